Background: an optimization exercise with open tools, aiming at small area, a short achievable clock period and few clock cycles. Do not read the settings as production practice.
At most, simulation tests tie the RTL to the original design; equivalence was not proved.
Runs are listed by start time; runs that overlapped did not see each other's results, and the first one shown may already differ from the original design.
The series may have gaps, and a smaller design here may also do less where the tests do not look.
No functional check of the RTL was part of runs 14 to 18, 20, 27 and 28.
The clock port is modelled as an ideal driver, which makes a skipped or thinned clock tree look cheaper than it is; a real chip needs a root buffer or a tree.

--- flow/run.sh ---
#!/bin/bash
# synth_recipe.tcl (not shown) runs the flow's synth.tcl, then flattens the netlist and writes it again
# the make line also repeats each setting of config.mk as NAME=value (left out here)
make -C /OpenROAD-flow-scripts/flow DESIGN_CONFIG=/design/flow/config.mk WORK_HOME=/design/flow/orfs CLKGATE_MAP_FILE= SYNTH_SCRIPT=/design/flow/synth_recipe.tcl finish
--- flow/config.mk ---
export PLATFORM = sky130hd
export DESIGN_NAME = axi_data_width_converter_top
export DESIGN_NICKNAME = axi_data_width_converter_top
export VERILOG_FILES = /design/flow/design.v
export SDC_FILE = /design/flow/constraint.sdc
export NUM_CORES = 4
export LEC_CHECK = 0
export CAP_MARGIN = 20
export CORE_MARGIN = 2
export CORE_UTILIZATION = 40
export SLEW_MARGIN = 20
--- flow/constraint.sdc ---
create_clock -name core_clock -period 4.0 [get_ports {aclk}]
set_input_delay 0.8000 -clock core_clock [delete_from_list [all_inputs] [get_ports {aclk}]]
set_output_delay 0.8000 -clock core_clock [all_outputs]
set_load 0.01 [all_outputs]
--- flow/design.v ---
module axi_data_width_downsizer #(
	parameter			DATA_WIDTH_FROM	= 64,
	parameter			DATA_WIDTH_TO	= 8,
	parameter	byte	TID_WIDTH		= 1,
	parameter	byte	TDEST_WIDTH		= 1,
	parameter	byte	TUSER_WIDTH		= 1,
	parameter	bit		TID_EN			= 0,
	parameter	bit		TDEST_EN		= 0,
	parameter	bit		TUSER_EN		= 0
)(
	input logic aclk,
	input logic areset_n,
	output	logic								s_axis_tready,
	input	logic								s_axis_tvalid,
	input	logic [DATA_WIDTH_FROM - 1:0]		s_axis_tdata,
	input	logic [DATA_WIDTH_FROM / 8 - 1:0]	s_axis_tkeep,
	input	logic								s_axis_tlast,
	input	logic [TID_WIDTH - 1:0]				s_axis_tid,
	input	logic [TDEST_WIDTH - 1:0]			s_axis_tdest,
	input	logic [TUSER_WIDTH - 1:0]			s_axis_tuser,
	input	logic								m_axis_tready,
	output	logic								m_axis_tvalid,
	output	logic [DATA_WIDTH_TO - 1:0]			m_axis_tdata,
	output	logic [DATA_WIDTH_TO / 8 - 1:0]		m_axis_tkeep,
	output	logic								m_axis_tlast,
	output	logic [TID_WIDTH - 1:0]				m_axis_tid,
	output	logic [TDEST_WIDTH - 1:0]			m_axis_tdest,
	output	logic [TUSER_WIDTH - 1:0]			m_axis_tuser
);
localparam	COUNT = DATA_WIDTH_FROM / DATA_WIDTH_TO;
logic [DATA_WIDTH_FROM - 1:0]		data_in;
logic [DATA_WIDTH_FROM / 8 - 1:0]	data_in_keep;
logic								data_in_last;
logic [$clog2(COUNT):0]				counter;
assign s_axis_tready = counter == 0;
assign m_axis_tvalid = counter != 0;
logic [$clog2(COUNT):0]				chunk;
logic								end_of_beat;
assign chunk = COUNT - counter;
assign end_of_beat = (counter == 1) ||
	((counter > 1) && ('0 == data_in_keep[(chunk + 1) * (DATA_WIDTH_TO / 8) +: (DATA_WIDTH_TO / 8)]));
always_comb begin
	m_axis_tdata = '0;
	if (counter != 0)
		m_axis_tdata = data_in[chunk * DATA_WIDTH_TO +: DATA_WIDTH_TO];
end
always_comb begin
	m_axis_tkeep = '0;
	if (counter != 0)
		m_axis_tkeep = data_in_keep[chunk * (DATA_WIDTH_TO / 8) +: (DATA_WIDTH_TO / 8)];
end
always_comb begin
	m_axis_tlast = '0;
	if (counter != 0) begin
		if (counter == 1)
			m_axis_tlast = data_in_last;
		else if (end_of_beat)
			m_axis_tlast = 1'b1;
	end
end
always_ff @(posedge aclk) begin
	if (!areset_n)
		counter <= 0;
	else begin
		if (s_axis_tready && s_axis_tvalid)
			counter <= COUNT;
		else if (m_axis_tready && m_axis_tvalid) begin
			if (end_of_beat)
				counter <= '0;
			else
				counter <= counter - 1;
		end
	end
end
always_ff @(posedge aclk) begin
	if (!areset_n)
		data_in_last <= '0;
	else if (s_axis_tready && s_axis_tvalid)
		data_in_last <= s_axis_tlast;
end
always_ff @(posedge aclk) begin
	if (!areset_n)
		data_in_keep <= '0;
	else if (s_axis_tready && s_axis_tvalid)
		data_in_keep <= s_axis_tkeep;
end
always_ff @(posedge aclk) begin
	if (!areset_n)
		data_in <= '0;
	else if (s_axis_tready && s_axis_tvalid)
		data_in <= s_axis_tdata;
end
always_ff @(posedge aclk) begin
	if (!areset_n)
		m_axis_tuser <= 'b0;
	else if (TUSER_EN)
		m_axis_tuser <= s_axis_tuser;
end
always_ff @(posedge aclk) begin
	if (!areset_n)
		m_axis_tid <= 'b0;
	else if (TID_EN)
		m_axis_tid <= s_axis_tid;
end
always_ff @(posedge aclk) begin
	if (!areset_n) 
		m_axis_tdest <= 'b0;
	else if (TDEST_EN)
		m_axis_tdest <= s_axis_tdest;
end
endmodule
module axi_data_width_converter_top #(
	parameter		SLAVE_DATA_WIDTH	= 256,
	parameter		MASTER_DATA_WIDTH	= 32,
	parameter byte	TID_WIDTH			= 1, 
	parameter byte	TDEST_WIDTH			= 1,
	parameter byte	TUSER_WIDTH			= 1,
	parameter bit	TID_EN				= 0,
	parameter bit	TDEST_EN			= 0,
	parameter bit	TUSER_EN			= 0
)(
	input logic aclk,
	input logic areset_n,
	output	logic								s_axis_tready,
	input	logic								s_axis_tvalid,
	input	logic [SLAVE_DATA_WIDTH - 1:0]		s_axis_tdata,
	input	logic [SLAVE_DATA_WIDTH / 8 - 1:0]	s_axis_tkeep,
	input	logic								s_axis_tlast,
	input	logic [TID_WIDTH - 1:0]				s_axis_tid,
	input	logic [TDEST_WIDTH - 1:0]			s_axis_tdest,
	input	logic [TUSER_WIDTH - 1:0]			s_axis_tuser,
	input	logic								m_axis_tready,
	output	logic								m_axis_tvalid,
	output	logic [MASTER_DATA_WIDTH - 1:0]		m_axis_tdata,
	output	logic [MASTER_DATA_WIDTH / 8 - 1:0]	m_axis_tkeep,
	output	logic								m_axis_tlast,
	output	logic [TID_WIDTH - 1:0]				m_axis_tid,
	output	logic [TDEST_WIDTH - 1:0]			m_axis_tdest,
	output	logic [TUSER_WIDTH - 1:0]			m_axis_tuser
);
logic [SLAVE_DATA_WIDTH - 1:0]		reg_s_axis_tdata;
logic [SLAVE_DATA_WIDTH / 8 - 1:0]	reg_s_axis_tkeep;
logic [MASTER_DATA_WIDTH - 1:0]		reg_m_axis_tdata;
logic [MASTER_DATA_WIDTH / 8 - 1:0] reg_m_axis_tkeep;
logic reg_m_axis_tvalid;
logic reg_m_axis_tready;
logic reg_m_axis_tlast;
logic reg_s_axis_tready;
logic reg_s_axis_tvalid;
logic reg_s_axis_tlast;
assign s_axis_tready = reg_s_axis_tready || !reg_s_axis_tvalid;
assign reg_m_axis_tready = m_axis_tready || !m_axis_tvalid;
always_ff @(posedge aclk) begin
	if (!areset_n) begin 
		reg_s_axis_tvalid <= 'b0;
		reg_s_axis_tdata <= 'b0;
		reg_s_axis_tkeep <= 'b0;
		reg_s_axis_tlast <= 'b0;
	end
	else if (s_axis_tready) begin 
		reg_s_axis_tvalid <= s_axis_tvalid;
		reg_s_axis_tdata <= s_axis_tdata;
		reg_s_axis_tkeep <= s_axis_tkeep;
		reg_s_axis_tlast <= s_axis_tlast;
	end
end
always_ff @(posedge aclk) begin
	if (!areset_n) begin
		m_axis_tvalid <= 'b0;
		m_axis_tdata <= 'b0;
		m_axis_tkeep <= 'b0;
		m_axis_tlast <= 'b0;
	end
	else if (m_axis_tready || !m_axis_tvalid) begin 
		m_axis_tvalid <= reg_m_axis_tvalid;
		m_axis_tdata <= reg_m_axis_tdata;
		m_axis_tkeep <= reg_m_axis_tkeep;
		m_axis_tlast <= reg_m_axis_tlast;
	end
end
axi_data_width_downsizer #(
		.DATA_WIDTH_FROM(SLAVE_DATA_WIDTH),
		.DATA_WIDTH_TO(MASTER_DATA_WIDTH),
		.TID_WIDTH(TID_WIDTH),
		.TDEST_WIDTH(TDEST_WIDTH),
		.TUSER_WIDTH(TUSER_WIDTH),
		.TID_EN(TID_EN),
		.TDEST_EN(TDEST_EN),
		.TUSER_EN(TUSER_EN)
	) downsizer(
		.aclk(aclk),
		.areset_n(areset_n),
		.s_axis_tid(s_axis_tid),
		.s_axis_tdest(s_axis_tdest),
		.s_axis_tuser(s_axis_tuser),
		.m_axis_tid(m_axis_tid),
		.m_axis_tdest(m_axis_tdest),
		.m_axis_tuser(m_axis_tuser),
		.s_axis_tready(reg_s_axis_tready),
		.s_axis_tvalid(reg_s_axis_tvalid),
		.s_axis_tkeep(reg_s_axis_tkeep),
		.s_axis_tdata(reg_s_axis_tdata),
		.s_axis_tlast(reg_s_axis_tlast),
		.m_axis_tready(reg_m_axis_tready),
		.m_axis_tvalid(reg_m_axis_tvalid),
		.m_axis_tdata(reg_m_axis_tdata),
		.m_axis_tkeep(reg_m_axis_tkeep),
		.m_axis_tlast(reg_m_axis_tlast)
	);
endmodule
==> out/summary.md, run 1 <==
* **# clock sinks** 621
* **width of the die** 254.3 um
* **initial antenna violation count** 10
* **number of cells in the finished layout apart from fillers** 3942
* **clock latency at the later pin of the worst-skew pair** 600 ps
* **setup repair after global routing missed its margin** no
* **weighted congestion reported at the end of routability-driven placement** 0.8793
* **wire length per cell** 18.25 um
* **gr usage total** 22.10%
* **max-cap viol count** 0
* **net total in the final layout** 3356
* **minimum period implied by the final worst setup slack** 3485 ps
* **floorplan die area** 0.06468 mm2
* **required time of the critical path** 3200 ps
* **post-synth top area cell** sky130_fd_sc_hd__dfxtp_1
* **fillers** 5729
* **register-to-register setup slack** 960 ps
* **start-to-end type of the worst setup path** reg2out
* **number of instances in the synthesized netlist** 2856
* **hold bufs inserted after CTS** 0
* **cell type of the slowest stage on the worst timing path** sky130_fd_sc_hd__clkdlybuf4s50_1
* **global route overflow** 0
* **hold slack final** 447.3 ps
* **first-pass iteration count of the detailed router** 8
* **Synth top area share** 49.60%
* **synthesized area divided by synthesized cell count** 8.775 um2
* **cells along the critical path** inv_1, ha_4, or3b_1, and2_4, inv_8, clkdlybuf4s50_1
* **post-synthesis instance area** 0.02506 mm2
* **outcome** finished clean
* **half-perimeter wire length of the detailed placement result** 48960 um
* **Max Buffers Root-to-Sink** 3
* **final cycle utilization of the critical path** 87.13%
* **detailed router's first-iteration violation count** 1230
* **H-tree levels** 3
* **final routed wirelength across all metal layers** 71930 um
* **Worst Max-Slew Pin Slew** 1004 ps
* **via count of the first global-routing pass** 19430
* **worst hold path type** reg2reg
* **DP Cell Count** 3825
* **number of slew-limit violations in the final report** 0
* **top fanout value on the critical path** 20
* **total clock buffers created by CTS** 68
* **Root Buffer** sky130_fd_sc_hd__clkbuf_16
* **largest net degree at the start of global routing** 161
* **DRC viols** 0
* **input/output buffers** 331
* **dominant cell by count in the synthesized netlist** sky130_fd_sc_hd__nand2_1
* **CORE AREA** 0.06183 mm2
* **crit path buf inv count** 3
* **final antenna-violating net count** 0
* **vertical die dimension** 254.3 um
* **count of synthesis-stage warnings from yosys** 2
* **number of distinct library cells after synthesis** 39
* **via total after detailed routing** 19760
* **TritonCTS clock tree** done
* **layout-stage area growth over the synthesis result** 23.52%
* **Finished Core Util** 50.07%
* **arrival time of data at the critical path endpoint** 2690 ps
* **endpoint type of the worst setup path** output pin
* **fmax** 286.9 MHz
* **share of cells above drive strength 1** 6.765%
* **Final Hold Violating Endpoints** 0
* **Setup Viol. Count Final** 0
* **Area contributors post-synth** sky130_fd_sc_hd__dfxtp_1, sky130_fd_sc_hd__nand2_1, sky130_fd_sc_hd__a21boi_0
* **most used flip-flop cell after synthesis** sky130_fd_sc_hd__dfxtp_1
* **number of register bits inferred by synthesis** 621
* **io pins** 338
* **cell family with most CP delay** buffers and inverters
* **most common library cells after synthesis** sky130_fd_sc_hd__nand2_1, sky130_fd_sc_hd__dfxtp_1, sky130_fd_sc_hd__a21boi_0
* **number of synthesized flops with an enable pin** 0
* **placement row count** 91
* **setup_tns** 0 ps
* **Via density** 5.012
* **slowest cell delay on critical path** 550 ps
* **Max-slew headroom** 33.05%
* **sequential element share of the synthesized area** 49.60%
* **Critical Path Start Type** register
* **setup skew after layout** 21.69 ps
* **first-pass GRT wire length** 111200 um
* **starting density of the core** 40.54%
* **post-CTS resize count** 0
* **async set-reset flop share out of synthesis** 0%
* **clock-pin transition on the worst setup and hold timing paths** 60 ps
* **number of buffers added for setup after CTS** 0
through the flow:
stage | setup slack, ps | instance area, um2
5_1_grt | 409.7 | 30960
2_1_floorplan | 1313 | 25070
3_3_place_gp | 1070 | 28770
3_5_place_dp | 952.6 | 28770
6_report | 514.9 | 30960
4_1_cts | 460.6 | 30960
per-layer routing:
| layer | vias to the layer above | routed length [um] | GRT usage, % |
|---|---|---|---|
| met2 | 402 | 33070 | 35.58 |
| li1 | 9784 | - | - |
| met5 | - | 115 | 0 |
| met4 | 18 | 1435 | 5.445 |
| met3 | 107 | 3972 | 4.848 |
| met1 | 9446 | 33350 | 30.16 |
worst reg2reg max path, delay by kind of cell (launching register included):
| kind | cells | cell delay, ps |
|---|---|---|
| buffers and inverters | 3 | 1440 |
| and+or+nand+nor | 3 | 770 |
| DFF | 1 | 340 |
| adders and majority gates | 1 | 210 |
| AOI/OAI and AO/OA | 1 | 190 |
flip-flops by register name (all words and copies together) (netlist names):
name                    cells
reg_s_axis_tvalid           1
downsizer.data_in         256
downsizer.data_in_last      1
m_axis_tdata               32
m_axis_tkeep                4
reg_s_axis_tlast            1
downsizer.counter           4
downsizer.data_in_keep     32
m_axis_tlast                1
reg_s_axis_tdata          256
reg_s_axis_tkeep           32
m_axis_tvalid               1
final cells by class:
class,count,area [um2],share of cell area (%)
Antenna cell,1,2.502,0.008083
Clock buffer,100,2016,6.511
Clock inverter,16,167.7,0.5416
Inverter,5,26.28,0.08487
Multi-Input combinational cell,2002,11590,37.44
Sequential cell,621,12440,40.17
Tap cell,837,1047,3.383
Timing Repair Buffer,360,3674,11.87
cells in the final DEF (no fill, tap or decap), types with 2 or more instances in the layout:
cell                              synthesis  final
sky130_fd_sc_hd__nand2_1               1199   1199
sky130_fd_sc_hd__dfxtp_1                621    620
sky130_fd_sc_hd__a21boi_0               479    479
sky130_fd_sc_hd__clkdlybuf4s50_1          0    330
sky130_fd_sc_hd__a21boi_1               100    100
sky130_fd_sc_hd__mux4_2                  72     72
sky130_fd_sc_hd__clkbuf_16                0     71
sky130_fd_sc_hd__o21ai_0                 40     40
sky130_fd_sc_hd__mux2i_1                 37     37
sky130_fd_sc_hd__and2_1                  38     37
sky130_fd_sc_hd__buf_4                   14     18
sky130_fd_sc_hd__clkbuf_1               137     16
sky130_fd_sc_hd__clkbuf_8                 0     13
sky130_fd_sc_hd__buf_12                   0     11
sky130_fd_sc_hd__clkinv_2                 0      7
sky130_fd_sc_hd__nor4_1                   5      5
sky130_fd_sc_hd__inv_1                    4      4
sky130_fd_sc_hd__conb_1                   1      3
sky130_fd_sc_hd__clkinvlp_4               0      3
sky130_fd_sc_hd__nor3_1                   2      2
sky130_fd_sc_hd__nor2_1                   2      2
sky130_fd_sc_hd__nand3_1                  3      2
sky130_fd_sc_hd__o31ai_1                  2      2
sky130_fd_sc_hd__o21a_1                   2      2
sky130_fd_sc_hd__clkinv_8                 0      2
sky130_fd_sc_hd__bufinv_16                0      2
sky130_fd_sc_hd__inv_6                    0      2
final timing paths:
kind / from / endpoint / depth (start not counted)
setup / recovery: downsizer.counter[0] / s_axis_tready / 6
hold / removal: reg_s_axis_tdata[170] / reg_s_axis_tdata[170] / 2
setup reg to reg: downsizer.counter[0] / reg_s_axis_tdata[50] / 8
hold reg to reg: reg_s_axis_tdata[170] / reg_s_axis_tdata[170] / 2
logic make-up (layout without fill, tap and decap cells):
| family | count (synthesis) | after routing | share of synthesized area (%) |
|---|---|---|---|
| simple gates | 1258 | 1258 | 19.43 |
| compound gates | 628 | 628 | 18.42 |
| flops | 621 | 621 | 49.60 |
| buf+inv | 235 | 481 | 4.418 |
| mux | 109 | 109 | 7.948 |
| fa+ha+maj | 2 | 2 | 0.09983 |
| xor+xnor | 2 | 2 | 0.06990 |
| other cells | 1 | 4 | 0.01496 |
Testbench counts, summed over its fixed seeds: cycles 21,026.
Power of run 1 is not shown: the default activity estimate is doubtful for this run.
==> run 2, diff against run 1 <==
==> flow/design.v (replaced) <==
module axi_data_width_downsizer #(
	parameter			DATA_WIDTH_FROM	= 64,
	parameter			DATA_WIDTH_TO	= 8,
	parameter	byte	TID_WIDTH		= 1,
	parameter	byte	TDEST_WIDTH		= 1,
	parameter	byte	TUSER_WIDTH		= 1,
	parameter	bit		TID_EN			= 0,
	parameter	bit		TDEST_EN		= 0,
	parameter	bit		TUSER_EN		= 0
)(
	input logic aclk,
	input logic areset_n,
	output	logic								s_axis_tready,
	input	logic								s_axis_tvalid,
	input	logic [DATA_WIDTH_FROM - 1:0]		s_axis_tdata,
	input	logic [DATA_WIDTH_FROM / 8 - 1:0]	s_axis_tkeep,
	input	logic								s_axis_tlast,
	input	logic [TID_WIDTH - 1:0]				s_axis_tid,
	input	logic [TDEST_WIDTH - 1:0]			s_axis_tdest,
	input	logic [TUSER_WIDTH - 1:0]			s_axis_tuser,
	input	logic								m_axis_tready,
	output	logic								m_axis_tvalid,
	output	logic [DATA_WIDTH_TO - 1:0]			m_axis_tdata,
	output	logic [DATA_WIDTH_TO / 8 - 1:0]		m_axis_tkeep,
	output	logic								m_axis_tlast,
	output	logic [TID_WIDTH - 1:0]				m_axis_tid,
	output	logic [TDEST_WIDTH - 1:0]			m_axis_tdest,
	output	logic [TUSER_WIDTH - 1:0]			m_axis_tuser
);
localparam	COUNT	= DATA_WIDTH_FROM / DATA_WIDTH_TO;
localparam	KW		= DATA_WIDTH_TO / 8;
localparam	IW		= (COUNT > 1) ? $clog2(COUNT) : 1;
logic								b_valid;
logic [IW - 1:0]					b_idx;		 
logic [DATA_WIDTH_FROM - 1:0]		b_data;
logic [DATA_WIDTH_FROM / 8 - 1:0]	b_keep;
logic								b_last;
logic								o_valid;
logic [DATA_WIDTH_TO - 1:0]			o_data;
logic [KW - 1:0]					o_keep;
logic								o_last;
logic								o_load;
logic [DATA_WIDTH_TO - 1:0]			b_chunk_data;
logic [KW - 1:0]					b_chunk_keep;
logic								b_end;
logic								b_chunk_last;
logic								s_end;
assign s_axis_tready = !b_valid;
assign m_axis_tvalid = o_valid;
assign m_axis_tdata  = o_data;
assign m_axis_tkeep  = o_keep;
assign m_axis_tlast  = o_last;
assign m_axis_tid    = '0;
assign m_axis_tdest  = '0;
assign m_axis_tuser  = '0;
assign o_load = !o_valid || m_axis_tready;
assign b_chunk_data = b_data[b_idx * DATA_WIDTH_TO +: DATA_WIDTH_TO];
assign b_chunk_keep = b_keep[b_idx * KW +: KW];
always_comb begin
	b_end = 1'b1;
	b_chunk_last = b_last;
	for (int j = 0; j < COUNT - 1; j++)
		if (b_idx == j) begin
			b_end = (b_keep[(j + 1) * KW +: KW] == '0);
			b_chunk_last = b_end;
		end
end
assign s_end = (COUNT == 1) || (s_axis_tkeep[KW +: KW] == '0);
always_ff @(posedge aclk) begin
	if (!areset_n) begin
		b_valid <= 1'b0;
		o_valid <= 1'b0;
	end else begin
		if (o_load) begin
			if (b_valid) begin
				o_valid <= 1'b1;
				if (b_end)
					b_valid <= 1'b0;
			end else begin
				o_valid <= s_axis_tvalid;
				b_valid <= s_axis_tvalid && !s_end;
			end
		end else if (!b_valid)
			b_valid <= s_axis_tvalid;
	end
end
always_ff @(posedge aclk) begin
	if (b_valid) begin
		if (o_load)
			b_idx <= b_idx + 1'b1;
	end else
		b_idx <= o_load ? IW'(1) : IW'(0);
end
always_ff @(posedge aclk) begin
	if (!b_valid) begin
		b_data <= s_axis_tdata;
		b_keep <= s_axis_tkeep;
		b_last <= s_axis_tlast;
	end
end
always_ff @(posedge aclk) begin
	if (o_load) begin
		if (b_valid) begin
			o_data <= b_chunk_data;
			o_keep <= b_chunk_keep;
			o_last <= b_chunk_last;
		end else begin
			o_data <= s_axis_tdata[DATA_WIDTH_TO - 1:0];
			o_keep <= s_axis_tkeep[KW - 1:0];
			o_last <= s_end ? (COUNT == 1 ? s_axis_tlast : 1'b1) : 1'b0;
		end
	end
end
endmodule
module axi_data_width_converter_top #(
	parameter		SLAVE_DATA_WIDTH	= 256,
	parameter		MASTER_DATA_WIDTH	= 32,
	parameter byte	TID_WIDTH			= 1, 
	parameter byte	TDEST_WIDTH			= 1,
	parameter byte	TUSER_WIDTH			= 1,
	parameter bit	TID_EN				= 0,
	parameter bit	TDEST_EN			= 0,
	parameter bit	TUSER_EN			= 0
)(
	input logic aclk,
	input logic areset_n,
	output	logic								s_axis_tready,
	input	logic								s_axis_tvalid,
	input	logic [SLAVE_DATA_WIDTH - 1:0]		s_axis_tdata,
	input	logic [SLAVE_DATA_WIDTH / 8 - 1:0]	s_axis_tkeep,
	input	logic								s_axis_tlast,
	input	logic [TID_WIDTH - 1:0]				s_axis_tid,
	input	logic [TDEST_WIDTH - 1:0]			s_axis_tdest,
	input	logic [TUSER_WIDTH - 1:0]			s_axis_tuser,
	input	logic								m_axis_tready,
	output	logic								m_axis_tvalid,
	output	logic [MASTER_DATA_WIDTH - 1:0]		m_axis_tdata,
	output	logic [MASTER_DATA_WIDTH / 8 - 1:0]	m_axis_tkeep,
	output	logic								m_axis_tlast,
	output	logic [TID_WIDTH - 1:0]				m_axis_tid,
	output	logic [TDEST_WIDTH - 1:0]			m_axis_tdest,
	output	logic [TUSER_WIDTH - 1:0]			m_axis_tuser
);
axi_data_width_downsizer #(
		.DATA_WIDTH_FROM(SLAVE_DATA_WIDTH),
		.DATA_WIDTH_TO(MASTER_DATA_WIDTH),
		.TID_WIDTH(TID_WIDTH),
		.TDEST_WIDTH(TDEST_WIDTH),
		.TUSER_WIDTH(TUSER_WIDTH),
		.TID_EN(TID_EN),
		.TDEST_EN(TDEST_EN),
		.TUSER_EN(TUSER_EN)
	) downsizer(
		.aclk(aclk),
		.areset_n(areset_n),
		.s_axis_tid(s_axis_tid),
		.s_axis_tdest(s_axis_tdest),
		.s_axis_tuser(s_axis_tuser),
		.m_axis_tid(m_axis_tid),
		.m_axis_tdest(m_axis_tdest),
		.m_axis_tuser(m_axis_tuser),
		.s_axis_tready(s_axis_tready),
		.s_axis_tvalid(s_axis_tvalid),
		.s_axis_tkeep(s_axis_tkeep),
		.s_axis_tdata(s_axis_tdata),
		.s_axis_tlast(s_axis_tlast),
		.m_axis_tready(m_axis_tready),
		.m_axis_tvalid(m_axis_tvalid),
		.m_axis_tdata(m_axis_tdata),
		.m_axis_tkeep(m_axis_tkeep),
		.m_axis_tlast(m_axis_tlast)
	);
endmodule
==> run 2 against run 1 <==
  * Worst hold slack better by 330 ps
  * Non-clock buffer count shrank 17
  * Routed wire length down 59%
  * Sequential share of layout area up 16 points
  * Sequential cell count is 290 lower
  * Clock skew shrank 6.1 ps
  * Synthesized area shrank 49%
  * Cell area decreased by 43%
  * Maximum frequency increased by 26%
  * Utilization grew 5.9 points
  * Global-route usage is 4.4 points lower
==> out/summary.md, run 2 <==
* **outcome** finished clean
* **synthesized area divided by synthesized cell count** 20.14 um2, +130%
* **setup repair after global routing missed its margin** no
* **Root Buffer** sky130_fd_sc_hd__clkbuf_16
* **worst hold path type** reg2reg
* **via total after detailed routing** 7123, -64%
* **io pins** 338, unchanged
* **placement row count** 65, -29%
* **first-pass iteration count of the detailed router** 5, -3
* **input/output buffers** 331, unchanged
* **final antenna-violating net count** 0, unchanged
* **worst path setup slack after routing** 1245 ps, +730.1 ps
* **setup skew after layout** 15.62 ps, -6.071 ps
* **starting density of the core** 40.45%, -0.089 points
* **CORE AREA** 0.03147 mm2, -49%
* **H-tree levels** 2, -1
* **final routed wirelength across all metal layers** 29670 um, -59%
* **top fanout value on the critical path** 19, -5.0%
* **setup slack after placement** 1351 ps, +398.6 ps
* **Area contributors post-synth** sky130_fd_sc_hd__edfxtp_1, sky130_fd_sc_hd__mux4_2, sky130_fd_sc_hd__nand2_1
* **async set-reset flop share out of synthesis** 0%, unchanged
* **max-cap viol count** 0, unchanged
* **wire length per cell** 21.06 um, +15%
* **Largest regs** downsizer.b_data x256, downsizer.b_keep x32, downsizer.o_data x32
* **minimum period implied by the final worst setup slack** 2755 ps, -730.1 ps
* **vertical die dimension** 182.4 um, -28%
* **largest reg by FF count** downsizer.b_data
* **commonest non-fill, non-tap cells in the layout** sky130_fd_sc_hd__clkdlybuf4s50_1, sky130_fd_sc_hd__edfxtp_1, sky130_fd_sc_hd__nand2_1, sky130_fd_sc_hd__mux4_2, sky130_fd_sc_hd__nor2_1
* **number of flip-flops in the largest register** 256
* **sequential element share of the synthesized area** 77.92%, +28 points
* **number of instances in the synthesized netlist** 632, -78%
* **number of distinct library cells after synthesis** 37, -5.1%
* **initial antenna violation count** 3, -7
* **arrival time of data at the critical path endpoint** 1960 ps, -730 ps
* **most common library cells after synthesis** sky130_fd_sc_hd__edfxtp_1, sky130_fd_sc_hd__nand2_1, sky130_fd_sc_hd__mux4_2
* **Via density** 5.055, +0.87%
* **Final Hold Violating Endpoints** 0, unchanged
* **fmax** 363.0 MHz, +26%
* **most frequent standard cell in the layout excluding fill and tap cells** sky130_fd_sc_hd__clkdlybuf4s50_1
* **dominant cell by count in the synthesized netlist** sky130_fd_sc_hd__edfxtp_1
* **Setup Viol. Count Final** 0, unchanged
* **share of cells above drive strength 1** 13.94%, +7.2 points
* **Max Buffers Root-to-Sink** 3, unchanged
* **layout-stage area growth over the synthesis result** 38.43%
* **net total in the final layout** 1280, -62%
* **DRC viols** 0, unchanged
* **Multi-input gate area** 0.002604 mm2, -78%
* **final cycle utilization of the critical path** 68.88%, -18 points
* **required time of the critical path** 3200 ps, about the same
* **TritonCTS clock tree** done
* **Worst Max-Slew Pin Slew** 1064 ps, +59.63 ps
* **number of slew-limit violations in the final report** 0, unchanged
* **Max-slew headroom** 29.07%, -4.0 points
* **Synth top area share** 77.60%, +28 points
* **Critical Path Start Type** register
* **width of the die** 182.4 um, -28%
* **hold slack final** 781.9 ps, +334.6 ps
* **global route overflow** 0, unchanged
* **number of buffers added for setup after CTS** 0, unchanged
* **total clock buffers created by CTS** 36, -47%
* **fillers** 2438, -57%
* **clock latency at the later pin of the worst-skew pair** 510 ps, -90 ps
* **number of register bits inferred by synthesis** 331, -47%
* **flip-flop and latch area** 0.009923 mm2, -20%
* **count of synthesis-stage warnings from yosys** 1, -1
* **endpoint type of the worst setup path** output pin
* **half-perimeter wire length of the detailed placement result** 20090 um, -59%
* **first-pass GRT wire length** 43980 um, -60%
* **post-synth top area cell** sky130_fd_sc_hd__edfxtp_1
* **post-CTS resize count** 0, unchanged
* **hold bufs inserted after CTS** 0, unchanged
* **detailed router's first-iteration violation count** 393, -68%
* **largest net degree at the start of global routing** 194, +20%
* **post-synthesis instance area** 0.01273 mm2, -49%
* **start-to-end type of the worst setup path** reg2out
* **number of synthesized flops with an enable pin** 329, +329
* **# clock sinks** 331, -47%
* **weighted congestion reported at the end of routability-driven placement** 0.7347, -16%
* **floorplan die area** 0.03327 mm2, -49%
* **gr usage total** 17.75%, -4.4 points
* **via count of the first global-routing pass** 7658, -61%
* **clock-pin transition on the worst setup and hold timing paths** 60 ps, about the same
* **most used flip-flop cell after synthesis** sky130_fd_sc_hd__edfxtp_1
[run 2: cell types whose count changed in the layout (fill, tap and decap cells not counted), moves of 12 or more]
cell,previous run,this run
sky130_fd_sc_hd__a21boi_0,479,1
sky130_fd_sc_hd__a21boi_1,100,0
sky130_fd_sc_hd__a31oi_1,1,36
sky130_fd_sc_hd__and2_1,37,1
sky130_fd_sc_hd__clkbuf_16,71,37
sky130_fd_sc_hd__clkbuf_8,13,1
sky130_fd_sc_hd__dfxtp_1,620,1
sky130_fd_sc_hd__edfxtp_1,0,329
sky130_fd_sc_hd__mux2i_1,37,0
sky130_fd_sc_hd__nand2_1,1199,72
sky130_fd_sc_hd__nor2_1,2,42
sky130_fd_sc_hd__o21ai_0,40,0
[run 2: layout make-up]
cell class,instances,share of cell area (%)
sequential,331,56.31
timing repair buffer,343,19.45
clock buffer,48,5.545
clock inverter,15,0.9159
inverter,4,0.1065
tap,402,2.854
antenna,3,0.04260
multi-input combinational,263,14.77
[run 2: cell families after synthesis]
kind of cell / after synthesis / synth area share [%]
simple gates: 131 / 4.295
other cells: 1 / 0.02946
compound gates: 52 / 2.791
buf+inv: 40 / 1.710
flops: 331 / 77.92
fa+ha+maj: 5 / 0.4914
mux: 72 / 12.77
[run 2: final timing paths]
check	startpoint	slack, ps	depth (start not counted)	end
worst min-delay path	downsizer.b_last	780	3	downsizer.o_last
worst max register to register	downsizer.b_valid	1790	3	downsizer.b_keep[19]
worst max-delay path	downsizer.b_valid	1240	2	s_axis_tready
worst min register to register	downsizer.b_last	780	3	downsizer.o_last
[run 2: metrics by stage]
step,TNS [ps],util (%),area [um2],std cells
floorplan,-368570,-,12750,634
global placement,0,52.35,16480,1343
detailed placement,0,52.35,16480,1343
CTS,0,55.97,17620,1406
global route,0,55.98,17620,1408
finish,0,55.99,17620,1409
[run 2: critical path, cell delays in order (launching register included)]
cell and delay [ps]:
sky130_fd_sc_hd__dfxtp_4 360, sky130_fd_sc_hd__clkinvlp_4 420, sky130_fd_sc_hd__clkdlybuf4s50_1 670
[run 2: metal layers]
| metal | global-route usage (%) | part of all wire (%) |
|---|---|---|
| met1 | 21.51 | 39 |
| met4 | 5.000 | 2.1 |
| met2 | 29.66 | 49 |
| met5 | 0 | 0 |
| met3 | 6.945 | 9.9 |
Testbench counts for the RTL of run 2, summed over its fixed seeds: cycles 18,458.
Power of run 2 is not shown: the default activity estimate is doubtful for this run.
==> run 3, diff against run 2 <==
--- a/flow/design.v
+++ b/flow/design.v
@@ -31,5 +31,4 @@
 localparam	KW		= DATA_WIDTH_TO / 8;
-localparam	IW		= (COUNT > 1) ? $clog2(COUNT) : 1;
 logic								b_valid;
-logic [IW - 1:0]					b_idx;		 
+logic [COUNT - 1:0]					b_sel;
 logic [DATA_WIDTH_FROM - 1:0]		b_data;
@@ -37,3 +36,5 @@
 logic								b_last;
-logic								o_valid;
+logic								s_ready_q;	 
+logic								o_empty;	 
+logic								o_valid_q;	 
 logic [DATA_WIDTH_TO - 1:0]			o_data;
@@ -42,9 +43,14 @@
 logic								o_load;
-logic [DATA_WIDTH_TO - 1:0]			b_chunk_data;
-logic [KW - 1:0]					b_chunk_keep;
+logic [COUNT - 1:0]					chunk_end;	 
+logic [COUNT - 1:0]					chunk_last;	 
 logic								b_end;
-logic								b_chunk_last;
 logic								s_end;
-assign s_axis_tready = !b_valid;
-assign m_axis_tvalid = o_valid;
+logic [DATA_WIDTH_TO - 1:0]			n_data;
+logic [KW - 1:0]					n_keep;
+logic								n_last;
+logic								b_valid_n;
+logic								o_valid_n;
+logic [COUNT - 1:0]					b_sel_n;
+assign s_axis_tready = s_ready_q;
+assign m_axis_tvalid = o_valid_q;
 assign m_axis_tdata  = o_data;
@@ -55,31 +61,41 @@
 assign m_axis_tuser  = '0;
-assign o_load = !o_valid || m_axis_tready;
-assign b_chunk_data = b_data[b_idx * DATA_WIDTH_TO +: DATA_WIDTH_TO];
-assign b_chunk_keep = b_keep[b_idx * KW +: KW];
+assign o_load = o_empty || m_axis_tready;
 always_comb begin
-	b_end = 1'b1;
-	b_chunk_last = b_last;
-	for (int j = 0; j < COUNT - 1; j++)
-		if (b_idx == j) begin
-			b_end = (b_keep[(j + 1) * KW +: KW] == '0);
-			b_chunk_last = b_end;
+	for (int j = 0; j < COUNT - 1; j++) begin
+		chunk_end[j]  = (b_keep[(j + 1) * KW +: KW] == '0);
+		chunk_last[j] = chunk_end[j];
+	end
+	chunk_end[COUNT - 1]  = 1'b1;
+	chunk_last[COUNT - 1] = b_last;
+end
+assign b_end = |(b_sel & chunk_end);
+assign s_end = (COUNT == 1) || (s_axis_tkeep[KW +: KW] == '0);
+always_comb begin
+	n_data = b_valid ? '0 : s_axis_tdata[DATA_WIDTH_TO - 1:0];
+	n_keep = b_valid ? '0 : s_axis_tkeep[KW - 1:0];
+	n_last = b_valid ? |(b_sel & chunk_last) : (COUNT == 1 ? s_axis_tlast : s_end);
+	for (int j = 0; j < COUNT; j++) begin
+		n_data = n_data | ({DATA_WIDTH_TO{b_sel[j]}} & b_data[j * DATA_WIDTH_TO +: DATA_WIDTH_TO]);
+		n_keep = n_keep | ({KW{b_sel[j]}} & b_keep[j * KW +: KW]);
+	end
+end
+always_comb begin
+	if (b_valid) begin
+		o_valid_n = 1'b1;
+		if (o_load) begin
+			b_valid_n = !b_end;
+			b_sel_n = b_end ? '0 : (b_sel << 1);
+		end else begin
+			b_valid_n = 1'b1;
+			b_sel_n = b_sel;
 		end
-end
-assign s_end = (COUNT == 1) || (s_axis_tkeep[KW +: KW] == '0);
-always_ff @(posedge aclk) begin
-	if (!areset_n) begin
-		b_valid <= 1'b0;
-		o_valid <= 1'b0;
 	end else begin
+		o_valid_n = s_axis_tvalid;
 		if (o_load) begin
-			if (b_valid) begin
-				o_valid <= 1'b1;
-				if (b_end)
-					b_valid <= 1'b0;
-			end else begin
-				o_valid <= s_axis_tvalid;
-				b_valid <= s_axis_tvalid && !s_end;
-			end
-		end else if (!b_valid)
-			b_valid <= s_axis_tvalid;
+			b_valid_n = s_axis_tvalid && !s_end;
+			b_sel_n = (s_axis_tvalid && !s_end) ? COUNT'(2) : '0;
+		end else begin
+			b_valid_n = s_axis_tvalid;
+			b_sel_n = s_axis_tvalid ? COUNT'(1) : '0;
+		end
 	end
@@ -87,7 +103,17 @@
 always_ff @(posedge aclk) begin
-	if (b_valid) begin
-		if (o_load)
-			b_idx <= b_idx + 1'b1;
-	end else
-		b_idx <= o_load ? IW'(1) : IW'(0);
+	if (!areset_n) begin
+		b_valid   <= 1'b0;
+		s_ready_q <= 1'b1;
+		b_sel     <= '0;
+		o_empty   <= 1'b1;
+		o_valid_q <= 1'b0;
+	end else begin
+		b_valid   <= b_valid_n;
+		s_ready_q <= !b_valid_n;
+		b_sel     <= b_sel_n;
+		if (o_load) begin
+			o_empty   <= !o_valid_n;
+			o_valid_q <= o_valid_n;
+		end
+	end
 end
@@ -102,11 +128,5 @@
 	if (o_load) begin
-		if (b_valid) begin
-			o_data <= b_chunk_data;
-			o_keep <= b_chunk_keep;
-			o_last <= b_chunk_last;
-		end else begin
-			o_data <= s_axis_tdata[DATA_WIDTH_TO - 1:0];
-			o_keep <= s_axis_tkeep[KW - 1:0];
-			o_last <= s_end ? (COUNT == 1 ? s_axis_tlast : 1'b1) : 1'b0;
-		end
+		o_data <= n_data;
+		o_keep <= n_keep;
+		o_last <= n_last;
 	end
--- a/flow/config.mk
+++ b/flow/config.mk
@@ -10,2 +10,3 @@
 export CORE_UTILIZATION = 40
+export SETUP_SLACK_MARGIN = 2.5
 export SLEW_MARGIN = 20
==> run 3 against run 2 <==
  * Utilization up 3.3 points
  * Routed wire length up 21%
  * Critical path type unchanged
  * Die area down 5.9%
  * Largest cell class unchanged
  * Clock skew up 4.7 ps
  * Critical endpoint is now m_axis_tdata[25]
  * Highest routed layer is now met5
  * Worst hold slack worse by 300 ps
  * Still clean on timing, DRC and antenna
==> out/summary.md, run 3 <==
* **outcome** finished clean
* **largest reg by FF count** downsizer.b_data
* **number of cells on the worst reg-to-reg path** 5, +2
* **endpoint type of the worst setup path** output pin
* **clock latency at the later pin of the worst-skew pair** 510 ps, about the same
* **most frequent standard cell in the layout excluding fill and tap cells** sky130_fd_sc_hd__edfxtp_1
* **input/output buffers** 331, unchanged
* **setup_tns** 0 ps, unchanged
* **number of synthesized flops with an enable pin** 326, -0.91%
* **setup skew after layout** 20.33 ps, +4.707 ps
* **setup repair after global routing missed its margin** yes
* **dominant cell by count in the synthesized netlist** sky130_fd_sc_hd__edfxtp_1
* **# clock sinks** 338, +2.1%
* **min-delay src** s_axis_tkeep[6]
* **total clock buffers created by CTS** 37, +2.8%
* **hold slack final** 477.4 ps, -304.5 ps
* **Root Buffer** sky130_fd_sc_hd__clkbuf_16
* **Via density** 5.455, +7.9%
* **DRC viols** 0, unchanged
* **net total in the final layout** 1289, +0.70%
* **Synth top area share** 81.86%, +4.3 points
* **first-pass GRT wire length** 49250 um, +12%
* **arrival time of data at the critical path endpoint** 1040 ps, -920 ps
* **async set-reset flop share out of synthesis** 0%, unchanged
* **number of flip-flops in the largest register** 256, unchanged
* **hold path endpoint** downsizer.b_keep[6]
* **post-synthesis instance area** 0.01196 mm2, -6.1%
* **placement row count** 63, -3.1%
* **fmax** 544.3 MHz, +50%
* **H-tree levels** 2, unchanged
* **clock-pin transition on the worst setup and hold timing paths** 60 ps, about the same
* **Final Hold Violating Endpoints** 0, unchanged
* **post-synth top area cell** sky130_fd_sc_hd__edfxtp_1
* **width of the die** 176.9 um, -3.0%
* **half-perimeter wire length of the detailed placement result** 20590 um, +2.5%
* **cell type of the slowest stage on the worst timing path** sky130_fd_sc_hd__edfxtp_1
* **sequential element share of the synthesized area** 83.87%, +6.0 points
* **Area contributors post-synth** sky130_fd_sc_hd__edfxtp_1, sky130_fd_sc_hd__a22o_1, sky130_fd_sc_hd__a222oi_1
* **detailed router's first-iteration violation count** 855, +120%
* **cells along the critical path** buf_2
* **launch point of the worst path** downsizer.o_data[25]
* **top fanout value on the critical path** 1, -18
* **max-cap viol count** 0, unchanged
* **origin of the critical flop-to-flop path** downsizer.b_keep[16]
* **global route overflow** 0, unchanged
* **crit path buf inv count** 1, -1
* **commonest non-fill, non-tap cells in the layout** sky130_fd_sc_hd__edfxtp_1, sky130_fd_sc_hd__clkdlybuf4s50_1, sky130_fd_sc_hd__a22o_1, sky130_fd_sc_hd__clkbuf_16, sky130_fd_sc_hd__nand3_1
* **number of distinct library cells after synthesis** 32, -14%
* **number of register bits inferred by synthesis** 338, +2.1%
* **wire length per cell** 25.45 um, +21%
* **final antenna-violating net count** 0, unchanged
* **Critical Path Start Type** register
* **largest net degree at the start of global routing** 62, -68%
* **most used flip-flop cell after synthesis** sky130_fd_sc_hd__edfxtp_1
* **minimum period implied by the final worst setup slack** 1837 ps, -917.8 ps
* **initial antenna violation count** 3, unchanged
* **gr usage total** 21.91%, +4.2 points
* **starting density of the core** 40.46%, about the same
* **weighted congestion reported at the end of routability-driven placement** 0.7667, +4.4%
* **endpoint of the worst register-to-register path** downsizer.o_last
* **synthesized area divided by synthesized cell count** 19.67 um2, -2.4%
* **cell family with most CP delay** flip-flops
* **most common library cells after synthesis** sky130_fd_sc_hd__edfxtp_1, sky130_fd_sc_hd__a22o_1, sky130_fd_sc_hd__nand3_1
* **share of cells above drive strength 1** 17.84%, +3.9 points
* **hold bufs inserted after CTS** 0, unchanged
* **number of slew-limit violations in the final report** 0, unchanged
* **number of instances in the synthesized netlist** 608, -3.8%
* **Max Buffers Root-to-Sink** 3, unchanged
* **via total after detailed routing** 7703, +8.1%
* **slowest cell delay on critical path** 360 ps, -310 ps
* **vertical die dimension** 176.9 um, -3.0%
* **io pins** 338, unchanged
* **cell depth of the worst min-delay path** 1, -2
* **worst hold path type** in2reg
* **count of synthesis-stage warnings from yosys** 1, unchanged
* **start-to-end type of the worst setup path** reg2out
* **Largest regs** downsizer.b_data x256, downsizer.b_keep x32, downsizer.o_data x32
* **layout-stage area growth over the synthesis result** 46.51%
* **TritonCTS clock tree** done
* **CORE AREA** 0.02956 mm2, -6.1%
* **Setup Viol. Count Final** 0, unchanged
* **register-to-register setup slack** 2460 ps, +670 ps
* **final cycle utilization of the critical path** 45.93%, -23 points
* **floorplan die area** 0.03130 mm2, -5.9%
* **required time of the critical path** 3200 ps, about the same
* **final routed wirelength across all metal layers** 35940 um, +21%
* **via count of the first global-routing pass** 7695, +0.48%
* **first-pass iteration count of the detailed router** 5, unchanged
==> run 3: cell types whose count changed after synthesis, sizes merged, moves of 5 or more <==
cell    before  now
a31oi       36    1
dfxtp        2   12
ha           5    0
a22o         2   42
nand2       72    9
a221oi       1   36
a222oi       0   36
a22oi        0   37
clkbuf      15   23
nand3        0   39
nor2        42    5
mux4        72    0
==> run 3: cell families (layout without fill, tap and decap cells) <==
kind of cell / after synthesis / after routing / share of synthesized area (%)
AOI/OAI and AO/OA: 159 / 159 / 11.58
buffers and inverters: 42 / 452 / 1.496
DFF: 338 / 338 / 83.87
other: 1 / 5 / 0.03136
and+or+nand+nor: 68 / 68 / 3.024
==> run 3: routing by layer <==
| metal | track usage [%] | part of all wire [%] |
|---|---|---|
| met2 | 38.33 | 51 |
| met1 | 27.64 | 39 |
| met3 | 4.489 | 7.3 |
| met5 | 0 | 0.039 |
| met4 | 6.198 | 3.1 |
==> run 3: worst max-delay path by stage <==
stage,to,depth (start not counted)
3_3_place_gp,downsizer.s_ready_q,5
6_report,m_axis_tdata[25],1
4_1_cts,m_axis_tdata[1],1
3_5_place_dp,downsizer.s_ready_q,5
5_1_grt,m_axis_tdata[1],1
2_1_floorplan,downsizer.b_sel[2],5
==> run 3: timing repair <==
action,in CTS,in global routing
buffers inserted,20,15
gates cloned,4,3
pin swaps,11,19
setup endpoints to repair,413,89
resized for setup,208,29
==> run 3: stage by stage <==
step           util, %  instances  cell area [um2]  setup slack [ps]
4_1_cts          58.24       1392            17220              2121
5_1_grt          59.26       1411            17520              2108
6_report         59.27       1412            17520              2163
2_1_floorplan        -        610            12060              1754
3_3_place_gp     53.34       1302            15770              1311
3_5_place_dp     53.34       1302            15770              1277
==> run 3: final cells by class <==
type | count | area [um2]
antenna | 2 | 5.005
timing repair buffer | 381 | 3834
inverter | 2 | 37.54
fill | 2287 | 12040
tap | 390 | 488.0
sequential | 338 | 10060
clock inverter | 15 | 148.9
timing repair inverter | 3 | 38.79
clock buffer | 51 | 1021
multi-input combinational | 230 | 1886
Testbench counts for the RTL of run 3, summed over its fixed seeds: cycles 18,458.
Power of run 3 is not shown: the default activity estimate is doubtful for this run.
==> run 4, diff against run 3 <==
--- a/flow/config.mk
+++ b/flow/config.mk
@@ -10,3 +10,2 @@
 export CORE_UTILIZATION = 40
-export SETUP_SLACK_MARGIN = 2.5
 export SLEW_MARGIN = 20
==> run 4 against run 3 <==
  * First-iteration DRC count shrank 26%
  * Final cell count is 3.1% lower
  * Synthesized cell count unchanged
  * Utilization decreased by 2.4 points
  * Critical path depth is 3 higher
  * Maximum frequency down 19%
  * Critical path type is now reg2reg
  * Sequential share of layout area grew 2.3 points
  * Non-clock buffer count fell by 38
==> out/summary.md, run 4 <==
* **outcome** finished clean
* **vertical die dimension** 176.9 um, unchanged
* **area share of and/or/nand/nor cells after synthesis** 3.024%, unchanged
* **setup repair after global routing missed its margin** no
* **sequential element share of the synthesized area** 83.87%, unchanged
* **number of cells on the worst reg-to-reg path** 4, -1
* **weighted congestion reported at the end of routability-driven placement** 0.7538, -1.7%
* **total clock buffers created by CTS** 36, -2.7%
* **final routed wirelength across all metal layers** 31120 um, -13%
* **final antenna-violating net count** 0, unchanged
* **DRC viols** 0, unchanged
* **CORE AREA** 0.02956 mm2, unchanged
* **fmax** 443.1 MHz, -19%
* **# clock sinks** 338, unchanged
* **synthesized area divided by synthesized cell count** 19.67 um2, unchanged
* **TritonCTS clock tree** done
* **initial antenna violation count** 6, +3
* **Post-Synth Adder-Cell Area** 0%, unchanged
* **via count of the first global-routing pass** 7645, -0.65%
* **Root Buffer** sky130_fd_sc_hd__clkbuf_16
* **first-pass iteration count of the detailed router** 5, unchanged
* **largest net degree at the start of global routing** 155, +150%
* **Finished Cell Area** 0.01680 mm2, -4.1%
* **cell family with most CP delay** buffers and inverters
* **count of synthesis-stage warnings from yosys** 1, unchanged
* **number of synthesized flops with an enable pin** 326, unchanged
* **share of cells above drive strength 1** 6.982%, -11 points
* **Setup Viol. Count Final** 0, unchanged
* **io pins** 338, unchanged
* **setup slack after placement** 1318 ps, +40.79 ps
* **slowest cell delay on critical path** 710 ps, +350 ps
* **most common library cells after synthesis** sky130_fd_sc_hd__edfxtp_1, sky130_fd_sc_hd__a22o_1, sky130_fd_sc_hd__nand3_1
* **layout-stage area growth over the synthesis result** 40.51%
* **max-cap viol count** 0, unchanged
* **global route overflow** 0, unchanged
* **Compound-Gate Fraction of Synth Area** 11.58%, unchanged
* **worst hold path type** reg2reg
* **hold bufs inserted after CTS** 0, unchanged
* **starting density of the core** 40.46%, unchanged
* **number of instances in the synthesized netlist** 608, unchanged
* **Synth top area share** 81.86%, unchanged
* **clock latency at the later pin of the worst-skew pair** 500 ps, about the same
* **endpoint of the worst register-to-register path** downsizer.o_data[13]
* **post-synth top area cell** sky130_fd_sc_hd__edfxtp_1
* **required time of the critical path** 4230 ps, +1030 ps
* **first-pass GRT wire length** 44760 um, -9.1%
* **min-delay src** downsizer.o_valid_q
* **worst path setup slack after routing** 1743 ps, -419.6 ps
* **most used flip-flop cell after synthesis** sky130_fd_sc_hd__edfxtp_1
* **Via density** 5.395, -1.1%
* **width of the die** 176.9 um, unchanged
* **number of distinct library cells after synthesis** 32, unchanged
* **post-CTS resize count** 0, -100%
* **Final Hold Violating Endpoints** 0, unchanged
* **cell area reported after detailed placement** 0.01572 mm2, -0.32%
* **dominant cell by count in the synthesized netlist** sky130_fd_sc_hd__edfxtp_1
* **Max-slew headroom** 27.71%
* **Critical Path Start Type** register
* **wire length per cell** 22.75 um, -11%
* **Finished Core Util** 56.85%, -2.4 points
* **number of flip-flops in the largest register** 256, unchanged
* **origin of the critical flop-to-flop path** downsizer.b_valid
* **input/output buffers** 331, unchanged
* **register-to-register setup slack** 1740 ps, -720 ps
* **synthesized-area fraction occupied by xor and xnor cells** 0%, unchanged
* **most frequent standard cell in the layout excluding fill and tap cells** sky130_fd_sc_hd__clkdlybuf4s50_1
* **half-perimeter wire length of the detailed placement result** 20050 um, -2.6%
* **hold path endpoint** downsizer.o_valid_q
* **Max Buffers Root-to-Sink** 3, unchanged
* **endpoint type of the worst setup path** register
* **detailed router's first-iteration violation count** 633, -26%
* **arrival time of data at the critical path endpoint** 2490 ps, +1450 ps
* **top fanout value on the critical path** 154, +153
* **largest family of logic cells by synthesized area** compound AO/OA/AOI/OAI gates
* **placement row count** 63, unchanged
* **clock-pin transition on the worst setup and hold timing paths** 60 ps, about the same
* **mux contribution to synthesized area** 0%, unchanged
* **net total in the final layout** 1247, -3.3%
* **Area contributors post-synth** sky130_fd_sc_hd__edfxtp_1, sky130_fd_sc_hd__a22o_1, sky130_fd_sc_hd__a222oi_1
* **minimum period implied by the final worst setup slack** 2257 ps, +419.6 ps
* **setup_tns** 0 ps, unchanged
* **post-synthesis instance area** 0.01196 mm2, unchanged
* **via total after detailed routing** 7381, -4.2%
* **async set-reset flop share out of synthesis** 0%, unchanged
* **crit path buf inv count** 2, +1
* **setup skew after layout** 10.81 ps, -9.512 ps
* **H-tree levels** 2, unchanged
* **largest reg by FF count** downsizer.b_data
* **cell depth of the worst min-delay path** 2, +1
* **number of buffers added for setup after CTS** 0, -100%
* **cells along the critical path** inv_8, buf_12, a22oi_1, nand3_1
* **gr usage total** 19.39%, -2.5 points
* **cell type of the slowest stage on the worst timing path** sky130_fd_sc_hd__dfxtp_1
* **start-to-end type of the worst setup path** reg2reg
* **commonest non-fill, non-tap cells in the layout** sky130_fd_sc_hd__clkdlybuf4s50_1, sky130_fd_sc_hd__edfxtp_1, sky130_fd_sc_hd__a22o_1, sky130_fd_sc_hd__nand3_1
* **number of register bits inferred by synthesis** 338, unchanged
* **final cycle utilization of the critical path** 56.42%, +10 points
* **Worst Max-Slew Pin Slew** 1084 ps
* **Largest regs** downsizer.b_data x256, downsizer.b_keep x32, downsizer.o_data x32
* **floorplan die area** 0.03130 mm2, unchanged
* **number of slew-limit violations in the final report** 0, unchanged
==> run 4: changes by cell type in the layout (fill, tap and decap cells not counted), moves of 6 or more <==
cell / previous run / this run
sky130_fd_sc_hd__a22oi_1: 28 / 37
sky130_fd_sc_hd__a22oi_2: 9 / 0
sky130_fd_sc_hd__buf_12: 12 / 1
sky130_fd_sc_hd__buf_2: 36 / 0
sky130_fd_sc_hd__buf_4: 25 / 11
sky130_fd_sc_hd__buf_6: 9 / 0
sky130_fd_sc_hd__clkdlybuf4s50_1: 284 / 331
sky130_fd_sc_hd__dfxtp_4: 8 / 2
==> run 4: cell type report <==
type,instances,area (um2)
flip-flops and latches,338,10040
multi-input cells,230,1758
diodes,4,10.01
clock buffers,47,963.4
clock inverters,14,108.9
inverters,2,15.01
well taps,390,488.0
repair buffers,343,3416
fillers,2329,12760
==> run 4: worst min-delay path, delay by kind of cell, from the launching register on <==
kind / cells / cell delay (ps)
flops: 1 / 330
simple gates: 2 / 120
==> run 4: kinds of logic (layout without fill, tap and decap cells) <==
kind of cell,count (synthesis),after routing
buffers and inverters,42,406
AND/OR/NAND/NOR,68,68
flip-flops,338,338
other,1,7
AO/OA/AOI/OAI,159,159
==> run 4: layer usage <==
metal  wire [um]  track usage (%)  part of all wire (%)  vias up
li1            -                -                     -     3321
met1       12020            23.38                    39     3664
met2       15560            33.35                    50      331
met3        2589            5.262                   8.3       61
met4         920            7.163                   3.0        4
met5          27                0                 0.087        -
==> run 4: stage by stage <==
stage          std cells  hold slack [ps]
2_1_floorplan        610            504.9
3_3_place_gp        1303            480.4
3_5_place_dp        1303            483.9
4_1_cts             1364            494.4
5_1_grt             1368            535.2
6_report            1368            489.2
==> run 4: worst max-delay path by stage <==
stage / startpoint / to / slack [ps] / depth (start not counted)
2_1_floorplan: downsizer.b_valid / downsizer.o_data[20] / 810 / 5
3_3_place_gp: m_axis_tready / downsizer.o_valid_q / 1310 / 6
3_5_place_dp: m_axis_tready / downsizer.o_data[14] / 1320 / 4
4_1_cts: downsizer.o_data[22] / m_axis_tdata[22] / 1710 / 1
5_1_grt: downsizer.b_valid / downsizer.o_data[11] / 1530 / 4
6_report: downsizer.b_valid / downsizer.o_data[13] / 1740 / 4
Power of run 4 is not shown: the default activity estimate is doubtful for this run.
==> run 5, diff against run 4 <==
--- a/flow/config.mk
+++ b/flow/config.mk
@@ -10,2 +10,5 @@
 export CORE_UTILIZATION = 40
+export CTS_CLUSTER_DIAMETER = 100
+export CTS_CLUSTER_SIZE = 30
+export SETUP_SLACK_MARGIN = 2.5
 export SLEW_MARGIN = 20
==> run 5 against run 4 <==
  * Still clean
  * Die area did not move
  * Via count rose by 3.1%
  * Cell area rose by 1.8%
  * Clock skew rose by 21 ps
  * Worst setup slack improved by 390 ps
  * Sequential cell count did not move
  * Register-to-register slack improved by 640 ps
  * Critical path type is now reg2out
==> out/summary.md, run 5 <==
* **outcome** finished clean
* **number of flip-flops in the largest register** 256, unchanged
* **width of the die** 176.9 um, unchanged
* **starting density of the core** 40.46%, unchanged
* **async set-reset flop share out of synthesis** 0%, unchanged
* **vertical die dimension** 176.9 um, unchanged
* **cell type of the slowest stage on the worst timing path** sky130_fd_sc_hd__edfxtp_1
* **weighted congestion reported at the end of routability-driven placement** 0.7667, +1.7%
* **DRC viols** 0, unchanged
* **setup repair after global routing missed its margin** yes
* **worst hold path type** in2reg
* **minimum period implied by the final worst setup slack** 1872 ps, -385.3 ps
* **Setup Viol. Count Final** 0, unchanged
* **endpoint type of the worst setup path** output pin
* **count of synthesis-stage warnings from yosys** 1, unchanged
* **post-synthesis instance area** 0.01196 mm2, unchanged
* **Finished Core Util** 57.88%, +1.0 points
* **Critical Path Start Type** register
* **first-pass iteration count of the detailed router** 8, +3
* **DP Cell Count** 1302, -0.077%
* **final cycle utilization of the critical path** 46.79%, -9.6 points
* **share of cells above drive strength 1** 19.43%, +12 points
* **arrival time of data at the critical path endpoint** 1070 ps, -1420 ps
* **Max Buffers Root-to-Sink** 3, unchanged
* **# clock sinks** 338, unchanged
* **start-to-end type of the worst setup path** reg2out
* **max-cap viol count** 0, unchanged
* **largest net degree at the start of global routing** 62, -60%
* **io pins** 338, unchanged
* **launch point of the worst path** downsizer.o_data[21]
* **first-pass GRT wire length** 48480 um, +8.3%
* **net total in the final layout** 1276, +2.3%
* **synthesized area divided by synthesized cell count** 19.67 um2, unchanged
* **Root Buffer** sky130_fd_sc_hd__clkbuf_16
* **most common library cells after synthesis** sky130_fd_sc_hd__edfxtp_1, sky130_fd_sc_hd__a22o_1, sky130_fd_sc_hd__nand3_1
* **layout-stage area growth over the synthesis result** 43.05%
* **sequential element share of the synthesized area** 83.87%, unchanged
* **H-tree levels** 1, -1
* **most frequent standard cell in the layout excluding fill and tap cells** sky130_fd_sc_hd__edfxtp_1
* **detailed router's first-iteration violation count** 884, +40%
* **setup skew after layout** 32.22 ps, +21.40 ps
* **Area contributors post-synth** sky130_fd_sc_hd__edfxtp_1, sky130_fd_sc_hd__a22o_1, sky130_fd_sc_hd__a222oi_1
* **fmax** 534.3 MHz, +21%
* **top fanout value on the critical path** 1, -99%
* **number of synthesized flops with an enable pin** 326, unchanged
* **largest reg by FF count** downsizer.b_data
* **crit path buf inv count** 1, -1
* **via total after detailed routing** 7613, +3.1%
* **CORE AREA** 0.02956 mm2, unchanged
* **number of cells in the finished layout apart from fillers** 1380, +0.88%
* **total clock buffers created by CTS** 15, -58%
* **clock-pin transition on the worst setup and hold timing paths** 110 ps, +50 ps
* **global route overflow** 0, unchanged
* **number of distinct library cells after synthesis** 32, unchanged
* **Via density** 5.517, +2.2%
* **cells along the critical path** buf_2
* **final antenna-violating net count** 0, unchanged
* **Synth top area share** 81.86%, unchanged
* **floorplan die area** 0.03130 mm2, unchanged
* **commonest non-fill, non-tap cells in the layout** sky130_fd_sc_hd__edfxtp_1, sky130_fd_sc_hd__clkdlybuf4s50_1, sky130_fd_sc_hd__a22o_1, sky130_fd_sc_hd__nand3_1, sky130_fd_sc_hd__a222oi_1
* **number of instances in the synthesized netlist** 608, unchanged
* **TritonCTS clock tree** done
* **input/output buffers** 331, unchanged
* **placement row count** 63, unchanged
* **half-perimeter wire length of the detailed placement result** 20590 um, +2.7%
* **min-delay src** s_axis_tkeep[6]
* **slowest cell delay on critical path** 390 ps, -320 ps
* **Largest regs** downsizer.b_data x256, downsizer.b_keep x32, downsizer.o_data x32
* **Final Hold Violating Endpoints** 0, unchanged
* **cell family with most CP delay** flip-flops
* **most used flip-flop cell after synthesis** sky130_fd_sc_hd__edfxtp_1
* **number of slew-limit violations in the final report** 0, unchanged
* **setup_tns** 0 ps, unchanged
* **via count of the first global-routing pass** 7482, -2.1%
* **clock latency at the later pin of the worst-skew pair** 520 ps, +20 ps
* **fillers** 2296, -1.4%
* **wire length per cell** 26.02 um, +14%
* **final routed wirelength across all metal layers** 35910 um, +15%
* **gr usage total** 21.54%, +2.2 points
* **required time of the critical path** 3200 ps, -1030 ps
* **post-synth top area cell** sky130_fd_sc_hd__edfxtp_1
* **dominant cell by count in the synthesized netlist** sky130_fd_sc_hd__edfxtp_1
* **number of register bits inferred by synthesis** 338, unchanged
* **origin of the critical flop-to-flop path** downsizer.b_keep[16]
* **initial antenna violation count** 3, -3
[run 5: path summary, 6_finish.rpt]
check,endpoint,slack [ps],cells after the start
setup / recovery,m_axis_tdata[21],2130,1
hold / removal,downsizer.b_keep[6],480,1
setup reg to reg,downsizer.o_last,2380,5
hold reg to reg,downsizer.o_valid_q,490,2
[run 5: cells by family (layout without fill, tap and decap cells)]
family / Yosys count / in the layout / share of synthesized area [%]
buf+inv: 42 / 420 / 1.496
flops: 338 / 338 / 83.87
compound gates: 159 / 159 / 11.58
simple gates: 68 / 68 / 3.024
other cells: 1 / 5 / 0.03136
[run 5: layout make-up]
class	instances	area (um2)	area share [%]
antenna	2	5.005	0.02925
tap	390	488.0	2.852
timing repair buffer	390	3968	23.19
sequential	338	10060	58.82
clock inverter	3	33.78	0.1975
inverter	2	37.54	0.2194
timing repair inverter	3	38.79	0.2267
clock buffer	22	401.6	2.348
multi-input combinational	230	2073	12.12
[run 5: per-stage QoR]
| step | worst slack [ps] | instance area [um2] | hold WS, ps |
|---|---|---|---|
| floorplan | 1754 | 12060 | 504.9 |
| global placement | 1311 | 15770 | 470.5 |
| detailed placement | 1277 | 15770 | 464.3 |
| CTS | 2087 | 16580 | 478.1 |
| global route | 2065 | 17110 | 455.8 |
| finish | 2128 | 17110 | 476.7 |
[run 5: metal layers]
layer | global-route usage (%) | wire [um]
met3 | 3.909 | 2793
met4 | 5.923 | 1059
met2 | 37.40 | 18220
met5 | 0 | 13
met1 | 27.84 | 13830
[run 5: repair_timing]
| action | CTS | global route |
|---|---|---|
| endpoints found under the setup margin | 413 | 81 |
| gates cloned | 5 | 6 |
| buffers inserted | 22 | 18 |
| pin swaps | 10 | 33 |
| hold buffers | 0 | 0 |
| resized for setup | 227 | 53 |
Power of run 5 is not shown: the default activity estimate is doubtful for this run.
==> run 6, diff against run 5 <==
==> flow/flow/run.sh (new file) <==
#!/bin/bash
# Standard layout, with the port buffers made from the smallest plain buffer.
set -euo pipefail
export BUFFER_PORTS_ARGS="-buffer_cell sky130_fd_sc_hd__buf_1"
bash standard.sh > standard.log 2>&1
==> flow/standard.sh (new file) <==
#!/bin/bash
# synth_recipe.tcl (not shown) runs the flow's synth.tcl, then flattens the netlist and writes it again
# the make line also repeats each setting of config.mk as NAME=value (left out here)
make -C /OpenROAD-flow-scripts/flow DESIGN_CONFIG=/design/flow/config.mk WORK_HOME=/design/flow/orfs CLKGATE_MAP_FILE= SYNTH_SCRIPT=/design/flow/synth_recipe.tcl "${@:-finish}"
--- a/flow/config.mk
+++ b/flow/config.mk
@@ -10,4 +10,2 @@
 export CORE_UTILIZATION = 40
-export CTS_CLUSTER_DIAMETER = 100
-export CTS_CLUSTER_SIZE = 30
 export SETUP_SLACK_MARGIN = 2.5
removed: flow/run.sh
==> run 6 against run 5 <==
  * Register-to-register slack better by 70 ps
  * Die area stayed put
  * Sequential cell count stayed put
  * Via count is 1.1% higher
  * Largest cell class unchanged
  * Critical path type unchanged
  * Critical endpoint is now m_axis_tdata[18]
  * Sequential share of layout area is 4.4 points higher
==> out/summary.md, run 6 <==
* **outcome** finished clean
* **sequential element share of the synthesized area** 83.87%, unchanged
* **# clock sinks** 338, unchanged
* **origin of the critical flop-to-flop path** downsizer.b_keep[17]
* **net total in the final layout** 1294, +1.4%
* **DRC viols** 0, unchanged
* **CORE AREA** 0.02956 mm2, unchanged
* **gr usage total** 20.98%, -0.56 points
* **post-synthesis instance area** 0.01196 mm2, unchanged
* **fmax** 537.9 MHz, +0.68%
* **width of the die** 176.9 um, unchanged
* **number of instances in the synthesized netlist** 608, unchanged
* **number of cells on the worst reg-to-reg path** 5, unchanged
* **setup repair after global routing missed its margin** yes
* **async set-reset flop share out of synthesis** 0%, unchanged
* **fillers** 2383, +3.8%
* **endpoint of the worst register-to-register path** downsizer.o_last
* **Max-slew headroom** 65.48%
* **dominant cell by count in the synthesized netlist** sky130_fd_sc_hd__edfxtp_1
* **via count of the first global-routing pass** 7686, +2.7%
* **final cycle utilization of the critical path** 46.47%, -0.32 points
* **number of register bits inferred by synthesis** 338, unchanged
* **cell type of the slowest stage on the worst timing path** sky130_fd_sc_hd__edfxtp_1
* **worst hold path type** in2reg
* **wire length per cell** 24.17 um, -7.1%
* **TritonCTS clock tree** done
* **number of flip-flops in the largest register** 256, unchanged
* **slowest cell delay on critical path** 400 ps, about the same
* **top fanout value on the critical path** 1, unchanged
* **number of synthesized flops with an enable pin** 326, unchanged
* **Max Buffers Root-to-Sink** 3, unchanged
* **arrival time of data at the critical path endpoint** 1060 ps, about the same
* **Largest regs** downsizer.b_data x256, downsizer.b_keep x32, downsizer.o_data x32
* **logic depth of the worst path, buffers included** 1, unchanged
* **layout-stage area growth over the synthesis result** 33.13%
* **initial antenna violation count** 2, -1
* **floorplan die area** 0.03130 mm2, unchanged
* **cell family with most CP delay** flip-flops
* **Root Buffer** sky130_fd_sc_hd__clkbuf_16
* **count of synthesis-stage warnings from yosys** 1, unchanged
* **global route overflow** 0, unchanged
* **first-pass GRT wire length** 47490 um, -2.1%
* **Final Hold Violating Endpoints** 0, unchanged
* **share of cells above drive strength 1** 20.18%, +0.74 points
* **io pins** 338, unchanged
* **setup skew after layout** 12.70 ps, -19.52 ps
* **total clock buffers created by CTS** 38, +23
* **half-perimeter wire length of the detailed placement result** 19470 um, -5.4%
* **crit path buf inv count** 1, unchanged
* **register-to-register setup slack** 2450 ps, +70 ps
* **Critical Path Start Type** register
* **weighted congestion reported at the end of routability-driven placement** 0.8065, +5.2%
* **final routed wirelength across all metal layers** 34300 um, -4.5%
* **first-pass iteration count of the detailed router** 8, unchanged
* **final antenna-violating net count** 0, unchanged
* **synthesized area divided by synthesized cell count** 19.67 um2, unchanged
* **Area contributors post-synth** sky130_fd_sc_hd__edfxtp_1, sky130_fd_sc_hd__a22o_1, sky130_fd_sc_hd__a222oi_1
* **Synth top area share** 81.86%, unchanged
* **clock latency at the later pin of the worst-skew pair** 510 ps, about the same
* **min-delay src** s_axis_tdata[59]
* **number of distinct library cells after synthesis** 32, unchanged
* **commonest non-fill, non-tap cells in the layout** sky130_fd_sc_hd__edfxtp_1, sky130_fd_sc_hd__buf_1, sky130_fd_sc_hd__a22o_1, sky130_fd_sc_hd__clkbuf_16, sky130_fd_sc_hd__nand3_1
* **H-tree levels** 2, +1
* **endpoint type of the worst setup path** output pin
* **most common library cells after synthesis** sky130_fd_sc_hd__edfxtp_1, sky130_fd_sc_hd__a22o_1, sky130_fd_sc_hd__nand3_1
* **Worst Max-Slew Pin Slew** 517.8 ps
* **largest reg by FF count** downsizer.b_data
* **start-to-end type of the worst setup path** reg2out
* **most frequent standard cell in the layout excluding fill and tap cells** sky130_fd_sc_hd__edfxtp_1
* **largest net degree at the start of global routing** 59, -4.8%
* **vertical die dimension** 176.9 um, unchanged
* **Via density** 5.422, -1.7%
* **most used flip-flop cell after synthesis** sky130_fd_sc_hd__edfxtp_1
* **endpoint of the worst setup timing path** m_axis_tdata[18]
* **Setup Viol. Count Final** 0, unchanged
* **max-cap viol count** 0, unchanged
* **placement row count** 63, unchanged
* **flip-flop and latch area** 0.01006 mm2, about the same
* **setup_tns** 0 ps, unchanged
* **cells along the critical path** buf_6
* **post-synth top area cell** sky130_fd_sc_hd__edfxtp_1
* **number of slew-limit violations in the final report** 0, unchanged
* **minimum period implied by the final worst setup slack** 1859 ps, -12.68 ps
* **required time of the critical path** 3200 ps, about the same
* **clock-pin transition on the worst setup and hold timing paths** 60 ps, -50 ps
* **via total after detailed routing** 7694, +1.1%
* **starting density of the core** 40.46%, unchanged
* **detailed router's first-iteration violation count** 809, -8.5%
* **launch point of the worst path** downsizer.o_data[18]
* **hold bufs inserted after CTS** 0, unchanged
* **input/output buffers** 331, unchanged
* **Multi-input gate area** 0.002061 mm2, -0.60%
-- run 6: cell counts after synthesis --
Identical to the previous run, type by type.
-- run 6: stage by stage --
| stage | hold WS (ps) | util, % | area (um2) | instances | setup WS, ps |
|---|---|---|---|---|---|
| CTS | 428.1 | 52.38 | 15480 | 1397 | 2121 |
| global route | 432.2 | 53.85 | 15920 | 1418 | 2100 |
| finish | 454.2 | 53.86 | 15920 | 1419 | 2141 |
| detailed placement | 465.0 | 46.33 | 13700 | 1302 | 1579 |
| floorplan | 504.9 | - | 12060 | 610 | 1754 |
| global placement | 472.9 | 46.33 | 13700 | 1302 | 1563 |
-- run 6: worst min path at each step --
| stage | depth (start not counted) | to | slack (ps) |
|---|---|---|---|
| floorplan | 2 | downsizer.o_valid_q | 500 |
| global placement | 2 | downsizer.o_valid_q | 470 |
| detailed placement | 2 | downsizer.o_valid_q | 470 |
| CTS | 1 | downsizer.b_data[209] | 430 |
| global route | 1 | downsizer.b_data[83] | 430 |
| finish | 1 | downsizer.b_data[59] | 450 |
-- run 6: area by class of cell --
cell class	count	share of cell area, %
Inverter	2	0.2358
Timing Repair inverter	3	0.2200
Antenna cell	3	0.04715
Clock buffer	51	6.413
Sequential cell	338	63.21
Tap cell	390	3.065
Clock inverter	17	0.8723
Timing Repair Buffer	385	12.99
Multi-Input combinational cell	230	12.94
-- run 6: routing by layer --
layer | share of wire [%] | global-route usage (%) | vias up
li1 | - | - | 3426
met1 | 40 | 27.07 | 3810
met5 | 0 | 0 | -
met4 | 3.4 | 7.472 | 0
met3 | 7.6 | 4.338 | 63
met2 | 49 | 35.29 | 395
-- run 6: logic make-up (layout without fill, tap and decap cells) --
family	Yosys count	in the layout	synth area share [%]
compound gates	159	159	11.58
buf+inv	42	458	1.496
flops	338	338	83.87
other cells	1	6	0.03136
simple gates	68	68	3.024
-- run 6: what timing repair did --
action,CTS,global route
pin swaps,7,19
gates resized for setup,74,54
gates cloned,4,3
setup endpoints to repair,315,130
setup buffers,23,16
Power of run 6 is not shown: the default activity estimate is doubtful for this run.
==> run 7, diff against run 6 <==
--- a/flow/design.v
+++ b/flow/design.v
@@ -37,2 +37,4 @@
 logic								s_ready_q;	 
+logic								b_load;		 
+logic								b_hold;		 
 logic								o_empty;	 
@@ -53,2 +55,4 @@
 logic [COUNT - 1:0]					b_sel_n;
+logic								g_in;
+logic [COUNT - 1:0]					g_sel;
 assign s_axis_tready = s_ready_q;
@@ -72,9 +76,11 @@
 assign s_end = (COUNT == 1) || (s_axis_tkeep[KW +: KW] == '0);
+assign g_in  = o_load && b_load;
+assign g_sel = o_load ? b_sel : '0;
 always_comb begin
-	n_data = b_valid ? '0 : s_axis_tdata[DATA_WIDTH_TO - 1:0];
-	n_keep = b_valid ? '0 : s_axis_tkeep[KW - 1:0];
-	n_last = b_valid ? |(b_sel & chunk_last) : (COUNT == 1 ? s_axis_tlast : s_end);
+	n_data = {DATA_WIDTH_TO{g_in}} & s_axis_tdata[DATA_WIDTH_TO - 1:0];
+	n_keep = {KW{g_in}} & s_axis_tkeep[KW - 1:0];
+	n_last = (g_in & (COUNT == 1 ? s_axis_tlast : s_end)) | |(g_sel & chunk_last);
 	for (int j = 0; j < COUNT; j++) begin
-		n_data = n_data | ({DATA_WIDTH_TO{b_sel[j]}} & b_data[j * DATA_WIDTH_TO +: DATA_WIDTH_TO]);
-		n_keep = n_keep | ({KW{b_sel[j]}} & b_keep[j * KW +: KW]);
+		n_data = n_data | ({DATA_WIDTH_TO{g_sel[j]}} & b_data[j * DATA_WIDTH_TO +: DATA_WIDTH_TO]);
+		n_keep = n_keep | ({KW{g_sel[j]}} & b_keep[j * KW +: KW]);
 	end
@@ -106,2 +112,4 @@
 		s_ready_q <= 1'b1;
+		b_load    <= 1'b1;
+		b_hold    <= 1'b0;
 		b_sel     <= '0;
@@ -112,2 +120,4 @@
 		s_ready_q <= !b_valid_n;
+		b_load    <= !b_valid_n;
+		b_hold    <= b_valid_n;
 		b_sel     <= b_sel_n;
@@ -120,14 +130,10 @@
 always_ff @(posedge aclk) begin
-	if (!b_valid) begin
-		b_data <= s_axis_tdata;
-		b_keep <= s_axis_tkeep;
-		b_last <= s_axis_tlast;
-	end
+	b_data <= ({DATA_WIDTH_FROM{b_load}} & s_axis_tdata) | ({DATA_WIDTH_FROM{b_hold}} & b_data);
+	b_keep <= ({DATA_WIDTH_FROM / 8{b_load}} & s_axis_tkeep) | ({DATA_WIDTH_FROM / 8{b_hold}} & b_keep);
+	b_last <= (b_load & s_axis_tlast) | (b_hold & b_last);
 end
 always_ff @(posedge aclk) begin
-	if (o_load) begin
-		o_data <= n_data;
-		o_keep <= n_keep;
-		o_last <= n_last;
-	end
+	o_data <= n_data | ({DATA_WIDTH_TO{!o_load}} & o_data);
+	o_keep <= n_keep | ({KW{!o_load}} & o_keep);
+	o_last <= n_last | (!o_load & o_last);
 end
==> run 7 against run 6 <==
  * Clock-buffer cell count up 5
  * Highest routed layer is now met5
  * Sequential cell count unchanged
  * Utilization about the same
  * Via count up 33%
  * Worst setup slack better by 91 ps
  * Register-to-register slack better by 20 ps
  * Critical path type unchanged
  * Critical path depth unchanged
  * Synthesized cell count up 65%
  * Synthesized area down 1.2%
  * Sequential share of layout area down 19 points
  * Global-route usage up 4.6 points
  * Worst hold slack better by 15 ps
==> out/summary.md, run 7 <==
* **final antenna-violating net count** 0, unchanged
* **largest reg by FF count** downsizer.b_data
* **placement row count** 62, -1.6%
* **Via density** 5.960, +9.9%
* **share of cells above drive strength 1** 17.39%, -2.8 points
* **post-synthesis instance area** 0.01182 mm2, -1.2%
* **setup skew after layout** 10.03 ps, -2.674 ps
* **vertical die dimension** 175.9 um, -0.59%
* **most frequent standard cell in the layout excluding fill and tap cells** sky130_fd_sc_hd__a22o_1
* **number of slew-limit violations in the final report** 0, unchanged
* **most used flip-flop cell after synthesis** sky130_fd_sc_hd__dfxtp_1
* **global route overflow** 0, unchanged
* **io pins** 338, unchanged
* **register-to-register setup slack** 2470 ps, +20 ps
* **number of instances in the synthesized netlist** 1003, +65%
* **DRC viols** 0, unchanged
* **worst hold path type** reg2reg
* **Largest regs** downsizer.b_data x256, downsizer.b_keep x32, downsizer.o_data x32
* **final cycle utilization of the critical path** 44.21%, -2.3 points
* **largest net degree at the start of global routing** 82, +39%
* **number of register bits inferred by synthesis** 338, unchanged
* **detailed router's first-iteration violation count** 818, +1.1%
* **arrival time of data at the critical path endpoint** 970 ps, -90 ps
* **TritonCTS clock tree** done
* **Area contributors post-synth** sky130_fd_sc_hd__dfxtp_1, sky130_fd_sc_hd__a22o_1, sky130_fd_sc_hd__a222oi_1
* **clock latency at the later pin of the worst-skew pair** 500 ps, about the same
* **Max Buffers Root-to-Sink** 3, unchanged
* **gr usage total** 25.59%, +4.6 points
* **setup_tns** 0 ps, unchanged
* **number of flip-flops in the largest register** 256, unchanged
* **input/output buffers** 331, unchanged
* **Synth top area share** 57.26%, -25 points
* **Root Buffer** sky130_fd_sc_hd__clkbuf_16
* **crit path buf inv count** 1, unchanged
* **H-tree levels** 2, unchanged
* **endpoint of the worst setup timing path** s_axis_tready
* **fillers** 2561, +7.5%
* **via total after detailed routing** 10260, +33%
* **endpoint type of the worst setup path** output pin
* **hold bufs inserted after CTS** 0, unchanged
* **Finished Core Util** 53.82%, about the same
* **count of synthesis-stage warnings from yosys** 1, unchanged
* **post-synth top area cell** sky130_fd_sc_hd__dfxtp_1
* **top fanout value on the critical path** 2, +1
* **initial antenna violation count** 1, -1
* **cells along the critical path** buf_6
* **cell family with most CP delay** flip-flops
* **starting density of the core** 40.95%, +0.49 points
* **minimum period implied by the final worst setup slack** 1768 ps, -90.50 ps
* **commonest non-fill, non-tap cells in the layout** sky130_fd_sc_hd__a22o_1, sky130_fd_sc_hd__buf_1, sky130_fd_sc_hd__dfxtp_1, sky130_fd_sc_hd__buf_6, sky130_fd_sc_hd__dfxtp_2
* **first-pass GRT wire length** 61170 um, +29%
* **dominant cell by count in the synthesized netlist** sky130_fd_sc_hd__dfxtp_1
* **start-to-end type of the worst setup path** reg2out
* **endpoint of the worst register-to-register path** downsizer.o_data[26]
* **outcome** finished clean
* **most common library cells after synthesis** sky130_fd_sc_hd__dfxtp_1, sky130_fd_sc_hd__a22o_1, sky130_fd_sc_hd__clkbuf_1
* **Critical Path Start Type** register
* **number of cells on the worst reg-to-reg path** 4, -1
* **final routed wirelength across all metal layers** 41870 um, +22%
* **via count of the first global-routing pass** 10260, +34%
* **width of the die** 175.9 um, -0.59%
* **layout-stage area growth over the synthesis result** 31.45%
* **total clock buffers created by CTS** 36, -5.3%
* **Multi-input gate area** 0.004767 mm2, +130%
* **weighted congestion reported at the end of routability-driven placement** 0.7570, -6.1%
* **cell type of the slowest stage on the worst timing path** sky130_fd_sc_hd__dfxtp_4
* **clock-pin transition on the worst setup and hold timing paths** 60 ps, about the same
* **fmax** 565.5 MHz, +5.1%
* **cell depth of the worst min-delay path** 1, unchanged
* **flip-flop and latch area** 0.006854 mm2, -32%
* **number of synthesized flops with an enable pin** 0, -100%
* **half-perimeter wire length of the detailed placement result** 22100 um, +14%
* **CORE AREA** 0.02886 mm2, -2.4%
* **Final Hold Violating Endpoints** 0, unchanged
* **floorplan die area** 0.03093 mm2, -1.2%
* **origin of the critical flop-to-flop path** downsizer.s_ready_q
* **sequential element share of the synthesized area** 57.26%, -27 points
* **max-cap viol count** 0, unchanged
* **launch point of the worst path** downsizer.s_ready_q
* **first-pass iteration count of the detailed router** 8, unchanged
* **setup repair after global routing missed its margin** yes
* **number of distinct library cells after synthesis** 29, -9.4%
* **wire length per cell** 24.33 um, +0.66%
* **logic depth of the worst path, buffers included** 1, unchanged
* **synthesized area divided by synthesized cell count** 11.78 um2, -40%
* **async set-reset flop share out of synthesis** 0%, unchanged
* **# clock sinks** 338, unchanged
* **net total in the final layout** 1605, +24%
* **required time of the critical path** 3200 ps, about the same
* **Setup Viol. Count Final** 0, unchanged
* **slowest cell delay on critical path** 350 ps, -50 ps
==> run 7: changes by cell type in the layout (fill, tap and decap cells not counted), moves of 37 or more <==
cell / before / now
sky130_fd_sc_hd__a22o_1: 42 / 325
sky130_fd_sc_hd__nand3_1: 37 / 0
sky130_fd_sc_hd__dfxtp_1: 2 / 288
sky130_fd_sc_hd__buf_6: 9 / 47
sky130_fd_sc_hd__dfxtp_2: 1 / 40
sky130_fd_sc_hd__edfxtp_1: 326 / 0
==> run 7: metrics by stage <==
step           setup slack, ps  cells  cell area (um2)  hold WS (ps)
2_1_floorplan             2330   1005            12000         438.8
3_3_place_gp              1683   1617            13330         452.4
3_5_place_dp              1664   1617            13330         453.0
6_report                  2232   1721            15530         469.1
5_1_grt                   2202   1718            15520         481.9
4_1_cts                   2208   1709            15350         472.3
==> run 7: logic make-up (layout without fill, tap and decap cells) <==
logic type | count (synthesis) | count (layout) | share of synthesized area [%]
other | 1 | 6 | 0.03174
buffers and inverters | 114 | 441 | 4.183
AND/OR/NAND/NOR | 65 | 67 | 2.510
AO/OA/AOI/OAI | 484 | 484 | 35.92
multiplexers | 1 | 1 | 0.09529
flip-flops | 338 | 338 | 57.26
==> run 7: worst min-delay path by stage <==
stage	endpoint	start
final	downsizer.b_data[22]	downsizer.b_data[22]
after global routing	downsizer.b_data[147]	downsizer.b_data[147]
after CTS	downsizer.b_data[86]	downsizer.b_data[86]
after detailed placement	downsizer.b_keep[1]	downsizer.b_keep[1]
after global placement	downsizer.b_data[58]	downsizer.b_data[58]
after floorplan	downsizer.b_data[100]	downsizer.b_data[100]
==> run 7: layer usage <==
layer | up-vias | part of all wire (%) | GRT usage, %
met1 | 4991 | 42 | 34.02
met5 | - | 0.038 | 0
met4 | 2 | 2.0 | 7.507
li1 | 4733 | - | -
met3 | 67 | 8.3 | 6.126
met2 | 464 | 47 | 41.40
==> run 7: layout make-up <==
type | instances | area share, %
clock buffers | 56 | 7.065
well taps | 384 | 3.093
diodes | 3 | 0.04833
repair buffers | 378 | 14.75
multi-input cells | 555 | 30.69
flip-flops and latches | 338 | 44.13
clock inverters | 7 | 0.2256
==> run 7: worst reg2reg max path: cells and delay by family, from the launching register on <==
kind                   cells  cell delay, ps
AO/OA/AOI/OAI              2             520
buffers and inverters      2             510
flip-flops                 1             350
==> run 7: timing repair <==
| action | in CTS | in global routing |
|---|---|---|
| resized for setup | 146 | 14 |
| pin swaps | 6 | 15 |
| setup endpoints to repair | 313 | 149 |
| endpoints found under the hold margin | 0 | 0 |
| gates cloned | 8 | 2 |
| setup buffers | 21 | 7 |
Testbench counts for the RTL of run 7, summed over its fixed seeds: cycles 18,458.
Power of run 7 is not shown: the default activity estimate is doubtful for this run.
==> run 8, diff against run 7 <==
--- a/flow/config.mk
+++ b/flow/config.mk
@@ -10,3 +10,3 @@
 export CORE_UTILIZATION = 40
-export SETUP_SLACK_MARGIN = 2.5
+export SETUP_SLACK_MARGIN = 2.2
 export SLEW_MARGIN = 20
==> run 8 against run 7 <==
  * Worst setup slack got worse by 4.4 ps
  * Routed wire length fell by 9.6%
  * First-iteration DRC count fell by 0.12%
  * Final cell count fell by 1.5%
  * Maximum frequency fell by 0.25%
  * Clock-buffer cell count fell by 1
  * Largest cell class unchanged
  * Clock skew rose by 0.93 ps
  * Synthesized cell count did not move
  * Utilization fell by 3.1 points
  * Global-route usage fell by 2.4 points
  * Cell area fell by 5.8%
  * Worst hold slack got worse by 2.4 ps
==> out/summary.md, run 8 <==
* **async set-reset flop share out of synthesis** 0%, unchanged
* **endpoint of the worst setup timing path** downsizer.b_valid
* **origin of the critical flop-to-flop path** downsizer.o_empty
* **max-cap viol count** 0, unchanged
* **first-pass GRT wire length** 56570 um, -7.5%
* **cell depth of the worst min-delay path** 2, +1
* **placement row count** 62, unchanged
* **final routed wirelength across all metal layers** 37830 um, -9.6%
* **Final Hold Violating Endpoints** 0, unchanged
* **worst hold path type** reg2reg
* **layout-stage area growth over the synthesis result** 23.85%
* **required time of the critical path** 4390 ps, +1190 ps
* **cells along the critical path** buf_1, or2_4, buf_6, nand3_1, o2111a_1
* **endpoint of the worst register-to-register path** downsizer.b_valid
* **fmax** 564.1 MHz, -0.25%
* **crit path buf inv count** 2, +1
* **launch point of the worst path** m_axis_tready
* **endpoint type of the worst setup path** register
* **via total after detailed routing** 9914, -3.3%
* **detailed router's first-iteration violation count** 817, -0.12%
* **logic depth of the worst path, buffers included** 5, +4
* **half-perimeter wire length of the detailed placement result** 22990 um, +4.0%
* **most common library cells after synthesis** sky130_fd_sc_hd__dfxtp_1, sky130_fd_sc_hd__a22o_1, sky130_fd_sc_hd__clkbuf_1
* **Critical Path Start Type** input pin
* **width of the die** 175.9 um, unchanged
* **Multi-input gate area** 0.004572 mm2, -4.1%
* **most used flip-flop cell after synthesis** sky130_fd_sc_hd__dfxtp_1
* **Max Buffers Root-to-Sink** 3, unchanged
* **top fanout value on the critical path** 43, +41
* **Max-slew headroom** 56.56%
* **share of cells above drive strength 1** 12.76%, -4.6 points
* **number of cells on the worst reg-to-reg path** 4, unchanged
* **post-synthesis instance area** 0.01182 mm2, unchanged
* **post-synth top area cell** sky130_fd_sc_hd__dfxtp_1
* **number of synthesized flops with an enable pin** 0, unchanged
* **weighted congestion reported at the end of routability-driven placement** 0.7799, +3.0%
* **cell family with most CP delay** buffers and inverters
* **io pins** 338, unchanged
* **largest net degree at the start of global routing** 99, +21%
* **number of slew-limit violations in the final report** 0, unchanged
* **wire length per cell** 22.31 um, -8.3%
* **register-to-register setup slack** 2340 ps, -130 ps
* **Via density** 5.846, -1.9%
* **Synth top area share** 57.26%, unchanged
* **Setup Viol. Count Final** 0, unchanged
* **net total in the final layout** 1581, -1.5%
* **initial antenna violation count** 4, +3
* **number of distinct library cells after synthesis** 29, unchanged
* **DRC viols** 0, unchanged
* **dominant cell by count in the synthesized netlist** sky130_fd_sc_hd__dfxtp_1
* **most frequent standard cell in the layout excluding fill and tap cells** sky130_fd_sc_hd__a22o_1
* **number of flip-flops in the largest register** 256, unchanged
* **input/output buffers** 331, unchanged
* **total clock buffers created by CTS** 37, +2.8%
* **H-tree levels** 2, unchanged
* **vertical die dimension** 175.9 um, unchanged
* **Root Buffer** sky130_fd_sc_hd__clkbuf_16
* **clock-pin transition on the worst setup and hold timing paths** 60 ps, about the same
* **# clock sinks** 338, unchanged
* **count of synthesis-stage warnings from yosys** 1, unchanged
* **Largest regs** downsizer.b_data x256, downsizer.b_keep x32, downsizer.o_data x32
* **start-to-end type of the worst setup path** in2reg
* **Worst Max-Slew Pin Slew** 651.7 ps
* **CORE AREA** 0.02886 mm2, unchanged
* **flip-flop and latch area** 0.006840 mm2, -0.20%
* **number of register bits inferred by synthesis** 338, unchanged
* **Area contributors post-synth** sky130_fd_sc_hd__dfxtp_1, sky130_fd_sc_hd__a22o_1, sky130_fd_sc_hd__a222oi_1
* **number of instances in the synthesized netlist** 1003, unchanged
* **first-pass iteration count of the detailed router** 7, -1
* **slowest cell delay on critical path** 400 ps, +50 ps
* **gr usage total** 23.24%, -2.4 points
* **cell type of the slowest stage on the worst timing path** sky130_fd_sc_hd__buf_6
* **synthesized area divided by synthesized cell count** 11.78 um2, unchanged
* **fillers** 2681, +4.7%
* **setup skew after layout** 10.95 ps, +0.9250 ps
* **via count of the first global-routing pass** 9830, -4.2%
* **final antenna-violating net count** 0, unchanged
* **setup_tns** 0 ps, unchanged
* **floorplan die area** 0.03093 mm2, unchanged
* **commonest non-fill, non-tap cells in the layout** sky130_fd_sc_hd__a22o_1, sky130_fd_sc_hd__dfxtp_1, sky130_fd_sc_hd__buf_1, sky130_fd_sc_hd__nor2_1, sky130_fd_sc_hd__dfxtp_2
* **clock latency at the later pin of the worst-skew pair** 500 ps, about the same
* **TritonCTS clock tree** done
* **setup repair after global routing missed its margin** yes
* **starting density of the core** 40.95%, unchanged
* **largest reg by FF count** downsizer.b_data
* **outcome** finished clean
* **final cycle utilization of the critical path** 44.32%, +0.11 points
* **arrival time of data at the critical path endpoint** 2170 ps, +1200 ps
* **minimum period implied by the final worst setup slack** 1773 ps, +4.370 ps
* **hold bufs inserted after CTS** 0, unchanged
* **sequential element share of the synthesized area** 57.26%, unchanged
* **global route overflow** 0, unchanged
## run 8: kinds of logic (layout without fill, tap and decap cells)
group | after synthesis | after routing | share of synthesized area [%]
flip-flops | 338 | 338 | 57.26
AO/OA/AOI/OAI | 484 | 484 | 35.92
buffers and inverters | 114 | 417 | 4.183
AND/OR/NAND/NOR | 65 | 66 | 2.510
multiplexers | 1 | 1 | 0.09529
other | 1 | 6 | 0.03174
## run 8: worst min-delay path by stage
stage,startpoint,slack (ps),end
finish,downsizer.o_valid_q,470,downsizer.o_valid_q
CTS,downsizer.b_data[23],470,downsizer.b_data[23]
floorplan,downsizer.b_data[100],440,downsizer.b_data[100]
global placement,downsizer.b_data[211],450,downsizer.b_data[211]
detailed placement,downsizer.b_data[46],450,downsizer.b_data[46]
global route,downsizer.b_data[46],480,downsizer.b_data[46]
## run 8: layer usage
metal | up-vias | routed length (um) | track usage [%]
li1 | 4670 | - | -
met1 | 4776 | 16550 | 30.98
met2 | 408 | 17350 | 37.40
met3 | 58 | 3103 | 5.584
met4 | 2 | 809 | 6.956
met5 | - | 13 | 0
## run 8: area by class of cell
cell class	count	share of cell area [%]
Sequential cell	338	46.74
Multi-Input combinational cell	554	31.24
Timing Repair Buffer	354	11.23
Clock buffer	55	7.199
Tap cell	384	3.283
Clock inverter	8	0.2565
Antenna cell	3	0.05130
## run 8: worst min-delay path, delay by kind of cell, from the launching register on
kind,cells,cell delay (ps)
DFF,1,330
and+or+nand+nor,2,110
## run 8: timing repair
action / in CTS / in global routing
resized for setup: 74 / 27
buffers inserted: 5 / 1
setup endpoints to repair: 150 / 35
cloned: 0 / 1
pin swaps: 0 / 2
## run 8: stage by stage
step                std cells  utilization, %  area [um2]  setup slack, ps  hold slack (ps)
floorplan                1005               -       11820             2219            438.8
global placement         1623           45.86       13240             1407            452.0
detailed placement       1623           45.86       13240             1350            453.4
CTS                      1691           50.39       14540             2185            471.7
global route             1695           50.70       14630             2162            482.3
finish                   1696           50.71       14630             2227            466.7
Power of run 8 is not shown: the default activity estimate is doubtful for this run.
==> run 9, diff against run 8 <==
==> flow/flow/run.sh (replaced) <==
#!/bin/bash
# Standard layout, with the port buffers made from the smallest plain buffer
# and the clock tree flattened to two buffer levels after CTS (flow/post_cts.tcl).
set -euo pipefail
export BUFFER_PORTS_ARGS="-buffer_cell sky130_fd_sc_hd__buf_1"
export POST_CTS_TCL="$PWD/flow/post_cts.tcl"
bash standard.sh > standard.log 2>&1
==> flow/flow/post_cts.tcl (new file) <==
# Flatten the clock tree built by CTS to two buffer levels: the root buffer
# drives the leaf buffers directly. The inner H-tree buffers and the dummy
# loads go away.
set block [ord::get_db_block]
set port_net [$block findNet aclk]
set root ""
foreach it [$port_net getITerms] { set root [$it getInst] }
set root_out [[$root findITerm X] getNet]
puts "clock root [$root getName] -> [$root_out getName]"
set inner {}
foreach it [$root_out getITerms] {
  set inst [$it getInst]
  if {$inst == $root} continue
  if {[string match "*clkbuf*" [[$inst getMaster] getName]] && ![string match "clkload*" [$inst getName]]} {
    lappend inner $inst
  }
}
set moved 0
foreach b $inner {
  set onet [[$b findITerm X] getNet]
  set loads {}
  foreach it [$onet getITerms] {
    if {[$it getInst] == $b} continue
    lappend loads $it
  }
  foreach it $loads {
    $it disconnect
    $it connect $root_out
    incr moved
  }
  puts "removing inner clock buffer [$b getName]"
  odb::dbInst_destroy $b
  odb::dbNet_destroy $onet
}
set dummies 0
foreach inst [$block getInsts] {
  if {[string match "clkload*" [$inst getName]]} {
    odb::dbInst_destroy $inst
    incr dummies
  }
}
puts "moved $moved clock loads to the root, removed $dummies dummy loads"
estimate_parasitics -placement
report_clock_latency
repair_timing_helper
detailed_placement
check_placement -verbose
--- a/flow/config.mk
+++ b/flow/config.mk
@@ -10,3 +10,3 @@
 export CORE_UTILIZATION = 40
-export SETUP_SLACK_MARGIN = 2.2
+export SETUP_SLACK_MARGIN = 2.3
 export SLEW_MARGIN = 20
==> run 9 against run 8 <==
  * Still clean on timing, DRC and antenna
  * Critical endpoint is now s_axis_tready
  * Routed wire length is 0.58% lower
  * Cell area shrank 0.17%
  * Clock-buffer cell count decreased by 22
==> out/summary.md, run 9 <==
* **outcome** finished clean
* **Setup Viol. Count Final** 0, unchanged
* **dominant cell by count in the synthesized netlist** sky130_fd_sc_hd__dfxtp_1
* **setup_tns** 0 ps, unchanged
* **number of distinct library cells after synthesis** 29, unchanged
* **weighted congestion reported at the end of routability-driven placement** 0.7820, +0.27%
* **DRC viols** 0, unchanged
* **cell area reported after detailed placement** 0.01321 mm2, -0.18%
* **crit path buf inv count** 1, -1
* **synthesized area divided by synthesized cell count** 11.78 um2, unchanged
* **number of register bits inferred by synthesis** 338, unchanged
* **met2 track demand over resource** 36.55%, -0.85 points
* **share of cells above drive strength 1** 12.60%, -0.16 points
* **most common library cells after synthesis** sky130_fd_sc_hd__dfxtp_1, sky130_fd_sc_hd__a22o_1, sky130_fd_sc_hd__clkbuf_1
* **Area contributors post-synth** sky130_fd_sc_hd__dfxtp_1, sky130_fd_sc_hd__a22o_1, sky130_fd_sc_hd__a222oi_1
* **initial antenna violation count** 3, -1
* **slowest cell delay on critical path** 350 ps, -50 ps
* **final cycle utilization of the critical path** 46.93%, +2.6 points
* **cells along the critical path** buf_6
* **wire length per cell** 22.45 um, +0.66%
* **Worst Max-Slew Pin Slew** 897.7 ps, +246.0 ps
* **final antenna-violating net count** 0, unchanged
* **Via density** 5.868, +0.39%
* **global route overflow** 0, unchanged
* **io pins** 338, unchanged
* **clock latency at the later pin of the worst-skew pair** 610 ps, +110 ps
* **Final Hold Violating Endpoints** 0, unchanged
* **async set-reset flop share out of synthesis** 0%, unchanged
* **most used routing layer in global routing** met2
* **half-perimeter wire length of the detailed placement result** 22440 um, -2.4%
* **post-synthesis instance area** 0.01182 mm2, unchanged
* **most frequent standard cell in the layout excluding fill and tap cells** sky130_fd_sc_hd__a22o_1
* **arrival time of data at the critical path endpoint** 1080 ps, -1090 ps
* **final routed wirelength across all metal layers** 37610 um, -0.58%
* **met3 track demand over resource** 8.442%, +2.9 points
* **endpoint type of the worst setup path** output pin
* **largest net degree at the start of global routing** 111, +12%
* **Largest regs** downsizer.b_data x256, downsizer.b_keep x32, downsizer.o_data x32
* **width of the die** 175.9 um, unchanged
* **# clock sinks** 338, unchanged
* **post-synth top area cell** sky130_fd_sc_hd__dfxtp_1
* **max-cap viol count** 0, unchanged
* **Synth top area share** 57.26%, unchanged
* **CORE AREA** 0.02886 mm2, unchanged
* **worst hold path type** in2reg
* **number of synthesized flops with an enable pin** 0, unchanged
* **vertical die dimension** 175.9 um, unchanged
* **cell family with most CP delay** flip-flops
* **placement row count** 62, unchanged
* **floorplan die area** 0.03093 mm2, unchanged
* **required time of the critical path** 3200 ps, -1190 ps
* **detailed router's first-iteration violation count** 866, +6.0%
* **via count of the first global-routing pass** 9584, -2.5%
* **fmax** 532.7 MHz, -5.6%
* **most used flip-flop cell after synthesis** sky130_fd_sc_hd__dfxtp_1
* **gr usage total** 23.47%, +0.23 points
* **clock-pin transition on the worst setup and hold timing paths** 70 ps, about the same
* **Critical Path Start Type** register
* **Finished Cell Area** 0.01461 mm2, -0.17%
* **layout-stage area growth over the synthesis result** 23.63%
* **largest reg by FF count** downsizer.b_data
* **cell type of the slowest stage on the worst timing path** sky130_fd_sc_hd__dfxtp_4
* **commonest non-fill, non-tap cells in the layout** sky130_fd_sc_hd__a22o_1, sky130_fd_sc_hd__buf_1, sky130_fd_sc_hd__dfxtp_1, sky130_fd_sc_hd__buf_6, sky130_fd_sc_hd__nor2_1
* **via total after detailed routing** 9829, -0.86%
* **GR Util met1** 30.41%, -0.57 points
* **number of slew-limit violations in the final report** 0, unchanged
* **top fanout value on the critical path** 2, -95%
* **number of flip-flops in the largest register** 256, unchanged
* **net total in the final layout** 1584, +0.19%
* **number of cells in the finished layout apart from fillers** 1675, -1.2%
* **count of synthesis-stage warnings from yosys** 1, unchanged
* **first-pass iteration count of the detailed router** 7, unchanged
* **fillers** 2662, -0.71%
* **start-to-end type of the worst setup path** reg2out
* **first-pass GRT wire length** 55220 um, -2.4%
* **input/output buffers** 331, unchanged
* **sequential element share of the synthesized area** 57.26%, unchanged
* **starting density of the core** 40.95%, unchanged
* **setup repair after global routing missed its margin** yes
* **setup skew after layout** 15.52 ps, +4.574 ps
* **number of instances in the synthesized netlist** 1003, unchanged
* **minimum period implied by the final worst setup slack** 1877 ps, +104.6 ps
* **DP Cell Count** 1619, -0.25%
* **Max-slew headroom** 40.16%, -16 points
[run 9: worst paths after layout]
path                                               to  depth (start not counted)                   from  slack [ps]
worst max-delay path                    s_axis_tready                          1    downsizer.s_ready_q        2120
worst min-delay path            downsizer.b_data[229]                          2      s_axis_tdata[229]         400
worst max register to register     downsizer.b_sel[6]                          6     downsizer.b_sel[1]        2360
worst min register to register  downsizer.b_data[211]                          1  downsizer.b_data[211]         470
[run 9: layout make-up]
type	count	area, um2	share of cell area (%)
multi-input combinational	554	4578	31.34
tap	384	480.5	3.289
clock buffer	33	825.8	5.653
sequential	338	6847	46.87
antenna	5	12.51	0.08565
timing repair buffer	361	1866	12.77
[run 9: metrics by stage]
stage | setup WS, ps | utilization [%] | hold slack (ps)
finish | 2123 | 50.62 | 402.5
global route | 2078 | 50.58 | 376.5
detailed placement | 1275 | 45.78 | 452.7
global placement | 1307 | 45.78 | 451.8
floorplan | 2291 | - | 438.8
[run 9: logic make-up (layout without fill, tap and decap cells)]
family | count (synthesis) | after routing | share of synthesized area (%)
DFF | 338 | 338 | 57.26
muxes | 1 | 1 | 0.09529
AOI/OAI and AO/OA | 484 | 484 | 35.92
and+or+nand+nor | 65 | 66 | 2.510
buffers and inverters | 114 | 394 | 4.183
other | 1 | 8 | 0.03174
[run 9: per-layer routing]
layer | wire length [um] | vias to the layer above
li1 | - | 4657
met1 | 16410 | 4753
met2 | 17460 | 377
met3 | 3089 | 42
met4 | 651 | 0
met5 | 0 | -
Power of run 9 is not shown: the default activity estimate is doubtful for this run.
==> run 10, diff against run 9 <==
--- a/flow/config.mk
+++ b/flow/config.mk
@@ -10,2 +10,4 @@
 export CORE_UTILIZATION = 40
+export CTS_CLUSTER_DIAMETER = 200
+export CTS_CLUSTER_SIZE = 30
 export SETUP_SLACK_MARGIN = 2.3
==> run 10 against run 9 <==
  * Worst setup slack gained 110 ps
  * Critical path depth did not move
  * Register-to-register slack is essentially flat
  * Maximum frequency increased by 6.5%
  * Global-route usage down 0.19 points
  * Worst hold slack improved by 70 ps
  * First-iteration DRC count is 12% higher
  * Cell area is 3.1% lower
  * Final cell count is 1.1% lower
  * Synthesized area unchanged
  * Sequential share of layout area is 1.5 points higher
  * Utilization shrank 1.6 points
==> out/summary.md, run 10 <==
* **Area contributors post-synth** sky130_fd_sc_hd__dfxtp_1, sky130_fd_sc_hd__a22o_1, sky130_fd_sc_hd__a222oi_1
* **Worst Max-Slew Pin Slew** 896.3 ps, -1.400 ps
* **DRC viols** 0, unchanged
* **post-synthesis instance area** 0.01182 mm2, unchanged
* **global route overflow** 0, unchanged
* **crit path buf inv count** 1, unchanged
* **final antenna-violating net count** 0, unchanged
* **Multi-input gate area** 0.004578 mm2, unchanged
* **Via density** 5.931, +1.1%
* **minimum period implied by the final worst setup slack** 1763 ps, -114.8 ps
* **Max-slew headroom** 40.25%, +0.093 points
* **async set-reset flop share out of synthesis** 0%, unchanged
* **starting density of the core** 40.95%, unchanged
* **final cycle utilization of the critical path** 44.07%, -2.9 points
* **via total after detailed routing** 9822, -0.071%
* **width of the die** 175.9 um, unchanged
* **setup repair after global routing missed its margin** yes
* **cells along the critical path** buf_6
* **post-synth top area cell** sky130_fd_sc_hd__dfxtp_1
* **wire length per cell** 22.94 um, +2.2%
* **layout-stage area growth over the synthesis result** 19.83%
* **gr usage total** 23.28%, -0.19 points
* **clock-pin transition on the worst setup and hold timing paths** 120 ps, +50 ps
* **half-perimeter wire length of the detailed placement result** 22440 um, unchanged
* **final routed wirelength across all metal layers** 37990 um, +1.0%
* **largest net degree at the start of global routing** 111, unchanged
* **worst hold path type** reg2reg
* **count of synthesis-stage warnings from yosys** 1, unchanged
* **flip-flop and latch area** 0.006847 mm2, unchanged
* **setup_tns** 0 ps, unchanged
* **input/output buffers** 331, unchanged
* **number of distinct library cells after synthesis** 29, unchanged
* **most common library cells after synthesis** sky130_fd_sc_hd__dfxtp_1, sky130_fd_sc_hd__a22o_1, sky130_fd_sc_hd__clkbuf_1
* **synthesized area divided by synthesized cell count** 11.78 um2, unchanged
* **first-pass iteration count of the detailed router** 6, -1
* **number of instances in the synthesized netlist** 1003, unchanged
* **Critical Path Start Type** register
* **first-pass GRT wire length** 55280 um, +0.11%
* **number of slew-limit violations in the final report** 0, unchanged
* **required time of the critical path** 3200 ps, about the same
* **number of register bits inferred by synthesis** 338, unchanged
* **fmax** 567.3 MHz, +6.5%
* **start-to-end type of the worst setup path** reg2out
* **io pins** 338, unchanged
* **placement row count** 62, unchanged
* **Final Hold Violating Endpoints** 0, unchanged
* **endpoint type of the worst setup path** output pin
* **dominant cell by count in the synthesized netlist** sky130_fd_sc_hd__dfxtp_1
* **via count of the first global-routing pass** 9430, -1.6%
* **initial antenna violation count** 3, unchanged
* **detailed router's first-iteration violation count** 967, +12%
* **arrival time of data at the critical path endpoint** 960 ps, -120 ps
* **most used flip-flop cell after synthesis** sky130_fd_sc_hd__dfxtp_1
* **share of cells above drive strength 1** 11.36%, -1.2 points
* **sequential element share of the synthesized area** 57.26%, unchanged
* **clock latency at the later pin of the worst-skew pair** 470 ps, -140 ps
* **largest reg by FF count** downsizer.b_data
* **setup skew after layout** 55.92 ps, +40.40 ps
* **Synth top area share** 57.26%, unchanged
* **number of flip-flops in the largest register** 256, unchanged
* **outcome** finished clean
* **cell family with most CP delay** flip-flops
* **number of synthesized flops with an enable pin** 0, unchanged
* **Setup Viol. Count Final** 0, unchanged
* **slowest cell delay on critical path** 370 ps, +20 ps
* **max-cap viol count** 0, unchanged
* **weighted congestion reported at the end of routability-driven placement** 0.7820, unchanged
* **most frequent standard cell in the layout excluding fill and tap cells** sky130_fd_sc_hd__a22o_1
* **top fanout value on the critical path** 2, unchanged
* **floorplan die area** 0.03093 mm2, unchanged
* **commonest non-fill, non-tap cells in the layout** sky130_fd_sc_hd__a22o_1, sky130_fd_sc_hd__buf_1, sky130_fd_sc_hd__dfxtp_1, sky130_fd_sc_hd__buf_6, sky130_fd_sc_hd__nor2_1
* **fillers** 2716, +2.0%
* **net total in the final layout** 1566, -1.1%
* **cell type of the slowest stage on the worst timing path** sky130_fd_sc_hd__dfxtp_4
* **vertical die dimension** 175.9 um, unchanged
* **Largest regs** downsizer.b_data x256, downsizer.b_keep x32, downsizer.o_data x32
* **CORE AREA** 0.02886 mm2, unchanged
* **# clock sinks** 338, unchanged
## run 10: cell counts after synthesis
Identical to the previous run, type by type.
## run 10: cells by family after synthesis
group                  Yosys count  share of synthesized area, %
other                            1                       0.03174
AO/OA/AOI/OAI                  484                         35.92
flip-flops                     338                         57.26
AND/OR/NAND/NOR                 65                         2.510
multiplexers                     1                       0.09529
buffers and inverters          114                         4.183
## run 10: through the flow
step	cell area (um2)	utilization, %	hold slack [ps]	setup WS [ps]	std cells
floorplan	11830	-	438.8	2291	1005
global placement	13210	45.78	451.8	1307	1619
detailed placement	13210	45.78	452.7	1275	1619
global route	14150	49.03	480.1	2197	1652
finish	14160	49.07	472.1	2237	1656
## run 10: metal layers
| metal | vias up | wire (um) | global-route usage, % |
|---|---|---|---|
| li1 | 4614 | - | - |
| met1 | 4811 | 16710 | 30.59 |
| met2 | 364 | 17630 | 37.32 |
| met3 | 33 | 3039 | 6.861 |
| met4 | 0 | 600 | 6.405 |
| met5 | - | 0 | 0 |
## run 10: final cells by class
class | instances | share of cell area, %
clock buffers | 13 | 2.297
flip-flops and latches | 338 | 48.35
diodes | 4 | 0.07069
repair buffers | 363 | 13.55
well taps | 384 | 3.393
multi-input cells | 554 | 32.33
## run 10: final timing paths
check                        from                    to  slack (ps)  cells past startpoint
max reg2reg   downsizer.s_ready_q  downsizer.o_data[13]        2370                      4
min reg2reg  downsizer.b_data[56]  downsizer.b_data[56]         470                      1
max           downsizer.s_ready_q         s_axis_tready        2240                      1
min          downsizer.b_data[56]  downsizer.b_data[56]         470                      1
Power of run 10 is not shown: the default activity estimate is doubtful for this run.
==> run 11, diff against run 10 <==
--- a/flow/flow/run.sh
+++ b/flow/flow/run.sh
@@ -2,3 +2,3 @@
 # Standard layout, with the port buffers made from the smallest plain buffer
-# and the clock tree flattened to two buffer levels after CTS (flow/post_cts.tcl).
+# and the top of the clock tree rebuilt after CTS (flow/post_cts.tcl).
 set -euo pipefail
==> flow/flow/post_cts.tcl (replaced) <==
# Rebuild the top of the clock tree that CTS built: keep CTS's leaf buffers
# (each drives one cluster of flip-flops), drop the buffers above them and
# the dummy loads, and drive the leaves from a few root buffers, each placed
# at the centre of its group of leaves and driven by the clock port.
set nroots 4
if {[info exists ::env(CLK_ROOTS)]} { set nroots $::env(CLK_ROOTS) }
set block [ord::get_db_block]
set port_net [$block findNet aclk]
set master [[ord::get_db] findMaster sky130_fd_sc_hd__clkbuf_16]

# the leaf buffers: clock buffers that drive at least one flip-flop
set leaves {}
set upper {}
foreach inst [$block getInsts] {
  set name [$inst getName]
  if {[string match "clkload*" $name]} { odb::dbInst_destroy $inst; continue }
  if {![string match "clkbuf_*" $name]} continue
  set onet [[$inst findITerm X] getNet]
  set drives_ff 0
  foreach it [$onet getITerms] {
    if {[string match "*_*" [[$it getInst] getName]] && [[$it getMTerm] getName] eq "CLK"} { set drives_ff 1; break }
  }
  if {$drives_ff} { lappend leaves $inst } else { lappend upper $inst }
}
foreach inst $upper {
  set onet [[$inst findITerm X] getNet]
  odb::dbInst_destroy $inst
  if {$onet ne "NULL" && [llength [$onet getITerms]] == 0} { odb::dbNet_destroy $onet }
}
foreach inst $leaves {
  set it [$inst findITerm A]
  set n [$it getNet]
  $it disconnect
  if {$n ne "NULL" && $n ne $port_net && [llength [$n getITerms]] == 0 && [llength [$n getBTerms]] == 0} { odb::dbNet_destroy $n }
}
puts "clock tree: [llength $leaves] leaf buffers kept, [llength $upper] upper buffers removed"

# group the leaves by k-means on their locations
proc center {inst} {
  set b [$inst getBBox]
  return [list [expr {([$b xMin] + [$b xMax]) / 2}] [expr {([$b yMin] + [$b yMax]) / 2}]]
}
set pts {}
foreach inst $leaves { lappend pts [center $inst] }
set n [llength $pts]
set cents {}
set sorted [lsort -integer -index 0 $pts]
for {set k 0} {$k < $nroots} {incr k} {
  lappend cents [lindex $sorted [expr {($k * $n + $n / 2) / $nroots}]]
}
for {set iter 0} {$iter < 30} {incr iter} {
  set assign {}
  foreach p $pts {
    set best 0; set bd -1
    for {set k 0} {$k < $nroots} {incr k} {
      set c [lindex $cents $k]
      set d [expr {abs([lindex $p 0] - [lindex $c 0]) + abs([lindex $p 1] - [lindex $c 1])}]
      if {$bd < 0 || $d < $bd} { set bd $d; set best $k }
    }
    lappend assign $best
  }
  set new {}
  for {set k 0} {$k < $nroots} {incr k} {
    set sx 0; set sy 0; set c 0
    foreach p $pts a $assign { if {$a == $k} { incr sx [lindex $p 0]; incr sy [lindex $p 1]; incr c } }
    if {$c} { lappend new [list [expr {$sx / $c}] [expr {$sy / $c}]] } else { lappend new [lindex $cents $k] }
  }
  set cents $new
}
for {set k 0} {$k < $nroots} {incr k} {
  set members {}
  foreach inst $leaves a $assign { if {$a == $k} { lappend members $inst } }
  if {![llength $members]} continue
  set root [odb::dbInst_create $block $master "clkbuf_root_${k}_aclk"]
  set c [lindex $cents $k]
  $root setLocation [lindex $c 0] [lindex $c 1]
  $root setPlacementStatus PLACED
  set rnet [odb::dbNet_create $block "clknet_root_${k}_aclk"]
  $rnet setSigType CLOCK
  [$root findITerm A] connect $port_net
  [$root findITerm X] connect $rnet
  foreach inst $members { [$inst findITerm A] connect $rnet }
  puts "root $k at $c drives [llength $members] leaves"
}
# power pins of the new cells
foreach inst [$block getInsts] {
  if {![string match "clkbuf_root_*" [$inst getName]]} continue
  foreach it [$inst getITerms] {
    set m [[$it getMTerm] getName]
    if {$m eq "VPWR" || $m eq "VPB"} { $it connect [$block findNet VDD] }
    if {$m eq "VGND" || $m eq "VNB"} { $it connect [$block findNet VSS] }
  }
}
detailed_placement
estimate_parasitics -placement
report_clock_latency
repair_timing_helper
detailed_placement
check_placement -verbose
--- a/flow/config.mk
+++ b/flow/config.mk
@@ -10,5 +10,5 @@
 export CORE_UTILIZATION = 40
-export CTS_CLUSTER_DIAMETER = 200
-export CTS_CLUSTER_SIZE = 30
-export SETUP_SLACK_MARGIN = 2.3
+export CTS_CLUSTER_DIAMETER = 150
+export CTS_CLUSTER_SIZE = 20
+export SETUP_SLACK_MARGIN = 2.4
 export SLEW_MARGIN = 20
==> run 11 against run 10 <==
  * Die area unchanged
  * Utilization up 1.3 points
  * Final cell count up 0.30%
  * Synthesized area unchanged
  * Worst setup slack better by 150 ps
  * Routed wire length up 4.6%
  * Clock skew down 28 ps
  * Worst hold slack worse by 1.2 ps
  * Global-route usage up 1.4 points
  * Maximum frequency up 9.4%
  * Sequential cell count unchanged
  * Critical path type is now in2reg
  * Highest routed layer unchanged
==> out/summary.md, run 11 <==
* **register-to-register setup slack** 2430 ps, +60 ps
* **DP Cell Count** 1621, +0.12%
* **Synth top area share** 57.26%, unchanged
* **share of cells above drive strength 1** 12.70%, +1.3 points
* **largest reg by FF count** downsizer.b_data
* **# clock sinks** 338, unchanged
* **Worst Max-Slew Pin Slew** 593.7 ps, -302.5 ps
* **fmax** 620.8 MHz, +9.4%
* **vertical die dimension** 175.9 um, unchanged
* **most used flip-flop cell after synthesis** sky130_fd_sc_hd__dfxtp_1
* **required time of the critical path** 4170 ps, +970 ps
* **number of distinct library cells after synthesis** 29, unchanged
* **most common library cells after synthesis** sky130_fd_sc_hd__dfxtp_1, sky130_fd_sc_hd__a22o_1, sky130_fd_sc_hd__clkbuf_1
* **final antenna-violating net count** 0, unchanged
* **number of cells in the finished layout apart from fillers** 1661, +0.30%
* **input/output buffers** 331, unchanged
* **Finished Cell Area** 0.01453 mm2, +2.6%
* **Critical Path Start Type** input pin
* **Area contributors post-synth** sky130_fd_sc_hd__dfxtp_1, sky130_fd_sc_hd__a22o_1, sky130_fd_sc_hd__a222oi_1
* **Max-slew headroom** 60.42%, +20 points
* **final cycle utilization of the critical path** 40.27%, -3.8 points
* **first-pass GRT wire length** 59370 um, +7.4%
* **initial antenna violation count** 0, -3
* **final routed wirelength across all metal layers** 39730 um, +4.6%
* **width of the die** 175.9 um, unchanged
* **setup repair after global routing missed its margin** yes
* **post-synth top area cell** sky130_fd_sc_hd__dfxtp_1
* **worst hold path type** reg2reg
* **Final Hold Violating Endpoints** 0, unchanged
* **io pins** 338, unchanged
* **weighted congestion reported at the end of routability-driven placement** 0.7689, -1.7%
* **most frequent standard cell in the layout excluding fill and tap cells** sky130_fd_sc_hd__a22o_1
* **largest net degree at the start of global routing** 104, -6.3%
* **number of slew-limit violations in the final report** 0, unchanged
* **count of synthesis-stage warnings from yosys** 1, unchanged
* **sequential element share of the synthesized area** 57.26%, unchanged
* **starting density of the core** 40.95%, unchanged
* **layout-stage area growth over the synthesis result** 22.97%
* **largest family of logic cells by synthesized area** compound AO/OA/AOI/OAI gates
* **synthesized area divided by synthesized cell count** 11.78 um2, unchanged
* **floorplan die area** 0.03093 mm2, unchanged
* **arrival time of data at the critical path endpoint** 1790 ps, +830 ps
* **dominant cell by count in the synthesized netlist** sky130_fd_sc_hd__dfxtp_1
* **gr usage total** 24.68%, +1.4 points
* **setup_tns** 0 ps, unchanged
* **via count of the first global-routing pass** 9851, +4.5%
* **number of synthesized flops with an enable pin** 0, unchanged
* **outcome** finished clean
* **clock-pin transition on the worst setup and hold timing paths** 90 ps, -30 ps
* **net total in the final layout** 1575, +0.57%
* **first-pass iteration count of the detailed router** 5, -1
* **Setup Viol. Count Final** 0, unchanged
* **Largest regs** downsizer.b_data x256, downsizer.b_keep x32, downsizer.o_data x32
* **Post-Synth Adder-Cell Area** 0%, unchanged
* **async set-reset flop share out of synthesis** 0%, unchanged
* **endpoint type of the worst setup path** register
* **wire length per cell** 23.92 um, +4.3%
* **detailed router's first-iteration violation count** 925, -4.3%
* **cell area reported after detailed placement** 0.01325 mm2, +0.31%
* **clock latency at the later pin of the worst-skew pair** 330 ps, -140 ps
* **max-cap viol count** 0, unchanged
* **global route overflow** 0, unchanged
* **number of flip-flops in the largest register** 256, unchanged
* **Via density** 5.995, +1.1%
* **synthesized-area fraction occupied by xor and xnor cells** 0%, unchanged
* **start-to-end type of the worst setup path** in2reg
* **number of instances in the synthesized netlist** 1003, unchanged
* **minimum period implied by the final worst setup slack** 1611 ps, -151.8 ps
* **post-synthesis instance area** 0.01182 mm2, unchanged
* **mux contribution to synthesized area** 0.09530%, unchanged
* **Compound-Gate Fraction of Synth Area** 35.92%, unchanged
* **CORE AREA** 0.02886 mm2, unchanged
* **DRC viols** 0, unchanged
* **placement row count** 62, unchanged
* **number of register bits inferred by synthesis** 338, unchanged
* **setup skew after layout** 27.70 ps, -28.22 ps
* **via total after detailed routing** 9958, +1.4%
* **commonest non-fill, non-tap cells in the layout** sky130_fd_sc_hd__a22o_1, sky130_fd_sc_hd__dfxtp_1, sky130_fd_sc_hd__buf_1, sky130_fd_sc_hd__buf_6
* **half-perimeter wire length of the detailed placement result** 22720 um, +1.2%
* **Finished Core Util** 50.35%, +1.3 points
* **area share of and/or/nand/nor cells after synthesis** 2.510%, unchanged
* **top fanout value on the critical path** 5, +3
run 11: layout make-up, clock buffers not listed:
class                           instances  area, um2
Timing Repair Buffer                  362       2046
Buffer                                  4      100.1
Tap cell                              384      480.5
Antenna cell                            1      2.502
Sequential cell                       338       6847
Multi-Input combinational cell        555       4629
Fill cell                            2681      14330
run 11: kinds of logic (layout without fill, tap and decap cells):
| logic type | count (synthesis) | in the layout |
|---|---|---|
| buffers and inverters | 114 | 383 |
| other | 1 | 4 |
| flip-flops | 338 | 338 |
| multiplexers | 1 | 1 |
| AND/OR/NAND/NOR | 65 | 67 |
| AO/OA/AOI/OAI | 484 | 484 |
run 11: worst paths after layout:
kind,startpoint,end,cells after the start
worst max register to register,downsizer.b_keep[27],downsizer.b_sel[5],6
worst min register to register,downsizer.b_data[101],downsizer.b_data[101],1
worst min-delay path,downsizer.b_data[101],downsizer.b_data[101],1
worst max-delay path,m_axis_tready,downsizer.s_ready_q,6
run 11: per-layer routing:
metal	track usage (%)	vias up	wire length [um]
met5	0	-	0
met4	5.165	0	614
met3	5.758	40	3037
met2	40.09	373	18590
met1	33.61	4920	17490
li1	-	4625	-
run 11: worst max-delay path, cell delays in order:
cell and delay, ps:
sky130_fd_sc_hd__buf_2 140, sky130_fd_sc_hd__or2_4 280, sky130_fd_sc_hd__buf_4 170, sky130_fd_sc_hd__buf_4 170, sky130_fd_sc_hd__nand3_2 100, sky130_fd_sc_hd__o2111ai_2 130
run 11: per-stage QoR:
stage | hold slack (ps) | worst slack [ps]
2_1_floorplan | 438.8 | 2330
6_report | 470.9 | 2389
5_1_grt | 485.3 | 2374
3_5_place_dp | 452.6 | 1684
3_3_place_gp | 452.2 | 1703
Power of run 11 is not shown: the default activity estimate is doubtful for this run.
==> run 12, diff against run 11 <==
--- a/flow/config.mk
+++ b/flow/config.mk
@@ -12,3 +12,3 @@
 export CTS_CLUSTER_SIZE = 20
-export SETUP_SLACK_MARGIN = 2.4
+export SETUP_SLACK_MARGIN = 2.5
 export SLEW_MARGIN = 20
==> run 12 against run 11 <==
  * Still clean
  * Worst hold slack improved by 4.8 ps
  * Sequential share of layout area fell by 1.7 points
  * Critical path depth fell by 5
  * Routed wire length rose by 4.7%
  * Via count rose by 2.7%
  * Critical endpoint is now s_axis_tready
  * Highest routed layer unchanged
==> out/summary.md, run 12 <==
* **fmax** 624.3 MHz, +0.56%
* **number of instances in the synthesized netlist** 1003, unchanged
* **CORE AREA** 0.02886 mm2, unchanged
* **number of flip-flops in the largest register** 256, unchanged
* **number of register bits inferred by synthesis** 338, unchanged
* **most frequent standard cell in the layout excluding fill and tap cells** sky130_fd_sc_hd__a22o_1
* **Critical Path Start Type** register
* **net total in the final layout** 1597, +1.4%
* **placement row count** 62, unchanged
* **via total after detailed routing** 10220, +2.7%
* **count of synthesis-stage warnings from yosys** 1, unchanged
* **vertical die dimension** 175.9 um, unchanged
* **starting density of the core** 40.95%, unchanged
* **post-synthesis instance area** 0.01182 mm2, unchanged
* **input/output buffers** 331, unchanged
* **number of synthesized flops with an enable pin** 0, unchanged
* **start-to-end type of the worst setup path** reg2out
* **cells along the critical path** buf_6
* **first-pass GRT wire length** 61060 um, +2.8%
* **Synth top area share** 57.26%, unchanged
* **gr usage total** 25.78%, +1.1 points
* **width of the die** 175.9 um, unchanged
* **clock-pin transition on the worst setup and hold timing paths** 80 ps, about the same
* **crit path buf inv count** 1, -2
* **commonest non-fill, non-tap cells in the layout** sky130_fd_sc_hd__a22o_1, sky130_fd_sc_hd__dfxtp_1, sky130_fd_sc_hd__buf_1, sky130_fd_sc_hd__buf_6
* **clock latency at the later pin of the worst-skew pair** 330 ps, about the same
* **floorplan die area** 0.03093 mm2, unchanged
* **dominant cell by count in the synthesized netlist** sky130_fd_sc_hd__dfxtp_1
* **async set-reset flop share out of synthesis** 0%, unchanged
* **arrival time of data at the critical path endpoint** 800 ps, -990 ps
* **Via density** 6.071, +1.3%
* **via count of the first global-routing pass** 10050, +2.0%
* **DRC viols** 0, unchanged
* **cell family with most CP delay** flip-flops
* **minimum period implied by the final worst setup slack** 1602 ps, -8.920 ps
* **outcome** finished clean
* **final antenna-violating net count** 0, unchanged
* **Final Hold Violating Endpoints** 0, unchanged
* **sequential element share of the synthesized area** 57.26%, unchanged
* **weighted congestion reported at the end of routability-driven placement** 0.7570, -1.5%
* **cell type of the slowest stage on the worst timing path** sky130_fd_sc_hd__dfxtp_4
* **largest reg by FF count** downsizer.b_data
* **# clock sinks** 338, unchanged
* **number of slew-limit violations in the final report** 0, unchanged
* **detailed router's first-iteration violation count** 907, -1.9%
* **share of cells above drive strength 1** 16.56%, +3.9 points
* **Area contributors post-synth** sky130_fd_sc_hd__dfxtp_1, sky130_fd_sc_hd__a22o_1, sky130_fd_sc_hd__a222oi_1
* **setup skew after layout** 39.01 ps, +11.31 ps
* **io pins** 338, unchanged
* **final routed wirelength across all metal layers** 41590 um, +4.7%
* **Largest regs** downsizer.b_data x256, downsizer.b_keep x32, downsizer.o_data x32
* **half-perimeter wire length of the detailed placement result** 22100 um, -2.7%
* **most common library cells after synthesis** sky130_fd_sc_hd__dfxtp_1, sky130_fd_sc_hd__a22o_1, sky130_fd_sc_hd__clkbuf_1
* **slowest cell delay on critical path** 360 ps, +80 ps
* **number of distinct library cells after synthesis** 29, unchanged
* **setup_tns** 0 ps, unchanged
* **top fanout value on the critical path** 2, -3
* **layout-stage area growth over the synthesis result** 27.74%
* **required time of the critical path** 3200 ps, -970 ps
* **largest net degree at the start of global routing** 82, -21%
* **initial antenna violation count** 1, +1
* **setup repair after global routing missed its margin** yes
* **post-synth top area cell** sky130_fd_sc_hd__dfxtp_1
* **worst hold path type** reg2reg
* **most used flip-flop cell after synthesis** sky130_fd_sc_hd__dfxtp_1
* **first-pass iteration count of the detailed router** 8, +3
* **Setup Viol. Count Final** 0, unchanged
* **synthesized area divided by synthesized cell count** 11.78 um2, unchanged
* **global route overflow** 0, unchanged
* **max-cap viol count** 0, unchanged
* **endpoint type of the worst setup path** output pin
* **wire length per cell** 24.70 um, +3.2%
* **final cycle utilization of the critical path** 40.05%, -0.22 points
* **fillers** 2590, -3.4%
[run 12: cell types whose count changed in the layout (fill, tap and decap cells not counted), moves of 4 or more]
cell                       change
sky130_fd_sc_hd__a221oi_1      -4
sky130_fd_sc_hd__buf_4         +7
sky130_fd_sc_hd__a41oi_1      -11
sky130_fd_sc_hd__dfxtp_4       +4
sky130_fd_sc_hd__a41oi_2      +11
sky130_fd_sc_hd__nor2_2       +11
sky130_fd_sc_hd__nor2_1       -13
sky130_fd_sc_hd__a221oi_2      +4
sky130_fd_sc_hd__buf_6         +8
[run 12: cell families after synthesis]
logic type      count (synthesis)  synth area share [%]
simple gates                   65                 2.510
compound gates                484                 35.92
mux                             1               0.09529
buf+inv                       114                 4.183
other cells                     1               0.03174
flops                         338                 57.26
[run 12: area by class of cell, clock buffers not listed]
type,instances,area [um2],area share (%)
Tap cell,384,480.5,3.183
Buffer,4,100.1,0.6631
Timing Repair Buffer,384,2424,16.06
Antenna cell,2,5.005,0.03316
Multi-Input combinational cell,555,4802,31.81
Sequential cell,338,6858,45.43
[run 12: path summary, 6_finish.rpt]
check,start,end,slack [ps],depth (start not counted)
setup / recovery,downsizer.s_ready_q,s_axis_tready,2400,1
hold / removal,downsizer.b_data[53],downsizer.b_data[53],480,1
setup reg to reg,downsizer.b_keep[19],downsizer.b_sel[5],2530,6
hold reg to reg,downsizer.b_data[53],downsizer.b_data[53],480,1
[run 12: routing by layer]
layer	vias up	routed length (um)	global-route usage, %
li1	4692	-	-
met1	5034	17700	34.37
met2	445	19560	42.57
met3	52	3555	5.714
met4	0	779	6.302
met5	-	0	0
[run 12: per-stage QoR]
| stage | hold WS [ps] | area, um2 | cells | utilization (%) | setup slack (ps) |
|---|---|---|---|---|---|
| after floorplan | 438.8 | 12000 | 1005 | - | 2330 |
| after global placement | 452.4 | 13330 | 1617 | 46.18 | 1683 |
| after detailed placement | 453.0 | 13330 | 1617 | 46.18 | 1664 |
| after global routing | 488.2 | 15090 | 1682 | 52.29 | 2381 |
| final | 475.7 | 15090 | 1684 | 52.31 | 2398 |
Power of run 12 is not shown: the default activity estimate is doubtful for this run.
==> run 13, diff against run 12 <==
--- a/flow/config.mk
+++ b/flow/config.mk
@@ -9,6 +9,6 @@
 export CORE_MARGIN = 2
-export CORE_UTILIZATION = 40
+export CORE_UTILIZATION = 55
 export CTS_CLUSTER_DIAMETER = 150
 export CTS_CLUSTER_SIZE = 20
-export SETUP_SLACK_MARGIN = 2.5
+export SETUP_SLACK_MARGIN = 2.4
 export SLEW_MARGIN = 20
==> run 13 against run 12 <==
  * Still clean
  * Critical path type is now in2reg
  * Largest cell class unchanged
  * Worst setup slack improved by 3.5 ps
  * Maximum frequency increased by 0.22%
  * Cell area decreased by 4.9%
  * Critical endpoint is now downsizer.b_sel[6]
  * Highest routed layer is now met5
  * Synthesized area unchanged
  * Synthesized cell count unchanged
==> out/summary.md, run 13 <==
* **outcome** finished clean
* **Multi-input gate area** 0.004613 mm2, -3.9%
* **# clock sinks** 338, unchanged
* **flip-flop and latch area** 0.006852 mm2, about the same
* **io pins** 338, unchanged
* **number of flip-flops in the largest register** 256, unchanged
* **hold slack final** 475.2 ps, -0.5120 ps
* **vertical die dimension** 150.6 um, -14%
* **number of synthesized flops with an enable pin** 0, unchanged
* **arrival time of data at the critical path endpoint** 1800 ps, +1000 ps
* **endpoint type of the worst setup path** register
* **Critical Path Start Type** input pin
* **setup skew after layout** 25.79 ps, -13.22 ps
* **starting density of the core** 56.21%, +15 points
* **commonest non-fill, non-tap cells in the layout** sky130_fd_sc_hd__a22o_1, sky130_fd_sc_hd__dfxtp_1, sky130_fd_sc_hd__buf_1, sky130_fd_sc_hd__buf_6, sky130_fd_sc_hd__nor2_1
* **clock-pin transition on the worst setup and hold timing paths** 80 ps, about the same
* **fillers** 1673, -35%
* **synthesized area divided by synthesized cell count** 11.78 um2, unchanged
* **min-delay src** downsizer.b_data[81]
* **via total after detailed routing** 10040, -1.8%
* **largest reg by FF count** downsizer.b_data
* **Area contributors post-synth** sky130_fd_sc_hd__dfxtp_1, sky130_fd_sc_hd__a22o_1, sky130_fd_sc_hd__a222oi_1
* **first-pass iteration count of the detailed router** 5, -3
* **max-cap viol count** 0, unchanged
* **most common library cells after synthesis** sky130_fd_sc_hd__dfxtp_1, sky130_fd_sc_hd__a22o_1, sky130_fd_sc_hd__clkbuf_1
* **async set-reset flop share out of synthesis** 0%, unchanged
* **origin of the critical flop-to-flop path** downsizer.b_keep[15]
* **number of distinct library cells after synthesis** 29, unchanged
* **layout-stage area growth over the synthesis result** 21.54%
* **largest net degree at the start of global routing** 108, +32%
* **fmax** 625.6 MHz, +0.22%
* **number of instances in the synthesized netlist** 1003, unchanged
* **cells along the critical path** buf_2, or2_4, nand2_2, nor4_4, buf_4, a22o_2
* **clock latency at the later pin of the worst-skew pair** 320 ps, about the same
* **worst path setup slack after routing** 2402 ps, +3.490 ps
* **global route overflow** 0, unchanged
* **Synth top area share** 57.26%, unchanged
* **start-to-end type of the worst setup path** in2reg
* **required time of the critical path** 4200 ps, +1000 ps
* **placement row count** 53, -15%
* **most used flip-flop cell after synthesis** sky130_fd_sc_hd__dfxtp_1
* **post-synthesis instance area** 0.01182 mm2, unchanged
* **top fanout value on the critical path** 7, +5
* **Largest regs** downsizer.b_data x256, downsizer.b_keep x32, downsizer.o_data x32
* **number of slew-limit violations in the final report** 0, unchanged
* **net total in the final layout** 1575, -1.4%
* **Setup Viol. Count Final** 0, unchanged
* **minimum period implied by the final worst setup slack** 1598 ps, -3.490 ps
* **final routed wirelength across all metal layers** 37500 um, -9.8%
* **Final Hold Violating Endpoints** 0, unchanged
* **DRC viols** 0, unchanged
* **gr usage total** 31.01%, +5.2 points
* **CORE AREA** 0.02102 mm2, -27%
* **dominant cell by count in the synthesized netlist** sky130_fd_sc_hd__dfxtp_1
* **cell type of the slowest stage on the worst timing path** sky130_fd_sc_hd__or2_4
* **worst hold path type** reg2reg
* **final antenna-violating net count** 0, unchanged
* **slowest cell delay on critical path** 290 ps, -70 ps
* **setup_tns** 0 ps, unchanged
* **wire length per cell** 24.09 um, -2.5%
* **setup repair after global routing missed its margin** yes
* **launch point of the worst path** m_axis_tready
* **initial antenna violation count** 6, +5
* **count of synthesis-stage warnings from yosys** 1, unchanged
* **via count of the first global-routing pass** 9548, -5.0%
* **input/output buffers** 331, unchanged
* **setup slack after placement** 1449 ps, -215.0 ps
* **post-synth top area cell** sky130_fd_sc_hd__dfxtp_1
* **sequential element share of the synthesized area** 57.26%, unchanged
* **final cycle utilization of the critical path** 39.96%, -0.087 points
* **share of cells above drive strength 1** 12.38%, -4.2 points
* **weighted congestion reported at the end of routability-driven placement** 0.7872, +4.0%
* **width of the die** 150.6 um, -14%
* **Via density** 6.450, +6.3%
* **number of register bits inferred by synthesis** 338, unchanged
* **first-pass GRT wire length** 54570 um, -11%
* **detailed router's first-iteration violation count** 846, -6.7%
* **Max-slew headroom** 56.59%
* **half-perimeter wire length of the detailed placement result** 21420 um, -3.1%
* **floorplan die area** 0.02267 mm2, -27%
* **Worst Max-Slew Pin Slew** 651.2 ps
* **most frequent standard cell in the layout excluding fill and tap cells** sky130_fd_sc_hd__a22o_1
[run 13: cell counts after synthesis]
Identical to the previous run, type by type.
[run 13: layer usage]
metal,GRT usage [%],wire (um),vias up
met1,42.01,15430,4823
met2,48.84,16940,522
met3,7.212,3895,66
met5,0,13,-
li1,-,-,4630
met4,10.79,1230,2
[run 13: final timing paths]
kind / cells after the start / to / slack, ps
setup / recovery: 6 / downsizer.b_sel[6] / 2400
hold / removal: 1 / downsizer.b_data[81] / 480
setup reg to reg: 6 / downsizer.b_sel[6] / 2410
hold reg to reg: 1 / downsizer.b_data[81] / 480
[run 13: cell type report, clock buffers not listed]
class | count | area share, %
buffer | 4 | 0.6970
antenna | 6 | 0.1045
multi-input combinational | 555 | 32.12
tap | 275 | 2.396
sequential | 338 | 47.71
timing repair buffer | 362 | 14.01
[run 13: critical path: cells and delay by family]
kind	cells	cell delay [ps]
compound gates	1	230
buf+inv	2	310
simple gates	3	460
[run 13: cell families after synthesis]
| group | synth area share [%] |
|---|---|
| compound gates | 35.92 |
| flops | 57.26 |
| buf+inv | 4.183 |
| simple gates | 2.510 |
| mux | 0.09529 |
| other cells | 0.03174 |
[run 13: per-stage QoR]
step / cell area [um2] / util, % / instances
floorplan: 11880 / - / 1005
finish: 14360 / 68.32 / 1557
detailed placement: 13080 / 62.24 / 1508
global placement: 13080 / 62.24 / 1508
global route: 14360 / 68.29 / 1555
Power of run 13 is not shown: the default activity estimate is doubtful for this run.
==> run 14, diff against run 13 <==
--- a/flow/design.v
+++ b/flow/design.v
@@ -33,2 +33,4 @@
 logic [COUNT - 1:0]					b_sel;
+logic								b_end;		 
+logic								b_tlast;	 
 logic [DATA_WIDTH_FROM - 1:0]		b_data;
@@ -37,4 +39,2 @@
 logic								s_ready_q;	 
-logic								b_load;		 
-logic								b_hold;		 
 logic								o_empty;	 
@@ -47,4 +47,6 @@
 logic [COUNT - 1:0]					chunk_last;	 
-logic								b_end;
-logic								s_end;
+logic [COUNT - 1:0]					b_sel_up;	 
+logic								s_end;		 
+logic								s_end1;		 
+logic								s_last1;	 
 logic [DATA_WIDTH_TO - 1:0]			n_data;
@@ -52,2 +54,4 @@
 logic								n_last;
+logic								g_in;
+logic [COUNT - 1:0]					g_sel;
 logic								b_valid_n;
@@ -55,4 +59,4 @@
 logic [COUNT - 1:0]					b_sel_n;
-logic								g_in;
-logic [COUNT - 1:0]					g_sel;
+logic								b_end_n;
+logic								b_tlast_n;
 assign s_axis_tready = s_ready_q;
@@ -74,5 +78,7 @@
 end
-assign b_end = |(b_sel & chunk_end);
-assign s_end = (COUNT == 1) || (s_axis_tkeep[KW +: KW] == '0);
-assign g_in  = o_load && b_load;
+assign b_sel_up = b_sel << 1;
+assign s_end   = (COUNT == 1) || (s_axis_tkeep[KW +: KW] == '0);
+assign s_end1  = (COUNT <= 2) || (s_axis_tkeep[2 * KW +: KW] == '0);
+assign s_last1 = (COUNT == 2) ? s_axis_tlast : s_end1;
+assign g_in  = o_load && s_ready_q;
 assign g_sel = o_load ? b_sel : '0;
@@ -81,3 +87,3 @@
 	n_keep = {KW{g_in}} & s_axis_tkeep[KW - 1:0];
-	n_last = (g_in & (COUNT == 1 ? s_axis_tlast : s_end)) | |(g_sel & chunk_last);
+	n_last = (g_in & (COUNT == 1 ? s_axis_tlast : s_end)) | (o_load & b_valid & b_tlast);
 	for (int j = 0; j < COUNT; j++) begin
@@ -88,2 +94,4 @@
 always_comb begin
+	b_end_n   = b_end;
+	b_tlast_n = b_tlast;
 	if (b_valid) begin
@@ -92,6 +100,8 @@
 			b_valid_n = !b_end;
-			b_sel_n = b_end ? '0 : (b_sel << 1);
+			b_sel_n   = b_end ? '0 : b_sel_up;
+			b_end_n   = |(b_sel_up & chunk_end);
+			b_tlast_n = |(b_sel_up & chunk_last);
 		end else begin
 			b_valid_n = 1'b1;
-			b_sel_n = b_sel;
+			b_sel_n   = b_sel;
 		end
@@ -101,6 +111,10 @@
 			b_valid_n = s_axis_tvalid && !s_end;
-			b_sel_n = (s_axis_tvalid && !s_end) ? COUNT'(2) : '0;
+			b_sel_n   = (s_axis_tvalid && !s_end) ? COUNT'(2) : '0;
+			b_end_n   = s_end1;
+			b_tlast_n = s_last1;
 		end else begin
 			b_valid_n = s_axis_tvalid;
-			b_sel_n = s_axis_tvalid ? COUNT'(1) : '0;
+			b_sel_n   = s_axis_tvalid ? COUNT'(1) : '0;
+			b_end_n   = s_end;
+			b_tlast_n = (COUNT == 1) ? s_axis_tlast : s_end;
 		end
@@ -112,4 +126,2 @@
 		s_ready_q <= 1'b1;
-		b_load    <= 1'b1;
-		b_hold    <= 1'b0;
 		b_sel     <= '0;
@@ -120,4 +132,2 @@
 		s_ready_q <= !b_valid_n;
-		b_load    <= !b_valid_n;
-		b_hold    <= b_valid_n;
 		b_sel     <= b_sel_n;
@@ -130,5 +140,9 @@
 always_ff @(posedge aclk) begin
-	b_data <= ({DATA_WIDTH_FROM{b_load}} & s_axis_tdata) | ({DATA_WIDTH_FROM{b_hold}} & b_data);
-	b_keep <= ({DATA_WIDTH_FROM / 8{b_load}} & s_axis_tkeep) | ({DATA_WIDTH_FROM / 8{b_hold}} & b_keep);
-	b_last <= (b_load & s_axis_tlast) | (b_hold & b_last);
+	b_end   <= b_end_n;
+	b_tlast <= b_tlast_n;
+end
+always_ff @(posedge aclk) begin
+	b_data <= ({DATA_WIDTH_FROM{s_ready_q}} & s_axis_tdata) | ({DATA_WIDTH_FROM{b_valid}} & b_data);
+	b_keep <= ({DATA_WIDTH_FROM / 8{s_ready_q}} & s_axis_tkeep) | ({DATA_WIDTH_FROM / 8{b_valid}} & b_keep);
+	b_last <= (s_ready_q & s_axis_tlast) | (b_valid & b_last);
 end
==> run 14 against run 13 <==
  * Still clean on timing, DRC and antenna
  * Die area increased by 1.2%
  * Final cell count increased by 0.32%
  * Register-to-register slack barely moved
  * Worst hold slack worse by 2.7 ps
  * Maximum frequency fell by 2.2%
  * Sequential cell count up 2
  * Synthesized area is 1.2% higher
  * Worst setup slack worse by 35 ps
  * Sequential share of layout area grew 0.77 points
  * Critical path depth shrank 1
  * Cell area shrank 0.73%
  * Critical path type unchanged
==> out/summary.md, run 14 <==
* **outcome** finished clean
* **detailed router's first-iteration violation count** 844, -0.24%
* **cell depth of the worst min-delay path** 1, unchanged
* **setup slack after placement** 1521 ps, +72.56 ps
* **Setup Viol. Count Final** 0, unchanged
* **largest reg by FF count** downsizer.b_data
* **sequential element share of the synthesized area** 57.07%, -0.19 points
* **most used flip-flop cell after synthesis** sky130_fd_sc_hd__dfxtp_1
* **Largest regs** downsizer.b_data x256, downsizer.b_keep x32, downsizer.o_data x32
* **global route overflow** 0, unchanged
* **post-synthesis instance area** 0.01196 mm2, +1.2%
* **first-pass GRT wire length** 52210 um, -4.3%
* **CORE AREA** 0.02115 mm2, +0.63%
* **setup repair after global routing missed its margin** yes
* **Area contributors post-synth** sky130_fd_sc_hd__dfxtp_1, sky130_fd_sc_hd__a22o_1, sky130_fd_sc_hd__a222oi_1
* **Synth top area share** 56.57%, -0.69 points
* **fillers** 1708, +2.1%
* **layout-stage area growth over the synthesis result** 19.18%
* **post-synth top area cell** sky130_fd_sc_hd__dfxtp_1
* **origin of the critical flop-to-flop path** downsizer.b_valid
* **start-to-end type of the worst setup path** in2reg
* **worst path setup slack after routing** 2366 ps, -35.33 ps
* **weighted congestion reported at the end of routability-driven placement** 0.7694, -2.3%
* **arrival time of data at the critical path endpoint** 1820 ps, +20 ps
* **number of synthesized flops with an enable pin** 2, +2
* **synthesized area divided by synthesized cell count** 11.70 um2, -0.65%
* **cells along the critical path** buf_8, or4_4, o21ai_2, nand2b_1, and3_1
* **half-perimeter wire length of the detailed placement result** 20670 um, -3.5%
* **Via density** 6.392, -0.91%
* **width of the die** 151.5 um, +0.59%
* **worst hold path type** reg2reg
* **number of register bits inferred by synthesis** 340, +0.59%
* **cell family with most CP delay** simple AND/OR/NAND/NOR gates
* **Critical Path Start Type** input pin
* **async set-reset flop share out of synthesis** 0%, unchanged
* **Max-slew headroom** 55.70%, -0.89 points
* **hold slack final** 472.4 ps, -2.728 ps
* **register-to-register setup slack** 2410 ps, about the same
* **commonest non-fill, non-tap cells in the layout** sky130_fd_sc_hd__a22o_1, sky130_fd_sc_hd__dfxtp_1, sky130_fd_sc_hd__buf_1, sky130_fd_sc_hd__nor2_1, sky130_fd_sc_hd__buf_6
* **vertical die dimension** 151.5 um, +0.59%
* **first-pass iteration count of the detailed router** 5, unchanged
* **count of synthesis-stage warnings from yosys** 1, unchanged
* **floorplan die area** 0.02294 mm2, +1.2%
* **hold path endpoint** downsizer.b_data[174]
* **endpoint type of the worst setup path** register
* **required time of the critical path** 4190 ps, about the same
* **starting density of the core** 56.54%, +0.33 points
* **number of cells on the worst reg-to-reg path** 2, -4
* **final antenna-violating net count** 0, unchanged
* **Worst Max-Slew Pin Slew** 664.5 ps, +13.29 ps
* **number of instances in the synthesized netlist** 1022, +1.9%
* **min-delay src** downsizer.b_data[174]
* **slowest cell delay on critical path** 540 ps, +250 ps
* **net total in the final layout** 1582, +0.44%
* **crit path buf inv count** 1, -1
* **# clock sinks** 340, +0.59%
* **Final Hold Violating Endpoints** 0, unchanged
* **wire length per cell** 22.54 um, -6.4%
* **share of cells above drive strength 1** 11.15%, -1.2 points
* **final cycle utilization of the critical path** 40.84%, +0.88 points
* **setup_tns** 0 ps, unchanged
* **endpoint of the worst register-to-register path** downsizer.b_data[194]
* **minimum period implied by the final worst setup slack** 1634 ps, +35.33 ps
* **top fanout value on the critical path** 2, -5
* **io pins** 338, unchanged
* **max-cap viol count** 0, unchanged
* **via count of the first global-routing pass** 9240, -3.2%
* **number of flip-flops in the largest register** 256, unchanged
* **gr usage total** 29.09%, -1.9 points
* **input/output buffers** 331, unchanged
* **cell type of the slowest stage on the worst timing path** sky130_fd_sc_hd__or4_4
* **setup skew after layout** 48.95 ps, +23.16 ps
* **DP Cell Count** 1522, +0.93%
* **logic depth of the worst path, buffers included** 5, -1
* **dominant cell by count in the synthesized netlist** sky130_fd_sc_hd__dfxtp_1
* **placement row count** 53, unchanged
* **clock-pin transition on the worst setup and hold timing paths** 80 ps, about the same
* **number of slew-limit violations in the final report** 0, unchanged
* **number of distinct library cells after synthesis** 33, +14%
* **largest net degree at the start of global routing** 157, +45%
* **most frequent standard cell in the layout excluding fill and tap cells** sky130_fd_sc_hd__a22o_1
* **final routed wirelength across all metal layers** 35210 um, -6.1%
* **via total after detailed routing** 9984, -0.59%
* **fmax** 612.1 MHz, -2.2%
* **most common library cells after synthesis** sky130_fd_sc_hd__dfxtp_1, sky130_fd_sc_hd__a22o_1, sky130_fd_sc_hd__buf_2
* **initial antenna violation count** 3, -3
* **number of cells in the finished layout apart from fillers** 1562, +0.32%
* **DRC viols** 0, unchanged
* **clock latency at the later pin of the worst-skew pair** 340 ps, +20 ps
[run 14: worst max path at each step]
stage	from	end	slack, ps
finish	s_axis_tkeep[6]	downsizer.b_valid	2370
global route	s_axis_tkeep[6]	downsizer.b_valid	2330
floorplan	s_axis_tkeep[7]	downsizer.b_valid	2240
detailed placement	m_axis_tready	downsizer.b_sel[3]	1520
global placement	m_axis_tready	downsizer.b_sel[6]	1550
[run 14: cell type report, clock buffers not listed]
type	count	area [um2]	share of cell area [%]
timing repair buffer	351	1818	12.75
sequential	340	6912	48.48
multi-input combinational	570	4643	32.57
buffer	4	100.1	0.7021
inverter	1	3.754	0.02633
antenna	4	10.01	0.07021
tap	275	344.1	2.414
[run 14: routing by layer]
metal / GRT usage [%] / vias to the layer above / share of wire [%] / wire length [um]
met5: 0 / - / 0.031 / 11
li1: - / 4680 / - / -
met1: 39.74 / 4846 / 43 / 15090
met4: 5.841 / 2 / 1.8 / 631
met3: 7.994 / 48 / 9.3 / 3286
met2: 46.61 / 408 / 46 / 16180
[run 14: kinds of logic after synthesis]
family          share of synthesized area [%]
compound gates                          35.27
simple gates                            3.107
buf+inv                                 4.519
other cells                           0.03135
flops                                   57.07
[run 14: metrics by stage]
step | util (%) | instance area [um2]
2_1_floorplan | - | 11980
3_3_place_gp | 62.07 | 13130
3_5_place_dp | 62.07 | 13130
5_1_grt | 67.34 | 14250
6_report | 67.39 | 14260
Power of run 14 is not shown: the default activity estimate is doubtful for this run.
==> run 15, diff against run 14 <==
--- a/flow/config.mk
+++ b/flow/config.mk
@@ -12,3 +12,3 @@
 export CTS_CLUSTER_SIZE = 20
-export SETUP_SLACK_MARGIN = 2.4
+export SETUP_SLACK_MARGIN = 2.5
 export SLEW_MARGIN = 20
==> run 15 against run 14 <==
  * Sequential cell count stayed put
  * Synthesized area stayed put
  * Clock skew is 4.5 ps higher
  * Cell area increased by 3.2%
  * Synthesized cell count unchanged
  * Final cell count rose by 1.3%
  * Utilization up 2.1 points
  * Global-route usage rose by 1.8 points
  * Sequential share of layout area decreased by 1.5 points
  * Via count rose by 2.4%
  * Largest cell class unchanged
  * Highest routed layer unchanged
==> out/summary.md, run 15 <==
* **fmax** 600.3 MHz, -1.9%
* **input/output buffers** 331, unchanged
* **layout-stage area growth over the synthesis result** 22.96%
* **width of the die** 151.5 um, unchanged
* **global route overflow** 0, unchanged
* **commonest non-fill, non-tap cells in the layout** sky130_fd_sc_hd__a22o_1, sky130_fd_sc_hd__dfxtp_1, sky130_fd_sc_hd__buf_1, sky130_fd_sc_hd__buf_6, sky130_fd_sc_hd__dfxtp_2
* **first-pass iteration count of the detailed router** 9, +4
* **half-perimeter wire length of the detailed placement result** 21460 um, +3.8%
* **Critical Path Start Type** input pin
* **share of cells above drive strength 1** 13.06%, +1.9 points
* **most used flip-flop cell after synthesis** sky130_fd_sc_hd__dfxtp_1
* **DRC viols** 0, unchanged
* **Largest regs** downsizer.b_data x256, downsizer.b_keep x32, downsizer.o_data x32
* **initial antenna violation count** 4, +1
* **dominant cell by count in the synthesized netlist** sky130_fd_sc_hd__dfxtp_1
* **setup skew after layout** 53.41 ps, +4.465 ps
* **vertical die dimension** 151.5 um, unchanged
* **max-cap viol count** 0, unchanged
* **Area contributors post-synth** sky130_fd_sc_hd__dfxtp_1, sky130_fd_sc_hd__a22o_1, sky130_fd_sc_hd__a222oi_1
* **post-synth top area cell** sky130_fd_sc_hd__dfxtp_1
* **Max-slew headroom** 56.13%, +0.43 points
* **largest reg by FF count** downsizer.b_data
* **most common library cells after synthesis** sky130_fd_sc_hd__dfxtp_1, sky130_fd_sc_hd__a22o_1, sky130_fd_sc_hd__buf_2
* **gr usage total** 30.93%, +1.8 points
* **Synth top area share** 56.57%, unchanged
* **post-synthesis instance area** 0.01196 mm2, unchanged
* **start-to-end type of the worst setup path** in2reg
* **CORE AREA** 0.02115 mm2, unchanged
* **count of synthesis-stage warnings from yosys** 1, unchanged
* **number of flip-flops in the largest register** 256, unchanged
* **most frequent standard cell in the layout excluding fill and tap cells** sky130_fd_sc_hd__a22o_1
* **# clock sinks** 340, unchanged
* **number of instances in the synthesized netlist** 1022, unchanged
* **largest net degree at the start of global routing** 123, -22%
* **wire length per cell** 24.24 um, +7.6%
* **via total after detailed routing** 10220, +2.4%
* **final cycle utilization of the critical path** 41.64%, +0.80 points
* **minimum period implied by the final worst setup slack** 1666 ps, +32.00 ps
* **Setup Viol. Count Final** 0, unchanged
* **worst hold path type** reg2reg
* **final routed wirelength across all metal layers** 38350 um, +8.9%
* **required time of the critical path** 4200 ps, about the same
* **final antenna-violating net count** 0, unchanged
* **number of synthesized flops with an enable pin** 2, unchanged
* **async set-reset flop share out of synthesis** 0%, unchanged
* **detailed router's first-iteration violation count** 787, -6.8%
* **number of register bits inferred by synthesis** 340, unchanged
* **outcome** finished clean
* **number of slew-limit violations in the final report** 0, unchanged
* **clock latency at the later pin of the worst-skew pair** 340 ps, about the same
* **number of distinct library cells after synthesis** 33, unchanged
* **Worst Max-Slew Pin Slew** 658.1 ps, -6.432 ps
* **setup_tns** 0 ps, unchanged
* **endpoint type of the worst setup path** register
* **floorplan die area** 0.02294 mm2, unchanged
* **clock-pin transition on the worst setup and hold timing paths** 80 ps, about the same
* **net total in the final layout** 1601, +1.2%
* **first-pass GRT wire length** 54770 um, +4.9%
* **setup repair after global routing missed its margin** yes
* **Via density** 6.460, +1.1%
* **top fanout value on the critical path** 2, unchanged
* **via count of the first global-routing pass** 9659, +4.5%
* **weighted congestion reported at the end of routability-driven placement** 0.7684, -0.13%
* **starting density of the core** 56.54%, unchanged
* **fillers** 1664, -2.6%
* **Final Hold Violating Endpoints** 0, unchanged
* **arrival time of data at the critical path endpoint** 1860 ps, +40 ps
* **io pins** 338, unchanged
* **sequential element share of the synthesized area** 57.07%, unchanged
* **placement row count** 53, unchanged
* **synthesized area divided by synthesized cell count** 11.70 um2, unchanged
run 15: changes by cell type in the layout (fill, tap and decap cells not counted), sizes merged:
cell,delta
buf,+13
bufbuf,+3
clkbuf,+2
diode,+1
or2,+1
run 15: logic make-up (layout without fill, tap and decap cells):
group | count (synthesis) | in the layout | share of synthesized area, %
AOI/OAI and AO/OA | 486 | 486 | 35.27
buffers and inverters | 115 | 391 | 4.519
DFF | 340 | 340 | 57.07
other | 1 | 8 | 0.03135
and+or+nand+nor | 80 | 82 | 3.107
run 15: worst paths after layout:
check	startpoint	to	slack [ps]	depth (start not counted)
max	s_axis_tkeep[6]	downsizer.b_valid	2330	5
min	downsizer.b_data[3]	downsizer.b_data[3]	470	1
min reg2reg	downsizer.b_data[3]	downsizer.b_data[3]	470	1
max reg2reg	downsizer.b_sel[2]	downsizer.o_data[25]	2500	4
run 15: layout make-up, clock buffers not listed:
cell class	count	area, um2	share of cell area [%]
plain buffers	4	100.1	0.6806
diodes	5	12.51	0.08507
multi-input cells	571	4710	32.02
inverters	1	3.754	0.02552
flip-flops and latches	340	6912	46.99
repair buffers	369	2201	14.96
well taps	275	344.1	2.339
run 15: layer usage:
| layer | vias to the layer above | part of all wire, % | track usage [%] |
|---|---|---|---|
| li1 | 4719 | - | - |
| met5 | - | 0.031 | 0 |
| met4 | 2 | 2.3 | 7.617 |
| met2 | 492 | 46 | 50.54 |
| met1 | 4955 | 41 | 40.60 |
| met3 | 52 | 11 | 8.892 |
run 15: critical path, cell delays in order:
cell and delay (ps):
sky130_fd_sc_hd__buf_8 90, sky130_fd_sc_hd__or4_4 560, sky130_fd_sc_hd__o21ai_4 150, sky130_fd_sc_hd__nand2b_1 100
sky130_fd_sc_hd__and3_1 170
run 15: through the flow:
step,hold WS [ps],util (%),worst slack (ps),cells,area (um2)
after floorplan,438.8,-,2236,1024,12040
after global placement,451.5,62.18,1449,1525,13150
after detailed placement,452.8,62.18,1367,1525,13150
after global routing,488.0,69.49,2309,1579,14700
final,474.1,69.53,2334,1582,14710
Power of run 15 is not shown: the default activity estimate is doubtful for this run.
==> run 16, diff against run 15 <==
--- a/flow/config.mk
+++ b/flow/config.mk
@@ -7,2 +7,3 @@
 export LEC_CHECK = 0
+export ABC_AREA = 1
 export CAP_MARGIN = 20
@@ -12,3 +13,3 @@
 export CTS_CLUSTER_SIZE = 20
-export SETUP_SLACK_MARGIN = 2.5
+export SETUP_SLACK_MARGIN = 2.4
 export SLEW_MARGIN = 20
==> run 16 against run 15 <==
  * Still clean
  * Worst hold slack worse by 25 ps
  * Worst setup slack improved by 57 ps
  * Sequential cell count is the same
  * Die area grew 9.9%
  * First-iteration DRC count is 36% higher
  * Global-route usage increased by 1.3 points
  * Critical path depth shrank 4
  * Final cell count grew 48%
==> out/summary.md, run 16 <==
* **DP Cell Count** 2280, +50%
* **setup_tns** 0 ps, unchanged
* **final routed wirelength across all metal layers** 42290 um, +10%
* **number of register bits inferred by synthesis** 340, unchanged
* **outcome** finished clean
* **final cycle utilization of the critical path** 40.21%, -1.4 points
* **clock latency at the later pin of the worst-skew pair** 340 ps, about the same
* **number of instances in the synthesized netlist** 1721, +68%
* **width of the die** 158.8 um, +4.8%
* **synthesized area divided by synthesized cell count** 7.659 um2, -35%
* **number of cells in the finished layout apart from fillers** 2342, +48%
* **count of synthesis-stage warnings from yosys** 1, unchanged
* **top fanout value on the critical path** 2, unchanged
* **number of flip-flops in the largest register** 256, unchanged
* **input/output buffers** 331, unchanged
* **largest net degree at the start of global routing** 159, +29%
* **Final Hold Violating Endpoints** 0, unchanged
* **first-pass GRT wire length** 64240 um, +17%
* **weighted congestion reported at the end of routability-driven placement** 0.8596, +12%
* **Setup Viol. Count Final** 0, unchanged
* **most used flip-flop cell after synthesis** sky130_fd_sc_hd__dfxtp_1
* **required time of the critical path** 3200 ps, -1000 ps
* **cell depth of the worst min-delay path** 2, +1
* **post-synthesis instance area** 0.01318 mm2, +10%
* **via total after detailed routing** 12400, +21%
* **most common library cells after synthesis** sky130_fd_sc_hd__nand2_1, sky130_fd_sc_hd__dfxtp_1, sky130_fd_sc_hd__o21ai_0
* **detailed router's first-iteration violation count** 1069, +36%
* **net total in the final layout** 2313, +44%
* **half-perimeter wire length of the detailed placement result** 27050 um, +26%
* **floorplan die area** 0.02522 mm2, +9.9%
* **io pins** 338, unchanged
* **fmax** 621.7 MHz, +3.6%
* **number of distinct library cells after synthesis** 26, -21%
* **global route overflow** 0, unchanged
* **wire length per cell** 18.06 um, -26%
* **gr usage total** 32.18%, +1.3 points
* **number of synthesized flops with an enable pin** 2, unchanged
* **arrival time of data at the critical path endpoint** 810 ps, -1050 ps
* **commonest non-fill, non-tap cells in the layout** sky130_fd_sc_hd__nand2_1, sky130_fd_sc_hd__dfxtp_1, sky130_fd_sc_hd__buf_1, sky130_fd_sc_hd__o21ai_0, sky130_fd_sc_hd__inv_1
* **sequential element share of the synthesized area** 51.79%, -5.3 points
* **Worst Max-Slew Pin Slew** 756.8 ps, +98.72 ps
* **worst path setup slack after routing** 2392 ps, +57.26 ps
* **Max-slew headroom** 49.48%, -6.7 points
* **cell family with most CP delay** flip-flops
* **dominant cell by count in the synthesized netlist** sky130_fd_sc_hd__nand2_1
* **worst hold path type** reg2reg
* **endpoint type of the worst setup path** output pin
* **DRC viols** 0, unchanged
* **Area contributors post-synth** sky130_fd_sc_hd__dfxtp_1, sky130_fd_sc_hd__nand2_1, sky130_fd_sc_hd__o21ai_0
* **Synth top area share** 51.33%, -5.2 points
* **first-pass iteration count of the detailed router** 5, -4
* **Critical Path Start Type** register
* **share of cells above drive strength 1** 8.441%, -4.6 points
* **async set-reset flop share out of synthesis** 0%, unchanged
* **post-synth top area cell** sky130_fd_sc_hd__dfxtp_1
* **setup skew after layout** 48.11 ps, -5.305 ps
* **most frequent standard cell in the layout excluding fill and tap cells** sky130_fd_sc_hd__nand2_1
* **Via density** 5.295, -18%
* **cell type of the slowest stage on the worst timing path** sky130_fd_sc_hd__dfxtp_4
* **max-cap viol count** 0, unchanged
* **cells along the critical path** buf_6
* **Largest regs** downsizer.b_data x256, downsizer.b_keep x32, downsizer.o_data x32
* **via count of the first global-routing pass** 11840, +23%
* **setup repair after global routing missed its margin** yes
* **clock-pin transition on the worst setup and hold timing paths** 80 ps, about the same
* **setup slack after placement** 1170 ps, -197.2 ps
* **Finished Core Util** 67.28%, -2.3 points
* **minimum period implied by the final worst setup slack** 1608 ps, -57.26 ps
* **number of slew-limit violations in the final report** 0, unchanged
* **starting density of the core** 56.16%, -0.39 points
* **number of cells on the worst reg-to-reg path** 5, +1
* **logic depth of the worst path, buffers included** 1, -4
* **slowest cell delay on critical path** 360 ps, -200 ps
* **start-to-end type of the worst setup path** reg2out
* **crit path buf inv count** 1, unchanged
* **initial antenna violation count** 10, +6
* **vertical die dimension** 158.8 um, +4.8%
* **CORE AREA** 0.02347 mm2, +11%
* **final antenna-violating net count** 0, unchanged
* **placement row count** 56, +5.7%
* **largest reg by FF count** downsizer.b_data
* **# clock sinks** 340, unchanged
* **layout-stage area growth over the synthesis result** 19.80%
run 16: cell types whose count changed in the layout (fill, tap and decap cells not counted), moves of 36 or more:
cell,previous run,this run
sky130_fd_sc_hd__nand2_1,16,426
sky130_fd_sc_hd__o21ai_0,0,280
sky130_fd_sc_hd__a22o_1,324,72
sky130_fd_sc_hd__inv_1,0,228
sky130_fd_sc_hd__nor2_1,36,102
sky130_fd_sc_hd__a21oi_1,8,54
sky130_fd_sc_hd__o22ai_1,0,41
sky130_fd_sc_hd__a221oi_1,36,0
sky130_fd_sc_hd__a222oi_1,36,0
sky130_fd_sc_hd__a22oi_1,36,0
run 16: cell type report, clock buffers not listed:
type / instances / area [um2]
fill: 2149 / 7681
sequential: 340 / 6889
multi-input combinational: 1045 / 4999
timing repair buffer: 365 / 1968
inverter: 238 / 947.2
tap: 319 / 399.1
buffer: 4 / 100.1
timing repair inverter: 5 / 41.29
antenna: 9 / 22.52
run 16: logic make-up (layout without fill, tap and decap cells):
family / count (synthesis) / count (layout) / synth area share [%]
DFF: 340 / 340 / 51.79
buffers and inverters: 341 / 629 / 11.10
other: 1 / 12 / 0.02845
AOI/OAI and AO/OA: 491 / 491 / 21.13
and+or+nand+nor: 548 / 551 / 15.96
run 16: metal layers:
| layer | up-vias | GRT usage, % | routed length (um) |
|---|---|---|---|
| met2 | 472 | 50.83 | 19200 |
| met3 | 78 | 5.486 | 3280 |
| met4 | 2 | 13.18 | 1601 |
| met5 | - | 0 | 9 |
| li1 | 6082 | - | - |
| met1 | 5768 | 43.84 | 18200 |
run 16: final timing paths:
kind	start	to	slack (ps)
worst max-delay path	downsizer.s_ready_q	s_axis_tready	2390
worst min-delay path	downsizer.b_data[178]	downsizer.b_data[178]	450
worst max register to register	downsizer.b_sel[3]	downsizer.o_data[20]	2420
worst min register to register	downsizer.b_data[178]	downsizer.b_data[178]	450
run 16: metrics by stage:
step,hold slack [ps],instance area [um2]
after floorplan,422.3,13190
after global placement,433.0,14360
after detailed placement,436.3,14360
after global routing,468.1,15790
final,449.1,15790
Power of run 16 is not shown: the default activity estimate is doubtful for this run.
==> run 17, diff against run 16 <==
--- a/flow/config.mk
+++ b/flow/config.mk
@@ -7,3 +7,2 @@
 export LEC_CHECK = 0
-export ABC_AREA = 1
 export CAP_MARGIN = 20
@@ -13,3 +12,3 @@
 export CTS_CLUSTER_SIZE = 20
-export SETUP_SLACK_MARGIN = 2.4
+export SETUP_SLACK_MARGIN = 2.3
 export SLEW_MARGIN = 20
==> run 17 against run 16 <==
  * Still clean
  * Utilization fell by 0.21 points
  * Clock skew fell by 4.8 ps
  * Maximum frequency fell by 5.4%
  * Via count fell by 19%
  * Worst setup slack got worse by 91 ps
  * Sequential cell count did not move
  * First-iteration DRC count fell by 28%
  * Worst hold slack improved by 25 ps
  * Critical path type is now in2reg
  * Largest cell class unchanged
  * Highest routed layer unchanged
==> out/summary.md, run 17 <==
* **post-synthesis instance area** 0.01196 mm2, -9.3%
* **initial antenna violation count** 6, -4
* **slowest cell delay on critical path** 550 ps, +190 ps
* **cell depth of the worst min-delay path** 1, -1
* **# clock sinks** 340, unchanged
* **input/output buffers** 331, unchanged
* **floorplan die area** 0.02294 mm2, -9.0%
* **Via density** 6.431, +21%
* **post-synth top area cell** sky130_fd_sc_hd__dfxtp_1
* **largest reg by FF count** downsizer.b_data
* **minimum period implied by the final worst setup slack** 1700 ps, +91.01 ps
* **endpoint type of the worst setup path** register
* **CORE AREA** 0.02115 mm2, -9.9%
* **starting density of the core** 56.54%, +0.39 points
* **first-pass GRT wire length** 53090 um, -17%
* **Synth top area share** 56.57%, +5.2 points
* **Setup Viol. Count Final** 0, unchanged
* **final routed wirelength across all metal layers** 35850 um, -15%
* **async set-reset flop share out of synthesis** 0%, unchanged
* **half-perimeter wire length of the detailed placement result** 21260 um, -21%
* **weighted congestion reported at the end of routability-driven placement** 0.8223, -4.3%
* **setup slack after placement** 1409 ps, +238.5 ps
* **global route overflow** 0, unchanged
* **gr usage total** 29.73%, -2.5 points
* **Finished Core Util** 67.07%, -0.21 points
* **Max-slew headroom** 57.09%, +7.6 points
* **required time of the critical path** 4140 ps, +940 ps
* **setup skew after layout** 43.33 ps, -4.778 ps
* **largest net degree at the start of global routing** 109, -31%
* **worst hold path type** reg2reg
* **Critical Path Start Type** input pin
* **share of cells above drive strength 1** 10.39%, +1.9 points
* **final cycle utilization of the critical path** 42.49%, +2.3 points
* **dominant cell by count in the synthesized netlist** sky130_fd_sc_hd__dfxtp_1
* **DRC viols** 0, unchanged
* **setup repair after global routing missed its margin** yes
* **arrival time of data at the critical path endpoint** 1840 ps, +1030 ps
* **cells along the critical path** buf_1, or4_4, nand2_1, a21oi_1, a41oi_1
* **outcome** finished clean
* **vertical die dimension** 151.5 um, -4.6%
* **number of flip-flops in the largest register** 256, unchanged
* **top fanout value on the critical path** 3, +1
* **placement row count** 53, -5.4%
* **wire length per cell** 22.98 um, +27%
* **number of synthesized flops with an enable pin** 2, unchanged
* **most common library cells after synthesis** sky130_fd_sc_hd__dfxtp_1, sky130_fd_sc_hd__a22o_1, sky130_fd_sc_hd__buf_2
* **fmax** 588.4 MHz, -5.4%
* **clock-pin transition on the worst setup and hold timing paths** 80 ps, about the same
* **start-to-end type of the worst setup path** in2reg
* **clock latency at the later pin of the worst-skew pair** 340 ps, about the same
* **detailed router's first-iteration violation count** 769, -28%
* **number of cells in the finished layout apart from fillers** 1560, -33%
* **number of distinct library cells after synthesis** 33, +27%
* **Final Hold Violating Endpoints** 0, unchanged
* **via count of the first global-routing pass** 9509, -20%
* **io pins** 338, unchanged
* **Largest regs** downsizer.b_data x256, downsizer.b_keep x32, downsizer.o_data x32
* **synthesized area divided by synthesized cell count** 11.70 um2, +53%
* **first-pass iteration count of the detailed router** 6, +1
* **Worst Max-Slew Pin Slew** 643.7 ps, -113.1 ps
* **cell type of the slowest stage on the worst timing path** sky130_fd_sc_hd__or4_4
* **DP Cell Count** 1525, -33%
* **number of cells on the worst reg-to-reg path** 4, -1
* **worst path setup slack after routing** 2301 ps, -91.01 ps
* **most used flip-flop cell after synthesis** sky130_fd_sc_hd__dfxtp_1
* **width of the die** 151.5 um, -4.6%
* **sequential element share of the synthesized area** 57.07%, +5.3 points
* **layout-stage area growth over the synthesis result** 18.61%
* **number of register bits inferred by synthesis** 340, unchanged
* **number of instances in the synthesized netlist** 1022, -41%
* **most frequent standard cell in the layout excluding fill and tap cells** sky130_fd_sc_hd__a22o_1
* **number of slew-limit violations in the final report** 0, unchanged
* **via total after detailed routing** 10030, -19%
* **max-cap viol count** 0, unchanged
* **Area contributors post-synth** sky130_fd_sc_hd__dfxtp_1, sky130_fd_sc_hd__a22o_1, sky130_fd_sc_hd__a222oi_1
* **setup_tns** 0 ps, unchanged
* **commonest non-fill, non-tap cells in the layout** sky130_fd_sc_hd__a22o_1, sky130_fd_sc_hd__buf_1, sky130_fd_sc_hd__dfxtp_1, sky130_fd_sc_hd__buf_6, sky130_fd_sc_hd__nor2_1
* **final antenna-violating net count** 0, unchanged
* **net total in the final layout** 1579, -32%
* **count of synthesis-stage warnings from yosys** 1, unchanged
run 17: changes by cell type after synthesis, moves of 38 or more:
cell                      previous run  this run
sky130_fd_sc_hd__a41oi_1             0        38
sky130_fd_sc_hd__a22o_1             72       324
sky130_fd_sc_hd__a21oi_1            58        10
sky130_fd_sc_hd__inv_1             234         0
sky130_fd_sc_hd__nor2_1            102        41
sky130_fd_sc_hd__o22ai_1            41         0
sky130_fd_sc_hd__o21ai_0           288         0
sky130_fd_sc_hd__nand2_1           427        16
run 17: cell type report, clock buffers not listed:
| type | count | area, um2 |
|---|---|---|
| antenna | 5 | 12.51 |
| tap | 275 | 344.1 |
| buffer | 4 | 100.1 |
| inverter | 1 | 3.754 |
| timing repair buffer | 347 | 1763 |
| fill | 1734 | 6967 |
| sequential | 340 | 6912 |
| multi-input combinational | 571 | 4627 |
run 17: path summary, 6_finish.rpt:
kind / from / to / slack [ps]
hold / removal: downsizer.b_data[187] / downsizer.b_data[187] / 470
setup / recovery: s_axis_tkeep[6] / downsizer.b_tlast / 2300
setup reg to reg: downsizer.s_ready_q / downsizer.o_data[12] / 2380
hold reg to reg: downsizer.b_data[187] / downsizer.b_data[187] / 470
run 17: per-layer routing:
metal	share of wire (%)	vias to the layer above	global-route usage [%]	routed length [um]
met5	0.031	-	0	11
met4	2.9	2	9.065	1054
met3	9.3	67	8.323	3348
met2	45	398	46.70	15960
met1	43	4907	40.03	15480
li1	-	4658	-	-
run 17: critical path: cells and delay by family:
kind            cells  cell delay, ps
simple gates        2             620
compound gates      2             290
buf+inv             1             120
run 17: logic make-up after synthesis:
family                 synth area share (%)
AO/OA/AOI/OAI                         35.27
buffers and inverters                 4.519
flip-flops                            57.07
other                               0.03135
AND/OR/NAND/NOR                       3.107
run 17: stage by stage:
step,cell area (um2),hold WS (ps)
3_5_place_dp,13150,452.6
2_1_floorplan,11970,438.8
5_1_grt,14180,484.3
3_3_place_gp,13150,452.3
6_report,14190,473.7
Power of run 17 is not shown: the default activity estimate is doubtful for this run.
==> run 18, diff against run 17 <==
--- a/flow/design.v
+++ b/flow/design.v
@@ -39,2 +39,5 @@
 logic								s_ready_q;	 
+logic [COUNT - 1:0]					b_pend;
+logic [COUNT - 1:0]					b_npend;
+logic [COUNT - 1:0]					b_pend_n;
 logic								o_empty;	 
@@ -96,2 +99,3 @@
 	b_tlast_n = b_tlast;
+	b_pend_n  = b_pend;
 	if (b_valid) begin
@@ -101,2 +105,3 @@
 			b_sel_n   = b_end ? '0 : b_sel_up;
+			b_pend_n  = b_end ? '0 : (b_pend & ~b_sel);
 			b_end_n   = |(b_sel_up & chunk_end);
@@ -112,2 +117,3 @@
 			b_sel_n   = (s_axis_tvalid && !s_end) ? COUNT'(2) : '0;
+			b_pend_n  = (s_axis_tvalid && !s_end) ? {{(COUNT - 1){1'b1}}, 1'b0} : '0;
 			b_end_n   = s_end1;
@@ -117,2 +123,3 @@
 			b_sel_n   = s_axis_tvalid ? COUNT'(1) : '0;
+			b_pend_n  = {COUNT{s_axis_tvalid}};
 			b_end_n   = s_end;
@@ -127,2 +134,4 @@
 		b_sel     <= '0;
+		b_pend    <= '0;
+		b_npend   <= '1;
 		o_empty   <= 1'b1;
@@ -133,2 +142,4 @@
 		b_sel     <= b_sel_n;
+		b_pend    <= b_pend_n;
+		b_npend   <= ~b_pend_n;
 		if (o_load) begin
@@ -144,5 +155,11 @@
 always_ff @(posedge aclk) begin
-	b_data <= ({DATA_WIDTH_FROM{s_ready_q}} & s_axis_tdata) | ({DATA_WIDTH_FROM{b_valid}} & b_data);
-	b_keep <= ({DATA_WIDTH_FROM / 8{s_ready_q}} & s_axis_tkeep) | ({DATA_WIDTH_FROM / 8{b_valid}} & b_keep);
-	b_last <= (s_ready_q & s_axis_tlast) | (b_valid & b_last);
+	for (int j = 0; j < COUNT; j++) begin
+		b_data[j * DATA_WIDTH_TO +: DATA_WIDTH_TO] <=
+			({DATA_WIDTH_TO{b_npend[j]}} & s_axis_tdata[j * DATA_WIDTH_TO +: DATA_WIDTH_TO]) |
+			({DATA_WIDTH_TO{b_pend[j]}} & b_data[j * DATA_WIDTH_TO +: DATA_WIDTH_TO]);
+		b_keep[j * KW +: KW] <=
+			({KW{b_npend[j]}} & s_axis_tkeep[j * KW +: KW]) |
+			({KW{b_pend[j]}} & b_keep[j * KW +: KW]);
+	end
+	b_last <= (b_npend[COUNT - 1] & s_axis_tlast) | (b_pend[COUNT - 1] & b_last);
 end
--- a/flow/config.mk
+++ b/flow/config.mk
@@ -12,3 +12,3 @@
 export CTS_CLUSTER_SIZE = 20
-export SETUP_SLACK_MARGIN = 2.3
+export SETUP_SLACK_MARGIN = 2.4
 export SLEW_MARGIN = 20
==> run 18 against run 17 <==
  * Synthesized area rose by 4.0%
  * Sequential cell count grew 16
  * Critical endpoint is now downsizer.b_npend[3]
  * Utilization is 4.0 points higher
  * Worst setup slack worse by 130 ps
  * Maximum frequency is 7.3% lower
  * Global-route usage increased by 9.6 points
  * First-iteration DRC count is 64% higher
  * Critical path type unchanged
  * Cell area increased by 12%
  * Routed wire length up 35%
  * Still clean on timing, DRC and antenna
==> out/summary.md, run 18 <==
* **share of cells above drive strength 1** 21.08%, +11 points
* **cell depth of the worst min-delay path** 1, unchanged
* **width of the die** 154.4 um, +1.9%
* **placement row count** 55, +3.8%
* **most frequent standard cell in the layout excluding fill and tap cells** sky130_fd_sc_hd__dfxtp_1
* **number of cells in the finished layout apart from fillers** 1721, +10%
* **DP Cell Count** 1628, +6.8%
* **start-to-end type of the worst setup path** in2reg
* **most used flip-flop cell after synthesis** sky130_fd_sc_hd__dfxtp_1
* **Worst Max-Slew Pin Slew** 1172 ps, +528.5 ps
* **Critical Path Start Type** input pin
* **cells along the critical path** buf_12, or2_4, buf_12, a21oi_4, buf_4, a21oi_2, or2_1
* **most common library cells after synthesis** sky130_fd_sc_hd__dfxtp_1, sky130_fd_sc_hd__a22o_1, sky130_fd_sc_hd__a22oi_1
* **detailed router's first-iteration violation count** 1262, +64%
* **setup slack after placement** 1353 ps, -55.60 ps
* **first-pass GRT wire length** 70670 um, +33%
* **slowest cell delay on critical path** 270 ps, -280 ps
* **post-synth top area cell** sky130_fd_sc_hd__dfxtp_1
* **number of instances in the synthesized netlist** 1116, +9.2%
* **number of cells on the worst reg-to-reg path** 2, -2
* **cell family with most CP delay** simple AND/OR/NAND/NOR gates
* **weighted congestion reported at the end of routability-driven placement** 0.7938, -3.5%
* **floorplan die area** 0.02385 mm2, +3.9%
* **number of synthesized flops with an enable pin** 2, unchanged
* **fmax** 545.5 MHz, -7.3%
* **via count of the first global-routing pass** 11550, +21%
* **sequential element share of the synthesized area** 57.43%, +0.36 points
* **largest reg by FF count** downsizer.b_data
* **endpoint type of the worst setup path** register
* **final antenna-violating net count** 0, unchanged
* **commonest non-fill, non-tap cells in the layout** sky130_fd_sc_hd__dfxtp_1, sky130_fd_sc_hd__a22o_1, sky130_fd_sc_hd__buf_1, sky130_fd_sc_hd__a22oi_2, sky130_fd_sc_hd__dfxtp_2
* **Max-slew headroom** 21.85%, -35 points
* **final routed wirelength across all metal layers** 48430 um, +35%
* **async set-reset flop share out of synthesis** 0%, unchanged
* **post-synthesis instance area** 0.01244 mm2, +4.0%
* **most prevalent standard cell on the critical path** sky130_fd_sc_hd__buf_12
* **initial antenna violation count** 5, -1
* **# clock sinks** 356, +4.7%
* **setup repair after global routing missed its margin** yes
* **input/output buffers** 331, unchanged
* **Synth top area share** 56.95%, +0.38 points
* **clock latency at the later pin of the worst-skew pair** 330 ps, about the same
* **via total after detailed routing** 11750, +17%
* **outcome** finished clean
* **arrival time of data at the critical path endpoint** 2040 ps, +200 ps
* **synthesized area divided by synthesized cell count** 11.15 um2, -4.7%
* **clock-pin transition on the worst setup and hold timing paths** 90 ps, about the same
* **worst hold path type** reg2reg
* **Via density** 6.825, +6.1%
* **CORE AREA** 0.02243 mm2, +6.1%
* **wire length per cell** 28.14 um, +22%
* **dominant cell by count in the synthesized netlist** sky130_fd_sc_hd__dfxtp_1
* **setup_tns** 0 ps, unchanged
* **Final Hold Violating Endpoints** 0, unchanged
* **logic depth of the worst path, buffers included** 7, +2
* **first-pass iteration count of the detailed router** 6, unchanged
* **setup skew after layout** 30.86 ps, -12.47 ps
* **layout-stage area growth over the synthesis result** 28.16%
* **top fanout value on the critical path** 7, +4
* **hold slack final** 475.3 ps, +1.598 ps
* **number of slew-limit violations in the final report** 0, unchanged
* **Largest regs** downsizer.b_data x256, downsizer.b_keep x32, downsizer.o_data x32
* **final cycle utilization of the critical path** 45.83%, +3.3 points
* **cell type of the slowest stage on the worst timing path** sky130_fd_sc_hd__or2_4
* **global route overflow** 0, unchanged
* **worst path setup slack after routing** 2167 ps, -133.8 ps
* **number of register bits inferred by synthesis** 356, +4.7%
* **crit path buf inv count** 3, +2
* **largest net degree at the start of global routing** 41, -62%
* **required time of the critical path** 4200 ps, +60 ps
* **vertical die dimension** 154.4 um, +1.9%
* **DRC viols** 0, unchanged
* **starting density of the core** 55.47%, -1.1 points
* **Area contributors post-synth** sky130_fd_sc_hd__dfxtp_1, sky130_fd_sc_hd__a22o_1, sky130_fd_sc_hd__a22oi_1
* **number of flip-flops in the largest register** 256, unchanged
* **max-cap viol count** 0, unchanged
* **half-perimeter wire length of the detailed placement result** 25920 um, +22%
* **net total in the final layout** 1727, +9.4%
* **minimum period implied by the final worst setup slack** 1833 ps, +133.8 ps
* **Setup Viol. Count Final** 0, unchanged
* **gr usage total** 39.32%, +9.6 points
* **number of distinct library cells after synthesis** 40, +21%
* **io pins** 338, unchanged
* **count of synthesis-stage warnings from yosys** 1, unchanged
-- run 18: changes by cell type after synthesis, moves of 36 or more --
cell | before | now
sky130_fd_sc_hd__a22oi_1 | 36 | 108
sky130_fd_sc_hd__buf_2 | 72 | 10
sky130_fd_sc_hd__clkbuf_1 | 31 | 85
sky130_fd_sc_hd__nand3_1 | 2 | 43
sky130_fd_sc_hd__a221oi_1 | 37 | 1
sky130_fd_sc_hd__a41oi_1 | 38 | 2
-- run 18: layer usage --
| layer | vias up | global-route usage (%) | share of wire [%] |
|---|---|---|---|
| met4 | 0 | 16.84 | 4.4 |
| li1 | 5033 | - | - |
| met3 | 144 | 10.25 | 12 |
| met5 | - | 0 | 0 |
| met1 | 5754 | 52.16 | 39 |
| met2 | 815 | 61.08 | 45 |
-- run 18: logic make-up (layout without fill, tap and decap cells) --
group | Yosys count | count (layout) | synth area share [%]
simple gates | 144 | 150 | 5.952
other cells | 1 | 11 | 0.03013
compound gates | 497 | 497 | 32.75
flops | 356 | 356 | 57.43
buf+inv | 118 | 422 | 3.841
-- run 18: area by class of cell, clock buffers not listed --
type / instances / area [um2]
sequential: 356 / 7242
buffer: 4 / 100.1
inverter: 2 / 7.507
timing repair buffer: 398 / 2440
multi-input combinational: 650 / 5333
antenna: 8 / 20.02
fill: 1735 / 6485
tap: 285 / 356.6
-- run 18: final timing paths --
kind / slack [ps] / end / start
setup / recovery: 2170 / downsizer.b_npend[3] / m_axis_tready
hold / removal: 480 / downsizer.b_data[69] / downsizer.b_data[69]
setup reg to reg: 2240 / downsizer.b_npend[6] / downsizer.b_pend[6]
hold reg to reg: 480 / downsizer.b_data[69] / downsizer.b_data[69]
-- run 18: worst register-to-register path, cell delays in order (launching register included) --
cell and delay [ps]:
sky130_fd_sc_hd__dfxtp_2 1080, sky130_fd_sc_hd__a21oi_1 280, sky130_fd_sc_hd__or2_1 300
-- run 18: per-stage QoR --
step / util [%] / cell area (um2)
after detailed placement: 61.78 / 13860
after floorplan: - / 12720
after global placement: 61.78 / 13860
after global routing: 71.04 / 15940
final: 71.09 / 15950
Power of run 18 is not shown: the default activity estimate is doubtful for this run.
==> run 19, diff against run 18 <==
==> flow/design.v: back to that of run 7 <==
--- a/flow/config.mk
+++ b/flow/config.mk
@@ -9,3 +9,3 @@
 export CORE_MARGIN = 2
-export CORE_UTILIZATION = 55
+export CORE_UTILIZATION = 60
 export CTS_CLUSTER_DIAMETER = 150
==> run 19 against run 18 <==
  * Maximum frequency is 14% higher
  * Via count is 14% lower
  * Routed wire length is 24% lower
  * Sequential share of layout area is 2.5 points higher
  * Synthesized cell count is 10% lower
  * Die area is 13% lower
  * Critical path type is now reg2out
==> out/summary.md, run 19 <==
* **outcome** finished clean
* **min-delay src** downsizer.b_data[81]
* **Largest regs** downsizer.b_data x256, downsizer.b_keep x32, downsizer.o_data x32
* **DRC viols** 0, unchanged
* **cell type of the slowest stage on the worst timing path** sky130_fd_sc_hd__dfxtp_4
* **most used flip-flop cell after synthesis** sky130_fd_sc_hd__dfxtp_1
* **Setup Viol. Count Final** 0, unchanged
* **Worst Max-Slew Pin Slew** 505.6 ps, -666.6 ps
* **weighted congestion reported at the end of routability-driven placement** 0.8110, +2.2%
* **endpoint of the worst register-to-register path** downsizer.b_sel[5]
* **clock-pin transition on the worst setup and hold timing paths** 80 ps, about the same
* **most common library cells after synthesis** sky130_fd_sc_hd__dfxtp_1, sky130_fd_sc_hd__a22o_1, sky130_fd_sc_hd__clkbuf_1
* **setup slack after placement** 1536 ps, +182.7 ps
* **io pins** 338, unchanged
* **number of distinct library cells after synthesis** 29, -28%
* **width of the die** 144.3 um, -6.5%
* **slowest cell delay on critical path** 360 ps, +90 ps
* **detailed router's first-iteration violation count** 980, -22%
* **register-to-register setup slack** 2420 ps, +180 ps
* **origin of the critical flop-to-flop path** downsizer.b_keep[14]
* **async set-reset flop share out of synthesis** 0%, unchanged
* **wire length per cell** 23.64 um, -16%
* **largest net degree at the start of global routing** 95, +130%
* **Via density** 6.530, -4.3%
* **input/output buffers** 331, unchanged
* **cell depth of the worst min-delay path** 1, unchanged
* **clock latency at the later pin of the worst-skew pair** 330 ps, about the same
* **initial antenna violation count** 6, +1
* **share of cells above drive strength 1** 12.66%, -8.4 points
* **number of instances in the synthesized netlist** 1003, -10%
* **Synth top area share** 57.26%, +0.32 points
* **dominant cell by count in the synthesized netlist** sky130_fd_sc_hd__dfxtp_1
* **fmax** 622.0 MHz, +14%
* **most frequent standard cell in the layout excluding fill and tap cells** sky130_fd_sc_hd__a22o_1
* **count of synthesis-stage warnings from yosys** 1, unchanged
* **number of slew-limit violations in the final report** 0, unchanged
* **top fanout value on the critical path** 2, -5
* **# clock sinks** 338, -5.1%
* **cells along the critical path** buf_6
* **half-perimeter wire length of the detailed placement result** 21400 um, -17%
* **number of synthesized flops with an enable pin** 0, -2
* **synthesized area divided by synthesized cell count** 11.78 um2, +5.7%
* **Critical Path Start Type** register
* **CORE AREA** 0.01940 mm2, -14%
* **gr usage total** 33.45%, -5.9 points
* **required time of the critical path** 3200 ps, -1000 ps
* **minimum period implied by the final worst setup slack** 1608 ps, -225.6 ps
* **met3 WL** 3790 um, -33%
* **number of register bits inferred by synthesis** 338, -5.1%
* **starting density of the core** 60.91%, +5.4 points
* **final routed wirelength across all metal layers** 36640 um, -24%
* **net total in the final layout** 1579, -8.6%
* **first-pass GRT wire length** 54010 um, -24%
* **via count of the first global-routing pass** 9593, -17%
* **Met1 Wirelength** 14720 um, -22%
* **first-pass iteration count of the detailed router** 8, +2
* **layout-stage area growth over the synthesis result** 20.99%
* **crit path buf inv count** 1, -2
* **number of flip-flops in the largest register** 256, unchanged
* **final cycle utilization of the critical path** 40.19%, -5.6 points
* **hold path endpoint** downsizer.b_data[81]
* **post-synthesis instance area** 0.01182 mm2, -5.0%
* **via total after detailed routing** 10120, -14%
* **final antenna-violating net count** 0, unchanged
* **highest routing layer actually used** met5
* **Max-slew headroom** 66.29%, +44 points
* **start-to-end type of the worst setup path** reg2out
* **worst hold path type** reg2reg
* **global route overflow** 0, unchanged
* **commonest non-fill, non-tap cells in the layout** sky130_fd_sc_hd__a22o_1, sky130_fd_sc_hd__buf_1, sky130_fd_sc_hd__dfxtp_1, sky130_fd_sc_hd__buf_6, sky130_fd_sc_hd__nor2_1
* **Final Hold Violating Endpoints** 0, unchanged
* **Area contributors post-synth** sky130_fd_sc_hd__dfxtp_1, sky130_fd_sc_hd__a22o_1, sky130_fd_sc_hd__a222oi_1
* **setup repair after global routing missed its margin** yes
* **number of cells on the worst reg-to-reg path** 6, +4
* **setup skew after layout** 43.56 ps, +12.70 ps
* **largest reg by FF count** downsizer.b_data
* **placement row count** 51, -7.3%
* **arrival time of data at the critical path endpoint** 810 ps, -1230 ps
* **vertical die dimension** 144.3 um, -6.5%
* **sequential element share of the synthesized area** 57.26%, -0.17 points
* **floorplan die area** 0.02083 mm2, -13%
* **cell family with most CP delay** flip-flops
* **worst path setup slack after routing** 2392 ps, +225.6 ps
* **endpoint type of the worst setup path** output pin
* **sum of met2 wire segment lengths after detailed routing** 16830 um, -22%
* **max-cap viol count** 0, unchanged
* **setup_tns** 0 ps, unchanged
* **post-synth top area cell** sky130_fd_sc_hd__dfxtp_1
## run 19: changes by cell type after synthesis, sizes merged, moves of 31 or more
| cell | before | now |
|---|---|---|
| o21ai | 39 | 0 |
| a41oi | 2 | 36 |
| a221oi | 1 | 37 |
| clkbuf | 85 | 53 |
| a22oi | 108 | 37 |
| nand2 | 39 | 8 |
| a22o | 289 | 332 |
| nand3 | 43 | 1 |
## run 19: cell type report, clock buffers not listed
class	count	area, um2
Antenna cell	5	12.51
Buffer	4	100.1
Timing Repair Buffer	367	1958
Sequential cell	338	6849
Fill cell	1464	5102
Tap cell	265	331.6
Multi-Input combinational cell	554	4619
## run 19: worst max-delay path by stage
| stage | from | endpoint | slack [ps] | cells past startpoint |
|---|---|---|---|---|
| finish | downsizer.s_ready_q | s_axis_tready | 2390 | 1 |
| floorplan | s_axis_tkeep[7] | downsizer.b_sel[1] | 2330 | 4 |
| global placement | m_axis_tready | downsizer.o_keep[2] | 1590 | 4 |
| global route | downsizer.b_keep[14] | downsizer.b_sel[5] | 2370 | 6 |
| detailed placement | m_axis_tready | downsizer.o_data[21] | 1540 | 4 |
## run 19: cells by family (layout without fill, tap and decap cells)
kind of cell	count (synthesis)	after routing	share of synthesized area (%)
and+or+nand+nor	65	66	2.510
muxes	1	1	0.09529
other	1	8	0.03174
DFF	338	338	57.26
AOI/OAI and AO/OA	484	484	35.92
buffers and inverters	114	388	4.183
## run 19: routing by layer
layer / global-route usage, % / up-vias
met3: 9.338 / 94
li1: - / 4631
met1: 43.70 / 4899
met5: 0 / -
met2: 52.41 / 490
met4: 13.95 / 8
## run 19: stage by stage
step | cell area (um2) | util [%] | hold slack [ps] | std cells
global placement | 13080 | 67.41 | 452.1 | 1502
floorplan | 11880 | - | 438.8 | 1005
finish | 14300 | 73.70 | 474.4 | 1550
detailed placement | 13080 | 67.41 | 452.6 | 1502
global route | 14290 | 73.65 | 486.2 | 1546
Testbench counts for the RTL of run 19, summed over its fixed seeds: cycles 18,458.
Power of run 19 is not shown: the default activity estimate is doubtful for this run.
==> run 20, diff against run 19 <==
--- a/flow/design.v
+++ b/flow/design.v
@@ -33,2 +33,4 @@
 logic [COUNT - 1:0]					b_sel;
+logic								b_end;		 
+logic								b_tlast;	 
 logic [DATA_WIDTH_FROM - 1:0]		b_data;
@@ -37,4 +39,2 @@
 logic								s_ready_q;	 
-logic								b_load;		 
-logic								b_hold;		 
 logic								o_empty;	 
@@ -47,4 +47,6 @@
 logic [COUNT - 1:0]					chunk_last;	 
-logic								b_end;
-logic								s_end;
+logic [COUNT - 1:0]					b_sel_up;	 
+logic								s_end;		 
+logic								s_end1;		 
+logic								s_last1;	 
 logic [DATA_WIDTH_TO - 1:0]			n_data;
@@ -52,2 +54,4 @@
 logic								n_last;
+logic								g_in;
+logic [COUNT - 1:0]					g_sel;
 logic								b_valid_n;
@@ -55,4 +59,4 @@
 logic [COUNT - 1:0]					b_sel_n;
-logic								g_in;
-logic [COUNT - 1:0]					g_sel;
+logic								b_end_n;
+logic								b_tlast_n;
 assign s_axis_tready = s_ready_q;
@@ -74,6 +78,8 @@
 end
-assign b_end = |(b_sel & chunk_end);
-assign s_end = (COUNT == 1) || (s_axis_tkeep[KW +: KW] == '0);
-assign g_in  = o_load && b_load;
-assign g_sel = o_load ? b_sel : '0;
+assign b_sel_up = b_sel << 1;
+assign s_end   = (COUNT == 1) || (s_axis_tkeep[KW +: KW] == '0);
+assign s_end1  = (COUNT <= 2) || (s_axis_tkeep[2 * KW +: KW] == '0);
+assign s_last1 = (COUNT == 2) ? s_axis_tlast : s_end1;
+assign g_in  = o_load && s_ready_q;
+assign g_sel = (o_load && b_valid) ? b_sel : '0;
 always_comb begin
@@ -81,3 +87,3 @@
 	n_keep = {KW{g_in}} & s_axis_tkeep[KW - 1:0];
-	n_last = (g_in & (COUNT == 1 ? s_axis_tlast : s_end)) | |(g_sel & chunk_last);
+	n_last = (g_in & (COUNT == 1 ? s_axis_tlast : s_end)) | (o_load & b_valid & b_tlast);
 	for (int j = 0; j < COUNT; j++) begin
@@ -88,2 +94,4 @@
 always_comb begin
+	b_end_n   = b_end;
+	b_tlast_n = b_tlast;
 	if (b_valid) begin
@@ -92,6 +100,8 @@
 			b_valid_n = !b_end;
-			b_sel_n = b_end ? '0 : (b_sel << 1);
+			b_sel_n   = b_sel_up;
+			b_end_n   = |(b_sel_up & chunk_end);
+			b_tlast_n = |(b_sel_up & chunk_last);
 		end else begin
 			b_valid_n = 1'b1;
-			b_sel_n = b_sel;
+			b_sel_n   = b_sel;
 		end
@@ -101,6 +111,10 @@
 			b_valid_n = s_axis_tvalid && !s_end;
-			b_sel_n = (s_axis_tvalid && !s_end) ? COUNT'(2) : '0;
+			b_sel_n   = COUNT'(2);
+			b_end_n   = s_end1;
+			b_tlast_n = s_last1;
 		end else begin
 			b_valid_n = s_axis_tvalid;
-			b_sel_n = s_axis_tvalid ? COUNT'(1) : '0;
+			b_sel_n   = COUNT'(1);
+			b_end_n   = s_end;
+			b_tlast_n = (COUNT == 1) ? s_axis_tlast : s_end;
 		end
@@ -112,5 +126,2 @@
 		s_ready_q <= 1'b1;
-		b_load    <= 1'b1;
-		b_hold    <= 1'b0;
-		b_sel     <= '0;
 		o_empty   <= 1'b1;
@@ -120,5 +131,2 @@
 		s_ready_q <= !b_valid_n;
-		b_load    <= !b_valid_n;
-		b_hold    <= b_valid_n;
-		b_sel     <= b_sel_n;
 		if (o_load) begin
@@ -130,5 +138,10 @@
 always_ff @(posedge aclk) begin
-	b_data <= ({DATA_WIDTH_FROM{b_load}} & s_axis_tdata) | ({DATA_WIDTH_FROM{b_hold}} & b_data);
-	b_keep <= ({DATA_WIDTH_FROM / 8{b_load}} & s_axis_tkeep) | ({DATA_WIDTH_FROM / 8{b_hold}} & b_keep);
-	b_last <= (b_load & s_axis_tlast) | (b_hold & b_last);
+	b_sel   <= b_sel_n;
+	b_end   <= b_end_n;
+	b_tlast <= b_tlast_n;
+end
+always_ff @(posedge aclk) begin
+	b_data <= ({DATA_WIDTH_FROM{s_ready_q}} & s_axis_tdata) | ({DATA_WIDTH_FROM{b_valid}} & b_data);
+	b_keep <= ({DATA_WIDTH_FROM / 8{s_ready_q}} & s_axis_tkeep) | ({DATA_WIDTH_FROM / 8{b_valid}} & b_keep);
+	b_last <= (s_ready_q & s_axis_tlast) | (b_valid & b_last);
 end
==> run 20 against run 19 <==
  * Maximum frequency shrank 3.3%
  * First-iteration DRC count grew 3.0%
  * Critical path type is now in2reg
  * Final cell count grew 7.0%
  * Still clean
  * Synthesized cell count grew 8.0%
  * Synthesized area grew 3.0%
  * Utilization grew 1.2 points
==> out/summary.md, run 20 <==
* **io pins** 338, unchanged
* **wire length per cell** 23.89 um, +1.0%
* **setup_tns** 0 ps, unchanged
* **first-pass GRT wire length** 59140 um, +9.5%
* **number of register bits inferred by synthesis** 340, +0.59%
* **worst hold path type** reg2reg
* **global route overflow** 0, unchanged
* **detailed router's first-iteration violation count** 1009, +3.0%
* **share of cells above drive strength 1** 14.10%, +1.4 points
* **starting density of the core** 60.71%, -0.21 points
* **sequential element share of the synthesized area** 56.77%, -0.49 points
* **layout-stage area growth over the synthesis result** 23.31%
* **net total in the final layout** 1682, +6.5%
* **floorplan die area** 0.02143 mm2, +2.9%
* **worst path setup slack after routing** 2337 ps, -54.93 ps
* **DRC viols** 0, unchanged
* **# clock sinks** 340, +0.59%
* **weighted congestion reported at the end of routability-driven placement** 0.8243, +1.6%
* **Final Hold Violating Endpoints** 0, unchanged
* **setup skew after layout** 25.34 ps, -18.22 ps
* **async set-reset flop share out of synthesis** 0%, unchanged
* **clock-pin transition on the worst setup and hold timing paths** 90 ps, about the same
* **largest net degree at the start of global routing** 119, +25%
* **Area contributors post-synth** sky130_fd_sc_hd__dfxtp_1, sky130_fd_sc_hd__a22o_1, sky130_fd_sc_hd__a22oi_1
* **arrival time of data at the critical path endpoint** 1820 ps, +1010 ps
* **setup slack after placement** 1647 ps, +110.9 ps
* **placement row count** 52, +2.0%
* **final antenna-violating net count** 0, unchanged
* **Critical Path Start Type** input pin
* **endpoint type of the worst setup path** register
* **number of instances in the synthesized netlist** 1083, +8.0%
* **number of slew-limit violations in the final report** 0, unchanged
* **clock latency at the later pin of the worst-skew pair** 330 ps, about the same
* **commonest non-fill, non-tap cells in the layout** sky130_fd_sc_hd__a22o_1, sky130_fd_sc_hd__dfxtp_1, sky130_fd_sc_hd__buf_1, sky130_fd_sc_hd__a22oi_1, sky130_fd_sc_hd__buf_6
* **largest reg by FF count** downsizer.b_data
* **required time of the critical path** 4160 ps, +960 ps
* **fmax** 601.5 MHz, -3.3%
* **Synth top area share** 54.30%, -3.0 points
* **most common library cells after synthesis** sky130_fd_sc_hd__dfxtp_1, sky130_fd_sc_hd__a22o_1, sky130_fd_sc_hd__buf_2
* **max-cap viol count** 0, unchanged
* **count of synthesis-stage warnings from yosys** 1, unchanged
* **Largest regs** downsizer.b_data x256, downsizer.b_keep x32, downsizer.o_data x32
* **gr usage total** 35.13%, +1.7 points
* **fillers** 1467, +0.20%
* **input/output buffers** 331, unchanged
* **initial antenna violation count** 3, -3
* **final cycle utilization of the critical path** 41.56%, +1.4 points
* **half-perimeter wire length of the detailed placement result** 22610 um, +5.7%
* **width of the die** 146.4 um, +1.4%
* **most used flip-flop cell after synthesis** sky130_fd_sc_hd__dfxtp_1
* **post-synthesis instance area** 0.01217 mm2, +3.0%
* **start-to-end type of the worst setup path** in2reg
* **Via density** 6.485, -0.70%
* **minimum period implied by the final worst setup slack** 1663 ps, +54.93 ps
* **number of distinct library cells after synthesis** 37, +28%
* **number of synthesized flops with an enable pin** 10, +10
* **post-synth top area cell** sky130_fd_sc_hd__dfxtp_1
* **Worst Max-Slew Pin Slew** 581.4 ps, +75.81 ps
* **setup repair after global routing missed its margin** yes
* **vertical die dimension** 146.4 um, +1.4%
* **top fanout value on the critical path** 3, +1
* **final routed wirelength across all metal layers** 39630 um, +8.1%
* **dominant cell by count in the synthesized netlist** sky130_fd_sc_hd__dfxtp_1
* **via total after detailed routing** 10760, +6.3%
* **CORE AREA** 0.02004 mm2, +3.3%
* **synthesized area divided by synthesized cell count** 11.23 um2, -4.7%
* **via count of the first global-routing pass** 10490, +9.4%
* **Setup Viol. Count Final** 0, unchanged
* **number of flip-flops in the largest register** 256, unchanged
* **first-pass iteration count of the detailed router** 8, unchanged
* **Max-slew headroom** 61.24%, -5.1 points
* **outcome** finished clean
-- run 20: cell count changes in the layout (fill, tap and decap cells not counted), moves of 10 or more --
cell                       delta
sky130_fd_sc_hd__a21oi_1     +27
sky130_fd_sc_hd__buf_4       +20
sky130_fd_sc_hd__a41oi_1     -36
sky130_fd_sc_hd__a22o_1      -36
sky130_fd_sc_hd__nand3_1     +35
sky130_fd_sc_hd__edfxtp_1    +10
sky130_fd_sc_hd__a22oi_1     +31
sky130_fd_sc_hd__nand2_1     +28
sky130_fd_sc_hd__a221oi_1    -15
-- run 20: worst max-delay path: stages --
cell and delay, ps:
sky130_fd_sc_hd__buf_6 90, sky130_fd_sc_hd__or4_4 560, sky130_fd_sc_hd__nand2_2 90, sky130_fd_sc_hd__a21oi_2 60, sky130_fd_sc_hd__a31oi_1 220
-- run 20: cell type report, clock buffers not listed --
type / instances / area, um2 / share of cell area, %
antenna: 6 / 15.01 / 0.1001
buffer: 4 / 100.1 / 0.6673
inverter: 2 / 7.507 / 0.05005
multi-input combinational: 626 / 4808 / 32.05
sequential: 340 / 6963 / 46.42
tap: 270 / 337.8 / 2.252
timing repair buffer: 394 / 2344 / 15.62
-- run 20: kinds of logic (layout without fill, tap and decap cells) --
family	count (synthesis)	in the layout	synth area share (%)
compound gates	486	486	33.30
buf+inv	121	417	4.782
flops	340	340	56.77
other cells	1	9	0.03083
simple gates	135	137	5.112
-- run 20: routing by layer --
| metal | share of wire (%) | vias up | global-route usage (%) |
|---|---|---|---|
| li1 | - | 4889 | - |
| met1 | 40 | 5195 | 46.44 |
| met2 | 47 | 589 | 56.46 |
| met3 | 10 | 85 | 8.188 |
| met4 | 3.2 | 0 | 13.35 |
| met5 | 0 | - | 0 |
-- run 20: final timing paths --
path,endpoint,cells past startpoint,slack [ps],startpoint
max,downsizer.b_end,5,2340,s_axis_tkeep[7]
min,downsizer.b_data[170],1,470,downsizer.b_data[170]
max reg2reg,downsizer.o_data[6],5,2400,downsizer.b_sel[4]
min reg2reg,downsizer.b_data[170],1,470,downsizer.b_data[170]
-- run 20: through the flow --
stage / cell area, um2 / hold slack [ps] / cells / utilization [%]
after floorplan: 12230 / 438.1 / 1085 / -
after global placement: 13380 / 450.1 / 1582 / 66.79
after detailed placement: 13380 / 453.4 / 1582 / 66.79
after global routing: 14990 / 487.9 / 1655 / 74.81
final: 15000 / 474.9 / 1659 / 74.86
Power of run 20 is not shown: the default activity estimate is doubtful for this run.
==> run 21, diff against run 20 <==
==> flow/design.v: back to that of run 7 <==
--- a/flow/config.mk
+++ b/flow/config.mk
@@ -12,3 +12,3 @@
 export CTS_CLUSTER_SIZE = 20
-export SETUP_SLACK_MARGIN = 2.4
+export SETUP_SLACK_MARGIN = 2.45
 export SLEW_MARGIN = 20
==> run 21 against run 20 <==
  * Routed wire length is 4.7% lower
  * Synthesized area is 2.9% lower
  * Final cell count is 6.3% lower
  * Worst setup slack better by 61 ps
  * Global-route usage is 1.1 points lower
  * Critical path type is now reg2out
==> out/summary.md, run 21 <==
* **cells along the critical path** buf_6
* **top fanout value on the critical path** 2, -1
* **start-to-end type of the worst setup path** reg2out
* **clock-pin transition on the worst setup and hold timing paths** 80 ps, about the same
* **number of distinct library cells after synthesis** 29, -22%
* **largest family of logic cells by synthesized area** compound AO/OA/AOI/OAI gates
* **# clock sinks** 338, -0.59%
* **number of cells on the worst reg-to-reg path** 6, +1
* **vertical die dimension** 144.3 um, -1.4%
* **Synth top area share** 57.26%, +3.0 points
* **final cycle utilization of the critical path** 40.03%, -1.5 points
* **GR Util met1** 44.18%, -2.3 points
* **initial antenna violation count** 4, +1
* **slowest cell delay on critical path** 350 ps, -210 ps
* **arrival time of data at the critical path endpoint** 800 ps, -1020 ps
* **number of register bits inferred by synthesis** 338, -0.59%
* **Post-Synth Adder-Cell Area** 0%, unchanged
* **first-pass GRT wire length** 54720 um, -7.5%
* **most used flip-flop cell after synthesis** sky130_fd_sc_hd__dfxtp_1
* **layout-stage area growth over the synthesis result** 23.66%
* **starting density of the core** 60.91%, +0.21 points
* **Area contributors post-synth** sky130_fd_sc_hd__dfxtp_1, sky130_fd_sc_hd__a22o_1, sky130_fd_sc_hd__a222oi_1
* **DRC viols** 0, unchanged
* **setup_tns** 0 ps, unchanged
* **number of flip-flops in the largest register** 256, unchanged
* **commonest non-fill, non-tap cells in the layout** sky130_fd_sc_hd__a22o_1, sky130_fd_sc_hd__buf_1, sky130_fd_sc_hd__dfxtp_1, sky130_fd_sc_hd__buf_6, sky130_fd_sc_hd__dfxtp_2
* **io pins** 338, unchanged
* **Final Hold Violating Endpoints** 0, unchanged
* **post-synthesis instance area** 0.01182 mm2, -2.9%
* **post-synth top area cell** sky130_fd_sc_hd__dfxtp_1
* **setup repair after global routing missed its margin** yes
* **Via density** 6.617, +2.0%
* **number of instances in the synthesized netlist** 1003, -7.4%
* **via count of the first global-routing pass** 9733, -7.2%
* **async set-reset flop share out of synthesis** 0%, unchanged
* **cell depth of the worst min-delay path** 1, unchanged
* **weighted congestion reported at the end of routability-driven placement** 0.7898, -4.2%
* **placement row count** 51, -1.9%
* **max-cap viol count** 0, unchanged
* **Critical Path Start Type** register
* **final routed wirelength across all metal layers** 37760 um, -4.7%
* **final antenna-violating net count** 0, unchanged
* **worst hold path type** reg2reg
* **input/output buffers** 331, unchanged
* **synthesized area divided by synthesized cell count** 11.78 um2, +4.9%
* **cell type of the slowest stage on the worst timing path** sky130_fd_sc_hd__dfxtp_2
* **sequential element share of the synthesized area** 57.26%, +0.49 points
* **dominant cell by count in the synthesized netlist** sky130_fd_sc_hd__dfxtp_1
* **gr usage total** 34.06%, -1.1 points
* **mux contribution to synthesized area** 0.09530%, +0.095 points
* **number of synthesized flops with an enable pin** 0, -10
* **Largest regs** downsizer.b_data x256, downsizer.b_keep x32, downsizer.o_data x32
* **Compound-Gate Fraction of Synth Area** 35.92%, +2.6 points
* **outcome** finished clean
* **largest net degree at the start of global routing** 80, -33%
* **met2 track demand over resource** 54.68%, -1.8 points
* **width of the die** 144.3 um, -1.4%
* **most frequent standard cell in the layout excluding fill and tap cells** sky130_fd_sc_hd__a22o_1
* **floorplan die area** 0.02083 mm2, -2.8%
* **met3 track demand over resource** 8.278%, +0.091 points
* **count of synthesis-stage warnings from yosys** 1, unchanged
* **net total in the final layout** 1583, -5.9%
* **most common library cells after synthesis** sky130_fd_sc_hd__dfxtp_1, sky130_fd_sc_hd__a22o_1, sky130_fd_sc_hd__clkbuf_1
* **synthesized-area fraction occupied by xor and xnor cells** 0%, unchanged
* **register-to-register setup slack** 2490 ps, +90 ps
* **area share of and/or/nand/nor cells after synthesis** 2.510%, -2.6 points
* **required time of the critical path** 3200 ps, -960 ps
* **global route overflow** 0, unchanged
* **logic depth of the worst path, buffers included** 1, -4
* **share of cells above drive strength 1** 14.95%, +0.85 points
* **detailed router's first-iteration violation count** 965, -4.4%
* **wire length per cell** 24.28 um, +1.7%
* **largest reg by FF count** downsizer.b_data
* **most used routing layer in global routing** met2
* **via total after detailed routing** 10290, -4.4%
* **CORE AREA** 0.01940 mm2, -3.2%
* **half-perimeter wire length of the detailed placement result** 20850 um, -7.8%
* **number of slew-limit violations in the final report** 0, unchanged
* **crit path buf inv count** 1, unchanged
* **clock latency at the later pin of the worst-skew pair** 340 ps, about the same
* **Setup Viol. Count Final** 0, unchanged
* **cell family with most CP delay** flip-flops
* **setup skew after layout** 50.14 ps, +24.80 ps
* **fmax** 624.5 MHz, +3.8%
* **minimum period implied by the final worst setup slack** 1601 ps, -61.27 ps
* **endpoint type of the worst setup path** output pin
* **first-pass iteration count of the detailed router** 6, -2
==> run 21: kinds of logic after synthesis <==
group,count (synthesis)
AOI/OAI and AO/OA,484
buffers and inverters,114
DFF,338
muxes,1
other,1
and+or+nand+nor,65
==> run 21: worst paths after layout <==
| check | start | endpoint |
|---|---|---|
| worst max-delay path | downsizer.o_data[1] | m_axis_tdata[1] |
| worst min register to register | downsizer.b_data[52] | downsizer.b_data[52] |
| worst min-delay path | downsizer.b_data[52] | downsizer.b_data[52] |
| worst max register to register | downsizer.b_keep[27] | downsizer.b_sel[4] |
==> run 21: final cells by class, clock buffers not listed <==
type / instances / area (um2)
antenna: 6 / 15.01
tap: 265 / 331.6
sequential: 338 / 6860
timing repair buffer: 370 / 2130
buffer: 4 / 100.1
multi-input combinational: 555 / 4750
fill: 1413 / 4787
==> run 21: through the flow <==
step / utilization (%) / setup slack [ps] / instance area [um2] / hold WS (ps) / instances
3_5_place_dp: 67.82 / 1679 / 13160 / 452.1 / 1497
3_3_place_gp: 67.82 / 1742 / 13160 / 452.0 / 1497
6_report: 75.32 / 2399 / 14610 / 475.3 / 1555
5_1_grt: 75.27 / 2383 / 14600 / 488.7 / 1551
2_1_floorplan: - / 2330 / 12000 / 438.8 / 1005
==> run 21: routing by layer <==
layer,wire length [um],up-vias
met2,17300,529
met3,3691,101
met4,1607,2
li1,-,4660
met5,16,-
met1,15140,4998
Testbench counts for the RTL of run 21, summed over its fixed seeds: cycles 18,458.
Power of run 21 is not shown: the default activity estimate is doubtful for this run.
==> run 22, diff against run 21 <==
--- a/flow/config.mk
+++ b/flow/config.mk
@@ -12,3 +12,3 @@
 export CTS_CLUSTER_SIZE = 20
-export SETUP_SLACK_MARGIN = 2.45
+export SETUP_SLACK_MARGIN = 2.35
 export SLEW_MARGIN = 20
==> run 22 against run 21 <==
  * Cell area down 2.4%
  * Worst hold slack worse by 1.5 ps
  * Register-to-register slack worse by 100 ps
  * Via count down 1.5%
  * Die area unchanged
  * First-iteration DRC count down 28%
  * Largest cell class unchanged
  * Critical path type is now in2reg
==> out/summary.md, run 22 <==
* **arrival time of data at the critical path endpoint** 1840 ps, +1040 ps
* **number of instances in the synthesized netlist** 1003, unchanged
* **clock latency at the later pin of the worst-skew pair** 330 ps, about the same
* **DRC viols** 0, unchanged
* **endpoint of the worst register-to-register path** downsizer.o_data[24]
* **global route overflow** 0, unchanged
* **setup_tns** 0 ps, unchanged
* **setup repair after global routing missed its margin** yes
* **Final Hold Violating Endpoints** 0, unchanged
* **gr usage total** 32.06%, -2.0 points
* **origin of the critical flop-to-flop path** downsizer.s_ready_q
* **Setup Viol. Count Final** 0, unchanged
* **async set-reset flop share out of synthesis** 0%, unchanged
* **outcome** finished clean
* **final cycle utilization of the critical path** 40.73%, +0.70 points
* **largest net degree at the start of global routing** 164, +110%
* **initial antenna violation count** 4, unchanged
* **post-synthesis instance area** 0.01182 mm2, unchanged
* **minimum period implied by the final worst setup slack** 1629 ps, +28.03 ps
* **via count of the first global-routing pass** 9562, -1.8%
* **slowest cell delay on critical path** 400 ps, +50 ps
* **worst hold path type** reg2reg
* **cells along the critical path** clkbuf_2, nor4_4, nor3_2, a32o_1, a22o_1
* **post-synth top area cell** sky130_fd_sc_hd__dfxtp_1
* **number of cells in the finished layout apart from fillers** 1546, -0.58%
* **first-pass GRT wire length** 52410 um, -4.2%
* **Area contributors post-synth** sky130_fd_sc_hd__dfxtp_1, sky130_fd_sc_hd__a22o_1, sky130_fd_sc_hd__a222oi_1
* **width of the die** 144.3 um, unchanged
* **Critical Path Start Type** input pin
* **weighted congestion reported at the end of routability-driven placement** 0.7918, +0.25%
* **cell family with most CP delay** simple AND/OR/NAND/NOR gates
* **share of cells above drive strength 1** 12.30%, -2.6 points
* **final routed wirelength across all metal layers** 36400 um, -3.6%
* **number of flip-flops in the largest register** 256, unchanged
* **wire length per cell** 23.55 um, -3.0%
* **start-to-end type of the worst setup path** in2reg
* **register-to-register setup slack** 2390 ps, -100 ps
* **detailed router's first-iteration violation count** 690, -28%
* **starting density of the core** 60.91%, unchanged
* **dominant cell by count in the synthesized netlist** sky130_fd_sc_hd__dfxtp_1
* **placement row count** 51, unchanged
* **min-delay src** downsizer.b_data[50]
* **Max-slew headroom** 58.04%
* **crit path buf inv count** 1, unchanged
* **commonest non-fill, non-tap cells in the layout** sky130_fd_sc_hd__a22o_1, sky130_fd_sc_hd__dfxtp_1, sky130_fd_sc_hd__buf_1, sky130_fd_sc_hd__buf_6, sky130_fd_sc_hd__nor2_1
* **fillers** 1475, +4.4%
* **io pins** 338, unchanged
* **most used flip-flop cell after synthesis** sky130_fd_sc_hd__dfxtp_1
* **required time of the critical path** 4220 ps, +1020 ps
* **setup skew after layout** 22.50 ps, -27.64 ps
* **largest reg by FF count** downsizer.b_data
* **cell type of the slowest stage on the worst timing path** sky130_fd_sc_hd__nor4_4
* **cell depth of the worst min-delay path** 1, unchanged
* **number of synthesized flops with an enable pin** 0, unchanged
* **hold path endpoint** downsizer.b_data[50]
* **CORE AREA** 0.01940 mm2, unchanged
* **via total after detailed routing** 10140, -1.5%
* **most common library cells after synthesis** sky130_fd_sc_hd__dfxtp_1, sky130_fd_sc_hd__a22o_1, sky130_fd_sc_hd__clkbuf_1
* **number of register bits inferred by synthesis** 338, unchanged
* **final antenna-violating net count** 0, unchanged
* **count of synthesis-stage warnings from yosys** 1, unchanged
* **number of slew-limit violations in the final report** 0, unchanged
* **DP Cell Count** 1498, +0.067%
* **floorplan die area** 0.02083 mm2, unchanged
* **Largest regs** downsizer.b_data x256, downsizer.b_keep x32, downsizer.o_data x32
* **top fanout value on the critical path** 3, +1
* **hold slack final** 473.7 ps, -1.550 ps
* **sequential element share of the synthesized area** 57.26%, unchanged
* **most frequent standard cell in the layout excluding fill and tap cells** sky130_fd_sc_hd__a22o_1
* **net total in the final layout** 1575, -0.51%
* **fmax** 613.7 MHz, -1.7%
* **endpoint type of the worst setup path** register
* **Via density** 6.556, -0.92%
* **flip-flop and latch area** 0.006847 mm2, -0.20%
* **number of distinct library cells after synthesis** 29, unchanged
* **input/output buffers** 331, unchanged
* **# clock sinks** 338, unchanged
* **number of cells on the worst reg-to-reg path** 4, -2
* **Synth top area share** 57.26%, unchanged
* **Worst Max-Slew Pin Slew** 629.4 ps
* **first-pass iteration count of the detailed router** 8, +2
* **vertical die dimension** 144.3 um, unchanged
* **synthesized area divided by synthesized cell count** 11.78 um2, unchanged
* **clock-pin transition on the worst setup and hold timing paths** 80 ps, about the same
* **layout-stage area growth over the synthesis result** 20.66%
* **Multi-input gate area** 0.004607 mm2, -3.0%
* **max-cap viol count** 0, unchanged
* **half-perimeter wire length of the detailed placement result** 21010 um, +0.76%
run 22: changes by cell type in the layout (fill, tap and decap cells not counted), sizes merged:
cell	before	now
buf	365	360
bufbuf	3	0
diode	6	5
run 22: cell type report, clock buffers not listed:
cell class	count	share of cell area (%)
flip-flops and latches	338	48.02
multi-input cells	555	32.31
repair buffers	362	13.57
well taps	265	2.326
plain buffers	4	0.7021
diodes	5	0.08776
run 22: kinds of logic after synthesis:
family | share of synthesized area, %
buffers and inverters | 4.183
multiplexers | 0.09529
AO/OA/AOI/OAI | 35.92
other | 0.03174
flip-flops | 57.26
AND/OR/NAND/NOR | 2.510
run 22: layer usage:
layer | part of all wire, % | global-route usage, % | vias up
met3 | 10 | 8.742 | 74
met1 | 40 | 41.64 | 4908
met2 | 47 | 52.16 | 518
met4 | 3.0 | 10.32 | 8
li1 | - | - | 4628
met5 | 0.15 | 0 | -
run 22: stage by stage:
stage / worst slack [ps] / cell area, um2 / utilization [%]
2_1_floorplan: 2291 / 11860 / -
3_3_place_gp: 1573 / 13050 / 67.27
3_5_place_dp: 1535 / 13050 / 67.27
5_1_grt: 2303 / 14240 / 73.43
6_report: 2371 / 14260 / 73.50
run 22: how the worst max path moves through the flow:
stage / start / end / cells past startpoint
6_report: s_axis_tkeep[4] / downsizer.b_sel[1] / 5
5_1_grt: s_axis_tkeep[4] / downsizer.b_sel[1] / 5
3_5_place_dp: m_axis_tready / downsizer.o_data[30] / 4
3_3_place_gp: m_axis_tready / downsizer.b_sel[4] / 5
2_1_floorplan: s_axis_tkeep[7] / downsizer.b_sel[1] / 4
run 22: worst reg2reg max path: stages (launching register included):
cell and delay, ps:
sky130_fd_sc_hd__dfxtp_4 370, sky130_fd_sc_hd__buf_4 240, sky130_fd_sc_hd__buf_16 270, sky130_fd_sc_hd__a222oi_1 430
sky130_fd_sc_hd__a41oi_1 160
Power of run 22 is not shown: the default activity estimate is doubtful for this run.
==> run 23, diff against run 22 <==
--- a/flow/config.mk
+++ b/flow/config.mk
@@ -12,3 +12,4 @@
 export CTS_CLUSTER_SIZE = 20
-export SETUP_SLACK_MARGIN = 2.35
+export PLACE_DENSITY = 0.75
+export SETUP_SLACK_MARGIN = 2.4
 export SLEW_MARGIN = 20
==> run 23 against run 22 <==
  * Highest routed layer unchanged
  * Synthesized cell count did not move
  * Via count barely moved
  * Worst setup slack improved by 38 ps
==> out/summary.md, run 23 <==
* **input/output buffers** 331, unchanged
* **clock-pin transition on the worst setup and hold timing paths** 80 ps, about the same
* **crit path buf inv count** 1, unchanged
* **width of the die** 144.3 um, unchanged
* **first-pass iteration count of the detailed router** 6, -2
* **cells along the critical path** buf_6
* **minimum period implied by the final worst setup slack** 1591 ps, -37.95 ps
* **min-delay src** downsizer.b_data[215]
* **register-to-register setup slack** 2420 ps, +30 ps
* **starting density of the core** 60.91%, unchanged
* **largest net degree at the start of global routing** 131, -20%
* **setup repair after global routing missed its margin** yes
* **cell depth of the worst min-delay path** 1, unchanged
* **via count of the first global-routing pass** 9615, +0.55%
* **final cycle utilization of the critical path** 39.78%, -0.95 points
* **wire length per cell** 23.65 um, +0.43%
* **origin of the critical flop-to-flop path** downsizer.s_ready_q
* **top fanout value on the critical path** 2, -1
* **number of cells in the finished layout apart from fillers** 1544, -0.13%
* **weighted congestion reported at the end of routability-driven placement** 0.8129, +2.7%
* **detailed router's first-iteration violation count** 938, +36%
* **Setup Viol. Count Final** 0, unchanged
* **Finished Core Util** 73.72%, +0.22 points
* **share of cells above drive strength 1** 11.87%, -0.43 points
* **Largest regs** downsizer.b_data x256, downsizer.b_keep x32, downsizer.o_data x32
* **most used flip-flop cell after synthesis** sky130_fd_sc_hd__dfxtp_1
* **number of synthesized flops with an enable pin** 0, unchanged
* **start-to-end type of the worst setup path** reg2out
* **post-synth top area cell** sky130_fd_sc_hd__dfxtp_1
* **Compound-Gate Fraction of Synth Area** 35.92%, unchanged
* **post-synthesis instance area** 0.01182 mm2, unchanged
* **first-pass GRT wire length** 52120 um, -0.55%
* **sequential element share of the synthesized area** 57.26%, unchanged
* **slowest cell delay on critical path** 360 ps, -40 ps
* **commonest non-fill, non-tap cells in the layout** sky130_fd_sc_hd__a22o_1, sky130_fd_sc_hd__buf_1, sky130_fd_sc_hd__dfxtp_1, sky130_fd_sc_hd__buf_6, sky130_fd_sc_hd__nor2_1
* **DRC viols** 0, unchanged
* **fmax** 628.4 MHz, +2.4%
* **largest reg by FF count** downsizer.b_data
* **cell type of the slowest stage on the worst timing path** sky130_fd_sc_hd__dfxtp_4
* **half-perimeter wire length of the detailed placement result** 21110 um, +0.46%
* **Post-Synth Adder-Cell Area** 0%, unchanged
* **Critical Path Start Type** register
* **layout-stage area growth over the synthesis result** 21.02%
* **setup skew after layout** 40.51 ps, +18.01 ps
* **Worst Max-Slew Pin Slew** 634.0 ps, +4.684 ps
* **clock latency at the later pin of the worst-skew pair** 320 ps, about the same
* **number of slew-limit violations in the final report** 0, unchanged
* **Area contributors post-synth** sky130_fd_sc_hd__dfxtp_1, sky130_fd_sc_hd__a22o_1, sky130_fd_sc_hd__a222oi_1
* **number of distinct library cells after synthesis** 29, unchanged
* **DP Cell Count** 1500, +0.13%
* **synthesized-area fraction occupied by xor and xnor cells** 0%, unchanged
* **number of instances in the synthesized netlist** 1003, unchanged
* **most common library cells after synthesis** sky130_fd_sc_hd__dfxtp_1, sky130_fd_sc_hd__a22o_1, sky130_fd_sc_hd__clkbuf_1
* **gr usage total** 32.13%, +0.068 points
* **endpoint type of the worst setup path** output pin
* **net total in the final layout** 1571, -0.25%
* **global route overflow** 0, unchanged
* **outcome** finished clean
* **floorplan die area** 0.02083 mm2, unchanged
* **final routed wirelength across all metal layers** 36510 um, +0.30%
* **Max-slew headroom** 57.73%, -0.31 points
* **max-cap viol count** 0, unchanged
* **CORE AREA** 0.01940 mm2, unchanged
* **Via density** 6.571, +0.22%
* **vertical die dimension** 144.3 um, unchanged
* **placement row count** 51, unchanged
* **synthesized area divided by synthesized cell count** 11.78 um2, unchanged
* **async set-reset flop share out of synthesis** 0%, unchanged
* **number of register bits inferred by synthesis** 338, unchanged
* **mux contribution to synthesized area** 0.09530%, unchanged
* **largest family of logic cells by synthesized area** compound AO/OA/AOI/OAI gates
* **most frequent standard cell in the layout excluding fill and tap cells** sky130_fd_sc_hd__a22o_1
* **setup_tns** 0 ps, unchanged
* **cell family with most CP delay** flip-flops
* **initial antenna violation count** 3, -1
* **endpoint of the worst register-to-register path** downsizer.o_data[0]
* **dominant cell by count in the synthesized netlist** sky130_fd_sc_hd__dfxtp_1
* **Synth top area share** 57.26%, unchanged
* **required time of the critical path** 3200 ps, -1020 ps
* **arrival time of data at the critical path endpoint** 790 ps, -1050 ps
* **Final Hold Violating Endpoints** 0, unchanged
* **count of synthesis-stage warnings from yosys** 1, unchanged
* **io pins** 338, unchanged
* **hold path endpoint** downsizer.b_data[215]
* **final antenna-violating net count** 0, unchanged
* **via total after detailed routing** 10150, +0.089%
* **worst hold path type** reg2reg
* **number of cells on the worst reg-to-reg path** 4, unchanged
* **area share of and/or/nand/nor cells after synthesis** 2.510%, unchanged
* **number of flip-flops in the largest register** 256, unchanged
* **# clock sinks** 338, unchanged
## run 23: cell count changes in the layout (fill, tap and decap cells not counted), moves of 2 or more
cell / previous run / this run
sky130_fd_sc_hd__or2_2: 2 / 0
sky130_fd_sc_hd__buf_8: 0 / 2
sky130_fd_sc_hd__buf_6: 44 / 46
sky130_fd_sc_hd__diode_2: 5 / 7
sky130_fd_sc_hd__dfxtp_2: 40 / 38
sky130_fd_sc_hd__clkbuf_16: 22 / 24
sky130_fd_sc_hd__buf_4: 16 / 9
sky130_fd_sc_hd__dfxtp_4: 8 / 10
## run 23: area by class of cell, clock buffers not listed
cell class | instances | area (um2)
fill | 1470 | 5099
antenna | 7 | 17.52
sequential | 338 | 6852
buffer | 4 | 100.1
timing repair buffer | 360 | 1986
tap | 265 | 331.6
multi-input combinational | 553 | 4588
## run 23: cells by family (layout without fill, tap and decap cells)
| family | after synthesis | in the layout |
|---|---|---|
| compound gates | 484 | 484 |
| buf+inv | 114 | 381 |
| flops | 338 | 338 |
| mux | 1 | 1 |
| other cells | 1 | 10 |
| simple gates | 65 | 65 |
## run 23: metal layers
metal	global-route usage (%)	wire, um	part of all wire [%]	up-vias
li1	-	-	-	4626
met1	41.97	14630	40	4911
met2	51.16	16930	46	533
met3	8.775	3908	11	73
met4	12.06	1028	2.8	2
met5	0	13	0.036	-
## run 23: worst max-delay path by stage
stage                          end  slack [ps]  cells after the start                 from
6_report             s_axis_tready        2410                      1  downsizer.s_ready_q
3_5_place_dp     downsizer.b_valid        1950                      6        m_axis_tready
3_3_place_gp     downsizer.b_valid        2000                      6        m_axis_tready
5_1_grt        downsizer.o_keep[3]        2370                      4  downsizer.s_ready_q
2_1_floorplan   downsizer.b_sel[1]        2330                      4      s_axis_tkeep[7]
## run 23: through the flow
step / area [um2] / setup slack [ps] / hold WS [ps]
after floorplan: 11880 / 2330 / 438.8
after global placement: 13070 / 2001 / 452.1
after detailed placement: 13070 / 1954 / 452.3
after global routing: 14290 / 2366 / 484.3
final: 14300 / 2409 / 473.8
Power of run 23 is not shown: the default activity estimate is doubtful for this run.
==> run 24, diff against run 23 <==
--- a/flow/config.mk
+++ b/flow/config.mk
@@ -12,3 +12,3 @@
 export CTS_CLUSTER_SIZE = 20
-export PLACE_DENSITY = 0.75
+export GPL_ROUTABILITY_DRIVEN = 0
 export SETUP_SLACK_MARGIN = 2.4
==> run 24 against run 23 <==
  * Still clean on timing, DRC and antenna
  * Synthesized area did not move
  * Sequential share of layout area barely moved
  * Worst hold slack improved by 0.67 ps
  * Final cell count rose by 0.39%
  * Critical endpoint unchanged
==> out/summary.md, run 24 <==
* **worst hold path type** reg2reg
* **number of distinct library cells after synthesis** 29, unchanged
* **gr usage total** 33.45%, +1.3 points
* **most frequent standard cell in the layout excluding fill and tap cells** sky130_fd_sc_hd__a22o_1
* **max-cap viol count** 0, unchanged
* **post-synth top area cell** sky130_fd_sc_hd__dfxtp_1
* **slowest cell delay on critical path** 360 ps, about the same
* **top fanout value on the critical path** 2, unchanged
* **floorplan die area** 0.02083 mm2, unchanged
* **fmax** 622.0 MHz, -1.0%
* **Synth top area share** 57.26%, unchanged
* **clock latency at the later pin of the worst-skew pair** 330 ps, about the same
* **input/output buffers** 331, unchanged
* **vertical die dimension** 144.3 um, unchanged
* **placement row count** 51, unchanged
* **area share of and/or/nand/nor cells after synthesis** 2.510%, unchanged
* **start-to-end type of the worst setup path** reg2out
* **global route overflow** 0, unchanged
* **final cycle utilization of the critical path** 40.19%, +0.41 points
* **half-perimeter wire length of the detailed placement result** 21400 um, +1.4%
* **cells along the critical path** buf_6
* **clock-pin transition on the worst setup and hold timing paths** 80 ps, about the same
* **dominant cell by count in the synthesized netlist** sky130_fd_sc_hd__dfxtp_1
* **Final Hold Violating Endpoints** 0, unchanged
* **worst path setup slack after routing** 2392 ps, -16.26 ps
* **via total after detailed routing** 10120, -0.23%
* **share of cells above drive strength 1** 12.66%, +0.79 points
* **number of register bits inferred by synthesis** 338, unchanged
* **via count of the first global-routing pass** 9593, -0.23%
* **number of synthesized flops with an enable pin** 0, unchanged
* **starting density of the core** 60.91%, unchanged
* **first-pass iteration count of the detailed router** 8, +2
* **Critical Path Start Type** register
* **largest reg by FF count** downsizer.b_data
* **Largest regs** downsizer.b_data x256, downsizer.b_keep x32, downsizer.o_data x32
* **initial antenna violation count** 6, +3
* **final antenna-violating net count** 0, unchanged
* **async set-reset flop share out of synthesis** 0%, unchanged
* **final routed wirelength across all metal layers** 36640 um, +0.35%
* **cell family with most CP delay** flip-flops
* **number of instances in the synthesized netlist** 1003, unchanged
* **synthesized-area fraction occupied by xor and xnor cells** 0%, unchanged
* **mux contribution to synthesized area** 0.09530%, unchanged
* **Area contributors post-synth** sky130_fd_sc_hd__dfxtp_1, sky130_fd_sc_hd__a22o_1, sky130_fd_sc_hd__a222oi_1
* **commonest non-fill, non-tap cells in the layout** sky130_fd_sc_hd__a22o_1, sky130_fd_sc_hd__buf_1, sky130_fd_sc_hd__dfxtp_1, sky130_fd_sc_hd__buf_6, sky130_fd_sc_hd__nor2_1
* **required time of the critical path** 3200 ps, about the same
* **synthesized area divided by synthesized cell count** 11.78 um2, unchanged
* **Compound-Gate Fraction of Synth Area** 35.92%, unchanged
* **largest net degree at the start of global routing** 95, -27%
* **Max-slew headroom** 66.29%, +8.6 points
* **setup skew after layout** 43.56 ps, +3.049 ps
* **first-pass GRT wire length** 54010 um, +3.6%
* **outcome** finished clean
* **Finished Core Util** 73.70%, about the same
* **most common library cells after synthesis** sky130_fd_sc_hd__dfxtp_1, sky130_fd_sc_hd__a22o_1, sky130_fd_sc_hd__clkbuf_1
* **most used flip-flop cell after synthesis** sky130_fd_sc_hd__dfxtp_1
* **detailed router's first-iteration violation count** 980, +4.5%
* **DRC viols** 0, unchanged
* **arrival time of data at the critical path endpoint** 810 ps, +20 ps
* **wire length per cell** 23.64 um, about the same
* **Worst Max-Slew Pin Slew** 505.6 ps, -128.5 ps
* **width of the die** 144.3 um, unchanged
* **crit path buf inv count** 1, unchanged
* **minimum period implied by the final worst setup slack** 1608 ps, +16.26 ps
* **cell type of the slowest stage on the worst timing path** sky130_fd_sc_hd__dfxtp_4
* **net total in the final layout** 1579, +0.51%
* **# clock sinks** 338, unchanged
* **count of synthesis-stage warnings from yosys** 1, unchanged
* **setup slack after placement** 1536 ps, -418.3 ps
* **layout-stage area growth over the synthesis result** 20.99%, about the same
* **endpoint type of the worst setup path** output pin
* **setup_tns** 0 ps, unchanged
* **largest family of logic cells by synthesized area** compound AO/OA/AOI/OAI gates
* **io pins** 338, unchanged
* **Setup Viol. Count Final** 0, unchanged
* **number of slew-limit violations in the final report** 0, unchanged
* **post-synthesis instance area** 0.01182 mm2, unchanged
* **number of flip-flops in the largest register** 256, unchanged
* **CORE AREA** 0.01940 mm2, unchanged
* **Post-Synth Adder-Cell Area** 0%, unchanged
* **Via density** 6.530, -0.61%
* **sequential element share of the synthesized area** 57.26%, unchanged
* **setup repair after global routing missed its margin** yes
run 24: layer usage:
metal  vias up  global-route usage, %  routed length, um
li1       4631                      -                  -
met1      4899                  43.70              14720
met2       490                  52.41              16830
met3        94                  9.338               3790
met4         8                  13.95               1245
met5         -                      0                 58
run 24: cells by family after synthesis:
family / Yosys count
DFF: 338
other: 1
muxes: 1
buffers and inverters: 114
and+or+nand+nor: 65
AOI/OAI and AO/OA: 484
run 24: worst paths after layout:
kind | startpoint | to | slack (ps) | cells past startpoint
worst max-delay path | downsizer.s_ready_q | s_axis_tready | 2390 | 1
worst min-delay path | downsizer.b_data[81] | downsizer.b_data[81] | 470 | 1
worst max register to register | downsizer.b_keep[14] | downsizer.b_sel[5] | 2420 | 6
worst min register to register | downsizer.b_data[81] | downsizer.b_data[81] | 470 | 1
run 24: area by class of cell, clock buffers not listed:
type,count,area (um2)
sequential,338,6849
antenna,5,12.51
tap,265,331.6
buffer,4,100.1
multi-input combinational,554,4619
timing repair buffer,367,1958
fill,1464,5102
run 24: through the flow:
stage | hold slack [ps] | instance area, um2 | instances
2_1_floorplan | 438.8 | 11880 | 1005
6_report | 474.4 | 14300 | 1550
3_5_place_dp | 452.6 | 13080 | 1502
3_3_place_gp | 452.1 | 13080 | 1502
5_1_grt | 486.2 | 14290 | 1546
Power of run 24 is not shown: the default activity estimate is doubtful for this run.
==> run 25, diff against run 24 <==
--- a/flow/config.mk
+++ b/flow/config.mk
@@ -9,6 +9,5 @@
 export CORE_MARGIN = 2
-export CORE_UTILIZATION = 60
+export CORE_UTILIZATION = 65
 export CTS_CLUSTER_DIAMETER = 150
 export CTS_CLUSTER_SIZE = 20
-export GPL_ROUTABILITY_DRIVEN = 0
 export SETUP_SLACK_MARGIN = 2.4
==> run 25 against run 24 <==
  * Critical path depth up 5
  * Largest cell class unchanged
  * Sequential share of layout area up 0.16 points
  * Routed wire length up 4.1%
  * Final cell count fell by 2.8%
  * Sequential cell count unchanged
  * Utilization is 5.9 points higher
  * Critical path type is now in2reg
  * Via count increased by 3.3%
  * Worst hold slack hardly changed
  * Register-to-register slack hardly changed
  * Cell area decreased by 0.30%
==> out/summary.md, run 25 <==
* **count of synthesis-stage warnings from yosys** 1, unchanged
* **most prevalent standard cell on the critical path** sky130_fd_sc_hd__buf_4
* **most frequent standard cell in the layout excluding fill and tap cells** sky130_fd_sc_hd__a22o_1
* **max-cap viol count** 0, unchanged
* **starting density of the core** 66.01%, +5.1 points
* **setup slack after placement** 1426 ps, -109.6 ps
* **initial antenna violation count** 7, +1
* **most used flip-flop cell after synthesis** sky130_fd_sc_hd__dfxtp_1
* **most common library cells after synthesis** sky130_fd_sc_hd__dfxtp_1, sky130_fd_sc_hd__a22o_1, sky130_fd_sc_hd__clkbuf_1
* **top fanout value on the critical path** 7, +5
* **Area contributors post-synth** sky130_fd_sc_hd__dfxtp_1, sky130_fd_sc_hd__a22o_1, sky130_fd_sc_hd__a222oi_1
* **number of slew-limit violations in the final report** 0, unchanged
* **# clock sinks** 338, unchanged
* **floorplan die area** 0.01927 mm2, -7.5%
* **arrival time of data at the critical path endpoint** 1800 ps, +990 ps
* **width of the die** 138.8 um, -3.8%
* **largest net degree at the start of global routing** 131, +38%
* **share of cells above drive strength 1** 12.43%, -0.23 points
* **async set-reset flop share out of synthesis** 0%, unchanged
* **Final Hold Violating Endpoints** 0, unchanged
* **number of instances in the synthesized netlist** 1003, unchanged
* **number of synthesized flops with an enable pin** 0, unchanged
* **required time of the critical path** 4200 ps, +1000 ps
* **setup repair after global routing missed its margin** yes
* **clock-pin transition on the worst setup and hold timing paths** 80 ps, about the same
* **fmax** 627.6 MHz, +0.90%
* **slowest cell delay on critical path** 280 ps, -80 ps
* **half-perimeter wire length of the detailed placement result** 20850 um, -2.6%
* **setup skew after layout** 21.72 ps, -21.84 ps
* **post-synthesis instance area** 0.01182 mm2, unchanged
* **minimum period implied by the final worst setup slack** 1593 ps, -14.36 ps
* **vertical die dimension** 138.8 um, -3.8%
* **hold slack final** 474.1 ps, -0.3370 ps
* **CORE AREA** 0.01790 mm2, -7.7%
* **dominant cell by count in the synthesized netlist** sky130_fd_sc_hd__dfxtp_1
* **DRC viols** 0, unchanged
* **final routed wirelength across all metal layers** 38140 um, +4.1%
* **Via density** 6.942, +6.3%
* **worst path setup slack after routing** 2407 ps, +14.36 ps
* **first-pass iteration count of the detailed router** 6, -2
* **setup_tns** 0 ps, unchanged
* **via total after detailed routing** 10460, +3.3%
* **Largest regs** downsizer.b_data x256, downsizer.b_keep x32, downsizer.o_data x32
* **endpoint type of the worst setup path** register
* **final cycle utilization of the critical path** 39.83%, -0.36 points
* **first-pass GRT wire length** 56460 um, +4.5%
* **placement row count** 49, -3.9%
* **clock latency at the later pin of the worst-skew pair** 320 ps, about the same
* **post-synth top area cell** sky130_fd_sc_hd__dfxtp_1
* **Setup Viol. Count Final** 0, unchanged
* **largest reg by FF count** downsizer.b_data
* **layout-stage area growth over the synthesis result** 20.63%
* **Synth top area share** 57.26%, unchanged
* **global route overflow** 0, unchanged
* **final antenna-violating net count** 0, unchanged
* **wire length per cell** 25.31 um, +7.0%
* **gr usage total** 36.65%, +3.2 points
* **cell type of the slowest stage on the worst timing path** sky130_fd_sc_hd__or2_4
* **input/output buffers** 331, unchanged
* **commonest non-fill, non-tap cells in the layout** sky130_fd_sc_hd__a22o_1, sky130_fd_sc_hd__dfxtp_1, sky130_fd_sc_hd__buf_1, sky130_fd_sc_hd__buf_6, sky130_fd_sc_hd__nor2_1
* **start-to-end type of the worst setup path** in2reg
* **weighted congestion reported at the end of routability-driven placement** 0.8177
* **cells along the critical path** buf_4, or2_4, nand2_2, nor4_4, buf_4, a22o_2
* **Max-slew headroom** 58.40%, -7.9 points
* **net total in the final layout** 1570, -0.57%
* **via count of the first global-routing pass** 10190, +6.2%
* **synthesized area divided by synthesized cell count** 11.78 um2, unchanged
* **number of distinct library cells after synthesis** 29, unchanged
* **outcome** finished clean
* **Worst Max-Slew Pin Slew** 624.0 ps, +118.4 ps
* **detailed router's first-iteration violation count** 1182, +21%
* **sequential element share of the synthesized area** 57.26%, unchanged
* **worst hold path type** reg2reg
* **number of register bits inferred by synthesis** 338, unchanged
* **io pins** 338, unchanged
* **Critical Path Start Type** input pin
* **number of flip-flops in the largest register** 256, unchanged
-- run 25: logic make-up after synthesis --
family	count (synthesis)	synth area share, %
AOI/OAI and AO/OA	484	35.92
DFF	338	57.26
buffers and inverters	114	4.183
and+or+nand+nor	65	2.510
muxes	1	0.09529
other	1	0.03174
-- run 25: layout make-up, clock buffers not listed --
class | count | area, um2
plain buffers | 4 | 100.1
repair buffers | 357 | 1939
well taps | 229 | 286.5
flip-flops and latches | 338 | 6852
multi-input cells | 555 | 4633
diodes | 7 | 17.52
fillers | 1216 | 3649
-- run 25: final timing paths --
check	start	endpoint	slack, ps	cells after the start
worst max-delay path	m_axis_tready	downsizer.b_sel[5]	2410	6
worst min-delay path	downsizer.b_data[91]	downsizer.b_data[91]	470	1
worst max register to register	downsizer.s_ready_q	downsizer.o_data[24]	2410	4
worst min register to register	downsizer.b_data[91]	downsizer.b_data[91]	470	1
-- run 25: critical path: cells and delay by family --
kind            cells  cell delay (ps)
buf+inv             2              300
simple gates        3              460
compound gates      1              240
-- run 25: through the flow --
step,instances,utilization (%),instance area (um2)
floorplan,1005,-,11880
global placement,1460,72.61,13000
detailed placement,1460,72.61,13000
global route,1503,79.56,14240
finish,1507,79.62,14250
-- run 25: per-layer routing --
| metal | wire length (um) | share of wire (%) | GRT usage [%] | up-vias |
|---|---|---|---|---|
| met5 | 27 | 0.071 | 0 | - |
| li1 | - | - | - | 4627 |
| met1 | 14610 | 38 | 47.86 | 5041 |
| met3 | 4481 | 12 | 9.289 | 119 |
| met4 | 1557 | 4.1 | 15.05 | 4 |
| met2 | 17460 | 46 | 58.65 | 670 |
Power of run 25 is not shown: the default activity estimate is doubtful for this run.
==> run 26, diff against run 25 <==
--- a/flow/config.mk
+++ b/flow/config.mk
@@ -9,5 +9,5 @@
 export CORE_MARGIN = 2
-export CORE_UTILIZATION = 65
+export CORE_UTILIZATION = 60
 export CTS_CLUSTER_DIAMETER = 150
-export CTS_CLUSTER_SIZE = 20
+export CTS_CLUSTER_SIZE = 25
 export SETUP_SLACK_MARGIN = 2.4
==> run 26 against run 25 <==
  * Routed wire length fell by 4.8%
  * Synthesized area stayed put
  * Synthesized cell count stayed put
  * Worst hold slack better by 2.3 ps
  * Still clean
  * Worst setup slack improved by 1.1 ps
  * Final cell count rose by 2.7%
  * Cell area decreased by 0.42%
  * Sequential share of layout area is 0.19 points higher
==> out/summary.md, run 26 <==
* **wire length per cell** 23.47 um, -7.3%
* **gr usage total** 33.48%, -3.2 points
* **number of flip-flops in the largest register** 256, unchanged
* **fillers** 1471, +21%
* **net total in the final layout** 1574, +0.25%
* **detailed router's first-iteration violation count** 859, -27%
* **worst hold path type** reg2reg
* **Worst Max-Slew Pin Slew** 630.1 ps, +6.047 ps
* **first-pass iteration count of the detailed router** 6, unchanged
* **number of synthesized flops with an enable pin** 0, unchanged
* **number of slew-limit violations in the final report** 0, unchanged
* **Largest regs** downsizer.b_data x256, downsizer.b_keep x32, downsizer.o_data x32
* **share of cells above drive strength 1** 12.39%, -0.039 points
* **clock-pin transition on the worst setup and hold timing paths** 90 ps, about the same
* **width of the die** 144.3 um, +4.0%
* **max-cap viol count** 0, unchanged
* **floorplan die area** 0.02083 mm2, +8.1%
* **number of instances in the synthesized netlist** 1003, unchanged
* **Area contributors post-synth** sky130_fd_sc_hd__dfxtp_1, sky130_fd_sc_hd__a22o_1, sky130_fd_sc_hd__a222oi_1
* **endpoint type of the worst setup path** register
* **dominant cell by count in the synthesized netlist** sky130_fd_sc_hd__dfxtp_1
* **commonest non-fill, non-tap cells in the layout** sky130_fd_sc_hd__a22o_1, sky130_fd_sc_hd__dfxtp_1, sky130_fd_sc_hd__buf_1, sky130_fd_sc_hd__buf_6, sky130_fd_sc_hd__nor2_1
* **arrival time of data at the critical path endpoint** 1800 ps, about the same
* **number of register bits inferred by synthesis** 338, unchanged
* **fmax** 628.1 MHz, about the same
* **starting density of the core** 60.91%, -5.1 points
* **sequential element share of the synthesized area** 57.26%, unchanged
* **vertical die dimension** 144.3 um, +4.0%
* **most common library cells after synthesis** sky130_fd_sc_hd__dfxtp_1, sky130_fd_sc_hd__a22o_1, sky130_fd_sc_hd__clkbuf_1
* **synthesized area divided by synthesized cell count** 11.78 um2, unchanged
* **Critical Path Start Type** input pin
* **count of synthesis-stage warnings from yosys** 1, unchanged
* **cell type of the slowest stage on the worst timing path** sky130_fd_sc_hd__or2_4
* **input/output buffers** 331, unchanged
* **setup repair after global routing missed its margin** yes
* **global route overflow** 0, unchanged
* **post-synthesis instance area** 0.01182 mm2, unchanged
* **outcome** finished clean
* **via total after detailed routing** 10090, -3.5%
* **io pins** 338, unchanged
* **Final Hold Violating Endpoints** 0, unchanged
* **layout-stage area growth over the synthesis result** 20.12%
* **setup_tns** 0 ps, unchanged
* **slowest cell delay on critical path** 290 ps, about the same
* **minimum period implied by the final worst setup slack** 1592 ps, -1.050 ps
* **most frequent standard cell in the layout excluding fill and tap cells** sky130_fd_sc_hd__a22o_1
* **setup skew after layout** 46.87 ps, +25.15 ps
* **most used flip-flop cell after synthesis** sky130_fd_sc_hd__dfxtp_1
* **number of distinct library cells after synthesis** 29, unchanged
* **half-perimeter wire length of the detailed placement result** 21400 um, +2.6%
* **largest reg by FF count** downsizer.b_data
* **async set-reset flop share out of synthesis** 0%, unchanged
* **weighted congestion reported at the end of routability-driven placement** 0.8110, -0.82%
* **Setup Viol. Count Final** 0, unchanged
* **cells along the critical path** buf_2, or2_4, nand2_2, nor4_4, buf_4, a22o_2
* **# clock sinks** 338, unchanged
* **placement row count** 51, +4.1%
* **clock latency at the later pin of the worst-skew pair** 320 ps, about the same
* **post-synth top area cell** sky130_fd_sc_hd__dfxtp_1
* **Max-slew headroom** 57.99%, -0.40 points
* **top fanout value on the critical path** 7, unchanged
* **initial antenna violation count** 7, unchanged
* **via count of the first global-routing pass** 9642, -5.4%
* **first-pass GRT wire length** 53940 um, -4.5%
* **Synth top area share** 57.26%, unchanged
* **DRC viols** 0, unchanged
* **Via density** 6.523, -6.0%
* **CORE AREA** 0.01940 mm2, +8.4%
* **required time of the critical path** 4200 ps, about the same
* **largest net degree at the start of global routing** 95, -27%
* **final cycle utilization of the critical path** 39.81%, about the same
* **final routed wirelength across all metal layers** 36310 um, -4.8%
* **start-to-end type of the worst setup path** in2reg
* **final antenna-violating net count** 0, unchanged
-- run 26: changes by cell type in the layout (fill, tap and decap cells not counted), moves of 2 or more --
cell	change
sky130_fd_sc_hd__buf_12	-5
sky130_fd_sc_hd__buf_4	+10
sky130_fd_sc_hd__buf_6	+2
sky130_fd_sc_hd__clkbuf_16	-3
-- run 26: worst max-delay path: cells and delay by family --
family	cells	cell delay, ps
compound gates	1	240
buf+inv	2	310
simple gates	3	450
-- run 26: cells by family (layout without fill, tap and decap cells) --
| group | after synthesis | after routing | synth area share, % |
|---|---|---|---|
| multiplexers | 1 | 1 | 0.09529 |
| buffers and inverters | 114 | 383 | 4.183 |
| AO/OA/AOI/OAI | 484 | 484 | 35.92 |
| flip-flops | 338 | 338 | 57.26 |
| other | 1 | 10 | 0.03174 |
| AND/OR/NAND/NOR | 65 | 66 | 2.510 |
-- run 26: layout make-up, clock buffers not listed --
type	count	area (um2)	share of cell area, %
plain buffers	4	100.1	0.7052
flip-flops and latches	338	6849	48.25
diodes	7	17.52	0.1234
multi-input cells	554	4608	32.47
well taps	265	331.6	2.336
repair buffers	365	1937	13.65
-- run 26: stage by stage --
step                area (um2)  utilization, %  hold WS [ps]  setup WS [ps]  std cells
floorplan                11880               -         438.8           2330       1005
global placement         13080           67.41         452.1           1589       1502
detailed placement       13080           67.41         452.6           1536       1502
global route             14180           73.12         489.4           2358       1543
finish                   14190           73.17         476.4           2408       1547
-- run 26: metal layers --
metal | GRT usage, % | share of wire (%) | vias to the layer above
met2 | 52.96 | 46 | 481
li1 | - | - | 4626
met5 | 0 | 0.096 | -
met1 | 43.43 | 40 | 4883
met4 | 15.28 | 4.2 | 6
met3 | 8.311 | 10 | 95
-- run 26: final timing paths --
check,cells past startpoint,to,from,slack (ps)
worst max-delay path,6,downsizer.b_sel[6],m_axis_tready,2410
worst min-delay path,1,downsizer.b_data[60],downsizer.b_data[60],480
worst max register to register,6,downsizer.b_sel[6],downsizer.b_keep[14],2430
worst min register to register,1,downsizer.b_data[60],downsizer.b_data[60],480
Power of run 26 is not shown: the default activity estimate is doubtful for this run.
==> run 27, diff against run 26 <==
--- a/flow/design.v
+++ b/flow/design.v
@@ -56,2 +56,5 @@
 logic								g_in;
+logic								g_0;
+logic [DATA_WIDTH_FROM - 1:0]		b_data_n;
+logic [DATA_WIDTH_FROM / 8 - 1:0]	b_keep_n;
 logic [COUNT - 1:0]					g_sel;
@@ -78,7 +81,8 @@
 assign g_sel = o_load ? b_sel : '0;
+assign g_0 = o_load && (b_load || b_sel[0]);
 always_comb begin
-	n_data = {DATA_WIDTH_TO{g_in}} & s_axis_tdata[DATA_WIDTH_TO - 1:0];
-	n_keep = {KW{g_in}} & s_axis_tkeep[KW - 1:0];
+	n_data = {DATA_WIDTH_TO{g_0}} & b_data_n[DATA_WIDTH_TO - 1:0];
+	n_keep = {KW{g_0}} & b_keep_n[KW - 1:0];
 	n_last = (g_in & (COUNT == 1 ? s_axis_tlast : s_end)) | |(g_sel & chunk_last);
-	for (int j = 0; j < COUNT; j++) begin
+	for (int j = 1; j < COUNT; j++) begin
 		n_data = n_data | ({DATA_WIDTH_TO{g_sel[j]}} & b_data[j * DATA_WIDTH_TO +: DATA_WIDTH_TO]);
@@ -129,5 +133,7 @@
 end
+assign b_data_n = ({DATA_WIDTH_FROM{b_load}} & s_axis_tdata) | ({DATA_WIDTH_FROM{b_hold}} & b_data);
+assign b_keep_n = ({DATA_WIDTH_FROM / 8{b_load}} & s_axis_tkeep) | ({DATA_WIDTH_FROM / 8{b_hold}} & b_keep);
 always_ff @(posedge aclk) begin
-	b_data <= ({DATA_WIDTH_FROM{b_load}} & s_axis_tdata) | ({DATA_WIDTH_FROM{b_hold}} & b_data);
-	b_keep <= ({DATA_WIDTH_FROM / 8{b_load}} & s_axis_tkeep) | ({DATA_WIDTH_FROM / 8{b_hold}} & b_keep);
+	b_data <= b_data_n;
+	b_keep <= b_keep_n;
 	b_last <= (b_load & s_axis_tlast) | (b_hold & b_last);
--- a/flow/config.mk
+++ b/flow/config.mk
@@ -11,3 +11,3 @@
 export CTS_CLUSTER_DIAMETER = 150
-export CTS_CLUSTER_SIZE = 25
+export CTS_CLUSTER_SIZE = 20
 export SETUP_SLACK_MARGIN = 2.4
==> run 27 against run 26 <==
  * Via count hardly changed
  * Worst hold slack worse by 2.3 ps
  * Maximum frequency shrank 1.2%
  * Die area is 0.42% lower
  * First-iteration DRC count shrank 5.4%
  * Utilization grew 1.9 points
  * Cell area is 2.2% higher
  * Clock skew is 19 ps higher
  * Global-route usage increased by 0.59 points
==> out/summary.md, run 27 <==
* **Final Hold Violating Endpoints** 0, unchanged
* **start-to-end type of the worst setup path** reg2out
* **number of synthesized flops with an enable pin** 0, unchanged
* **fmax** 620.4 MHz, -1.2%
* **Critical Path Start Type** register
* **via total after detailed routing** 10090, +0.0099%
* **number of instances in the synthesized netlist** 999, -0.40%
* **most frequent standard cell in the layout excluding fill and tap cells** sky130_fd_sc_hd__a22o_1
* **Max-slew headroom** 65.39%, +7.4 points
* **origin of the critical flop-to-flop path** downsizer.b_sel[6]
* **input/output buffers** 331, unchanged
* **commonest non-fill, non-tap cells in the layout** sky130_fd_sc_hd__a22o_1, sky130_fd_sc_hd__dfxtp_1, sky130_fd_sc_hd__buf_1, sky130_fd_sc_hd__a22oi_1, sky130_fd_sc_hd__buf_6
* **outcome** finished clean
* **fillers** 1397, -5.0%
* **Setup Viol. Count Final** 0, unchanged
* **wire length per cell** 24.58 um, +4.7%
* **number of distinct library cells after synthesis** 34, +17%
* **Compound-Gate Fraction of Synth Area** 34.75%, -1.2 points
* **sum of met2 wire segment lengths after detailed routing** 17880 um, +8.1%
* **layout-stage area growth over the synthesis result** 23.32%
* **flip-flop and latch area** 0.006845 mm2, about the same
* **width of the die** 144.0 um, -0.21%
* **largest family of logic cells by synthesized area** compound AO/OA/AOI/OAI gates
* **sequential element share of the synthesized area** 57.51%, +0.24 points
* **cells along the critical path** buf_6
* **vertical die dimension** 144.0 um, -0.21%
* **synthesized-area fraction occupied by xor and xnor cells** 0%, unchanged
* **number of slew-limit violations in the final report** 0, unchanged
* **most used flip-flop cell after synthesis** sky130_fd_sc_hd__dfxtp_1
* **initial antenna violation count** 8, +1
* **via count of the first global-routing pass** 9707, +0.67%
* **clock latency at the later pin of the worst-skew pair** 340 ps, +20 ps
* **endpoint of the worst setup timing path** m_axis_tdata[14]
* **CORE AREA** 0.01933 mm2, -0.33%
* **number of flip-flops in the largest register** 256, unchanged
* **minimum period implied by the final worst setup slack** 1612 ps, +19.60 ps
* **Via density** 6.440, -1.3%
* **Post-Synth Adder-Cell Area** 0%, unchanged
* **DRC viols** 0, unchanged
* **Synth top area share** 57.51%, +0.24 points
* **cell family with most CP delay** flip-flops
* **area share of and/or/nand/nor cells after synthesis** 3.158%, +0.65 points
* **crit path buf inv count** 1, -1
* **final routed wirelength across all metal layers** 38510 um, +6.1%
* **first-pass GRT wire length** 54300 um, +0.65%
* **count of synthesis-stage warnings from yosys** 1, unchanged
* **share of cells above drive strength 1** 14.15%, +1.8 points
* **arrival time of data at the critical path endpoint** 810 ps, -990 ps
* **met3 WL** 4164 um, +15%
* **number of register bits inferred by synthesis** 338, unchanged
* **net total in the final layout** 1592, +1.1%
* **number of cells on the worst reg-to-reg path** 3, -3
* **cell type of the slowest stage on the worst timing path** sky130_fd_sc_hd__dfxtp_2
* **weighted congestion reported at the end of routability-driven placement** 0.8313, +2.5%
* **post-synth top area cell** sky130_fd_sc_hd__dfxtp_1
* **starting density of the core** 60.86%, about the same
* **largest net degree at the start of global routing** 126, +33%
* **setup_tns** 0 ps, unchanged
* **max-cap viol count** 0, unchanged
* **floorplan die area** 0.02075 mm2, -0.42%
* **first-pass iteration count of the detailed router** 6, unchanged
* **global route overflow** 0, unchanged
* **endpoint type of the worst setup path** output pin
* **Largest regs** downsizer.b_data x256, downsizer.b_keep x32, downsizer.o_data x32
* **register-to-register setup slack** 2470 ps, +40 ps
* **setup skew after layout** 65.80 ps, +18.93 ps
* **dominant cell by count in the synthesized netlist** sky130_fd_sc_hd__dfxtp_1
* **synthesized area divided by synthesized cell count** 11.78 um2, about the same
* **slowest cell delay on critical path** 370 ps, +80 ps
* **logic depth of the worst path, buffers included** 1, -5
* **detailed router's first-iteration violation count** 813, -5.4%
* **mux contribution to synthesized area** 0.08507%, -0.010 points
* **half-perimeter wire length of the detailed placement result** 21160 um, -1.1%
* **# clock sinks** 338, unchanged
* **final antenna-violating net count** 0, unchanged
* **launch point of the worst path** downsizer.o_data[14]
* **endpoint of the worst register-to-register path** downsizer.o_data[19]
* **post-synthesis instance area** 0.01177 mm2, -0.42%
* **Multi-input gate area** 0.004538 mm2, -1.5%
* **Worst Max-Slew Pin Slew** 519.2 ps, -110.9 ps
* **Met1 Wirelength** 14900 um, +2.3%
* **final cycle utilization of the critical path** 40.30%, +0.49 points
* **most common library cells after synthesis** sky130_fd_sc_hd__dfxtp_1, sky130_fd_sc_hd__a22o_1, sky130_fd_sc_hd__a22oi_1
* **largest reg by FF count** downsizer.b_data
* **async set-reset flop share out of synthesis** 0%, unchanged
* **worst hold path type** reg2reg
* **clock-pin transition on the worst setup and hold timing paths** 80 ps, about the same
* **gr usage total** 34.07%, +0.59 points
* **setup repair after global routing missed its margin** yes
* **top fanout value on the critical path** 2, -5
* **highest routing layer actually used** met5
* **placement row count** 51, unchanged
* **io pins** 338, unchanged
* **Area contributors post-synth** sky130_fd_sc_hd__dfxtp_1, sky130_fd_sc_hd__a22o_1, sky130_fd_sc_hd__a22oi_1
* **required time of the critical path** 3200 ps, -1000 ps
-- run 27: cell count changes after synthesis, moves of 17 or more --
cell	change
sky130_fd_sc_hd__a41oi_1	-36
sky130_fd_sc_hd__nand2_1	+18
sky130_fd_sc_hd__a22oi_1	+56
sky130_fd_sc_hd__nor2_1	-33
sky130_fd_sc_hd__a221oi_1	-36
sky130_fd_sc_hd__buf_2	+19
sky130_fd_sc_hd__a31oi_1	+22
sky130_fd_sc_hd__a221o_1	+21
sky130_fd_sc_hd__a22o_1	-29
sky130_fd_sc_hd__o21ai_0	+17
sky130_fd_sc_hd__clkbuf_1	-28
-- run 27: layout make-up, clock buffers not listed --
type                       count  share of cell area [%]
antenna                        9                  0.1552
buffer                         4                  0.6898
multi-input combinational    556                   31.28
sequential                   338                   47.18
tap                          265                   2.285
timing repair buffer         378                   15.49
-- run 27: worst min-delay path by stage --
stage | start | endpoint | slack [ps] | cells past startpoint
6_report | downsizer.b_data[48] | downsizer.b_data[48] | 470 | 1
5_1_grt | downsizer.b_data[225] | downsizer.b_data[225] | 490 | 1
3_5_place_dp | downsizer.b_data[217] | downsizer.b_data[217] | 450 | 1
3_3_place_gp | downsizer.b_data[117] | downsizer.b_data[117] | 450 | 1
2_1_floorplan | downsizer.b_data[101] | downsizer.b_data[101] | 440 | 1
-- run 27: logic make-up (layout without fill, tap and decap cells) --
group,Yosys count,after routing
AOI/OAI and AO/OA,484,484
DFF,338,338
buffers and inverters,108,399
and+or+nand+nor,67,68
other,1,12
muxes,1,1
-- run 27: per-layer routing --
layer / track usage, % / vias up
met2: 54.89 / 547
li1: - / 4598
met4: 14.34 / 2
met3: 9.139 / 93
met1: 43.45 / 4852
met5: 0 / -
-- run 27: stage by stage --
step | hold slack (ps) | instances | utilization [%] | worst slack [ps] | area, um2
finish | 474.1 | 1567 | 75.05 | 2388 | 14510
global placement | 451.6 | 1497 | 67.00 | 1769 | 12950
detailed placement | 452.9 | 1497 | 67.00 | 1753 | 12950
global route | 485.9 | 1562 | 74.98 | 2370 | 14500
floorplan | 438.8 | 1001 | - | 2191 | 11800
Power of run 27 is not shown: the default activity estimate is doubtful for this run.
==> run 28, diff against run 27 <==
--- a/flow/config.mk
+++ b/flow/config.mk
@@ -11,3 +11,3 @@
 export CTS_CLUSTER_DIAMETER = 150
-export CTS_CLUSTER_SIZE = 20
+export CTS_CLUSTER_SIZE = 25
 export SETUP_SLACK_MARGIN = 2.4
==> run 28 against run 27 <==
  * Synthesized cell count unchanged
  * Routed wire length decreased by 1.3%
  * Die area unchanged
  * Critical path depth increased by 6
  * Register-to-register slack got worse by 60 ps
  * Worst setup slack got worse by 5.6 ps
  * Via count increased by 0.64%
==> out/summary.md, run 28 <==
* **outcome** finished clean
* **Finished Cell Area** 0.01442 mm2, -0.60%
* **floorplan die area** 0.02075 mm2, unchanged
* **number of register bits inferred by synthesis** 338, unchanged
* **number of distinct library cells after synthesis** 34, unchanged
* **first-pass GRT wire length** 54590 um, +0.53%
* **commonest non-fill, non-tap cells in the layout** sky130_fd_sc_hd__a22o_1, sky130_fd_sc_hd__dfxtp_1, sky130_fd_sc_hd__buf_1, sky130_fd_sc_hd__a22oi_1, sky130_fd_sc_hd__buf_6
* **most common library cells after synthesis** sky130_fd_sc_hd__dfxtp_1, sky130_fd_sc_hd__a22o_1, sky130_fd_sc_hd__a22oi_1
* **final routed wirelength across all metal layers** 38030 um, -1.3%
* **most prevalent standard cell on the critical path** sky130_fd_sc_hd__buf_12
* **met3 track demand over resource** 8.709%, -0.43 points
* **cell family with most CP delay** simple AND/OR/NAND/NOR gates
* **count of synthesis-stage warnings from yosys** 1, unchanged
* **flip-flop and latch area** 0.006843 mm2, about the same
* **global route overflow** 0, unchanged
* **most used flip-flop cell after synthesis** sky130_fd_sc_hd__dfxtp_1
* **number of flip-flops in the largest register** 256, unchanged
* **top fanout value on the critical path** 5, +3
* **Final Hold Violating Endpoints** 0, unchanged
* **net total in the final layout** 1587, -0.31%
* **half-perimeter wire length of the detailed placement result** 21160 um, unchanged
* **final cycle utilization of the critical path** 40.44%, +0.14 points
* **Worst Max-Slew Pin Slew** 540.7 ps, +21.45 ps
* **largest net degree at the start of global routing** 126, unchanged
* **first-pass iteration count of the detailed router** 5, -1
* **number of synthesized flops with an enable pin** 0, unchanged
* **cells along the critical path** buf_8, nor2_4, buf_12, buf_12, or3_4, nor3_4, a22o_1
* **minimum period implied by the final worst setup slack** 1617 ps, +5.620 ps
* **max-cap viol count** 0, unchanged
* **Synth top area share** 57.51%, unchanged
* **fillers** 1380, -1.2%
* **crit path buf inv count** 3, +2
* **vertical die dimension** 144.0 um, unchanged
* **layout-stage area growth over the synthesis result** 22.58%
* **initial antenna violation count** 10, +2
* **most frequent standard cell in the layout excluding fill and tap cells** sky130_fd_sc_hd__a22o_1
* **gr usage total** 34.09%, about the same
* **most used routing layer in global routing** met2
* **weighted congestion reported at the end of routability-driven placement** 0.8313, unchanged
* **via count of the first global-routing pass** 9726, +0.20%
* **Setup Viol. Count Final** 0, unchanged
* **# clock sinks** 338, unchanged
* **sequential element share of the synthesized area** 57.51%, unchanged
* **clock-pin transition on the worst setup and hold timing paths** 100 ps, +20 ps
* **placement row count** 51, unchanged
* **cell type of the slowest stage on the worst timing path** sky130_fd_sc_hd__or3_4
* **worst path setup slack after routing** 2383 ps, -5.620 ps
* **detailed router's first-iteration violation count** 882, +8.5%
* **Largest regs** downsizer.b_data x256, downsizer.b_keep x32, downsizer.o_data x32
* **synthesized area divided by synthesized cell count** 11.78 um2, unchanged
* **setup_tns** 0 ps, unchanged
* **met2 track demand over resource** 53.63%, -1.3 points
* **number of slew-limit violations in the final report** 0, unchanged
* **largest reg by FF count** downsizer.b_data
* **dominant cell by count in the synthesized netlist** sky130_fd_sc_hd__dfxtp_1
* **cell area reported after detailed placement** 0.01295 mm2, unchanged
* **CORE AREA** 0.01933 mm2, unchanged
* **Critical Path Start Type** input pin
* **DRC viols** 0, unchanged
* **number of instances in the synthesized netlist** 999, unchanged
* **post-synth top area cell** sky130_fd_sc_hd__dfxtp_1
* **via total after detailed routing** 10160, +0.64%
* **async set-reset flop share out of synthesis** 0%, unchanged
* **setup skew after layout** 48.90 ps, -16.90 ps
* **fmax** 618.3 MHz, -0.35%
* **setup repair after global routing missed its margin** yes
* **endpoint type of the worst setup path** register
* **starting density of the core** 60.86%, unchanged
* **hold slack final** 467.4 ps, -6.746 ps
* **slowest cell delay on critical path** 330 ps, -40 ps
* **worst hold path type** reg2reg
* **post-synthesis instance area** 0.01177 mm2, unchanged
* **GR Util met1** 44.26%, +0.81 points
* **required time of the critical path** 4270 ps, +1070 ps
* **io pins** 338, unchanged
* **Multi-input gate area** 0.004534 mm2, about the same
* **clock latency at the later pin of the worst-skew pair** 320 ps, -20 ps
* **Max-slew headroom** 63.96%, -1.4 points
* **input/output buffers** 331, unchanged
* **Area contributors post-synth** sky130_fd_sc_hd__dfxtp_1, sky130_fd_sc_hd__a22o_1, sky130_fd_sc_hd__a22oi_1
* **start-to-end type of the worst setup path** in2reg
* **width of the die** 144.0 um, unchanged
* **wire length per cell** 24.35 um, -0.94%
* **Via density** 6.503, +0.97%
* **arrival time of data at the critical path endpoint** 1890 ps, +1080 ps
* **setup slack after placement** 1753 ps, unchanged
* **share of cells above drive strength 1** 13.74%, -0.41 points
* **final antenna-violating net count** 0, unchanged
run 28: worst register-to-register path: stages (launching register included):
cell and delay (ps):
sky130_fd_sc_hd__dfxtp_4 570, sky130_fd_sc_hd__nand2_2 170, sky130_fd_sc_hd__or3_4 400, sky130_fd_sc_hd__nor3_4 210
sky130_fd_sc_hd__a22o_1 180
run 28: logic make-up (layout without fill, tap and decap cells):
kind of cell / Yosys count / in the layout / share of synthesized area [%]
compound gates: 484 / 484 / 34.75
flops: 338 / 338 / 57.51
buf+inv: 108 / 394 / 4.466
simple gates: 67 / 68 / 3.158
other cells: 1 / 12 / 0.03187
mux: 1 / 1 / 0.08507
run 28: metal layers:
layer	wire, um	share of wire (%)
met1	14990	39
met2	17410	46
met3	3823	10
met4	1796	4.7
met5	13	0.034
run 28: cell type report, clock buffers not listed:
cell class / count / area share, %
Sequential cell: 338 / 47.45
Multi-Input combinational cell: 556 / 31.44
Buffer: 4 / 0.6940
Timing Repair Buffer: 376 / 15.54
Tap cell: 265 / 2.299
Antenna cell: 9 / 0.1562
run 28: final timing paths:
kind | start | endpoint | slack [ps] | cells after the start
max | m_axis_tready | downsizer.b_sel[7] | 2380 | 7
min | downsizer.b_data[70] | downsizer.o_data[6] | 470 | 2
max reg2reg | downsizer.b_valid | downsizer.b_sel[7] | 2410 | 4
min reg2reg | downsizer.b_data[70] | downsizer.o_data[6] | 470 | 2
run 28: stage by stage:
step / util (%) / instances
global route: 74.54 / 1558
finish: 74.59 / 1562
detailed placement: 67.00 / 1497
floorplan: - / 1001
global placement: 67.00 / 1497
Power of run 28 is not shown: the default activity estimate is doubtful for this run.
==> run 29, diff against run 28 <==
--- a/flow/design.v
+++ b/flow/design.v
@@ -56,5 +56,2 @@
 logic								g_in;
-logic								g_0;
-logic [DATA_WIDTH_FROM - 1:0]		b_data_n;
-logic [DATA_WIDTH_FROM / 8 - 1:0]	b_keep_n;
 logic [COUNT - 1:0]					g_sel;
@@ -81,8 +78,7 @@
 assign g_sel = o_load ? b_sel : '0;
-assign g_0 = o_load && (b_load || b_sel[0]);
 always_comb begin
-	n_data = {DATA_WIDTH_TO{g_0}} & b_data_n[DATA_WIDTH_TO - 1:0];
-	n_keep = {KW{g_0}} & b_keep_n[KW - 1:0];
+	n_data = {DATA_WIDTH_TO{g_in}} & s_axis_tdata[DATA_WIDTH_TO - 1:0];
+	n_keep = {KW{g_in}} & s_axis_tkeep[KW - 1:0];
 	n_last = (g_in & (COUNT == 1 ? s_axis_tlast : s_end)) | |(g_sel & chunk_last);
-	for (int j = 1; j < COUNT; j++) begin
+	for (int j = 0; j < COUNT; j++) begin
 		n_data = n_data | ({DATA_WIDTH_TO{g_sel[j]}} & b_data[j * DATA_WIDTH_TO +: DATA_WIDTH_TO]);
@@ -133,7 +129,5 @@
 end
-assign b_data_n = ({DATA_WIDTH_FROM{b_load}} & s_axis_tdata) | ({DATA_WIDTH_FROM{b_hold}} & b_data);
-assign b_keep_n = ({DATA_WIDTH_FROM / 8{b_load}} & s_axis_tkeep) | ({DATA_WIDTH_FROM / 8{b_hold}} & b_keep);
 always_ff @(posedge aclk) begin
-	b_data <= b_data_n;
-	b_keep <= b_keep_n;
+	b_data <= ({DATA_WIDTH_FROM{b_load}} & s_axis_tdata) | ({DATA_WIDTH_FROM{b_hold}} & b_data);
+	b_keep <= ({DATA_WIDTH_FROM / 8{b_load}} & s_axis_tkeep) | ({DATA_WIDTH_FROM / 8{b_hold}} & b_keep);
 	b_last <= (b_load & s_axis_tlast) | (b_hold & b_last);
--- a/flow/config.mk
+++ b/flow/config.mk
@@ -14 +14,2 @@
 export SLEW_MARGIN = 20
+export TNS_END_PERCENT = 50
==> run 29 against run 28 <==
  * Sequential share of layout area up 0.62 points
  * Final cell count down 1.2%
  * Via count down 0.55%
  * Synthesized area up 0.43%
  * Worst hold slack better by 5.1 ps
  * Register-to-register slack better by 40 ps
  * Critical path depth down 6
  * First-iteration DRC count up 3.2%
  * Maximum frequency up 1.0%
  * Global-route usage down 2.0 points
==> out/summary.md, run 29 <==
* **Via density** 6.546, +0.67%
* **Finished Core Util** 73.51%, -1.1 points
* **sequential element share of the synthesized area** 57.26%, -0.24 points
* **required time of the critical path** 3200 ps, -1070 ps
* **DP Cell Count** 1500, +0.20%
* **cell type of the slowest stage on the worst timing path** sky130_fd_sc_hd__dfxtp_2
* **placement row count** 51, unchanged
* **setup skew after layout** 79.91 ps, +31.00 ps
* **final routed wirelength across all metal layers** 37020 um, -2.6%
* **vertical die dimension** 144.3 um, +0.21%
* **most frequent standard cell in the layout excluding fill and tap cells** sky130_fd_sc_hd__a22o_1
* **io pins** 338, unchanged
* **starting density of the core** 60.91%, about the same
* **outcome** finished clean
* **via count of the first global-routing pass** 9407, -3.3%
* **minimum period implied by the final worst setup slack** 1601 ps, -16.21 ps
* **largest reg by FF count** downsizer.b_data
* **number of flip-flops in the largest register** 256, unchanged
* **largest net degree at the start of global routing** 154, +22%
* **# clock sinks** 338, unchanged
* **crit path buf inv count** 1, -2
* **Setup Viol. Count Final** 0, unchanged
* **arrival time of data at the critical path endpoint** 800 ps, -1090 ps
* **final cycle utilization of the critical path** 40.03%, -0.41 points
* **start-to-end type of the worst setup path** reg2out
* **number of distinct library cells after synthesis** 29, -15%
* **commonest non-fill, non-tap cells in the layout** sky130_fd_sc_hd__a22o_1, sky130_fd_sc_hd__buf_1, sky130_fd_sc_hd__dfxtp_1, sky130_fd_sc_hd__buf_6, sky130_fd_sc_hd__nor2_1
* **floorplan die area** 0.02083 mm2, +0.42%
* **post-synthesis instance area** 0.01182 mm2, +0.43%
* **most common library cells after synthesis** sky130_fd_sc_hd__dfxtp_1, sky130_fd_sc_hd__a22o_1, sky130_fd_sc_hd__clkbuf_1
* **Largest regs** downsizer.b_data x256, downsizer.b_keep x32, downsizer.o_data x32
* **net total in the final layout** 1574, -0.82%
* **post-synth top area cell** sky130_fd_sc_hd__dfxtp_1
* **Worst Max-Slew Pin Slew** 535.5 ps, -5.134 ps
* **Max-slew headroom** 64.30%, +0.34 points
* **top fanout value on the critical path** 2, -3
* **endpoint type of the worst setup path** output pin
* **Final Hold Violating Endpoints** 0, unchanged
* **cell family with most CP delay** flip-flops
* **input/output buffers** 331, unchanged
* **slowest cell delay on critical path** 360 ps, +30 ps
* **weighted congestion reported at the end of routability-driven placement** 0.8416, +1.2%
* **fmax** 624.5 MHz, +1.0%
* **number of slew-limit violations in the final report** 0, unchanged
* **worst hold path type** reg2reg
* **first-pass GRT wire length** 52300 um, -4.2%
* **most used flip-flop cell after synthesis** sky130_fd_sc_hd__dfxtp_1
* **Critical Path Start Type** register
* **count of synthesis-stage warnings from yosys** 1, unchanged
* **setup repair after global routing missed its margin** yes
* **async set-reset flop share out of synthesis** 0%, unchanged
* **Synth top area share** 57.26%, -0.24 points
* **Area contributors post-synth** sky130_fd_sc_hd__dfxtp_1, sky130_fd_sc_hd__a22o_1, sky130_fd_sc_hd__a222oi_1
* **initial antenna violation count** 2, -8
* **share of cells above drive strength 1** 12.78%, -0.96 points
* **first-pass iteration count of the detailed router** 8, +3
* **dominant cell by count in the synthesized netlist** sky130_fd_sc_hd__dfxtp_1
* **cells along the critical path** buf_6
* **layout-stage area growth over the synthesis result** 20.68%
* **final antenna-violating net count** 0, unchanged
* **setup_tns** 0 ps, unchanged
* **setup slack after placement** 1869 ps, +116.7 ps
* **clock-pin transition on the worst setup and hold timing paths** 100 ps, about the same
* **number of cells in the finished layout apart from fillers** 1543, -1.2%
* **number of instances in the synthesized netlist** 1003, +0.40%
* **wire length per cell** 23.99 um, -1.4%
* **CORE AREA** 0.01940 mm2, +0.33%
* **number of register bits inferred by synthesis** 338, unchanged
* **width of the die** 144.3 um, +0.21%
* **gr usage total** 32.10%, -2.0 points
* **DRC viols** 0, unchanged
* **number of synthesized flops with an enable pin** 0, unchanged
* **detailed router's first-iteration violation count** 910, +3.2%
* **via total after detailed routing** 10100, -0.55%
* **global route overflow** 0, unchanged
* **clock latency at the later pin of the worst-skew pair** 340 ps, +20 ps
* **max-cap viol count** 0, unchanged
* **half-perimeter wire length of the detailed placement result** 21480 um, +1.5%
* **synthesized area divided by synthesized cell count** 11.78 um2, about the same
* **worst path setup slack after routing** 2399 ps, +16.21 ps
run 29: cell types whose count changed after synthesis, sizes merged, moves of 28 or more:
cell and change:
clkbuf +28, a22oi -66, a41oi +36, a22o +36, a221oi +36, nor2 +32
run 29: area by class of cell, clock buffers not listed:
class / instances / area (um2)
plain buffers: 4 / 100.1
well taps: 265 / 331.6
multi-input cells: 554 / 4623
diodes: 3 / 7.507
fillers: 1455 / 5139
flip-flops and latches: 338 / 6854
repair buffers: 365 / 1993
run 29: kinds of logic (layout without fill, tap and decap cells):
family / count (synthesis) / in the layout / share of synthesized area [%]
AND/OR/NAND/NOR: 65 / 66 / 2.510
AO/OA/AOI/OAI: 484 / 484 / 35.92
other: 1 / 6 / 0.03174
buffers and inverters: 114 / 383 / 4.183
multiplexers: 1 / 1 / 0.09529
flip-flops: 338 / 338 / 57.26
run 29: final timing paths:
path | startpoint | endpoint | slack [ps] | depth (start not counted)
min reg2reg | downsizer.b_data[251] | downsizer.b_data[251] | 470 | 1
min | downsizer.b_data[251] | downsizer.b_data[251] | 470 | 1
max | downsizer.o_data[6] | m_axis_tdata[6] | 2400 | 1
max reg2reg | downsizer.b_valid | downsizer.b_valid | 2450 | 3
run 29: per-stage QoR:
stage                     area [um2]  hold WS [ps]
after floorplan                11870         438.8
final                          14260         472.4
after global placement         13060         451.6
after detailed placement       13060         454.8
after global routing           14250         492.0
run 29: per-layer routing:
| layer | global-route usage [%] | routed length [um] | vias up |
|---|---|---|---|
| li1 | - | - | 4628 |
| met1 | 43.84 | 15200 | 4915 |
| met2 | 50.64 | 16910 | 485 |
| met3 | 7.682 | 3771 | 71 |
| met4 | 10.07 | 1126 | 2 |
| met5 | 0 | 13 | - |
Testbench counts for the RTL of run 29, summed over its fixed seeds: cycles 18,458.
Power of run 29 is not shown: the default activity estimate is doubtful for this run.
==> run 30, diff against run 29 <==
--- a/flow/config.mk
+++ b/flow/config.mk
@@ -12,4 +12,4 @@
 export CTS_CLUSTER_SIZE = 25
+export GPL_TIMING_DRIVEN = 0
 export SETUP_SLACK_MARGIN = 2.4
 export SLEW_MARGIN = 20
-export TNS_END_PERCENT = 50
==> run 30 against run 29 <==
  * Maximum frequency is 1.9% lower
  * Worst setup slack worse by 31 ps
  * Sequential share of layout area is 0.88 points lower
  * Critical path depth stayed put
  * Synthesized cell count stayed put
  * Largest cell class unchanged
  * Cell area is 1.4% higher
  * Synthesized area stayed put
  * Routed wire length is 17% higher
  * Final cell count is 5.6% higher
  * Die area stayed put
  * Via count is 10% higher
==> out/summary.md, run 30 <==
* **share of cells above drive strength 1** 16.74%, +4.0 points
* **first-pass iteration count of the detailed router** 6, -2
* **register-to-register setup slack** 2420 ps, -30 ps
* **CORE AREA** 0.01940 mm2, unchanged
* **floorplan die area** 0.02083 mm2, unchanged
* **# clock sinks** 338, unchanged
* **commonest non-fill, non-tap cells in the layout** sky130_fd_sc_hd__a22o_1, sky130_fd_sc_hd__dfxtp_1, sky130_fd_sc_hd__buf_1, sky130_fd_sc_hd__buf_6, sky130_fd_sc_hd__dfxtp_2
* **largest reg by FF count** downsizer.b_data
* **Final Hold Violating Endpoints** 0, unchanged
* **final routed wirelength across all metal layers** 43290 um, +17%
* **final antenna-violating net count** 0, unchanged
* **required time of the critical path** 3200 ps, about the same
* **starting density of the core** 60.91%, unchanged
* **half-perimeter wire length of the detailed placement result** 30090 um, +40%
* **via count of the first global-routing pass** 10500, +12%
* **sequential element share of the synthesized area** 57.26%, unchanged
* **final cycle utilization of the critical path** 40.82%, +0.79 points
* **global route overflow** 0, unchanged
* **endpoint type of the worst setup path** output pin
* **most common library cells after synthesis** sky130_fd_sc_hd__dfxtp_1, sky130_fd_sc_hd__a22o_1, sky130_fd_sc_hd__clkbuf_1
* **DRC viols** 0, unchanged
* **net total in the final layout** 1661, +5.5%
* **width of the die** 144.3 um, unchanged
* **weighted congestion reported at the end of routability-driven placement** 0.9695, +15%
* **cells along the critical path** buf_6
* **via total after detailed routing** 11140, +10%
* **arrival time of data at the critical path endpoint** 830 ps, +30 ps
* **synthesized area divided by synthesized cell count** 11.78 um2, unchanged
* **Setup Viol. Count Final** 0, unchanged
* **cell type of the slowest stage on the worst timing path** sky130_fd_sc_hd__dfxtp_2
* **Worst Max-Slew Pin Slew** 718.3 ps, +182.8 ps
* **most frequent standard cell in the layout excluding fill and tap cells** sky130_fd_sc_hd__a22o_1
* **Critical Path Start Type** register
* **number of register bits inferred by synthesis** 338, unchanged
* **setup repair after global routing missed its margin** yes
* **placement row count** 51, unchanged
* **gr usage total** 40.08%, +8.0 points
* **Synth top area share** 57.26%, unchanged
* **setup_tns** 0 ps, unchanged
* **cell family with most CP delay** flip-flops
* **initial antenna violation count** 1, -1
* **most used flip-flop cell after synthesis** sky130_fd_sc_hd__dfxtp_1
* **io pins** 338, unchanged
* **start-to-end type of the worst setup path** reg2out
* **number of instances in the synthesized netlist** 1003, unchanged
* **post-synth top area cell** sky130_fd_sc_hd__dfxtp_1
* **clock-pin transition on the worst setup and hold timing paths** 100 ps, about the same
* **outcome** finished clean
* **clock latency at the later pin of the worst-skew pair** 330 ps, about the same
* **number of flip-flops in the largest register** 256, unchanged
* **top fanout value on the critical path** 2, unchanged
* **wire length per cell** 26.58 um, +11%
* **dominant cell by count in the synthesized netlist** sky130_fd_sc_hd__dfxtp_1
* **post-synthesis instance area** 0.01182 mm2, unchanged
* **number of slew-limit violations in the final report** 0, unchanged
* **input/output buffers** 331, unchanged
* **setup skew after layout** 46.61 ps, -33.29 ps
* **async set-reset flop share out of synthesis** 0%, unchanged
* **count of synthesis-stage warnings from yosys** 1, unchanged
* **Largest regs** downsizer.b_data x256, downsizer.b_keep x32, downsizer.o_data x32
* **vertical die dimension** 144.3 um, unchanged
* **number of distinct library cells after synthesis** 29, unchanged
* **number of synthesized flops with an enable pin** 0, unchanged
* **first-pass GRT wire length** 61880 um, +18%
* **Area contributors post-synth** sky130_fd_sc_hd__dfxtp_1, sky130_fd_sc_hd__a22o_1, sky130_fd_sc_hd__a222oi_1
* **Max-slew headroom** 52.11%, -12 points
* **detailed router's first-iteration violation count** 1416, +56%
* **worst hold path type** reg2reg
* **slowest cell delay on critical path** 380 ps, +20 ps
* **layout-stage area growth over the synthesis result** 22.38%
* **crit path buf inv count** 1, unchanged
* **minimum period implied by the final worst setup slack** 1633 ps, +31.45 ps
* **largest net degree at the start of global routing** 26, -83%
* **fmax** 612.5 MHz, -1.9%
* **Via density** 6.839, +4.5%
* **max-cap viol count** 0, unchanged
[run 30: cell counts after synthesis]
Identical to the previous run, type by type.
[run 30: metal layers]
layer / global-route usage [%] / routed length (um) / vias up
li1: - / - / 4789
met1: 54.16 / 16860 / 5372
met2: 62.09 / 18970 / 837
met3: 8.444 / 5236 / 143
met4: 18.14 / 2223 / 0
met5: 0 / 0 / -
[run 30: logic make-up after synthesis]
logic type | share of synthesized area (%)
AOI/OAI and AO/OA | 35.92
and+or+nand+nor | 2.510
muxes | 0.09529
other | 0.03174
buffers and inverters | 4.183
DFF | 57.26
[run 30: area by class of cell, clock buffers not listed]
class	count	area, um2
flip-flops and latches	338	6824
fillers	1487	4937
multi-input cells	553	4599
repair buffers	339	1597
plain buffers	118	754.5
well taps	265	331.6
diodes	2	5.005
[run 30: per-stage QoR]
stage,worst slack [ps],instance area (um2),utilization [%],cells,hold slack (ps)
after floorplan,2330,11880,-,1005,438.8
after global placement,1943,13460,69.36,1601,451.4
after detailed placement,1934,13460,69.36,1601,452.7
after global routing,2359,14460,74.54,1628,493.1
final,2367,14460,74.55,1629,474.8
[run 30: path summary, 6_finish.rpt]
check                       startpoint                   end  cells after the start
setup reg to reg    downsizer.b_sel[7]  downsizer.o_data[25]                      4
hold reg to reg   downsizer.b_data[56]  downsizer.b_data[56]                      1
setup / recovery  downsizer.o_data[15]      m_axis_tdata[15]                      1
hold / removal    downsizer.b_data[56]  downsizer.b_data[56]                      1
Power of run 30 is not shown: the default activity estimate is doubtful for this run.

## port drivers added, routing unchanged
The results above use ideal ports. As a check the final layouts listed here were re-extracted and re-timed, cells and wires unchanged.
Step 1 sets driving cells, clkbuf_16 on the clock port and buf_2 on the other inputs (assumed; they add their load-dependent delay and slew).
Step 2 times the ports against the registers' clock, not the clock port: input delays grow and output delays shrink by t, the midpoint of the rising clock arrivals with the driver on.
Three values: ideal, step 1, step 2; two values: the first two.
| run | t (ns) | slack for setup (ns) | worst register clock-pin slew, ns |
|---|---|---|---|
| run 1 | 0.655 | 0.515 / 0.451 / 0.961 | 0.06 / 0.06 |
| run 2 | 0.548 | 1.245 / 1.198 / 1.373 | 0.06 / 0.06 |
| run 3 | 0.553 | 2.163 / 2.114 / 1.961 | 0.06 / 0.06 |
| run 4 | 0.544 | 1.743 / 1.701 / 1.367 | 0.06 / 0.06 |
| run 5 | 0.553 | 2.128 / 2.080 / 1.964 | 0.12 / 0.12 |
| run 6 | 0.554 | 2.141 / 2.091 / 1.998 | 0.06 / 0.06 |
| run 7 | 0.550 | 2.232 / 2.180 / 1.974 | 0.06 / 0.06 |
| run 8 | 0.546 | 2.227 / 2.186 / 1.696 | 0.06 / 0.06 |
| run 9 | 0.657 | 2.123 / 2.072 / 1.879 | 0.07 / 0.07 |
| run 10 | 0.496 | 2.237 / 2.190 / 1.896 | 0.12 / 0.12 |
| run 11 | 0.426 | 2.389 / 2.289 / 2.045 | 0.09 / 0.09 |
| run 12 | 0.408 | 2.398 / 2.298 / 2.144 | 0.09 / 0.09 |
| run 13 | 0.415 | 2.402 / 2.300 / 2.069 | 0.08 / 0.08 |
| run 14 | 0.410 | 2.366 / 2.310 / 2.013 | 0.09 / 0.09 |
| run 15 | 0.419 | 2.334 / 2.287 / 1.978 | 0.08 / 0.08 |
| run 16 | 0.413 | 2.392 / 2.296 / 2.067 | 0.08 / 0.08 |
| run 17 | 0.414 | 2.300 / 2.303 / 1.965 | 0.08 / 0.08 |
| run 18 | 0.419 | 2.167 / 2.225 / 1.805 | 0.09 / 0.09 |
| run 19 | 0.404 | 2.392 / 2.298 / 2.061 | 0.08 / 0.08 |
| run 20 | 0.415 | 2.337 / 2.305 / 1.979 | 0.09 / 0.09 |
| run 21 | 0.405 | 2.399 / 2.312 / 2.110 | 0.08 / 0.08 |
| run 22 | 0.403 | 2.371 / 2.314 / 2.034 | 0.09 / 0.09 |
| run 23 | 0.400 | 2.409 / 2.310 / 2.115 | 0.08 / 0.08 |
| run 24 | 0.404 | 2.392 / 2.298 / 2.061 | 0.08 / 0.08 |
| run 25 | 0.406 | 2.407 / 2.317 / 2.061 | 0.08 / 0.08 |
| run 26 | 0.397 | 2.408 / 2.313 / 2.062 | 0.10 / 0.10 |
| run 27 | 0.411 | 2.388 / 2.286 / 2.055 | 0.09 / 0.09 |
| run 28 | 0.395 | 2.383 / 2.293 / 2.031 | 0.10 / 0.10 |
| run 29 | 0.390 | 2.399 / 2.308 / 2.102 | 0.10 / 0.10 |
| run 30 | 0.406 | 2.367 / 2.267 / 2.097 | 0.10 / 0.10 |
After both steps every run listed still meets setup and hold. The setup slack of run 8, which loses most, moves by -0.041 ns with the drivers and by -0.531 ns with both steps.
